Background: an optimization exercise with open tools, aiming at small area. Do not read the settings as production practice.
At most, simulation tests tie the RTL to the original design; equivalence was not proved.
Order is by start time. A run may have started before the one above it ended, and the first run may already hold edits.
Some runs may be left out. An edit can pass the tests and still lose a function that they never use.
Function not checked in runs 3 to 5 and 29: the RTL went through the layout flow alone.

### run.sh
#!/bin/bash
# synth_recipe.tcl (not shown) runs the flow's synth.tcl, then flattens the netlist and writes it again
# the make line also repeats each setting of config.mk as NAME=value (left out here)
make -C /OpenROAD-flow-scripts/flow DESIGN_CONFIG=/design/flow/config.mk WORK_HOME=/design/flow/orfs CLKGATE_MAP_FILE= SYNTH_SCRIPT=/design/flow/synth_recipe.tcl finish
### config.mk
export PLATFORM = sky130hd
export DESIGN_NAME = Sine_wave
export DESIGN_NICKNAME = Sine_wave
export VERILOG_FILES = /design/flow/design.v
export SDC_FILE = /design/flow/constraint.sdc
export NUM_CORES = 4
export LEC_CHECK = 0
export CAP_MARGIN = 20
export CORE_MARGIN = 2
export CORE_UTILIZATION = 40
export SLEW_MARGIN = 20
### constraint.sdc
create_clock -name core_clock -period 5.0 [get_ports {clk}]
set_input_delay 1.0000 -clock core_clock [delete_from_list [all_inputs] [get_ports {clk}]]
set_output_delay 1.0000 -clock core_clock [all_outputs]
set_load 0.01 [all_outputs]
### design.v
`timescale 1ns / 1ps
module rotator
    #( 
    parameter DATA_WIDTH    = 12,
    parameter ANGLE_WIDTH   = 16,
    parameter ROTATOR_NUMBER = 1
    )(  
    input                                   clk,
    input                                   rst,
    input  wire signed [DATA_WIDTH:0]       x_i,
    input  wire signed [DATA_WIDTH:0]       y_i,
    input  wire signed [ANGLE_WIDTH:0]      z_i,
    input              [1:0]                quarter_in,
    input  wire        [ANGLE_WIDTH:0]      atan,
    output reg signed  [DATA_WIDTH:0]       x_o,
    output reg signed  [DATA_WIDTH:0]       y_o,
    output reg signed  [ANGLE_WIDTH:0]      z_o,
    output reg         [1:0]                quarter_out
);
wire signed [DATA_WIDTH:0] shifted_x;
wire signed [DATA_WIDTH:0] shifted_y;
assign shifted_x = x_i >>> ROTATOR_NUMBER;
assign shifted_y = y_i >>> ROTATOR_NUMBER;
always@(posedge clk)begin
    if (rst) begin
        x_o <= 0;
        y_o <= 0;
        z_o <= 0;
        quarter_out <=0;
    end else begin
        quarter_out <= quarter_in;
        if (z_i > 0) begin
            x_o <= x_i - shifted_y;
            y_o <= y_i + shifted_x;
            z_o <= z_i - atan;
        end else begin
            x_o <= x_i + shifted_y;
            y_o <= y_i - shifted_x;
            z_o <= z_i + atan;
        end
    end
end
endmodule
`timescale 1ns / 1ps
module cordic#(
    parameter DATA_WIDTH    = 12,
    parameter ANGLE_WIDTH   = 16
    )(
    input                           clk,
    input                           rst,
    input  signed [DATA_WIDTH:0]    x_i,
    input         [1:0]             quarter_in,
    input         [ANGLE_WIDTH-1:0]   theta_i,  
    output signed [DATA_WIDTH:0]    x_o,
    output signed [DATA_WIDTH:0]    y_o,
    output        [1:0]             quarter_out
    );
parameter ROTATORS_COUNT = 16;
genvar i;
wire signed   [DATA_WIDTH:0]  x_wire     [ROTATORS_COUNT:0]; 
wire signed   [DATA_WIDTH:0]  y_wire     [ROTATORS_COUNT:0]; 
wire signed   [ANGLE_WIDTH:0] z_wire     [ROTATORS_COUNT:0]; 
wire          [1:0]           quarter    [ROTATORS_COUNT:0]; 
assign x_wire[0][DATA_WIDTH:0] = x_i[DATA_WIDTH:0];
assign y_wire[0][DATA_WIDTH:0] = 0;
assign z_wire[0][ANGLE_WIDTH:0] = theta_i[ANGLE_WIDTH-1:0];
assign quarter[0][1:0] = quarter_in[1:0];
assign x_o[DATA_WIDTH:0] = x_wire[ROTATORS_COUNT][DATA_WIDTH:0];
assign y_o[DATA_WIDTH:0] = y_wire[ROTATORS_COUNT][DATA_WIDTH:0];
assign quarter_out[1:0] = quarter[ROTATORS_COUNT][1:0];
generate
    for(i=0; i < ROTATORS_COUNT; i = i + 1) begin
        rotator
        #( 
        .DATA_WIDTH    (DATA_WIDTH),
        .ANGLE_WIDTH   (ANGLE_WIDTH),
        .ROTATOR_NUMBER(i)
        ) rotator (  
        .clk        ( clk ),
        .rst        ( rst ),
        .x_i        ( x_wire[i][DATA_WIDTH:0]   ),
        .y_i        ( y_wire[i][DATA_WIDTH:0]   ),
        .z_i        ( z_wire[i][ANGLE_WIDTH:0]  ),
        .quarter_in (quarter[i]                 ),
        .atan       ( tanangle(i)               ),
        .x_o        ( x_wire[i+1][DATA_WIDTH:0] ),
        .y_o        ( y_wire[i+1][DATA_WIDTH:0] ),
        .z_o        ( z_wire[i+1][ANGLE_WIDTH:0]),
        .quarter_out( quarter[i+1]              )
        );
    end
endgenerate
function [ANGLE_WIDTH:0] tanangle;
    input [3:0] i;
begin
    case (i)
    4'b0000: tanangle = 25723;  
    4'b0001: tanangle = 15204;  
    4'b0010: tanangle = 8028;  
    4'b0011: tanangle = 4076;  
    4'b0100: tanangle = 2045;  
    4'b0101: tanangle = 1022;  
    4'b0110: tanangle = 511;  
    4'b0111: tanangle = 256;  
    4'b1000: tanangle = 128;  
    4'b1001: tanangle = 65;  
    4'b1010: tanangle = 32;  
    4'b1011: tanangle = 16;  
    4'b1100: tanangle = 8;  
    4'b1101: tanangle = 4;  
    4'b1110: tanangle = 2;  
    4'b1111: tanangle = 1;  
    endcase
    end
endfunction
endmodule
`timescale 1ns / 1ps
module Sine_wave
    #(
        parameter DATA_WIDTH    = 12,
        parameter ANGLE_WIDTH   = 16
    )(
    input                       clk,
    input                       reset,
    input                       ce,
    input  [DATA_WIDTH:0]       ampl,  
    input  [ANGLE_WIDTH-1:0]    step,  
    output [DATA_WIDTH:0]    sin_wave,
    output [DATA_WIDTH:0]    cos_wave   
);
localparam  MID_LVL = 2 << (DATA_WIDTH-1);
localparam angle_90 = 51315; 
wire signed [DATA_WIDTH:0] Xo_cordic, Yo_cordic;
reg [ANGLE_WIDTH-1:0] angle ;
wire [1:0] quarter;
localparam QUARTER_1 = 0;
localparam QUARTER_2 = 1;
localparam QUARTER_3 = 2;
localparam QUARTER_4 = 3;
reg [2:0] state;
cordic # (
    .DATA_WIDTH    (DATA_WIDTH),
    .ANGLE_WIDTH   (ANGLE_WIDTH)
    ) cordic ( 
    .clk        ( clk), 
    .rst        ( reset      ),
    .x_i        ( ampl       ), 
    .quarter_in ( state      ),
    .theta_i    ( angle      ),
    .x_o        ( Xo_cordic  ), 
    .y_o        ( Yo_cordic  ),
    .quarter_out( quarter    )
);
assign sin_wave = (quarter == QUARTER_1) | (quarter == QUARTER_2) ? MID_LVL + Yo_cordic : MID_LVL -Yo_cordic;
assign cos_wave = (quarter == QUARTER_1) | (quarter == QUARTER_4) ? MID_LVL + Xo_cordic : MID_LVL -Xo_cordic;
always@(posedge clk)begin
    if (!ce) begin
    end else if (reset) begin
        state <= QUARTER_1;
        angle <= 0;
    end else begin
        case (state)
            QUARTER_1: begin
                if (angle < angle_90 - step)
                    angle <= angle + step;
                else begin
                    state <= QUARTER_2;
                end
            end
            QUARTER_2: begin
                if (angle > step)
                    angle <= angle - step;
                else begin
                    state <= QUARTER_3;
                end
            end
            QUARTER_3: begin
                if (angle < angle_90 - step)
                    angle <= angle + step;
                else begin
                    state <= QUARTER_4;
                end
            end
            QUARTER_4: begin
                if (angle > step)
                    angle <= angle - step;
                else begin
                    state <= QUARTER_1;
                end
            end
        endcase
    end
end
endmodule
==> results of run 1 <==
## state kept, by name, summed over array words and instances, names as in the netlist
| signal | count |
|---|---|
| angle | 16 |
| cordic.genblk1.rotator.quarter_out | 32 |
| cordic.genblk1.rotator.x_o | 208 |
| cordic.genblk1.rotator.y_o | 207 |
| cordic.genblk1.rotator.z_o | 255 |
| state | 2 |
## Yosys cell counts, types with 83 or more instances
library cell,number
a211oi_1,84
a21o_1,189
a21oi_1,373
clkbuf_1,111
dfxtp_1,702
ha_1,635
inv_1,264
nand2_1,252
nand3_1,92
nor2_1,845
nor2b_1,221
nor3_1,149
nor4_1,85
o21ai_0,252
o21bai_1,83
xnor2_1,379
xor2_1,203
## worst paths after layout
path	start	end	slack, ns	cells after the start
min	cordic.genblk1[7].rotator.quarter_out[1]$_SDFF_PP0_	cordic.genblk1[8].rotator.quarter_out[1]$_SDFF_PP0_	0.42	1
max reg2reg	cordic.genblk1[0].rotator.z_o[9]$_SDFF_PP0_	cordic.genblk1[1].rotator.x_o[12]$_SDFF_PP0_	0.78	13
max	cordic.genblk1[0].rotator.z_o[9]$_SDFF_PP0_	cordic.genblk1[1].rotator.x_o[12]$_SDFF_PP0_	0.78	13
min reg2reg	cordic.genblk1[7].rotator.quarter_out[1]$_SDFF_PP0_	cordic.genblk1[8].rotator.quarter_out[1]$_SDFF_PP0_	0.42	1
## layout make-up
type / instances / area [um^2]
diodes: 1 / 2.502
repair buffers: 88 / 883.3
well taps: 1625 / 2033
fillers: 12016 / 67430
multi-input cells: 4618 / 32790
clock inverters: 31 / 415.4
inverters: 269 / 1022
flip-flops and latches: 720 / 14590
clock buffers: 114 / 2386
## worst reg2reg max path, cell delays in order (launching register included)
cell and delay [ns]:
dfxtp_1 0.32, or4_1 0.54, o41a_1 0.76, inv_2 0.48, a21oi_1 0.10, xor2_1 0.16, ha_1 0.25, a21o_1 0.20
a21o_1 0.17, a2111oi_0 0.56, a21boi_0 0.25, a221oi_1 0.08, xnor2_1 0.18, nor2_1 0.05
## through the flow
stage / util, % / hold slack, ns / cells
floorplan: - / 0.4138 / 5742
global placement: 42.22 / 0.4196 / 7320
detailed placement: 42.22 / 0.4228 / 7320
CTS: 44.52 / 0.4201 / 7465
global route: 44.52 / 0.4456 / 7465
finish: 44.53 / 0.4178 / 7466
## per-layer routing
layer	track usage [%]	wire length, um	up-vias
met5	0	0	-
met4	4.468	2560	0
met3	2.186	3430	169
met2	28.54	48960	542
met1	22.59	52470	17909
li1	-	-	20454
## kinds of logic (layout without fill, tap and decap cells)
logic type	count (synthesis)	in the layout	share of synthesized area (%)
AOI/OAI and AO/OA	1365	1365	18.20
xor gates and xnor gates	586	586	10.59
adders and majority gates	681	681	18.13
buffers and inverters	404	502	3.170
DFF	720	720	29.84
muxes	48	48	1.110
other	0	1	0
and+or+nand+nor	1938	1938	18.96
==> flow_metrics.tcl, run 1 <==
set metrics [dict create \
    status "finished clean" \
    vias 39074 \
    yosys-top-cells-area "dfxtp_1, ha_1, xnor2_1, nor2_1, a21oi_1" \
    grt_pass1_vias 37658 \
    drt-initial-drc-count 2206 \
    rows 128 \
    pre_cts_ws_ns 0.5307 \
    setup_viol 0 \
    overflow 0 \
    critPathLaunchType "register" \
    ys.flop_type "dfxtp_1" \
    chipWidth_um 353.7 \
    cts_buffers 83 \
    drv_slew 0 \
    port_buffers 57 \
    yosysSeqAreaShare_pct 29.84 \
    area_delta_synth_final_pct 10.66 \
    nNetsFinal 6493 \
    crit_slowest_cell "o41a_1" \
    ctsHoldBuffers 0 \
    place_hpwl_mm 83.40 \
    path_class "register to register" \
    clock_latency_ns 0.68 \
    grt_first_pass_wirelength_mm 181.9 \
    worstPathCellList "or4_1 > o41a_1 > inv_2 > a21oi_1 > xor2_1 > ha_1 > a21o_1 > a21o_1 > a2111oi_0 > a21boi_0 > a221oi_1 > xnor2_1 > nor2_1" \
    io_pins 58 \
    clk_pin_slew_worst_paths_ns 0.06 \
    yosysTopAreaCell "dfxtp_1" \
    crit_family "compound AO/OA/AOI/OAI gates" \
    grt_util_all_layers_pct 16.89 \
    fmax_ghz 0.2370 \
    drive_gt1_share_pct 4.349 \
    hold_path.class "register to register" \
    gp_congestion 0.8719 \
    grt_max_degree 162 \
    finalHoldViolations 0 \
    fin_skew_ns 0.04802 \
    crit_top_cell "a21o_1" \
    critical_path.max_fanout 23 \
    slew_headroom_pct 34.27 \
    tns_ns 0 \
    firstDrtPassIters 7 \
    h-tree-depth 3 \
    drv_cap 0 \
    die_y_um 353.7 \
    cts_tree "done" \
    dieArea_um2 125100 \
    rsz0062_at_grt "false" \
    final_cell_mix "nor2_1, dfxtp_1, ha_1" \
    placed_cell_area_um2 51320 \
    core_um2 121600 \
    critPathBufInv 1 \
    clock-sinks 720 \
    synth_edf_count 18 \
    yosys_register_bits 720 \
    worst-slew-pin-transition_ns 0.9849 \
    postLayoutCellArea_um2 54120 \
    ys_types 87 \
    ctsRootBufferMaster "clkbuf_16" \
    worst_ep_required_time_ns 5.53 \
    cts_buffer_depth 3 \
    cts_resized 0 \
    cp.arrival_ns 4.75 \
    synth_top_area_share_pct 28.73 \
    end_kind "register" \
    period_needed_ns 4.219 \
    start_util_pct 40.24 \
    drc 0 \
    final.setup.worst_slack_ns 0.7809 \
    finalCritPeriodShare_pct 84.38 \
    slowest_delay_ns 0.76 \
    cts_setup_buffers 0 \
    layout_commonest_cell "nor2_1" \
    drt-total-wl_mm 107.4 \
    antenna_found_initial 0 \
    syn_inst 5742 \
    vias_per_cell 5.234 \
    synth_area_um2 48910 \
    ys_async_sr_fraction_pct 0 \
    avgSynthCellArea_um2 8.518 \
    wl_per_cell_um 14.39 \
    antenna_left 0 \
    yosys_warnings 19 \
]
Power of run 1 is not shown: the default activity estimate is doubtful for this run.
==> run 2: changes to the inputs <==
==> design.v (replaced) <==
module rotator_rca #(parameter W = 13) (
    input  [W-1:0] a,
    input  [W-1:0] b,
    input          ci,
    output [W-1:0] s
);
wire [W:0] c;
assign c[0] = ci;
genvar i;
generate
    for (i = 0; i < W; i = i + 1) begin : bit_
        assign s[i]   = a[i] ^ b[i] ^ c[i];
        assign c[i+1] = (a[i] & b[i]) | (c[i] & (a[i] ^ b[i]));
    end
endgenerate
endmodule
module rotator_incdec #(parameter W = 13) (
    input  [W-1:0] a,
    input          inc,
    input          dec,
    output [W-1:0] s
);
wire [W:0] pi, pd;
assign pi[0] = inc;
assign pd[0] = dec;
genvar i;
generate
    for (i = 0; i < W; i = i + 1) begin : bit_
        assign s[i]    = a[i] ^ (pi[i] | pd[i]);
        assign pi[i+1] = pi[i] & a[i];
        assign pd[i+1] = pd[i] & ~a[i];
    end
endgenerate
endmodule
module rotator #(parameter SH = 1) (
    input  [12:0] x_i,
    input  [12:0] y_i,
    input         d,
    output [12:0] x_o,
    output [12:0] y_o
);
wire [12:0] sx = {{SH{x_i[12]}}, x_i[12:SH]};
wire [12:0] sy = {{SH{y_i[12]}}, y_i[12:SH]};
rotator_rca #(13) ax (.a(x_i), .b(sy ^ {13{d}}),  .ci(d),  .s(x_o));
rotator_rca #(13) ay (.a(y_i), .b(sx ^ {13{~d}}), .ci(~d), .s(y_o));
endmodule
module rotator_tail (
    input  [12:0] x_i,
    input  [12:0] y_i,
    input         d,
    output [12:0] x_o,
    output [12:0] y_o
);
rotator_incdec #(13) ax (.a(x_i), .inc(y_i[12] & d),  .dec(y_i[12] & ~d), .s(x_o));
rotator_incdec #(13) ay (.a(y_i), .inc(x_i[12] & ~d), .dec(x_i[12] & d),  .s(y_o));
endmodule
module cordic (
    input         clk,
    input         rst,
    input  [12:0] x_i,
    input  [1:0]  quarter_in,
    input  [15:0] theta_i,
    output [12:0] sin_o,
    output [12:0] cos_o
);
reg  [12:0] a1;
reg         n1;
reg  [15:0] z1;
reg  [1:0]  q1;
reg         f1;
wire        big = theta_i > 16'd57121;
wire [15:0] ang = big ? 16'd57121 : theta_i;
wire [15:0] z1_sub;
rotator_rca #(16) az0 (.a(ang), .b(16'd39812), .ci(1'b0), .s(z1_sub));  
wire        nz = |theta_i;
always @(posedge clk) begin
    a1 <= x_i;
    n1 <= nz;
    z1 <= nz ? z1_sub : 16'd25722;
    q1 <= quarter_in;
    f1 <= rst;
end
wire [12:0] neg_a;
rotator_rca #(13) aneg (.a(~a1), .b(13'd0), .ci(1'b1), .s(neg_a));
wire [12:0] y1 = n1 ? a1 : neg_a;
wire        d1 = ~z1[15];
wire [12:0] x2_n, y2_n;
rotator #(1) r1 (.x_i(a1), .y_i(y1), .d(d1), .x_o(x2_n), .y_o(y2_n));
wire [14:0] z2_n;
rotator_rca #(15) az1 (.a(z1[14:0]), .b(d1 ? -15'sd15204 : 15'sd15204), .ci(1'b0), .s(z2_n));
reg [12:0] x2, y2;
reg [14:0] z2;
reg [1:0]  q2;
reg        f2;
always @(posedge clk) begin
    x2 <= x2_n; y2 <= y2_n; z2 <= z2_n; q2 <= q1; f2 <= rst | f1;
end
wire        d2 = ~z2[14];
wire [12:0] x3_n, y3_n;
rotator #(2) r2 (.x_i(x2), .y_i(y2), .d(d2), .x_o(x3_n), .y_o(y3_n));
wire [13:0] z3_n;
rotator_rca #(14) az2 (.a(z2[13:0]), .b(d2 ? -14'sd8028 : 14'sd8028), .ci(1'b0), .s(z3_n));
reg [12:0] x3, y3;
reg [13:0] z3;
reg [1:0]  q3;
reg        f3;
always @(posedge clk) begin
    x3 <= x3_n; y3 <= y3_n; z3 <= z3_n; q3 <= q2; f3 <= rst | f2;
end
wire        d3 = ~z3[13];
wire [12:0] x4_n, y4_n;
rotator #(3) r3 (.x_i(x3), .y_i(y3), .d(d3), .x_o(x4_n), .y_o(y4_n));
wire [12:0] z4_n;
rotator_rca #(13) az3 (.a(z3[12:0]), .b(d3 ? -13'sd4076 : 13'sd4076), .ci(1'b0), .s(z4_n));
reg [12:0] x4, y4;
reg [12:0] z4;
reg [1:0]  q4;
reg        f4;
always @(posedge clk) begin
    x4 <= x4_n; y4 <= y4_n; z4 <= z4_n; q4 <= q3; f4 <= rst | f3;
end
wire        d4 = ~z4[12];
wire [12:0] x5_n, y5_n;
rotator #(4) r4 (.x_i(x4), .y_i(y4), .d(d4), .x_o(x5_n), .y_o(y5_n));
wire [11:0] z5_n;
rotator_rca #(12) az4 (.a(z4[11:0]), .b(d4 ? -12'sd2045 : 12'sd2045), .ci(1'b0), .s(z5_n));
reg [12:0] x5, y5;
reg [11:0] z5;
reg [1:0]  q5;
reg        f5;
always @(posedge clk) begin
    x5 <= x5_n; y5 <= y5_n; z5 <= z5_n; q5 <= q4; f5 <= rst | f4;
end
wire        d5 = ~z5[11];
wire [12:0] x6_n, y6_n;
rotator #(5) r5 (.x_i(x5), .y_i(y5), .d(d5), .x_o(x6_n), .y_o(y6_n));
wire [10:0] z6_n;
rotator_rca #(11) az5 (.a(z5[10:0]), .b(d5 ? -11'sd1022 : 11'sd1022), .ci(1'b0), .s(z6_n));
reg [12:0] x6, y6;
reg [10:0] z6;
reg [1:0]  q6;
reg        f6;
always @(posedge clk) begin
    x6 <= x6_n; y6 <= y6_n; z6 <= z6_n; q6 <= q5; f6 <= rst | f5;
end
wire        d6 = ~z6[10];
wire [12:0] x7_n, y7_n;
rotator #(6) r6 (.x_i(x6), .y_i(y6), .d(d6), .x_o(x7_n), .y_o(y7_n));
wire [9:0] z7_n;
rotator_rca #(10) az6 (.a(z6[9:0]), .b(d6 ? -10'sd511 : 10'sd511), .ci(1'b0), .s(z7_n));
reg [12:0] x7, y7;
reg [9:0]  z7;
reg [1:0]  q7;
reg        f7;
always @(posedge clk) begin
    x7 <= x7_n; y7 <= y7_n; z7 <= z7_n; q7 <= q6; f7 <= rst | f6;
end
wire        d7 = ~z7[9];
wire [12:0] x8_n, y8_n;
rotator #(7) r7 (.x_i(x7), .y_i(y7), .d(d7), .x_o(x8_n), .y_o(y8_n));
reg [12:0] x8, y8;
reg [8:0]  z8;
reg [1:0]  q8;
reg        f8;
always @(posedge clk) begin
    x8 <= x8_n; y8 <= y8_n; z8 <= {~z7[8], z7[7:0]}; q8 <= q7; f8 <= rst | f7;
end
wire        d8 = ~z8[8];
wire [12:0] x9_n, y9_n;
rotator #(8) r8 (.x_i(x8), .y_i(y8), .d(d8), .x_o(x9_n), .y_o(y9_n));
reg [12:0] x9, y9;
reg [7:0]  z9;
reg [1:0]  q9;
reg        f9;
always @(posedge clk) begin
    x9 <= x9_n; y9 <= y9_n; z9 <= {~z8[7], z8[6:0]}; q9 <= q8; f9 <= rst | f8;
end
wire        d9 = ~z9[7];
wire [12:0] x10_n, y10_n;
rotator #(9) r9 (.x_i(x9), .y_i(y9), .d(d9), .x_o(x10_n), .y_o(y10_n));
wire [6:0]  u9 = {~z9[6], z9[5:0]};
wire [6:0]  v9;
rotator_incdec #(7) az9 (.a(u9), .inc(~d9 & (u9 != 7'h3f)), .dec(d9 & (u9 != 7'h40)), .s(v9));
reg [12:0] x10, y10;
reg [5:0]  dd10;      
reg [1:0]  q10;
reg        f10;
always @(posedge clk) begin
    x10 <= x10_n; y10 <= y10_n; dd10 <= {~v9[6], v9[5:1]}; q10 <= q9; f10 <= rst | f9;
end
wire [12:0] x11_n, y11_n;
rotator #(10) r10 (.x_i(x10), .y_i(y10), .d(dd10[5]), .x_o(x11_n), .y_o(y11_n));
reg [12:0] x11, y11;
reg [4:0]  dd11;
reg [1:0]  q11;
reg        f11;
always @(posedge clk) begin
    x11 <= x11_n; y11 <= y11_n; dd11 <= dd10[4:0]; q11 <= q10; f11 <= rst | f10;
end
wire [12:0] x12_n, y12_n;
rotator #(11) r11 (.x_i(x11), .y_i(y11), .d(dd11[4]), .x_o(x12_n), .y_o(y12_n));
reg [12:0] x12, y12;
reg [3:0]  dd12;
reg [1:0]  q12;
reg        f12;
always @(posedge clk) begin
    x12 <= x12_n; y12 <= y12_n; dd12 <= dd11[3:0]; q12 <= q11; f12 <= rst | f11;
end
wire [12:0] x13_n, y13_n;
rotator_tail r12 (.x_i(x12), .y_i(y12), .d(dd12[3]), .x_o(x13_n), .y_o(y13_n));
reg [12:0] x13, y13;
reg [2:0]  dd13;
reg [1:0]  q13;
reg        f13;
always @(posedge clk) begin
    x13 <= x13_n; y13 <= y13_n; dd13 <= dd12[2:0]; q13 <= q12; f13 <= rst | f12;
end
wire [12:0] x14_n, y14_n;
rotator_tail r13 (.x_i(x13), .y_i(y13), .d(dd13[2]), .x_o(x14_n), .y_o(y14_n));
reg [12:0] x14, y14;
reg [1:0]  dd14;
reg [1:0]  q14;
reg        f14;
always @(posedge clk) begin
    x14 <= x14_n; y14 <= y14_n; dd14 <= dd13[1:0]; q14 <= q13; f14 <= rst | f13;
end
wire [12:0] x15_n, y15_n;
rotator_tail r14 (.x_i(x14), .y_i(y14), .d(dd14[1]), .x_o(x15_n), .y_o(y15_n));
reg [12:0] x15, y15;
reg        dd15;
reg [1:0]  q15;
reg        f15;
always @(posedge clk) begin
    x15 <= x15_n; y15 <= y15_n; dd15 <= dd14[0]; q15 <= q14; f15 <= rst | f14;
end
wire [12:0] x16, y16;
rotator_tail r15 (.x_i(x15), .y_i(y15), .d(dd15), .x_o(x16), .y_o(y16));
wire        ns = q15[1];             
wire        nc = q15[1] ^ q15[0];    
wire [12:0] s_n, c_n;
rotator_rca #(13) as (.a(y16 ^ {13{ns}}), .b(13'd0), .ci(ns), .s(s_n));
rotator_rca #(13) ac (.a(x16 ^ {13{nc}}), .b(13'd0), .ci(nc), .s(c_n));
wire        clr = rst | f15;
reg [12:0] sin_r, cos_r;
always @(posedge clk) begin
    sin_r <= clr ? 13'h1000 : {~s_n[12], s_n[11:0]};
    cos_r <= clr ? 13'h1000 : {~c_n[12], c_n[11:0]};
end
assign sin_o = sin_r;
assign cos_o = cos_r;
endmodule
module Sine_wave
    #(
        parameter DATA_WIDTH    = 12,
        parameter ANGLE_WIDTH   = 16
    )(
    input                       clk,
    input                       reset,
    input                       ce,
    input  [DATA_WIDTH:0]       ampl,
    input  [ANGLE_WIDTH-1:0]    step,
    output [DATA_WIDTH:0]    sin_wave,
    output [DATA_WIDTH:0]    cos_wave
);
reg [15:0] angle;
reg [1:0]  state;
wire        up = ~state[0];
wire [16:0] sum;
rotator_rca #(17) aseq (.a({1'b0, angle}), .b({~up, up ? step : ~step}), .ci(~up), .s(sum));
wire        up_ok = (step > 16'd51315) | (sum < 17'd51315);
wire        dn_ok = ~sum[16] & (|sum[15:0]);
wire        ok = up ? up_ok : dn_ok;
always @(posedge clk) begin
    if (ce) begin
        if (reset) begin
            state <= 2'd0;
            angle <= 16'd0;
        end else if (ok) begin
            angle <= sum[15:0];
        end else begin
            state <= state + 2'd1;
        end
    end
end
cordic cordic (
    .clk        (clk),
    .rst        (reset),
    .x_i        (ampl),
    .quarter_in (state),
    .theta_i    (angle),
    .sin_o      (sin_wave),
    .cos_o      (cos_wave)
);
endmodule
==> run 2 against run 1 <==
The layout now fails its checks (setup timing). Global-route usage decreased by 4.5 points. Clock-buffer cell count decreased by 27. Critical path type unchanged. Clock skew shrank 0.026 ns. Non-clock buffer count increased by 54. Sequential cell count is 124 lower. Highest routed layer unchanged. Hold slack worse by 0.11 ns. Routed wire length is 62% lower.
==> flow_metrics.tcl, run 2 <==
set metrics [dict create \
    status "failed layout checks" \
    violations "setup timing" \
    yosys-top-cells-area "dfxtp_1, fa_1, inv_1, xnor2_1, xor2_1" \
    ctsRootBufferMaster "clkbuf_16" \
    critPathLaunchType "register" \
    chipWidth_um 264.4 \
    utilization_pct 47.84 \
    start_util_pct 40.40 \
    vias_per_cell 4.250 \
    fin_skew_ns 0.02187 \
    largestRegisters "angle (16), cordic.z1 (16), cordic.z2 (15)" \
    clk_pin_slew_worst_paths_ns 0.06 \
    rows 95 \
    clock_latency_ns 0.62 \
    yosys_warnings 2 \
    cts_buffer_depth 3 \
    yosys_register_bits 596 \
    overflow 0 \
    setup_viol 26 \
    antenna_left 0 \
    hold_path.class "register to register" \
    period_needed_ns 7.046 \
    end_kind "register" \
    place_hpwl_mm 31.60 \
    syn_inst 2358 \
    io_pins 58 \
    vias 14596 \
    yosysSeqAreaShare_pct 44.64 \
    drt-total-wl_mm 40.44 \
    fmax_ghz 0.1419 \
    worst_ep_required_time_ns 5.36 \
    slew_headroom_pct 34.53 \
    grt_max_degree 25 \
    final_cell_mix "dfxtp_1, inv_1, fa_2" \
    ys.flop_type "dfxtp_1" \
    cts_buffers 59 \
    rsz0062_at_grt "true" \
    final.setup.worst_slack_ns -2.046 \
    avgSynthCellArea_um2 11.51 \
    die_y_um 264.4 \
    finalCritPeriodShare_pct 140.9 \
    grt_pass1_vias 16225 \
    synth_top_area_share_pct 42.65 \
    synthTopCellsByCount "dfxtp_1, inv_1, fa_1" \
    dieArea_um2 69930 \
    wl_per_cell_um 11.78 \
    grt_first_pass_wirelength_mm 72.42 \
    drive_gt1_share_pct 20.85 \
    grt_util_all_layers_pct 12.34 \
    yosysTopAreaCell "dfxtp_1" \
    clock-sinks 596 \
    cts_tree "done" \
    worst-slew-pin-transition_ns 0.9750 \
    tns_ns -39.89 \
    cp.arrival_ns 7.40 \
    synth_area_um2 27130 \
    path_class "register to register" \
    antennaDiodeCount 0 \
    synth_edf_count 18 \
    whs_ns 0.3072 \
    drc 0 \
    nNetsFinal 2902 \
    layout_commonest_cell "dfxtp_1" \
    gp_congestion 0.8304 \
    synth.most_common_cell "dfxtp_1" \
    firstDrtPassIters 5 \
    core_um2 67160 \
    antenna_found_initial 0 \
    drv_cap 0 \
    port_buffers 57 \
    ys_async_sr_fraction_pct 0 \
    finalHoldViolations 0 \
    h-tree-depth 2 \
    drv_slew 0 \
    ys_types 70 \
    critical_path.max_fanout 8 \
    area_delta_synth_final_pct 18.43 \
    drt-initial-drc-count 491 \
    ctsHoldBuffers 0 \
]
==> run 2: changes by cell type after synthesis, moves of 188 or more <==
cell,change
nor2b_1,-212
inv_1,+274
nor2_1,-780
ha_1,-588
fa_1,+267
nand2_1,-189
o21ai_0,-231
a21oi_1,-355
a21o_1,-188
==> run 2: final timing paths <==
path                          startpoint                 endpoint  slack, ns  depth (start not counted)
hold / removal      cordic.z8[0]$_DFF_P_     cordic.z9[0]$_DFF_P_       0.31                          0
hold reg to reg     cordic.z8[0]$_DFF_P_     cordic.z9[0]$_DFF_P_       0.31                          0
setup / recovery  state[0]$_SDFFCE_PP0P_  angle[11]$_SDFFCE_PP0P_      -2.05                         25
setup reg to reg  state[0]$_SDFFCE_PP0P_  angle[11]$_SDFFCE_PP0P_      -2.05                         25
==> run 2: metrics by stage <==
step	instance area (um^2)	setup slack [ns]	std cells
finish	32130	-2.046	3434
global route	32130	-2.253	3434
CTS	31930	-2.063	3424
detailed placement	29800	-3.058	3311
global placement	29800	-2.947	3311
floorplan	27980	-2.251	2358
==> run 2: worst max-delay path, cell delays in order, from the launching register on <==
cell	delay, ns
edfxtp_1	0.51
xnor2_4	0.18
fa_2	0.36
fa_2	0.34
inv_2	0.06
fa_2	0.18
fa_2	0.19
inv_2	0.04
fa_2	0.33
fa_2	0.35
fa_2	0.34
fa_2	0.34
fa_2	0.35
fa_2	0.35
fa_2	0.35
fa_2	0.35
fa_2	0.35
inv_2	0.07
fa_2	0.18
inv_2	0.04
fa_1	0.46
inv_1	0.07
a31oi_1	0.08
a41o_1	0.23
or4_4	0.49
and3_4	0.22
==> run 2: logic make-up after synthesis <==
logic type               count (synthesis)  share of synthesized area, %
AND/OR/NAND/NOR                        325                         6.696
XOR/XNOR                               360                         11.62
adder cells (fa/ha/maj)                360                         25.26
flip-flops                             596                         44.64
multiplexers                            39                         1.490
buffers and inverters                  591                         8.287
AO/OA/AOI/OAI                           87                         2.002
==> run 2: layout make-up <==
class                           count  area [um^2]
Fill cell                        5954        35030
Tap cell                          873         1092
Clock buffer                       87         1753
Clock inverter                     25        275.3
Multi-Input combinational cell   1172        13590
Inverter                          539         2036
Timing Repair Buffer              142         1222
Sequential cell                   596        12160
==> run 2: what timing repair did <==
item,CTS,global route
endpoints found under the setup margin,48,55
pin swaps,14,50
gates cloned,1,0
gates resized for setup,50,43
setup buffers,0,10
==> run 2: per-layer routing <==
metal	vias to the layer above	wire length [um]	track usage [%]
li1	7288	-	-
met1	7088	16450	14.19
met2	153	21730	23.06
met3	67	1308	2.062
met4	0	963	4.208
met5	-	0	0
Power of run 2 is not shown: default switching activity piles up to over one toggle a cycle in this logic, so the estimate is an artifact.
==> run 3: changes to the inputs <==
--- a/design.v
+++ b/design.v
@@ -9,8 +9,8 @@
 genvar i;
 generate
     for (i = 0; i < W; i = i + 1) begin : bit_
-        assign s[i]   = a[i] ^ b[i] ^ c[i];
-        assign c[i+1] = (a[i] & b[i]) | (c[i] & (a[i] ^ b[i]));
+        assign s[i]   = ~(~a[i] ^ b[i] ^ c[i]);
+        assign c[i+1] = ~((~a[i] & ~b[i]) | (~c[i] & (~a[i] | ~b[i])));
     end
 endgenerate
 endmodule
@@ -64,7 +64,7 @@
     output [12:0] cos_o
 );
 reg  [12:0] a1;
-reg         n1;
+reg         n1;       
 reg  [15:0] z1;
 reg  [1:0]  q1;
 reg         f1;
@@ -75,17 +75,17 @@
 wire        nz = |theta_i;
 always @(posedge clk) begin
     a1 <= x_i;
-    n1 <= nz;
+    n1 <= nz | (x_i == 13'h1000);    
     z1 <= nz ? z1_sub : 16'd25722;
     q1 <= quarter_in;
     f1 <= rst;
 end
-wire [12:0] neg_a;
-rotator_rca #(13) aneg (.a(~a1), .b(13'd0), .ci(1'b1), .s(neg_a));
-wire [12:0] y1 = n1 ? a1 : neg_a;
 wire        d1 = ~z1[15];
+wire [12:0] sa = {a1[12], a1[12:1]};
+wire        mx = n1 & d1;
 wire [12:0] x2_n, y2_n;
-rotator #(1) r1 (.x_i(a1), .y_i(y1), .d(d1), .x_o(x2_n), .y_o(y2_n));
+rotator_rca #(13) ax1 (.a(a1), .b(sa ^ {13{mx}}), .ci(mx | (~n1 & a1[0])), .s(x2_n));
+rotator_rca #(13) ay1 (.a(a1 ^ {13{~n1}}), .b(sa ^ {13{~d1}}), .ci(~d1 | ~n1), .s(y2_n));
 wire [14:0] z2_n;
 rotator_rca #(15) az1 (.a(z1[14:0]), .b(d1 ? -15'sd15204 : 15'sd15204), .ci(1'b0), .s(z2_n));
 reg [12:0] x2, y2;
@@ -264,19 +264,18 @@
 );
 reg [15:0] angle;
 reg [1:0]  state;
-wire        up = ~state[0];
-wire [16:0] sum;
-rotator_rca #(17) aseq (.a({1'b0, angle}), .b({~up, up ? step : ~step}), .ci(~up), .s(sum));
-wire        up_ok = (step > 16'd51315) | (sum < 17'd51315);
-wire        dn_ok = ~sum[16] & (|sum[15:0]);
-wire        ok = up ? up_ok : dn_ok;
+wire        up    = ~state[0];    
+wire [15:0] nxt   = up ? angle + step : angle - step;
+wire        up_ok = (step > 16'd51315) | (({1'b0, angle} + {1'b0, step}) < 17'd51315);
+wire        dn_ok = angle > step;
+wire        ok    = up ? up_ok : dn_ok;
 always @(posedge clk) begin
     if (ce) begin
         if (reset) begin
             state <= 2'd0;
             angle <= 16'd0;
         end else if (ok) begin
-            angle <= sum[15:0];
+            angle <= nxt;
         end else begin
             state <= state + 2'd1;
         end
==> run 3 against run 2 <==
The layout still fails its checks (setup timing). Via count shrank 1.5%. Maximum frequency grew 36%. Sequential cell count is the same. Global-route usage grew 0.92 points. Synthesized area shrank 2.3%. Core utilization shrank 0.078 points. Design area shrank 2.3%. First-iteration DRC count shrank 7.1%. Register-to-register slack gained 1.9 ns. Critical path type unchanged.
==> flow_metrics.tcl, run 3 <==
set metrics [dict create \
    slowest_delay_ns 0.40 \
    die_y_um 261.5 \
    clock-sinks 596 \
    worstPathCellList "nand2b_4 > fa_2 > fa_2 > fa_2 > fa_2 > fa_2 > fa_2 > fa_2 > fa_2 > fa_2 > fa_2 > fa_2 > fa_2 > xor2_1 > xnor2_1" \
    slew_headroom_pct 28.05 \
    startpoint "cordic.z1[15]$_SDFF_PN0_" \
    cts_tree "done" \
    avgSynthCellArea_um2 12.53 \
    ys.flop_type "dfxtp_1" \
    tns_ns -0.3693 \
    vias_per_cell 4.530 \
    start_util_pct 40.33 \
    place_hpwl_mm 33.99 \
    grt_util_all_layers_pct 13.26 \
    chipWidth_um 261.5 \
    yosysSeqAreaShare_pct 45.68 \
    violations "setup timing" \
    synthTopCellsByCount "dfxtp_1, fa_1, xnor2_1" \
    endpoint "cordic.y2[12]$_DFF_P_" \
    ctsHoldBuffers 0 \
    setup_viol 3 \
    area_delta_synth_final_pct 18.45 \
    fmax_ghz 0.1937 \
    h-tree-depth 3 \
    gp_congestion 0.8384 \
    yosys_register_bits 596 \
    yosys-top-cells-area "dfxtp_1, fa_1, xnor2_1, xor2_1, ha_1" \
    final_cell_mix "dfxtp_1, xnor2_1, fa_2" \
    hold_path.class "register to register" \
    port_buffers 57 \
    rows 94 \
    r2r_end "cordic.y2[12]$_DFF_P_" \
    antennaDiodeCount 0 \
    rr_worst_depth 15 \
    reg2reg_from "cordic.z1[15]$_SDFF_PN0_" \
    io_pins 58 \
    yosysTopAreaCell "dfxtp_1" \
    clk_pin_slew_worst_paths_ns 0.06 \
    synth_edf_count 18 \
    critical_path.max_fanout 5 \
    clock_latency_ns 0.59 \
    grt_pass1_vias 15334 \
    worst-slew-pin-transition_ns 1.076 \
    grt_max_degree 27 \
    finalHoldViolations 0 \
    crit_slowest_cell "fa_2" \
    cts_buffers 66 \
    end_kind "register" \
    firstDrtPassIters 4 \
    yosys_warnings 2 \
    drc 0 \
    ys_types 65 \
    crit_top_cell "fa_2" \
    final.setup.worst_slack_ns -0.1618 \
    drt-total-wl_mm 43.87 \
    grt_first_pass_wirelength_mm 73.15 \
    ys_async_sr_fraction_pct 0 \
    period_needed_ns 5.162 \
    vias 14375 \
    drv_cap 0 \
    cts_buffer_depth 3 \
    ctsRootBufferMaster "clkbuf_16" \
    syn_inst 2116 \
    wl_per_cell_um 13.83 \
    dieArea_um2 68360 \
    antenna_found_initial 0 \
    worst_ep_required_time_ns 5.48 \
    core_um2 65750 \
    finalCritPeriodShare_pct 103.2 \
    synth_area_um2 26510 \
    overflow 0 \
    layout_commonest_cell "dfxtp_1" \
    drv_slew 0 \
    largestRegisters "angle (16), cordic.z1 (16), cordic.z2 (15)" \
    nNetsFinal 2656 \
    fin_skew_ns 0.02139 \
    drt-initial-drc-count 456 \
    rsz0062_at_grt "true" \
    cp.arrival_ns 5.64 \
    synth.most_common_cell "dfxtp_1" \
    synth_top_area_share_pct 43.64 \
    reg2reg_slack_ns -0.16 \
    status "failed layout checks" \
    drive_gt1_share_pct 19.88 \
    antenna_left 0 \
    path_class "register to register" \
    critPathLaunchType "register" \
]
run 3: worst min-delay path by stage:
stage | start | end | slack [ns] | cells after the start
2_1_floorplan | cordic.dd10[4]$_DFF_P_ | cordic.dd11[4]$_DFF_P_ | 0.31 | 0
3_3_place_gp | cordic.z8[6]$_DFF_P_ | cordic.z9[6]$_DFF_P_ | 0.31 | 0
3_5_place_dp | cordic.z3[0]$_DFF_P_ | cordic.z4[0]$_DFF_P_ | 0.31 | 0
4_1_cts | cordic.q7[0]$_DFF_P_ | cordic.q8[0]$_DFF_P_ | 0.32 | 0
5_1_grt | cordic.q7[0]$_DFF_P_ | cordic.q8[0]$_DFF_P_ | 0.32 | 0
6_report | cordic.q9[1]$_DFF_P_ | cordic.q10[1]$_DFF_P_ | 0.31 | 0
run 3: cell families (layout without fill, tap and decap cells):
kind of cell / count (synthesis) / count (layout) / share of synthesized area [%]
multiplexers: 22 / 22 / 0.8730
adder cells (fa/ha/maj): 368 / 368 / 25.92
flip-flops: 596 / 596 / 45.68
AND/OR/NAND/NOR: 380 / 380 / 7.924
AO/OA/AOI/OAI: 170 / 170 / 4.082
XOR/XNOR: 384 / 384 / 12.69
buffers and inverters: 196 / 389 / 2.836
run 3: per-layer routing:
layer / vias up / share of wire [%] / global-route usage, % / routed length [um]
met3: 88 / 3.3 / 3.000 / 1457
met2: 172 / 53 / 24.02 / 23090
met1: 7017 / 41 / 15.24 / 18120
met5: - / 0 / 0 / 0
li1: 7098 / - / - / -
met4: 0 / 2.8 / 4.877 / 1210
run 3: per-stage QoR:
stage | utilization, % | worst slack [ns] | hold slack (ns) | cell area [um^2] | cells
after global placement | 43.91 | -0.1513 | 0.3096 | 28870 | 3041
after floorplan | - | -0.4676 | 0.3089 | 27140 | 2116
after CTS | 47.44 | -0.1691 | 0.3174 | 31190 | 3163
after global routing | 47.77 | -0.2724 | 0.3216 | 31400 | 3173
final | 47.77 | -0.1618 | 0.3101 | 31400 | 3173
after detailed placement | 43.91 | -0.1971 | 0.3121 | 28870 | 3041
run 3: cell type report:
cell class,instances,area (um^2)
inverter,125,474.2
multi-input combinational,1324,14230
tap,864,1081
fill,5827,34340
timing repair buffer,143,1229
sequential,596,12160
clock buffer,97,1949
clock inverter,24,272.8
run 3: what timing repair did:
action	CTS	global route
setup buffers	2	10
setup endpoints to repair	26	34
endpoints found under the hold margin	0	0
pin swaps	7	9
resized for setup	39	53
run 3: critical path, delay by kind of cell, from the launching register on:
kind | cells | cell delay, ns
xor+xnor | 2 | 0.29
fa+ha+maj | 12 | 4.25
flops | 1 | 0.36
simple gates | 1 | 0.17
Power of run 3 is not shown: the default activity estimate is doubtful for this run.
==> run 4: changes to the inputs <==
--- a/config.mk
+++ b/config.mk
@@ -7,5 +7,7 @@
 export LEC_CHECK = 0
 export CAP_MARGIN = 20
 export CORE_MARGIN = 2
-export CORE_UTILIZATION = 40
+export CORE_UTILIZATION = 60
+export CTS_BUF_LIST = sky130_fd_sc_hd__clkbuf_4
+export CTS_CLUSTER_SIZE = 30
 export SLEW_MARGIN = 20
==> run 4 against run 3 <==
Critical endpoint unchanged. Synthesized area unchanged. The layout still fails its checks (setup timing). Design area fell by 1.8%. Hold slack lost 0.0088 ns. Routed wire length increased by 4.4%. Highest routed layer unchanged. Global-route usage rose by 7.9 points. Critical path type unchanged. Core utilization grew 22 points.
==> flow_metrics.tcl, run 4 <==
set metrics [dict create \
    status "failed layout checks" \
    violations "setup timing" \
    cts_tree "done" \
    synth_top_family_by_area "adder cells" \
    gp_congestion 0.8600 \
    yosysSeqAreaShare_pct 45.68 \
    critPathLaunchType "register" \
    yosysTopAreaCell "dfxtp_1" \
    chipWidth_um 214.2 \
    wl_per_cell_um 15.07 \
    yosys_warnings 2 \
    synth_fa_ha_area_share_pct 25.92 \
    path_class "register to register" \
    synth.most_common_cell "dfxtp_1" \
    slew_headroom_pct 28.34 \
    antenna_found_initial 2 \
    h-tree-depth 4 \
    final_cell_mix "dfxtp_1, xnor2_1, clkbuf_4" \
    grt_first_pass_wirelength_mm 76.67 \
    antenna_left 0 \
    whs_ns 0.3013 \
    vias 14929 \
    reg2reg_slack_ns -0.15 \
    grt_pass1_vias 16190 \
    ys.flop_type "dfxtp_1" \
    rr_worst_depth 15 \
    synthXorXnorAreaFrac_pct 12.69 \
    clk_pin_slew_worst_paths_ns 0.06 \
    cts_buffers 152 \
    yosys-top-cells-area "dfxtp_1, fa_1, xnor2_1, xor2_1, ha_1" \
    rsz0062_at_grt "true" \
    period_needed_ns 5.154 \
    end_kind "register" \
    dieArea_um2 45890 \
    ys_types 65 \
    layout_commonest_cell "dfxtp_1" \
    port_buffers 57 \
    worst-slew-pin-transition_ns 1.067 \
    synth_top_area_share_pct 43.64 \
    cts_buffer_depth 3 \
    grt_max_degree 29 \
    avgSynthCellArea_um2 12.53 \
    cp.arrival_ns 5.96 \
    critPathBufInv 0 \
    synth_area_um2 26510 \
    fmax_ghz 0.1940 \
    r2r_end "cordic.y2[12]$_DFF_P_" \
    finalCritPeriodShare_pct 103.1 \
    syn_inst 2116 \
    drc 0 \
    nNetsFinal 2731 \
    firstDrtPassIters 4 \
    synthTopCellsByCount "dfxtp_1, fa_1, xnor2_1" \
    slowest_delay_ns 0.39 \
    synth-compound-area-share_pct 4.082 \
    start_util_pct 60.35 \
    vias_per_cell 4.916 \
    setup_viol 4 \
    drt-total-wl_mm 45.78 \
    fillers 3268 \
    grt_util_all_layers_pct 21.18 \
    reg2reg_from "cordic.z1[15]$_SDFF_PN0_" \
    hold_path_depth 0 \
    fin_skew_ns 0.06758 \
    drt-initial-drc-count 554 \
    largestRegisters "angle (16), cordic.z1 (16), cordic.z2 (15)" \
    crit_top_cell "fa_2" \
    overflow 0 \
    drv_cap 0 \
    drive_gt1_share_pct 24.25 \
    clock-sinks 596 \
    ys_async_sr_fraction_pct 0 \
    rows 77 \
    drv_slew 0 \
    die_y_um 214.2 \
    ctsHoldBuffers 0 \
    worst_ep_required_time_ns 5.80 \
    critical_path.max_fanout 4 \
    crit_family "adder cells" \
    crit_slowest_cell "fa_2" \
    ctsRootBufferMaster "clkbuf_4" \
    multi_input_area_um2 14270 \
    worstPathCellList "xor2_2 > fa_2 > fa_2 > fa_2 > fa_2 > fa_2 > fa_2 > fa_2 > fa_2 > fa_2 > fa_2 > fa_2 > fa_2 > xor2_1 > xnor2_1" \
    final.setup.worst_slack_ns -0.1538 \
    yosys_register_bits 596 \
    finalHoldViolations 0 \
    core_um2 43930 \
    hold_path.class "register to register" \
    place_hpwl_mm 35.17 \
    synthMuxAreaShare_pct 0.8731 \
    io_pins 58 \
    area_delta_synth_final_pct 16.34 \
    yosys.area_share.simple_pct 7.924 \
    min_from "cordic.dd10[4]$_DFF_P_" \
    register_area_um2 12170 \
    hold_path_end "cordic.dd11[4]$_DFF_P_" \
    clock_latency_ns 0.96 \
    synth_edf_count 18 \
]
## run 4: per-stage QoR
stage	setup WS [ns]	util [%]	area (um^2)	std cells	TNS, ns
finish	-0.1538	70.21	30850	3037	-0.3701
global route	-0.2562	70.21	30850	3037	-1.056
CTS	-0.1417	69.74	30640	3027	-0.3551
detailed placement	-0.2763	64.80	28470	2759	-2.473
global placement	-0.2390	64.80	28470	2759	-1.223
floorplan	-0.4676	-	27140	2116	-1.790
## run 4: layer usage
layer / up-vias / part of all wire, % / track usage [%]
met1: 7200 / 41 / 24.47
met5: - / 0 / 0
met4: 0 / 2.9 / 10.69
met2: 253 / 51 / 36.56
met3: 106 / 4.6 / 5.518
li1: 7370 / - / -
## run 4: timing repair
| action | in CTS | in global routing |
|---|---|---|
| endpoints found under the setup margin | 28 | 34 |
| gates resized for setup | 41 | 64 |
| pin swaps | 3 | 9 |
| buffers inserted | 4 | 6 |
## run 4: how the worst max path moves through the flow
stage	startpoint	end	slack [ns]	depth (start not counted)
final	cordic.z1[15]$_SDFF_PN0_	cordic.y2[12]$_DFF_P_	-0.15	15
after global routing	cordic.z1[15]$_SDFF_PN0_	cordic.y2[12]$_DFF_P_	-0.26	15
after CTS	cordic.z1[15]$_SDFF_PN0_	cordic.y2[12]$_DFF_P_	-0.14	15
after detailed placement	cordic.n1$_DFF_P_	cordic.y2[12]$_DFF_P_	-0.28	15
after global placement	cordic.n1$_DFF_P_	cordic.y2[12]$_DFF_P_	-0.24	15
after floorplan	cordic.z1[15]$_SDFF_PN0_	cordic.y2[12]$_DFF_P_	-0.47	18
## run 4: logic make-up (layout without fill, tap and decap cells)
family                     count (synthesis)  after routing
DFF                                      596            596
xor gates and xnor gates                 384            384
and+or+nand+nor                          380            380
adders and majority gates                368            368
buffers and inverters                    196            521
AOI/OAI and AO/OA                        170            170
muxes                                     22             22
other                                      0              4
## run 4: layout make-up
| cell class | count | share of cell area [%] |
|---|---|---|
| Antenna cell | 4 | 0.03245 |
| Clock buffer | 216 | 5.257 |
| Timing Repair Buffer | 132 | 3.736 |
| Sequential cell | 596 | 39.44 |
| Clock inverter | 48 | 1.347 |
| Tap cell | 592 | 2.401 |
| Inverter | 125 | 1.537 |
| Multi-Input combinational cell | 1324 | 46.25 |
Power of run 4 is not shown: default switching activity piles up to over one toggle a cycle in this logic, so the estimate is an artifact.
==> run 5: changes to the inputs <==
--- a/design.v
+++ b/design.v
@@ -84,8 +84,8 @@
 wire [12:0] sa = {a1[12], a1[12:1]};
 wire        mx = n1 & d1;
 wire [12:0] x2_n, y2_n;
-rotator_rca #(13) ax1 (.a(a1), .b(sa ^ {13{mx}}), .ci(mx | (~n1 & a1[0])), .s(x2_n));
-rotator_rca #(13) ay1 (.a(a1 ^ {13{~n1}}), .b(sa ^ {13{~d1}}), .ci(~d1 | ~n1), .s(y2_n));
+assign x2_n = a1 + (sa ^ {13{mx}}) + {12'd0, mx | (~n1 & a1[0])};
+assign y2_n = (a1 ^ {13{~n1}}) + (sa ^ {13{~d1}}) + {12'd0, ~d1 | ~n1};
 wire [14:0] z2_n;
 rotator_rca #(15) az1 (.a(z1[14:0]), .b(d1 ? -15'sd15204 : 15'sd15204), .ci(1'b0), .s(z2_n));
 reg [12:0] x2, y2;
--- a/config.mk
+++ b/config.mk
@@ -8,6 +8,4 @@
 export CAP_MARGIN = 20
 export CORE_MARGIN = 2
 export CORE_UTILIZATION = 60
-export CTS_BUF_LIST = sky130_fd_sc_hd__clkbuf_4
-export CTS_CLUSTER_SIZE = 30
 export SLEW_MARGIN = 20
==> run 5 against run 4 <==
Now clean on timing, DRC and antenna. Hold slack improved by 0.0089 ns. Global-route usage increased by 1.0 points. Setup slack improved by 0.26 ns. Design area increased by 0.80%. First-iteration DRC count increased by 5.1%.
==> flow_metrics.tcl, run 5 <==
set metrics [dict create \
    status "finished clean" \
    antenna_found_initial 0 \
    antenna_left 0 \
    nNetsFinal 2740 \
    ys.flop_type "dfxtp_1" \
    core_um2 44220 \
    multi_input_area_um2 14550 \
    start_util_pct 60.87 \
    register_area_um2 12170 \
    yosys_warnings 2 \
    grt_pass1_vias 16765 \
    synth_top_area_share_pct 42.99 \
    yosysSeqAreaShare_pct 44.99 \
    syn_inst 2221 \
    cts_buffer_depth 3 \
    crit_top_cell "fa_2" \
    worst_ep_required_time_ns 5.46 \
    synth.most_common_cell "dfxtp_1" \
    period_needed_ns 4.897 \
    cts_buffers 59 \
    largestRegisters "angle (16), cordic.z1 (16), cordic.z2 (15)" \
    critPathBufInv 0 \
    worst-slew-pin-transition_ns 1.067 \
    synth_area_um2 26920 \
    cts_tree "done" \
    drc 0 \
    slowest_delay_ns 0.41 \
    yosysTopAreaCell "dfxtp_1" \
    critical_path.max_fanout 4 \
    critPathLaunchType "register" \
    avgSynthCellArea_um2 12.12 \
    yosys_register_bits 596 \
    firstDrtPassIters 5 \
    synth_edf_count 18 \
    whs_ns 0.3102 \
    h-tree-depth 2 \
    ys_async_sr_fraction_pct 0 \
    drt-total-wl_mm 48.67 \
    ys_types 68 \
    fin_skew_ns 0.01997 \
    drive_gt1_share_pct 17.55 \
    die_y_um 215.8 \
    worstPathCellList "o21ai_0 > fa_1 > fa_2 > fa_2 > fa_2 > fa_2 > fa_2 > fa_2 > fa_2 > fa_2 > fa_1 > fa_2 > xor2_2" \
    vias 15197 \
    io_pins 58 \
    rsz0062_at_grt "false" \
    hold_path.class "register to register" \
    finalCritPeriodShare_pct 97.93 \
    overflow 0 \
    drv_slew 0 \
    vias_per_cell 5.101 \
    clock_latency_ns 0.61 \
    drt-initial-drc-count 582 \
    clk_pin_slew_worst_paths_ns 0.07 \
    fmax_ghz 0.2042 \
    slew_headroom_pct 28.61 \
    path_class "register to register" \
    place_hpwl_mm 37.30 \
    chipWidth_um 215.8 \
    antennaDiodeCount 0 \
    grt_max_degree 28 \
    grt_util_all_layers_pct 22.19 \
    port_buffers 57 \
    layout_commonest_cell "dfxtp_1" \
    synthTopCellsByCount "dfxtp_1, fa_1, xnor2_1" \
    ctsHoldBuffers 0 \
    end_kind "register" \
    dieArea_um2 46570 \
    crit_slowest_cell "dfxtp_1" \
    rows 77 \
    yosys-top-cells-area "dfxtp_1, fa_1, xnor2_1, xor2_1, ha_1" \
    fillers 3173 \
    cp.arrival_ns 5.36 \
    grt_first_pass_wirelength_mm 82.42 \
    clock-sinks 596 \
    setup_viol 0 \
    finalHoldViolations 0 \
    wl_per_cell_um 16.34 \
    ctsRootBufferMaster "clkbuf_16" \
    drv_cap 0 \
    area_delta_synth_final_pct 15.51 \
    crit_family "adder cells" \
    gp_congestion 0.8701 \
    final_cell_mix "dfxtp_1, xnor2_1, fa_2" \
]
-- run 5: cell types whose count changed in the layout (fill, tap and decap cells not counted), sizes merged, moves of 15 or more --
cell	delta
nor2b	+15
fa	-20
ha	+22
inv	+18
a21oi	+20
nor2	+27
clkinv	-19
clkbuf	-137
-- run 5: through the flow --
step / worst slack [ns] / area (um^2) / utilization [%] / setup TNS (ns) / std cells
after floorplan: -0.1007 / 27430 / - / -0.2443 / 2221
after global placement: -0.03465 / 28770 / 65.06 / -0.07424 / 2867
after detailed placement: -0.1922 / 28770 / 65.06 / -1.206 / 2867
after CTS: 0.00003819 / 30910 / 69.90 / 0 / 2979
after global routing: 0.002228 / 31090 / 70.31 / 0 / 2979
final: 0.1033 / 31090 / 70.31 / 0 / 2979
-- run 5: cell families (layout without fill, tap and decap cells) --
group                      Yosys count  after routing  share of synthesized area, %
AOI/OAI and AO/OA                  204            204                         4.792
adders and majority gates          370            370                         25.06
xor gates and xnor gates           395            395                         12.85
and+or+nand+nor                    423            423                         8.353
DFF                                596            596                         44.99
buffers and inverters              208            374                         2.966
muxes                               25             25                        0.9807
-- run 5: worst reg2reg max path: stages (launching register included) --
cell and delay (ns):
dfxtp_1 0.41, o21ai_0 0.14, fa_1 0.41, fa_2 0.37, fa_2 0.36, fa_2 0.35
fa_2 0.37, fa_2 0.35, fa_2 0.34, fa_2 0.35, fa_2 0.34, fa_1 0.39
fa_2 0.37, xor2_2 0.20
-- run 5: layer usage --
| layer | vias to the layer above | GRT usage, % | share of wire, % |
|---|---|---|---|
| li1 | 7421 | - | - |
| met1 | 7504 | 25.72 | 40 |
| met2 | 185 | 42.58 | 55 |
| met3 | 87 | 2.833 | 2.7 |
| met4 | 0 | 6.391 | 2.3 |
| met5 | - | 0 | 0 |
-- run 5: final timing paths --
path | startpoint | endpoint | slack [ns] | cells past startpoint
worst max register to register | cordic.y4[4]$_DFF_P_ | cordic.x5[12]$_DFF_P_ | 0.10 | 13
worst min register to register | cordic.z8[2]$_DFF_P_ | cordic.z9[2]$_DFF_P_ | 0.31 | 0
worst max-delay path | cordic.y4[4]$_DFF_P_ | cordic.x5[12]$_DFF_P_ | 0.10 | 13
worst min-delay path | cordic.z8[2]$_DFF_P_ | cordic.z9[2]$_DFF_P_ | 0.31 | 0
-- run 5: timing repair --
action                                  CTS  global route
resized for setup                        38            70
endpoints found under the hold margin     0             0
endpoints found under the setup margin   23            31
pin swaps                                 5            10
buffers inserted                          2             0
cloned                                    0             0
-- run 5: area by class of cell --
class	instances	share of cell area (%)
multi-input combinational	1417	46.78
sequential	596	39.14
clock buffer	79	5.312
timing repair buffer	125	3.529
tap	592	2.382
inverter	139	1.678
clock inverter	31	1.183
Power of run 5 is left out for the same reason.
==> run 6: changes to the inputs <==
--- a/design.v
+++ b/design.v
@@ -47,12 +47,40 @@
 module rotator_tail (
     input  [12:0] x_i,
     input  [12:0] y_i,
-    input         d,
-    output [12:0] x_o,
-    output [12:0] y_o
+    input  [3:0]  d,       
+    input         nc,
+    input         ns,
+    output [3:0]  kc,
+    output [3:0]  ks
 );
-rotator_incdec #(13) ax (.a(x_i), .inc(y_i[12] & d),  .dec(y_i[12] & ~d), .s(x_o));
-rotator_incdec #(13) ay (.a(y_i), .inc(x_i[12] & ~d), .dec(x_i[12] & d),  .s(y_o));
+wire xa1 = &x_i[11:2], xa0 = ~|x_i[11:2];
+wire ya1 = &y_i[11:2], ya0 = ~|y_i[11:2];
+function sgn;
+    input       s, a1, a0;
+    input [1:0] lo;
+    input [3:0] e;
+    reg   [3:0] t;
+begin
+    t   = {2'b00, lo} + e;
+    sgn = s ^ (~t[3] & t[2] & a1) ^ (t[3] & a0);
+end
+endfunction
+wire [3:0] ex1 = y_i[12] ? (d[3] ? 4'd1 : 4'hf) : 4'd0;
+wire [3:0] ey1 = x_i[12] ? (d[3] ? 4'hf : 4'd1) : 4'd0;
+wire sx1 = sgn(x_i[12], xa1, xa0, x_i[1:0], ex1);
+wire sy1 = sgn(y_i[12], ya1, ya0, y_i[1:0], ey1);
+wire [3:0] ex2 = ex1 + (sy1 ? (d[2] ? 4'd1 : 4'hf) : 4'd0);
+wire [3:0] ey2 = ey1 + (sx1 ? (d[2] ? 4'hf : 4'd1) : 4'd0);
+wire sx2 = sgn(x_i[12], xa1, xa0, x_i[1:0], ex2);
+wire sy2 = sgn(y_i[12], ya1, ya0, y_i[1:0], ey2);
+wire [3:0] ex3 = ex2 + (sy2 ? (d[1] ? 4'd1 : 4'hf) : 4'd0);
+wire [3:0] ey3 = ey2 + (sx2 ? (d[1] ? 4'hf : 4'd1) : 4'd0);
+wire sx3 = sgn(x_i[12], xa1, xa0, x_i[1:0], ex3);
+wire sy3 = sgn(y_i[12], ya1, ya0, y_i[1:0], ey3);
+wire [3:0] ex4 = ex3 + (sy3 ? (d[0] ? 4'd1 : 4'hf) : 4'd0);
+wire [3:0] ey4 = ey3 + (sx3 ? (d[0] ? 4'hf : 4'd1) : 4'd0);
+assign kc = nc ? 4'd1 - ex4 : ex4;
+assign ks = ns ? 4'd1 - ey4 : ey4;
 endmodule
 module cordic (
     input         clk,
@@ -206,45 +234,37 @@
 always @(posedge clk) begin
     x12 <= x12_n; y12 <= y12_n; dd12 <= dd11[3:0]; q12 <= q11; f12 <= rst | f11;
 end
-wire [12:0] x13_n, y13_n;
-rotator_tail r12 (.x_i(x12), .y_i(y12), .d(dd12[3]), .x_o(x13_n), .y_o(y13_n));
-reg [12:0] x13, y13;
-reg [2:0]  dd13;
-reg [1:0]  q13;
+wire        ns = q12[1];             
+wire        nc = q12[1] ^ q12[0];    
+wire [3:0]  kc_n, ks_n;
+rotator_tail tail (
+    .x_i(x12), .y_i(y12), .d(dd12), .nc(nc), .ns(ns), .kc(kc_n), .ks(ks_n)
+);
+reg [12:0] xs13, ys13;
+reg [3:0]  kc13, ks13;
 reg        f13;
 always @(posedge clk) begin
-    x13 <= x13_n; y13 <= y13_n; dd13 <= dd12[2:0]; q13 <= q12; f13 <= rst | f12;
+    xs13 <= x12 ^ {13{nc}}; ys13 <= y12 ^ {13{ns}};
+    kc13 <= kc_n; ks13 <= ks_n; f13 <= rst | f12;
 end
-wire [12:0] x14_n, y14_n;
-rotator_tail r13 (.x_i(x13), .y_i(y13), .d(dd13[2]), .x_o(x14_n), .y_o(y14_n));
-reg [12:0] x14, y14;
-reg [1:0]  dd14;
-reg [1:0]  q14;
+wire [12:0] c_n, s_n;
+rotator_rca #(13) ac (.a(xs13), .b({{9{kc13[3]}}, kc13}), .ci(1'b0), .s(c_n));
+rotator_rca #(13) as (.a(ys13), .b({{9{ks13[3]}}, ks13}), .ci(1'b0), .s(s_n));
+reg [12:0] cos14, sin14;
 reg        f14;
 always @(posedge clk) begin
-    x14 <= x14_n; y14 <= y14_n; dd14 <= dd13[1:0]; q14 <= q13; f14 <= rst | f13;
+    cos14 <= {~c_n[12], c_n[11:0]}; sin14 <= {~s_n[12], s_n[11:0]}; f14 <= rst | f13;
 end
-wire [12:0] x15_n, y15_n;
-rotator_tail r14 (.x_i(x14), .y_i(y14), .d(dd14[1]), .x_o(x15_n), .y_o(y15_n));
-reg [12:0] x15, y15;
-reg        dd15;
-reg [1:0]  q15;
+reg [12:0] cos15, sin15;
 reg        f15;
 always @(posedge clk) begin
-    x15 <= x15_n; y15 <= y15_n; dd15 <= dd14[0]; q15 <= q14; f15 <= rst | f14;
+    cos15 <= cos14; sin15 <= sin14; f15 <= rst | f14;
 end
-wire [12:0] x16, y16;
-rotator_tail r15 (.x_i(x15), .y_i(y15), .d(dd15), .x_o(x16), .y_o(y16));
-wire        ns = q15[1];             
-wire        nc = q15[1] ^ q15[0];    
-wire [12:0] s_n, c_n;
-rotator_rca #(13) as (.a(y16 ^ {13{ns}}), .b(13'd0), .ci(ns), .s(s_n));
-rotator_rca #(13) ac (.a(x16 ^ {13{nc}}), .b(13'd0), .ci(nc), .s(c_n));
 wire        clr = rst | f15;
 reg [12:0] sin_r, cos_r;
 always @(posedge clk) begin
-    sin_r <= clr ? 13'h1000 : {~s_n[12], s_n[11:0]};
-    cos_r <= clr ? 13'h1000 : {~c_n[12], c_n[11:0]};
+    sin_r <= clr ? 13'h1000 : sin15;
+    cos_r <= clr ? 13'h1000 : cos15;
 end
 assign sin_o = sin_r;
 assign cos_o = cos_r;
==> run 6 against run 5 <==
Cell count down 5.9%. Register-to-register slack lost 1.8 ns. Maximum frequency fell by 27%. Largest cell class unchanged. Critical path type unchanged. Hold slack improved by 0.0025 ns. Highest routed layer unchanged. The layout now fails its checks (setup timing). Non-clock buffer count up 127.
==> flow_metrics.tcl, run 6 <==
set metrics [dict create \
    multi_input_area_um2 14130 \
    vias 14063 \
    yosys-top-cells-area "dfxtp_1, fa_1, xnor2_1, xor2_1, ha_1" \
    status "failed layout checks" \
    grt_util_all_layers_pct 21.25 \
    cts_buffers 57 \
    worst-slew-pin-transition_ns 1.097 \
    dieArea_um2 44510 \
    period_needed_ns 6.686 \
    slowest_delay_ns 0.37 \
    drive_gt1_share_pct 27.57 \
    utilization_pct 74.50 \
    path_class "register to register" \
    start_util_pct 61.00 \
    setup_viol 8 \
    finalHoldViolations 0 \
    area_delta_synth_final_pct 22.13 \
    rows 75 \
    final_cell_mix "dfxtp_1, fa_2, buf_4" \
    h-tree-depth 2 \
    placedCellCount 2677 \
    antennaDiodeCount 0 \
    fin_skew_ns 0.01543 \
    ys.flop_type "dfxtp_1" \
    drt-total-wl_mm 44.83 \
    largestRegisters "angle (16), cordic.z1 (16), cordic.z2 (15)" \
    clock-sinks 592 \
    ctsRootBufferMaster "clkbuf_16" \
    grt_pass1_vias 15432 \
    drv_slew 0 \
    register_area_um2 12090 \
    tns_ns -9.062 \
    synth_edf_count 18 \
    overflow 0 \
    yosysSeqAreaShare_pct 46.81 \
    critical_path.max_fanout 3 \
    core_um2 42130 \
    cts_tree "done" \
    antenna_left 0 \
    gp_congestion 0.8566 \
    fillers 2763 \
    critPathLaunchType "register" \
    die_y_um 211.0 \
    avgSynthCellArea_um2 13.09 \
    final.setup.worst_slack_ns -1.686 \
    fmax_ghz 0.1496 \
    wl_per_cell_um 16.00 \
    synth_area_um2 25700 \
    rsz0062_at_grt "true" \
    layout_commonest_cell "dfxtp_1" \
    firstDrtPassIters 4 \
    slew_headroom_pct 26.89 \
    drv_cap 0 \
    drc 0 \
    chipWidth_um 211.0 \
    hold_path.class "register to register" \
    yosys_register_bits 592 \
    antenna_found_initial 0 \
    cts_buffer_depth 3 \
    synth.most_common_cell "dfxtp_1" \
    worst_ep_required_time_ns 5.49 \
    synth_top_area_share_pct 44.71 \
    syn_inst 1963 \
    end_kind "register" \
    ys_async_sr_fraction_pct 0 \
    port_buffers 57 \
    clock_latency_ns 0.60 \
    clk_pin_slew_worst_paths_ns 0.06 \
    ys_types 68 \
    violations "setup timing" \
    cp.arrival_ns 7.18 \
    vias_per_cell 5.019 \
    grt_first_pass_wirelength_mm 75.05 \
    place_hpwl_mm 33.17 \
    finalCritPeriodShare_pct 133.7 \
    yosysTopAreaCell "dfxtp_1" \
    grt_max_degree 37 \
    nNetsFinal 2642 \
    instances_no_fill 2802 \
    crit_top_cell "ha_4" \
    io_pins 58 \
    yosys_warnings 3 \
    synthTopCellsByCount "dfxtp_1, fa_1, xnor2_1" \
    crit_slowest_cell "or3_4" \
    drt-initial-drc-count 473 \
]
run 6: cell count changes after synthesis, moves of 9 or more:
cell	delta
a31oi_1	-9
nor2_1	-31
fa_1	+22
o21bai_1	+13
nor2b_1	-16
and3_1	-10
inv_1	-36
nand2_1	-27
o21ai_0	-20
xor2_1	-19
xnor2_1	-65
nand3_1	-11
nor3_1	-16
run 6: routing by layer:
layer	GRT usage [%]	part of all wire, %
met2	39.84	54
met1	25.14	40
met3	3.479	3.3
met4	5.852	2.4
met5	0	0
run 6: cell families (layout without fill, tap and decap cells):
logic type | after synthesis | count (layout) | share of synthesized area [%]
flops | 592 | 592 | 46.81
buf+inv | 159 | 459 | 2.327
fa+ha+maj | 393 | 393 | 28.01
mux | 27 | 27 | 1.222
simple gates | 298 | 298 | 6.314
compound gates | 181 | 181 | 4.571
xor+xnor | 313 | 313 | 10.75
run 6: critical path: cells and delay by family (launching register included):
kind,cells,cell delay [ns]
buffers and inverters,1,0.04
xor gates and xnor gates,9,1.70
DFF,1,0.36
and+or+nand+nor,9,1.49
AOI/OAI and AO/OA,2,0.40
muxes,4,1.27
adders and majority gates,6,1.27
run 6: through the flow:
step | hold WS, ns | worst slack, ns | area, um^2
2_1_floorplan | 0.3089 | -1.681 | 26330
3_3_place_gp | 0.3108 | -1.669 | 28540
3_5_place_dp | 0.3121 | -1.975 | 28540
4_1_cts | 0.3212 | -1.862 | 30960
5_1_grt | 0.3264 | -1.990 | 31390
6_report | 0.3127 | -1.686 | 31390
run 6: repair_timing:
| action | 4_1_cts | 5_1_grt |
|---|---|---|
| resized for setup | 95 | 94 |
| setup endpoints to repair | 35 | 58 |
| pin swaps | 30 | 47 |
| hold buffers | 0 | 0 |
| buffers inserted | 12 | 8 |
run 6: final cells by class:
| class | count | share of cell area (%) |
|---|---|---|
| clock buffer | 78 | 5.281 |
| clock inverter | 27 | 1.148 |
| inverter | 102 | 1.228 |
| multi-input combinational | 1212 | 45.00 |
| sequential | 592 | 38.52 |
| tap | 539 | 2.148 |
| timing repair buffer | 252 | 6.672 |
run 6: worst paths after layout:
kind,slack (ns),depth (start not counted),start,end
hold reg to reg,0.31,0,cordic.q11[0]$_DFF_P_,cordic.q12[0]$_DFF_P_
setup / recovery,-1.69,31,cordic.dd12[3]$_DFF_P_,cordic.kc13[3]$_DFF_P_
setup reg to reg,-1.69,31,cordic.dd12[3]$_DFF_P_,cordic.kc13[3]$_DFF_P_
hold / removal,0.31,0,cordic.q11[0]$_DFF_P_,cordic.q12[0]$_DFF_P_
Power of run 6 is left out for the same reason.
==> run 7: changes to the inputs <==
--- a/config.mk
+++ b/config.mk
@@ -7,5 +7,8 @@
 export LEC_CHECK = 0
 export CAP_MARGIN = 20
 export CORE_MARGIN = 2
-export CORE_UTILIZATION = 60
+export CORE_UTILIZATION = 65
+export CTS_BUF_LIST = sky130_fd_sc_hd__clkbuf_8
+export CTS_CLUSTER_DIAMETER = 50
+export CTS_CLUSTER_SIZE = 20
 export SLEW_MARGIN = 20
==> run 7 against run 6 <==
The layout still fails its checks (setup timing). Sequential cell count stayed put. Maximum frequency is 0.58% higher. First-iteration DRC count is 13% lower. Synthesized cell count stayed put. Clock-buffer cell count is 30 lower. Critical path depth is 1 higher. Register-to-register slack better by 0.04 ns. Die area is 7.5% lower. Core utilization is 4.2 points higher. Synthesized area stayed put. Critical endpoint unchanged.
==> flow_metrics.tcl, run 7 <==
set metrics [dict create \
    status "failed layout checks" \
    violations "setup timing" \
    ys_types 68 \
    cts_buffer_depth 3 \
    drv_slew 0 \
    highest_layer "met4" \
    grt_first_pass_wirelength_mm 71.53 \
    rsz0062_at_grt "true" \
    cts_buffers 46 \
    area_delta_synth_final_pct 18.90 \
    rows 72 \
    antennaDiodeCount 0 \
    avgSynthCellArea_um2 13.09 \
    drt-initial-drc-count 413 \
    largestRegisters "angle (16), cordic.z1 (16), cordic.z2 (15)" \
    vias 13925 \
    crit_top_cell "ha_4" \
    critical_path.max_fanout 3 \
    ys.flop_type "dfxtp_1" \
    fillers 2312 \
    yosys_register_bits 592 \
    critPathLaunchType "register" \
    synthMuxAreaShare_pct 1.222 \
    cts_tree "done" \
    placed_cell_area_um2 28540 \
    synth.most_common_cell "dfxtp_1" \
    slowest_delay_ns 0.39 \
    synthXorXnorAreaFrac_pct 10.75 \
    core_um2 38830 \
    ctsRootBufferMaster "clkbuf_8" \
    worst-slew-pin-transition_ns 0.9791 \
    final_cell_mix "dfxtp_1, fa_2, buf_4" \
    drc 0 \
    hold_path.class "register to register" \
    io_pins 58 \
    multi_input_area_um2 14260 \
    synthTopCellsByCount "dfxtp_1, fa_1, xnor2_1" \
    synth_top_family_by_area "adder cells" \
    layout_commonest_cell "dfxtp_1" \
    die_y_um 202.9 \
    firstDrtPassIters 4 \
    grt_max_degree 37 \
    h-tree-depth 2 \
    chipWidth_um 202.9 \
    drt-total-wl_mm 43.19 \
    antenna_found_initial 1 \
    ys_async_sr_fraction_pct 0 \
    gp_congestion 0.8606 \
    end_kind "register" \
    yosys_warnings 3 \
    vias_per_cell 5.031 \
    worst_ep_required_time_ns 5.58 \
    wl_met2_mm 22.79 \
    ctsHoldBuffers 0 \
    start_util_pct 66.20 \
    grt_pass1_vias 15089 \
    yosys-top-cells-area "dfxtp_1, fa_1, xnor2_1, xor2_1, ha_1" \
    period_needed_ns 6.648 \
    nNetsFinal 2639 \
    yosysTopAreaCell "dfxtp_1" \
    final.setup.worst_slack_ns -1.648 \
    postLayoutCellArea_um2 30560 \
    drive_gt1_share_pct 27.73 \
    synth_fa_ha_area_share_pct 28.01 \
    synth-compound-area-share_pct 4.571 \
    drt-met1-wl_mm 18.20 \
    port_buffers 57 \
    place_hpwl_mm 33.09 \
    dieArea_um2 41150 \
    path_class "register to register" \
    cp.arrival_ns 7.22 \
    grt_util_all_layers_pct 21.78 \
    clk_pin_slew_worst_paths_ns 0.11 \
    yosys.area_share.simple_pct 6.314 \
    synth_area_um2 25700 \
    fin_skew_ns 0.02117 \
    register_area_um2 12100 \
    wl_per_cell_um 15.60 \
    finalCritPeriodShare_pct 133.0 \
    synth_top_area_share_pct 44.71 \
    synth_edf_count 18 \
    fmax_ghz 0.1504 \
    overflow 0 \
    syn_inst 1963 \
    drv_cap 0 \
    finalHoldViolations 0 \
    clock_latency_ns 0.65 \
    yosysSeqAreaShare_pct 46.81 \
    antenna_left 0 \
    crit_slowest_cell "dfxtp_4" \
    slew_headroom_pct 34.64 \
    clock-sinks 592 \
    setup_viol 8 \
    dr_wl_met3_mm 1.060 \
]
## run 7: cell type report
class                           count  share of cell area, %
Timing Repair Buffer              260                  7.124
Multi-Input combinational cell   1212                  46.67
Sequential cell                   592                  39.60
Clock inverter                     36                  1.048
Clock buffer                       48                  2.162
Inverter                          102                  1.269
Tap cell                          518                  2.121
## run 7: kinds of logic (layout without fill, tap and decap cells)
| logic type | after synthesis | count (layout) |
|---|---|---|
| AND/OR/NAND/NOR | 298 | 298 |
| multiplexers | 27 | 27 |
| flip-flops | 592 | 592 |
| buffers and inverters | 159 | 446 |
| adder cells (fa/ha/maj) | 393 | 393 |
| AO/OA/AOI/OAI | 181 | 181 |
| XOR/XNOR | 313 | 313 |
## run 7: routing by layer
metal,track usage [%],up-vias
met1,26.74,6873
met5,0,-
li1,-,6833
met2,39.71,138
met3,3.242,81
met4,6.752,0
## run 7: final timing paths
path	startpoint	to	slack, ns	depth (start not counted)
max	cordic.dd12[3]$_DFF_P_	cordic.kc13[3]$_DFF_P_	-1.65	32
min	cordic.sin14[8]$_DFF_P_	cordic.sin15[8]$_DFF_P_	0.33	0
max reg2reg	cordic.dd12[3]$_DFF_P_	cordic.kc13[3]$_DFF_P_	-1.65	32
min reg2reg	cordic.sin14[8]$_DFF_P_	cordic.sin15[8]$_DFF_P_	0.33	0
## run 7: stage by stage
stage / setup TNS, ns / util, % / hold slack (ns) / worst slack, ns / instances
CTS: -10.41 / 76.76 / 0.3310 / -1.941 / 2749
global placement: -16.95 / 73.51 / 0.3095 / -1.678 / 2658
floorplan: -8.688 / - / 0.3089 / -1.681 / 1963
detailed placement: -21.11 / 73.51 / 0.3121 / -2.077 / 2658
finish: -8.911 / 78.71 / 0.3289 / -1.648 / 2768
global route: -10.77 / 78.71 / 0.3270 / -1.876 / 2768
## run 7: worst max-delay path: cells and delay by family (launching register included)
kind | cells | cell delay, ns
buf+inv | 2 | 0.23
fa+ha+maj | 7 | 1.34
compound gates | 2 | 0.37
xor+xnor | 9 | 1.71
flops | 1 | 0.39
simple gates | 9 | 1.50
mux | 3 | 1.02
## run 7: timing repair
action,in CTS,in global routing
endpoints found under the setup margin,33,38
gates resized for setup,73,139
setup buffers,7,19
pin swaps,21,59
Power of run 7 is left out for the same reason.
==> run 8: changes to the inputs <==
--- a/design.v
+++ b/design.v
@@ -50,37 +50,39 @@
     input  [3:0]  d,       
     input         nc,
     input         ns,
-    output [3:0]  kc,
-    output [3:0]  ks
+    output [4:0]  kc,
+    output [4:0]  ks
 );
 wire xa1 = &x_i[11:2], xa0 = ~|x_i[11:2];
 wire ya1 = &y_i[11:2], ya0 = ~|y_i[11:2];
 function sgn;
     input       s, a1, a0;
-    input [1:0] lo;
-    input [3:0] e;
-    reg   [3:0] t;
+    input [3:0] w;
 begin
-    t   = {2'b00, lo} + e;
-    sgn = s ^ (~t[3] & t[2] & a1) ^ (t[3] & a0);
+    sgn = s ^ (~w[3] & w[2] & a1) ^ (w[3] & a0);
 end
 endfunction
-wire [3:0] ex1 = y_i[12] ? (d[3] ? 4'd1 : 4'hf) : 4'd0;
-wire [3:0] ey1 = x_i[12] ? (d[3] ? 4'hf : 4'd1) : 4'd0;
-wire sx1 = sgn(x_i[12], xa1, xa0, x_i[1:0], ex1);
-wire sy1 = sgn(y_i[12], ya1, ya0, y_i[1:0], ey1);
-wire [3:0] ex2 = ex1 + (sy1 ? (d[2] ? 4'd1 : 4'hf) : 4'd0);
-wire [3:0] ey2 = ey1 + (sx1 ? (d[2] ? 4'hf : 4'd1) : 4'd0);
-wire sx2 = sgn(x_i[12], xa1, xa0, x_i[1:0], ex2);
-wire sy2 = sgn(y_i[12], ya1, ya0, y_i[1:0], ey2);
-wire [3:0] ex3 = ex2 + (sy2 ? (d[1] ? 4'd1 : 4'hf) : 4'd0);
-wire [3:0] ey3 = ey2 + (sx2 ? (d[1] ? 4'hf : 4'd1) : 4'd0);
-wire sx3 = sgn(x_i[12], xa1, xa0, x_i[1:0], ex3);
-wire sy3 = sgn(y_i[12], ya1, ya0, y_i[1:0], ey3);
-wire [3:0] ex4 = ex3 + (sy3 ? (d[0] ? 4'd1 : 4'hf) : 4'd0);
-wire [3:0] ey4 = ey3 + (sx3 ? (d[0] ? 4'hf : 4'd1) : 4'd0);
-assign kc = nc ? 4'd1 - ex4 : ex4;
-assign ks = ns ? 4'd1 - ey4 : ey4;
+function [3:0] step;
+    input [3:0] w;
+    input       s, up;
+begin
+    step = s ? (up ? w + 4'd1 : w - 4'd1) : w;
+end
+endfunction
+wire [3:0] wx0 = {2'b00, x_i[1:0]}, wy0 = {2'b00, y_i[1:0]};
+wire [3:0] wx1 = step(wx0, y_i[12],  d[3]);
+wire [3:0] wy1 = step(wy0, x_i[12], ~d[3]);
+wire sx1 = sgn(x_i[12], xa1, xa0, wx1), sy1 = sgn(y_i[12], ya1, ya0, wy1);
+wire [3:0] wx2 = step(wx1, sy1,  d[2]);
+wire [3:0] wy2 = step(wy1, sx1, ~d[2]);
+wire sx2 = sgn(x_i[12], xa1, xa0, wx2), sy2 = sgn(y_i[12], ya1, ya0, wy2);
+wire [3:0] wx3 = step(wx2, sy2,  d[1]);
+wire [3:0] wy3 = step(wy2, sx2, ~d[1]);
+wire sx3 = sgn(x_i[12], xa1, xa0, wx3), sy3 = sgn(y_i[12], ya1, ya0, wy3);
+wire [3:0] wx4 = step(wx3, sy3,  d[0]);
+wire [3:0] wy4 = step(wy3, sx3, ~d[0]);
+assign kc = nc ? 5'd4 - {wx4[3], wx4} : {wx4[3], wx4};
+assign ks = ns ? 5'd4 - {wy4[3], wy4} : {wy4[3], wy4};
 endmodule
 module cordic (
     input         clk,
@@ -91,29 +93,42 @@
     output [12:0] sin_o,
     output [12:0] cos_o
 );
-reg  [12:0] a1;
-reg         n1;       
-reg  [15:0] z1;
-reg  [1:0]  q1;
-reg         f1;
 wire        big = theta_i > 16'd57121;
 wire [15:0] ang = big ? 16'd57121 : theta_i;
 wire [15:0] z1_sub;
 rotator_rca #(16) az0 (.a(ang), .b(16'd39812), .ci(1'b0), .s(z1_sub));  
-wire        nz = |theta_i;
+wire        nz  = |theta_i;
+wire        n1v = nz | (x_i == 13'h1000);
+wire        d1v = ~nz | (theta_i >= 16'd25724);    
+wire [12:0] sa0 = {x_i[12], x_i[12:1]};
+wire        mx0 = n1v & d1v;
+wire [3:0]  x2lo_n = {1'b0, x_i[2:0]} + {1'b0, sa0[2:0] ^ {3{mx0}}}
+                     + {3'd0, mx0 | (~n1v & x_i[0])};
+wire [3:0]  y2lo_n = {1'b0, x_i[2:0] ^ {3{~n1v}}} + {1'b0, sa0[2:0] ^ {3{~d1v}}}
+                     + {3'd0, ~d1v | ~n1v};
+reg  [9:0]  ah1;      
+reg  [3:0]  x2lo1, y2lo1;    
+reg         n1;
+reg  [15:0] z1;
+reg  [1:0]  q1;
+reg         f1;
 always @(posedge clk) begin
-    a1 <= x_i;
-    n1 <= nz | (x_i == 13'h1000);    
-    z1 <= nz ? z1_sub : 16'd25722;
-    q1 <= quarter_in;
-    f1 <= rst;
+    ah1   <= x_i[12:3];
+    x2lo1 <= x2lo_n;
+    y2lo1 <= y2lo_n;
+    n1    <= n1v;
+    z1    <= nz ? z1_sub : 16'd25722;
+    q1    <= quarter_in;
+    f1    <= rst;
 end
 wire        d1 = ~z1[15];
-wire [12:0] sa = {a1[12], a1[12:1]};
+wire [9:0]  sah = {ah1[9], ah1[9:1]};    
 wire        mx = n1 & d1;
 wire [12:0] x2_n, y2_n;
-assign x2_n = a1 + (sa ^ {13{mx}}) + {12'd0, mx | (~n1 & a1[0])};
-assign y2_n = (a1 ^ {13{~n1}}) + (sa ^ {13{~d1}}) + {12'd0, ~d1 | ~n1};
+assign x2_n[2:0] = x2lo1[2:0];
+assign y2_n[2:0] = y2lo1[2:0];
+rotator_rca #(10) ax1 (.a(ah1), .b(sah ^ {10{mx}}), .ci(x2lo1[3]), .s(x2_n[12:3]));
+rotator_rca #(10) ay1 (.a(ah1 ^ {10{~n1}}), .b(sah ^ {10{~d1}}), .ci(y2lo1[3]), .s(y2_n[12:3]));
 wire [14:0] z2_n;
 rotator_rca #(15) az1 (.a(z1[14:0]), .b(d1 ? -15'sd15204 : 15'sd15204), .ci(1'b0), .s(z2_n));
 reg [12:0] x2, y2;
@@ -236,20 +251,22 @@
 end
 wire        ns = q12[1];             
 wire        nc = q12[1] ^ q12[0];    
-wire [3:0]  kc_n, ks_n;
+wire [4:0]  kc_n, ks_n;
 rotator_tail tail (
     .x_i(x12), .y_i(y12), .d(dd12), .nc(nc), .ns(ns), .kc(kc_n), .ks(ks_n)
 );
 reg [12:0] xs13, ys13;
-reg [3:0]  kc13, ks13;
+reg [4:0]  kc13, ks13;
 reg        f13;
 always @(posedge clk) begin
-    xs13 <= x12 ^ {13{nc}}; ys13 <= y12 ^ {13{ns}};
+    xs13 <= {x12[12:2] ^ {11{nc}}, 2'b00}; ys13 <= {y12[12:2] ^ {11{ns}}, 2'b00};
     kc13 <= kc_n; ks13 <= ks_n; f13 <= rst | f12;
 end
 wire [12:0] c_n, s_n;
-rotator_rca #(13) ac (.a(xs13), .b({{9{kc13[3]}}, kc13}), .ci(1'b0), .s(c_n));
-rotator_rca #(13) as (.a(ys13), .b({{9{ks13[3]}}, ks13}), .ci(1'b0), .s(s_n));
+assign c_n[1:0] = kc13[1:0];
+assign s_n[1:0] = ks13[1:0];
+rotator_rca #(11) ac (.a(xs13[12:2]), .b({{8{kc13[4]}}, kc13[4:2]}), .ci(1'b0), .s(c_n[12:2]));
+rotator_rca #(11) as (.a(ys13[12:2]), .b({{8{ks13[4]}}, ks13[4:2]}), .ci(1'b0), .s(s_n[12:2]));
 reg [12:0] cos14, sin14;
 reg        f14;
 always @(posedge clk) begin
@@ -284,10 +301,10 @@
 );
 reg [15:0] angle;
 reg [1:0]  state;
-wire        up    = ~state[0];    
-wire [15:0] nxt   = up ? angle + step : angle - step;
-wire        up_ok = (step > 16'd51315) | (({1'b0, angle} + {1'b0, step}) < 17'd51315);
-wire        dn_ok = angle > step;
+wire        up  = ~state[0];    
+wire [16:0] sum = {1'b0, angle} + {~up, step ^ {16{~up}}} + {16'd0, ~up};
+wire        up_ok = (step > 16'd51315) | (sum < 17'd51315);
+wire        dn_ok = ~sum[16] & (|sum[15:0]);
 wire        ok    = up ? up_ok : dn_ok;
 always @(posedge clk) begin
     if (ce) begin
@@ -295,7 +312,7 @@
             state <= 2'd0;
             angle <= 16'd0;
         end else if (ok) begin
-            angle <= nxt;
+            angle <= sum[15:0];
         end else begin
             state <= state + 2'd1;
         end
==> run 8 against run 7 <==
Now clean on timing, DRC and antenna. Register-to-register slack better by 1.8 ns. Synthesized cell count is 5.8% lower. Via count is 8.9% lower. Global-route usage is 1.4 points lower. Clock-buffer cell count is 1 lower. Maximum frequency is 36% higher. Synthesized area is 2.6% lower. Sequential share of layout area is 2.8 points higher. Die area is 2.6% lower. Sequential cell count is 3 higher. Non-clock buffer count is 107 lower.
==> flow_metrics.tcl, run 8 <==
set metrics [dict create \
    antenna_left 0 \
    io_pins 58 \
    placed_cell_area_um2 27160 \
    fillers 2396 \
    place_hpwl_mm 30.23 \
    clock-sinks 595 \
    drv_cap 0 \
    synthTopCellsByCount "dfxtp_1, fa_1, xor2_1" \
    reg2reg_slack_ns 0.11 \
    grt_util_all_layers_pct 20.42 \
    core_um2 37760 \
    finalCritPeriodShare_pct 97.71 \
    crit_slowest_cell "fa_1" \
    ctsRootBufferMaster "clkbuf_8" \
    rows 71 \
    instances_no_fill 2554 \
    wl_per_cell_um 15.11 \
    setup_viol 0 \
    gp_congestion 0.8330 \
    synth_top_area_share_pct 46.14 \
    status "finished clean" \
    largestRegisters "angle (16), cordic.z1 (16), cordic.z2 (15)" \
    yosys_register_bits 595 \
    avgSynthCellArea_um2 13.53 \
    yosys_warnings 3 \
    ys_types 68 \
    layout_commonest_cell "dfxtp_1" \
    worstPathCellList "mux2_2 > fa_2 > fa_2 > fa_2 > fa_2 > fa_2 > fa_2 > fa_2 > fa_1 > fa_2 > fa_2 > fa_2 > xnor2_2" \
    antenna_found_initial 0 \
    fmax_ghz 0.2047 \
    clk_pin_slew_worst_paths_ns 0.11 \
    r2r_end "cordic.y7[12]$_DFF_P_" \
    yosys-top-cells-area "dfxtp_1, fa_1, xor2_1, xnor2_1, ha_1" \
    hold_path.class "register to register" \
    hold_path_depth 0 \
    crit_top_cell "fa_2" \
    synth_area_um2 25030 \
    end_kind "register" \
    finalHoldViolations 0 \
    antennaDiodeCount 0 \
    crit_family "adder cells" \
    critical_path.max_fanout 2 \
    yosysTopAreaCell "dfxtp_1" \
    die_y_um 200.3 \
    vias_per_cell 4.965 \
    rsz0062_at_grt "true" \
    drc 0 \
    slowest_delay_ns 0.39 \
    path_class "register to register" \
    grt_pass1_vias 13777 \
    start_util_pct 66.31 \
    postLayoutCellArea_um2 28650 \
    grt_first_pass_wirelength_mm 66.47 \
    synth_edf_count 18 \
    path_depth 13 \
    fin_skew_ns 0.02759 \
    nNetsFinal 2415 \
    synth.most_common_cell "dfxtp_1" \
    critPathBufInv 0 \
    yosysSeqAreaShare_pct 48.30 \
    dieArea_um2 40100 \
    syn_inst 1850 \
    worst-slew-pin-transition_ns 0.8842 \
    critPathLaunchType "register" \
    drt-initial-drc-count 396 \
    drv_slew 0 \
    ys.flop_type "dfxtp_1" \
    clock_latency_ns 0.64 \
    tns_ns 0 \
    cp.arrival_ns 5.41 \
    h-tree-depth 2 \
    slew_headroom_pct 40.63 \
    cts_tree "done" \
    final_cell_mix "dfxtp_1, fa_2, fa_1" \
    period_needed_ns 4.886 \
    port_buffers 57 \
    ys_async_sr_fraction_pct 0 \
    rr_worst_depth 13 \
    firstDrtPassIters 4 \
    overflow 0 \
    placedCellCount 2469 \
    cts_buffers 45 \
    chipWidth_um 200.3 \
    vias 12681 \
    whs_ns 0.3260 \
    area_delta_synth_final_pct 14.43 \
    endpoint "cordic.y7[12]$_DFF_P_" \
    worst_ep_required_time_ns 5.53 \
    reg2reg_from "cordic.x6[6]$_DFF_P_" \
    drive_gt1_share_pct 22.86 \
    cts_buffer_depth 3 \
    drt-total-wl_mm 38.59 \
    grt_max_degree 25 \
    startpoint "cordic.x6[6]$_DFF_P_" \
]
==> run 8: cell types whose count changed after synthesis, moves of 8 or more <==
cell / before / now
ha_1: 89 / 50
inv_1: 102 / 128
xnor2_1: 174 / 151
a21oi_1: 53 / 33
fa_1: 304 / 323
nand2b_1: 26 / 7
xor2_1: 137 / 154
clkbuf_1: 48 / 32
nor2_1: 68 / 52
or2_2: 16 / 27
o21bai_1: 14 / 4
nor3_1: 20 / 12
==> run 8: how the worst min path moves through the flow <==
stage / slack [ns] / end / startpoint
after floorplan: 0.31 / cordic.dd11[4]$_DFF_P_ / cordic.dd10[4]$_DFF_P_
after global placement: 0.31 / cordic.cos15[1]$_DFF_P_ / cordic.cos14[1]$_DFF_P_
after detailed placement: 0.31 / cordic.dd12[2]$_DFF_P_ / cordic.dd11[2]$_DFF_P_
after CTS: 0.33 / cordic.z9[2]$_DFF_P_ / cordic.z8[2]$_DFF_P_
after global routing: 0.33 / cordic.y2[1]$_DFF_P_ / cordic.y2lo1[1]$_DFF_P_
final: 0.33 / cordic.dd12[2]$_DFF_P_ / cordic.dd11[2]$_DFF_P_
==> run 8: metrics by stage <==
step,utilization [%],setup WS (ns)
CTS,74.81,0.006587
detailed placement,71.95,-0.2016
global route,75.88,-0.05449
floorplan,-,-0.09136
finish,75.88,0.1143
global placement,71.95,-0.09423
==> run 8: layout make-up <==
class	instances	area, um^2	share of cell area, %
clock buffers	47	646.9	2.258
clock inverters	33	335.3	1.171
inverters	129	486.7	1.699
multi-input cells	1086	13050	45.56
flip-flops and latches	595	12160	42.44
well taps	511	639.4	2.232
repair buffers	153	1329	4.638
==> run 8: cells by family after synthesis <==
family | after synthesis | share of synthesized area [%]
flip-flops | 595 | 48.30
adder cells (fa/ha/maj) | 373 | 28.33
XOR/XNOR | 307 | 10.85
AND/OR/NAND/NOR | 255 | 5.468
buffers and inverters | 169 | 2.539
AO/OA/AOI/OAI | 123 | 3.309
multiplexers | 28 | 1.210
==> run 8: routing by layer <==
metal | global-route usage (%) | wire, um
met2 | 36.27 | 20060
met3 | 2.750 | 1088
met1 | 26.21 | 16520
met5 | 0 | 0
met4 | 6.270 | 918
==> run 8: what timing repair did <==
action                     CTS  global route
resized for setup           33            98
pin swaps                    3            20
setup endpoints to repair   20            35
hold buffers                 0             0
setup buffers                1             4
Power of run 8 is left out for the same reason.
==> run 9: changes to the inputs <==
--- a/config.mk
+++ b/config.mk
@@ -8,7 +8,4 @@
 export CAP_MARGIN = 20
 export CORE_MARGIN = 2
 export CORE_UTILIZATION = 65
-export CTS_BUF_LIST = sky130_fd_sc_hd__clkbuf_8
-export CTS_CLUSTER_DIAMETER = 50
-export CTS_CLUSTER_SIZE = 20
 export SLEW_MARGIN = 20
==> run 9 against run 8 <==
Clock-buffer cell count increased by 40. First-iteration DRC count increased by 13%. Critical path type unchanged. Register-to-register slack got worse by 0.05 ns. Core utilization increased by 2.3 points. Non-clock buffer count decreased by 5. Die area unchanged. Synthesized cell count unchanged. Hold slack got worse by 0.0079 ns. Maximum frequency decreased by 0.99%.
==> flow_metrics.tcl, run 9 <==
set metrics [dict create \
    io_pins 58 \
    ys_types 68 \
    synthMuxAreaShare_pct 1.210 \
    yosysSeqAreaShare_pct 48.30 \
    hold_path.class "register to register" \
    synth_top_family_by_area "adder cells" \
    ys.flop_type "dfxtp_1" \
    period_needed_ns 4.935 \
    synth_edf_count 18 \
    ys_async_sr_fraction_pct 0 \
    setup_viol 0 \
    ctsRootBufferMaster "clkbuf_16" \
    avgSynthCellArea_um2 13.53 \
    multi_input_area_um2 13030 \
    place_hpwl_mm 30.23 \
    firstDrtPassIters 4 \
    finalHoldViolations 0 \
    yosys_warnings 3 \
    drt-initial-drc-count 446 \
    rows 71 \
    min_from "cordic.dd11[2]$_DFF_P_" \
    finalCritPeriodShare_pct 98.69 \
    synthTopCellsByCount "dfxtp_1, fa_1, xor2_1" \
    h-tree-depth 2 \
    drv_cap 0 \
    drive_gt1_share_pct 23.00 \
    grt_max_degree 25 \
    grt_util_all_layers_pct 21.09 \
    syn_inst 1850 \
    vias 12773 \
    cts_buffers 56 \
    dieArea_um2 40100 \
    largestRegisters "angle (16), cordic.z1 (16), cordic.z2 (15)" \
    chipWidth_um 200.3 \
    clock-sinks 595 \
    fmax_ghz 0.2027 \
    r2r_end "cordic.x8[12]$_DFF_P_" \
    synth.most_common_cell "dfxtp_1" \
    nNetsFinal 2421 \
    drt-total-wl_mm 40.13 \
    critical_path.max_fanout 5 \
    port_buffers 57 \
    reg2reg_from "cordic.z7[9]$_DFF_P_" \
    final.setup.worst_slack_ns 0.06547 \
    utilization_pct 78.20 \
    register_area_um2 12150 \
    cts_setup_buffers 0 \
    die_y_um 200.3 \
    worst_ep_required_time_ns 5.46 \
    hold_path_depth 0 \
    yosys-top-cells-area "dfxtp_1, fa_1, xor2_1, xnor2_1, ha_1" \
    slew_headroom_pct 40.56 \
    antennaDiodeCount 0 \
    rr_worst_depth 13 \
    fillers 2273 \
    core_um2 37760 \
    worst-slew-pin-transition_ns 0.8852 \
    critPathLaunchType "register" \
    end_kind "register" \
    status "finished clean" \
    fin_skew_ns 0.01059 \
    grt_first_pass_wirelength_mm 68.01 \
    gp_congestion 0.8330 \
    final_cell_mix "dfxtp_1, fa_2, fa_1" \
    layout_commonest_cell "dfxtp_1" \
    wl_per_cell_um 15.60 \
    path_class "register to register" \
    clk_pin_slew_worst_paths_ns 0.06 \
    cp.arrival_ns 5.40 \
    area_delta_synth_final_pct 17.94 \
    yosys_register_bits 595 \
    start_util_pct 66.31 \
    drv_slew 0 \
    yosys.area_share.simple_pct 5.468 \
    cts_buffer_depth 3 \
    hold_path_end "cordic.dd12[2]$_DFF_P_" \
    synth_top_area_share_pct 46.14 \
    yosysTopAreaCell "dfxtp_1" \
    synth-compound-area-share_pct 3.309 \
    vias_per_cell 4.966 \
    grt_pass1_vias 14130 \
    synthXorXnorAreaFrac_pct 10.85 \
    pre_cts_ws_ns -0.2016 \
    rsz0062_at_grt "true" \
    reg2reg_slack_ns 0.07 \
    overflow 0 \
    antenna_left 0 \
    antenna_found_initial 0 \
    synth_fa_ha_area_share_pct 28.33 \
    clock_latency_ns 0.60 \
    drc 0 \
    cts_tree "done" \
    synth_area_um2 25030 \
]
-- run 9: cell counts after synthesis --
No cell type changed its count.
-- run 9: cell families after synthesis --
family / Yosys count
AO/OA/AOI/OAI: 123
XOR/XNOR: 307
adder cells (fa/ha/maj): 373
buffers and inverters: 169
flip-flops: 595
multiplexers: 28
AND/OR/NAND/NOR: 255
-- run 9: worst max-delay path, cell delays in order (launching register included) --
cell and delay (ns):
dfxtp_4 0.37, xnor2_1 0.16, fa_2 0.38, fa_2 0.35, fa_2 0.35, fa_2 0.39, fa_2 0.35, fa_2 0.34
fa_1 0.41, fa_1 0.42, fa_1 0.40, fa_2 0.35, fa_1 0.38, xor2_1 0.16
-- run 9: metal layers --
layer  global-route usage [%]  up-vias  wire (um)
met5                        0        -          0
met2                    37.83      154      21150
li1                         -     6198          -
met4                    6.190        0        970
met1                    26.25     6346      16780
met3                    3.726       75       1235
-- run 9: worst max path at each step --
stage                     cells after the start                endpoint  slack (ns)                   start
final                                        13   cordic.x8[12]$_DFF_P_        0.07    cordic.z7[9]$_DFF_P_
after global routing                         22  cordic.kc13[4]$_DFF_P_       -0.04   cordic.x12[1]$_DFF_P_
after CTS                                    14  cordic.y12[12]$_DFF_P_      0.0003  cordic.dd11[4]$_DFF_P_
after detailed placement                     13   cordic.x9[12]$_DFF_P_       -0.20    cordic.z8[8]$_DFF_P_
after global placement                       18  angle[3]$_SDFFCE_PP0P_       -0.09                 step[0]
after floorplan                              15   cordic.x5[12]$_DFF_P_       -0.09   cordic.z4[12]$_DFF_P_
-- run 9: through the flow --
step	std cells	TNS (ns)	hold slack, ns	area [um^2]
2_1_floorplan	1850	-0.09136	0.3089	25590
3_3_place_gp	2469	-1.635	0.3105	27160
3_5_place_dp	2469	-4.432	0.3121	27160
4_1_cts	2572	0	0.3185	29160
5_1_grt	2572	-0.1043	0.3277	29520
6_report	2572	0	0.3181	29520
-- run 9: final cells by class --
cell class                      count  area share [%]
Clock inverter                     16          0.5975
Sequential cell                   595           41.16
Inverter                          129           1.640
Tap cell                          511           2.166
Multi-Input combinational cell   1086           44.14
Timing Repair Buffer              148           4.331
Clock buffer                       87           5.963
-- run 9: repair_timing --
item | in CTS | in global routing
setup endpoints to repair | 21 | 35
gates resized for setup | 25 | 100
pin swaps | 3 | 18
hold buffers | 0 | 0
endpoints found under the hold margin | 0 | 0
Power of run 9 is left out for the same reason.
==> run 10: changes to the inputs <==
--- a/design.v
+++ b/design.v
@@ -111,7 +111,6 @@
 reg         n1;
 reg  [15:0] z1;
 reg  [1:0]  q1;
-reg         f1;
 always @(posedge clk) begin
     ah1   <= x_i[12:3];
     x2lo1 <= x2lo_n;
@@ -119,7 +118,6 @@
     n1    <= n1v;
     z1    <= nz ? z1_sub : 16'd25722;
     q1    <= quarter_in;
-    f1    <= rst;
 end
 wire        d1 = ~z1[15];
 wire [9:0]  sah = {ah1[9], ah1[9:1]};    
@@ -134,9 +132,8 @@
 reg [12:0] x2, y2;
 reg [14:0] z2;
 reg [1:0]  q2;
-reg        f2;
 always @(posedge clk) begin
-    x2 <= x2_n; y2 <= y2_n; z2 <= z2_n; q2 <= q1; f2 <= rst | f1;
+    x2 <= x2_n; y2 <= y2_n; z2 <= z2_n; q2 <= q1;
 end
 wire        d2 = ~z2[14];
 wire [12:0] x3_n, y3_n;
@@ -146,9 +143,8 @@
 reg [12:0] x3, y3;
 reg [13:0] z3;
 reg [1:0]  q3;
-reg        f3;
 always @(posedge clk) begin
-    x3 <= x3_n; y3 <= y3_n; z3 <= z3_n; q3 <= q2; f3 <= rst | f2;
+    x3 <= x3_n; y3 <= y3_n; z3 <= z3_n; q3 <= q2;
 end
 wire        d3 = ~z3[13];
 wire [12:0] x4_n, y4_n;
@@ -158,9 +154,8 @@
 reg [12:0] x4, y4;
 reg [12:0] z4;
 reg [1:0]  q4;
-reg        f4;
 always @(posedge clk) begin
-    x4 <= x4_n; y4 <= y4_n; z4 <= z4_n; q4 <= q3; f4 <= rst | f3;
+    x4 <= x4_n; y4 <= y4_n; z4 <= z4_n; q4 <= q3;
 end
 wire        d4 = ~z4[12];
 wire [12:0] x5_n, y5_n;
@@ -170,9 +165,8 @@
 reg [12:0] x5, y5;
 reg [11:0] z5;
 reg [1:0]  q5;
-reg        f5;
 always @(posedge clk) begin
-    x5 <= x5_n; y5 <= y5_n; z5 <= z5_n; q5 <= q4; f5 <= rst | f4;
+    x5 <= x5_n; y5 <= y5_n; z5 <= z5_n; q5 <= q4;
 end
 wire        d5 = ~z5[11];
 wire [12:0] x6_n, y6_n;
@@ -182,9 +176,8 @@
 reg [12:0] x6, y6;
 reg [10:0] z6;
 reg [1:0]  q6;
-reg        f6;
 always @(posedge clk) begin
-    x6 <= x6_n; y6 <= y6_n; z6 <= z6_n; q6 <= q5; f6 <= rst | f5;
+    x6 <= x6_n; y6 <= y6_n; z6 <= z6_n; q6 <= q5;
 end
 wire        d6 = ~z6[10];
 wire [12:0] x7_n, y7_n;
@@ -194,9 +187,8 @@
 reg [12:0] x7, y7;
 reg [9:0]  z7;
 reg [1:0]  q7;
-reg        f7;
 always @(posedge clk) begin
-    x7 <= x7_n; y7 <= y7_n; z7 <= z7_n; q7 <= q6; f7 <= rst | f6;
+    x7 <= x7_n; y7 <= y7_n; z7 <= z7_n; q7 <= q6;
 end
 wire        d7 = ~z7[9];
 wire [12:0] x8_n, y8_n;
@@ -204,9 +196,8 @@
 reg [12:0] x8, y8;
 reg [8:0]  z8;
 reg [1:0]  q8;
-reg        f8;
 always @(posedge clk) begin
-    x8 <= x8_n; y8 <= y8_n; z8 <= {~z7[8], z7[7:0]}; q8 <= q7; f8 <= rst | f7;
+    x8 <= x8_n; y8 <= y8_n; z8 <= {~z7[8], z7[7:0]}; q8 <= q7;
 end
 wire        d8 = ~z8[8];
 wire [12:0] x9_n, y9_n;
@@ -214,9 +205,8 @@
 reg [12:0] x9, y9;
 reg [7:0]  z9;
 reg [1:0]  q9;
-reg        f9;
 always @(posedge clk) begin
-    x9 <= x9_n; y9 <= y9_n; z9 <= {~z8[7], z8[6:0]}; q9 <= q8; f9 <= rst | f8;
+    x9 <= x9_n; y9 <= y9_n; z9 <= {~z8[7], z8[6:0]}; q9 <= q8;
 end
 wire        d9 = ~z9[7];
 wire [12:0] x10_n, y10_n;
@@ -227,27 +217,24 @@
 reg [12:0] x10, y10;
 reg [5:0]  dd10;      
 reg [1:0]  q10;
-reg        f10;
 always @(posedge clk) begin
-    x10 <= x10_n; y10 <= y10_n; dd10 <= {~v9[6], v9[5:1]}; q10 <= q9; f10 <= rst | f9;
+    x10 <= x10_n; y10 <= y10_n; dd10 <= {~v9[6], v9[5:1]}; q10 <= q9;
 end
 wire [12:0] x11_n, y11_n;
 rotator #(10) r10 (.x_i(x10), .y_i(y10), .d(dd10[5]), .x_o(x11_n), .y_o(y11_n));
 reg [12:0] x11, y11;
 reg [4:0]  dd11;
 reg [1:0]  q11;
-reg        f11;
 always @(posedge clk) begin
-    x11 <= x11_n; y11 <= y11_n; dd11 <= dd10[4:0]; q11 <= q10; f11 <= rst | f10;
+    x11 <= x11_n; y11 <= y11_n; dd11 <= dd10[4:0]; q11 <= q10;
 end
 wire [12:0] x12_n, y12_n;
 rotator #(11) r11 (.x_i(x11), .y_i(y11), .d(dd11[4]), .x_o(x12_n), .y_o(y12_n));
 reg [12:0] x12, y12;
 reg [3:0]  dd12;
 reg [1:0]  q12;
-reg        f12;
 always @(posedge clk) begin
-    x12 <= x12_n; y12 <= y12_n; dd12 <= dd11[3:0]; q12 <= q11; f12 <= rst | f11;
+    x12 <= x12_n; y12 <= y12_n; dd12 <= dd11[3:0]; q12 <= q11;
 end
 wire        ns = q12[1];             
 wire        nc = q12[1] ^ q12[0];    
@@ -257,10 +244,9 @@
 );
 reg [12:0] xs13, ys13;
 reg [4:0]  kc13, ks13;
-reg        f13;
 always @(posedge clk) begin
     xs13 <= {x12[12:2] ^ {11{nc}}, 2'b00}; ys13 <= {y12[12:2] ^ {11{ns}}, 2'b00};
-    kc13 <= kc_n; ks13 <= ks_n; f13 <= rst | f12;
+    kc13 <= kc_n; ks13 <= ks_n;
 end
 wire [12:0] c_n, s_n;
 assign c_n[1:0] = kc13[1:0];
@@ -268,16 +254,21 @@
 rotator_rca #(11) ac (.a(xs13[12:2]), .b({{8{kc13[4]}}, kc13[4:2]}), .ci(1'b0), .s(c_n[12:2]));
 rotator_rca #(11) as (.a(ys13[12:2]), .b({{8{ks13[4]}}, ks13[4:2]}), .ci(1'b0), .s(s_n[12:2]));
 reg [12:0] cos14, sin14;
-reg        f14;
 always @(posedge clk) begin
-    cos14 <= {~c_n[12], c_n[11:0]}; sin14 <= {~s_n[12], s_n[11:0]}; f14 <= rst | f13;
+    cos14 <= {~c_n[12], c_n[11:0]}; sin14 <= {~s_n[12], s_n[11:0]};
 end
 reg [12:0] cos15, sin15;
-reg        f15;
 always @(posedge clk) begin
-    cos15 <= cos14; sin15 <= sin14; f15 <= rst | f14;
+    cos15 <= cos14; sin15 <= sin14;
 end
-wire        clr = rst | f15;
+reg  [3:0]  since_rst;
+always @(posedge clk) begin
+    if (rst)
+        since_rst <= 4'd0;
+    else if (since_rst != 4'd15)
+        since_rst <= since_rst + 4'd1;
+end
+wire        clr = rst | (since_rst != 4'd15);
 reg [12:0] sin_r, cos_r;
 always @(posedge clk) begin
     sin_r <= clr ? 13'h1000 : sin15;
--- a/config.mk
+++ b/config.mk
@@ -8,4 +8,7 @@
 export CAP_MARGIN = 20
 export CORE_MARGIN = 2
 export CORE_UTILIZATION = 65
+export CTS_BUF_LIST = sky130_fd_sc_hd__clkbuf_8
+export CTS_CLUSTER_DIAMETER = 50
+export CTS_CLUSTER_SIZE = 20
 export SLEW_MARGIN = 20
==> run 10 against run 9 <==
Clock-buffer cell count decreased by 38. Setup slack improved by 0.044 ns. Critical path depth unchanged. Global-route usage increased by 0.092 points. Synthesized area increased by 0.15%. Sequential share of layout area increased by 0.53 points. Largest cell class unchanged. Critical endpoint is now cordic.y10[12]$_DFF_P_.
==> flow_metrics.tcl, run 10 <==
set metrics [dict create \
    chipWidth_um 200.4 \
    dieArea_um2 40160 \
    path_depth 13 \
    drt-total-wl_mm 40.23 \
    layout_commonest_cell "dfxtp_1" \
    rsz0062_at_grt "true" \
    critical_path.max_fanout 2 \
    pre_cts_ws_ns -0.1290 \
    vias 13107 \
    grt_util_all_layers_pct 21.19 \
    end_kind "register" \
    hold_path_depth 0 \
    placed_cell_area_um2 27130 \
    die_y_um 200.4 \
    status "finished clean" \
    yosysSeqAreaShare_pct 47.35 \
    clk_pin_slew_worst_paths_ns 0.11 \
    hold_path.class "register to register" \
    grt_max_degree 28 \
    finalHoldViolations 0 \
    drc 0 \
    worstPathCellList "mux2_2 > fa_1 > fa_2 > fa_2 > fa_1 > fa_2 > fa_2 > fa_2 > fa_2 > fa_2 > fa_1 > fa_2 > xnor2_1" \
    grt_first_pass_wirelength_mm 68.72 \
    antennaDiodeCount 0 \
    ys_types 76 \
    io_pins 58 \
    firstDrtPassIters 4 \
    yosys-top-cells-area "dfxtp_1, fa_1, xnor2_1, xor2_1, ha_1" \
    fin_skew_ns 0.03486 \
    synth.most_common_cell "dfxtp_1" \
    avgSynthCellArea_um2 13.35 \
    grt_pass1_vias 14236 \
    postLayoutCellArea_um2 28640 \
    fmax_ghz 0.2045 \
    gp_congestion 0.8830 \
    clock_latency_ns 0.64 \
    rows 71 \
    drt-initial-drc-count 484 \
    synth_edf_count 18 \
    crit_family "adder cells" \
    worst-slew-pin-transition_ns 0.8553 \
    critPathBufInv 0 \
    start_util_pct 66.25 \
    setup_viol 0 \
    crit_top_cell "fa_2" \
    utilization_pct 75.67 \
    slew_headroom_pct 42.57 \
    ctsRootBufferMaster "clkbuf_8" \
    finalCritPeriodShare_pct 97.81 \
    yosys_register_bits 584 \
    vias_per_cell 5.074 \
    cts_tree "done" \
    h-tree-depth 2 \
    path_class "register to register" \
    crit_slowest_cell "fa_1" \
    wl_per_cell_um 15.57 \
    antenna_found_initial 0 \
    final.setup.worst_slack_ns 0.1097 \
    overflow 0 \
    synth_top_area_share_pct 45.19 \
    cp.arrival_ns 5.40 \
    yosysTopAreaCell "dfxtp_1" \
    syn_inst 1878 \
    final_cell_mix "dfxtp_1, fa_2, fa_1" \
    synthTopCellsByCount "dfxtp_1, fa_1, xnor2_1" \
    drv_cap 0 \
    core_um2 37840 \
    fillers 2482 \
    yosys_warnings 3 \
    cts_buffer_depth 3 \
    antenna_left 0 \
    clock-sinks 584 \
    drv_slew 0 \
    synth_area_um2 25070 \
    rr_worst_depth 13 \
    ctsHoldBuffers 0 \
    slowest_delay_ns 0.39 \
    area_delta_synth_final_pct 14.21 \
    drive_gt1_share_pct 21.81 \
    ys.flop_type "dfxtp_1" \
    critPathLaunchType "register" \
    ys_async_sr_fraction_pct 0 \
    port_buffers 57 \
    period_needed_ns 4.890 \
    largestRegisters "angle (16), cordic.z1 (16), cordic.z2 (15)" \
    place_hpwl_mm 31.40 \
    cts_buffers 44 \
    nNetsFinal 2448 \
    worst_ep_required_time_ns 5.51 \
]
-- run 10: area by class of cell --
class	instances	area (um^2)	share of cell area [%]
Clock buffer	49	674.4	2.355
Sequential cell	584	11940	41.69
Tap cell	511	639.4	2.233
Inverter	128	483.0	1.687
Timing Repair Buffer	157	1345	4.697
Multi-Input combinational cell	1126	13260	46.31
Clock inverter	28	292.8	1.022
-- run 10: worst paths after layout --
path	from	endpoint	slack, ns
max	cordic.x9[9]$_DFF_P_	cordic.y10[12]$_DFF_P_	0.11
min	cordic.z8[4]$_DFF_P_	cordic.z9[4]$_DFF_P_	0.30
max reg2reg	cordic.x9[9]$_DFF_P_	cordic.y10[12]$_DFF_P_	0.11
min reg2reg	cordic.z8[4]$_DFF_P_	cordic.z9[4]$_DFF_P_	0.30
-- run 10: layer usage --
| metal | vias to the layer above | wire [um] | global-route usage [%] |
|---|---|---|---|
| li1 | 6317 | - | - |
| met5 | - | 0 | 0 |
| met2 | 167 | 21200 | 37.93 |
| met4 | 0 | 803 | 5.185 |
| met3 | 64 | 1332 | 3.645 |
| met1 | 6559 | 16890 | 26.91 |
-- run 10: kinds of logic (layout without fill, tap and decap cells) --
family	Yosys count	after routing	share of synthesized area [%]
AOI/OAI and AO/OA	146	146	3.982
DFF	584	584	47.35
buffers and inverters	168	362	2.535
adders and majority gates	375	375	28.36
and+or+nand+nor	268	268	5.704
xor gates and xnor gates	310	310	10.92
muxes	27	27	1.153
-- run 10: metrics by stage --
| step | cells | TNS, ns | hold slack (ns) |
|---|---|---|---|
| CTS | 2573 | 0 | 0.3121 |
| global route | 2583 | -0.2113 | 0.3180 |
| finish | 2583 | 0 | 0.2999 |
| detailed placement | 2491 | -0.7532 | 0.3121 |
| global placement | 2491 | -0.01180 | 0.3097 |
| floorplan | 1878 | -0.07735 | 0.3089 |
-- run 10: timing repair --
action | CTS | global route
pin swaps | 4 | 26
resized for setup | 31 | 100
setup endpoints to repair | 21 | 38
setup buffers | 5 | 10
Power of run 10 is left out for the same reason.
==> run 11: changes to the inputs <==
==> flow/run.sh (new file) <==
#!/bin/bash
set -euo pipefail
{
  echo 'export CTS_ARGS = -sink_clustering_enable -repair_clock_nets -dont_use_dummy_load -buf_list sky130_fd_sc_hd__clkbuf_8 -sink_clustering_size 20 -sink_clustering_max_diameter 50'
  echo 'export BUFFER_PORTS_ARGS = -buffer_cell sky130_fd_sc_hd__buf_2'
} >> config.mk
bash standard.sh > standard_flow.log 2>&1
==> standard.sh (new file) <==
#!/bin/bash
# synth_recipe.tcl (not shown) runs the flow's synth.tcl, then flattens the netlist and writes it again
# the make line also repeats each setting of config.mk as NAME=value (left out here)
make -C /OpenROAD-flow-scripts/flow DESIGN_CONFIG=/design/flow/config.mk WORK_HOME=/design/flow/orfs CLKGATE_MAP_FILE= SYNTH_SCRIPT=/design/flow/synth_recipe.tcl "${@:-finish}"
--- a/config.mk
+++ b/config.mk
@@ -12,3 +12,5 @@
 export CTS_CLUSTER_DIAMETER = 50
 export CTS_CLUSTER_SIZE = 20
 export SLEW_MARGIN = 20
+export CTS_ARGS = -sink_clustering_enable -repair_clock_nets -dont_use_dummy_load -buf_list sky130_fd_sc_hd__clkbuf_8 -sink_clustering_size 20 -sink_clustering_max_diameter 50
+export BUFFER_PORTS_ARGS = -buffer_cell sky130_fd_sc_hd__buf_2
removed: run.sh
==> run 11 against run 10 <==
Synthesized area did not move. Sequential share of layout area increased by 0.92 points. Cell count is 1.4% lower. Critical path depth unchanged. Critical path type unchanged.
==> flow_metrics.tcl, run 11 <==
set metrics [dict create \
    start_util_pct 66.25 \
    vias_per_cell 5.038 \
    grt_max_degree 28 \
    ys_async_sr_fraction_pct 0 \
    gp_congestion 0.8900 \
    wl_met2_mm 21.06 \
    ctsRootBufferMaster "clkbuf_8" \
    yosysSeqAreaShare_pct 47.35 \
    critPathLaunchType "register" \
    cp.arrival_ns 5.41 \
    drive_gt1_share_pct 23.61 \
    core_um2 37840 \
    synthTopCellsByCount "dfxtp_1, fa_1, xnor2_1" \
    fin_skew_ns 0.05981 \
    worst-slew-pin-transition_ns 0.9758 \
    fmax_ghz 0.2041 \
    syn_inst 1878 \
    yosys_register_bits 584 \
    clk_pin_slew_worst_paths_ns 0.10 \
    wl_per_cell_um 15.74 \
    yosys-top-cells-area "dfxtp_1, fa_1, xnor2_1, xor2_1, ha_1" \
    grt_first_pass_wirelength_mm 67.68 \
    vias 12837 \
    path_class "register to register" \
    area_delta_synth_final_pct 11.75 \
    synth_top_area_share_pct 45.19 \
    die_y_um 200.4 \
    drv_cap 0 \
    antenna_found_initial 0 \
    critical_path.max_fanout 2 \
    place_hpwl_mm 31.43 \
    h-tree-depth 2 \
    final_cell_mix "dfxtp_1, fa_1, fa_2" \
    clock-sinks 584 \
    ctsHoldBuffers 0 \
    synth.most_common_cell "dfxtp_1" \
    yosysTopAreaCell "dfxtp_1" \
    io_pins 58 \
    drt-met1-wl_mm 16.91 \
    finalCritPeriodShare_pct 98.00 \
    period_needed_ns 4.900 \
    ys_types 76 \
    largestRegisters "angle (16), cordic.z1 (16), cordic.z2 (15)" \
    clock_latency_ns 0.63 \
    port_buffers 57 \
    yosys_warnings 3 \
    placed_cell_area_um2 26790 \
    dieArea_um2 40160 \
    chipWidth_um 200.4 \
    ys.flop_type "dfxtp_1" \
    end_kind "register" \
    drc 0 \
    highest_layer "met4" \
    drv_slew 0 \
    rows 71 \
    placedCellCount 2486 \
    worst_ep_required_time_ns 5.51 \
    status "finished clean" \
    synth_area_um2 25070 \
    drt-total-wl_mm 40.11 \
    hold_path.class "register to register" \
    cts_buffers 46 \
    setup_viol 0 \
    antennaDiodeCount 0 \
    firstDrtPassIters 4 \
    slew_headroom_pct 34.73 \
    cts_tree "done" \
    synth_edf_count 18 \
    postLayoutCellArea_um2 28020 \
    layout_commonest_cell "dfxtp_1" \
    grt_util_all_layers_pct 20.95 \
    grt_pass1_vias 14166 \
    avgSynthCellArea_um2 13.35 \
    antenna_left 0 \
    nNetsFinal 2446 \
    overflow 0 \
    finalHoldViolations 0 \
    cts_buffer_depth 3 \
    drt-initial-drc-count 468 \
    instances_no_fill 2548 \
    dr_wl_met3_mm 1.175 \
]
[run 11: cell counts after synthesis]
Identical to the previous run, type by type.
[run 11: timing repair]
action	4_1_cts	5_1_grt
setup buffers	3	13
gates resized for setup	28	106
endpoints found under the setup margin	18	37
pin swaps	3	24
[run 11: final cells by class]
| class | instances | area (um^2) |
|---|---|---|
| multi-input cells | 1126 | 13300 |
| flip-flops and latches | 584 | 11940 |
| fillers | 2602 | 9826 |
| repair buffers | 153 | 1017 |
| well taps | 511 | 639.4 |
| clock buffers | 46 | 633.1 |
| inverters | 128 | 485.5 |
[run 11: worst max-delay path: stages (launching register included)]
cell and delay (ns):
dfxtp_2 0.34, mux2_2 0.34, fa_1 0.38, fa_2 0.35, fa_2 0.35, fa_2 0.35, fa_1 0.39, fa_2 0.35
fa_2 0.35, fa_2 0.35, fa_1 0.39, fa_2 0.35, fa_1 0.38, xnor2_1 0.13
[run 11: logic make-up after synthesis]
group | after synthesis | synth area share (%)
AOI/OAI and AO/OA | 146 | 3.982
muxes | 27 | 1.153
and+or+nand+nor | 268 | 5.704
buffers and inverters | 168 | 2.535
xor gates and xnor gates | 310 | 10.92
DFF | 584 | 47.35
adders and majority gates | 375 | 28.36
[run 11: path summary, 6_finish.rpt]
path	from	end	slack [ns]	cells past startpoint
min	cordic.q1[0]$_DFF_P_	cordic.q2[0]$_DFF_P_	0.26	0
min reg2reg	cordic.q1[0]$_DFF_P_	cordic.q2[0]$_DFF_P_	0.26	0
max	cordic.x7[7]$_DFF_P_	cordic.y8[12]$_DFF_P_	0.10	13
max reg2reg	cordic.x7[7]$_DFF_P_	cordic.y8[12]$_DFF_P_	0.10	13
[run 11: layer usage]
metal	global-route usage (%)	up-vias
li1	-	6260
met1	26.42	6363
met2	37.43	147
met3	3.124	67
met4	6.534	0
met5	0	-
[run 11: metrics by stage]
stage                     hold WS, ns  setup TNS [ns]  setup WS (ns)  util (%)
after floorplan                0.3089        -0.07735       -0.07735         -
after global placement         0.3097        -0.01320       -0.01320     70.80
after detailed placement       0.3121         -0.8171        -0.1088     70.80
after CTS                      0.2579               0       0.004449     72.74
after global routing           0.2503         -0.3927        -0.1122     74.04
final                          0.2610               0         0.1002     74.04
Power of run 11 is left out for the same reason.
==> run 12: changes to the inputs <==
--- a/config.mk
+++ b/config.mk
@@ -7,10 +7,8 @@
 export LEC_CHECK = 0
 export CAP_MARGIN = 20
 export CORE_MARGIN = 2
-export CORE_UTILIZATION = 65
-export CTS_BUF_LIST = sky130_fd_sc_hd__clkbuf_8
-export CTS_CLUSTER_DIAMETER = 50
-export CTS_CLUSTER_SIZE = 20
+export CORE_UTILIZATION = 80
+export PLACE_DENSITY = 0.8
 export SLEW_MARGIN = 20
 export CTS_ARGS = -sink_clustering_enable -repair_clock_nets -dont_use_dummy_load -buf_list sky130_fd_sc_hd__clkbuf_8 -sink_clustering_size 20 -sink_clustering_max_diameter 50
 export BUFFER_PORTS_ARGS = -buffer_cell sky130_fd_sc_hd__buf_2
==> run 12 against run 11 <==
Now fails the layout checks on setup timing. Die area fell by 18%. Routed wire length rose by 48%. Critical endpoint is now cordic.ks13[3]$_DFF_P_. Synthesized area did not move. Sequential cell count did not move. Register-to-register slack got worse by 0.22 ns. Sequential share of layout area fell by 0.052 points. Clock skew rose by 0.0074 ns.
==> flow_metrics.tcl, run 12 <==
set metrics [dict create \
    critical_path.max_fanout 3 \
    r2r_end "cordic.ks13[3]$_DFF_P_" \
    fmax_ghz 0.1952 \
    drv_cap 0 \
    yosys-top-cells-area "dfxtp_1, fa_1, xnor2_1, xor2_1, ha_1" \
    register_area_um2 11940 \
    synth.most_common_cell "dfxtp_1" \
    rows 64 \
    end_kind "register" \
    clock_latency_ns 0.62 \
    h-tree-depth 2 \
    yosys_register_bits 584 \
    grt_util_all_layers_pct 33.19 \
    largestRegisters "angle (16), cordic.z1 (16), cordic.z2 (15)" \
    startpoint "cordic.x12[0]$_DFF_P_" \
    vias 14575 \
    cts_buffers 44 \
    cts_buffer_depth 3 \
    finalCritPeriodShare_pct 102.5 \
    synth_edf_count 18 \
    clock-sinks 584 \
    endpoint "cordic.ks13[3]$_DFF_P_" \
    drt-initial-drc-count 1301 \
    reg2reg_slack_ns -0.12 \
    synth_area_um2 25070 \
    ys.flop_type "dfxtp_1" \
    overflow 0 \
    wl_per_cell_um 24.55 \
    drv_slew 0 \
    hold_path.class "register to register" \
    synthTopCellsByCount "dfxtp_1, fa_1, xnor2_1" \
    gp_congestion 0.8535 \
    cp.arrival_ns 5.57 \
    layout_commonest_cell "dfxtp_1" \
    finalHoldViolations 0 \
    ys_types 76 \
    status "failed layout checks" \
    yosysSeqAreaShare_pct 47.35 \
    syn_inst 1878 \
    violations "setup timing" \
    reg2reg_from "cordic.x12[0]$_DFF_P_" \
    area_delta_synth_final_pct 11.90 \
    ctsRootBufferMaster "clkbuf_8" \
    antenna_left 0 \
    core_um2 30750 \
    path_class "register to register" \
    dieArea_um2 32770 \
    chipWidth_um 181.0 \
    drc 0 \
    rsz0062_at_grt "true" \
    final_cell_mix "dfxtp_1, fa_2, xnor2_1" \
    avgSynthCellArea_um2 13.35 \
    cts_tree "done" \
    slew_headroom_pct 32.67 \
    multi_input_area_um2 13510 \
    utilization_pct 91.24 \
    rr_worst_depth 22 \
    antennaDiodeCount 0 \
    clk_pin_slew_worst_paths_ns 0.11 \
    grt_pass1_vias 15939 \
    setup_viol 5 \
    nNetsFinal 2439 \
    fin_skew_ns 0.06725 \
    yosys_warnings 3 \
    drt-total-wl_mm 59.56 \
    placed_cell_area_um2 26610 \
    firstDrtPassIters 5 \
    drive_gt1_share_pct 26.06 \
    antenna_found_initial 1 \
    die_y_um 181.0 \
    grt_max_degree 28 \
    period_needed_ns 5.123 \
    vias_per_cell 6.008 \
    postLayoutCellArea_um2 28060 \
    place_hpwl_mm 35.36 \
    ys_async_sr_fraction_pct 0 \
    worst_ep_required_time_ns 5.44 \
    start_util_pct 81.53 \
    worst-slew-pin-transition_ns 1.003 \
    synth_top_area_share_pct 45.19 \
    fillers 1041 \
    io_pins 58 \
    critPathLaunchType "register" \
    port_buffers 57 \
    final.setup.worst_slack_ns -0.1233 \
    grt_first_pass_wirelength_mm 83.76 \
    yosysTopAreaCell "dfxtp_1" \
    tns_ns -0.3111 \
]
## run 12: how the worst min path moves through the flow
stage	startpoint	end	slack, ns	depth (start not counted)
finish	cordic.dd10[2]$_DFF_P_	cordic.dd11[2]$_DFF_P_	0.28	0
global route	cordic.dd10[2]$_DFF_P_	cordic.dd11[2]$_DFF_P_	0.27	0
CTS	cordic.dd10[2]$_DFF_P_	cordic.dd11[2]$_DFF_P_	0.25	0
detailed placement	cordic.cos14[3]$_DFF_P_	cordic.cos15[3]$_DFF_P_	0.31	0
global placement	cordic.z8[4]$_DFF_P_	cordic.z9[4]$_DFF_P_	0.31	0
floorplan	cordic.dd10[4]$_DFF_P_	cordic.dd11[4]$_DFF_P_	0.31	0
## run 12: repair_timing
action                                  in CTS  in global routing
buffers inserted                             5                 12
hold buffers                                 0                  0
hold endpoints to repair                     0                  0
endpoints found under the setup margin      30                 41
pin swaps                                    8                 39
gates resized for setup                     78                122
## run 12: worst max-delay path: stages, from the launching register on
cell and delay (ns):
dfxtp_1 0.36, inv_1 0.09, ha_1 0.33, xnor2_1 0.16, mux2i_2 0.26, inv_1 0.12, ha_4 0.29, buf_4 0.10
inv_1 0.04, o21ai_2 0.15, o2bb2ai_2 0.08, a211o_1 0.35, nor4_4 0.32, nor3_2 0.09, buf_4 0.17, nor2_1 0.24
nor2_1 0.12, a21oi_2 0.21, buf_4 0.18, fa_1 0.48, o311ai_0 0.51, a21boi_1 0.16, xor2_1 0.18
## run 12: kinds of logic after synthesis
| logic type | share of synthesized area (%) |
|---|---|
| multiplexers | 1.153 |
| adder cells (fa/ha/maj) | 28.36 |
| buffers and inverters | 2.535 |
| flip-flops | 47.35 |
| XOR/XNOR | 10.92 |
| AO/OA/AOI/OAI | 3.982 |
| AND/OR/NAND/NOR | 5.704 |
## run 12: per-stage QoR
step                hold WS [ns]  std cells  setup slack (ns)
finish                    0.2796       2426           -0.1233
global route              0.2738       2426           -0.2645
CTS                       0.2503       2414          0.001797
detailed placement        0.3121       2365           -0.2698
global placement          0.3101       2365          -0.06193
floorplan                 0.3089       1878          -0.07735
## run 12: metal layers
metal / wire length (um) / GRT usage [%] / up-vias
met3: 3383 / 4.777 / 285
met1: 20120 / 37.35 / 7314
met2: 32340 / 63.14 / 716
met4: 3694 / 13.63 / 2
li1: - / - / 6258
met5: 12 / 0 / -
## run 12: cell type report
cell class                 instances  share of cell area (%)
multi-input combinational       1126                   48.16
inverter                         128                   1.713
timing repair buffer             148                   3.639
tap                              396                   1.766
sequential                       584                   42.56
clock buffer                      44                   2.158
Power of run 12 is left out for the same reason.
==> run 13: changes to the inputs <==
--- a/design.v
+++ b/design.v
@@ -293,7 +293,13 @@
 reg [15:0] angle;
 reg [1:0]  state;
 wire        up  = ~state[0];    
-wire [16:0] sum = {1'b0, angle} + {~up, step ^ {16{~up}}} + {16'd0, ~up};
+wire [15:0] op  = step ^ {16{~up}};
+wire [8:0]  lo, hi0, hi1;
+rotator_rca #(9) alo (.a({1'b0, angle[7:0]}),  .b({1'b0, op[7:0]}),  .ci(~up),  .s(lo));
+rotator_rca #(9) ah0 (.a({1'b0, angle[15:8]}), .b({1'b0, op[15:8]}), .ci(1'b0), .s(hi0));
+rotator_rca #(9) ah1 (.a({1'b0, angle[15:8]}), .b({1'b0, op[15:8]}), .ci(1'b1), .s(hi1));
+wire [8:0]  hi  = lo[8] ? hi1 : hi0;
+wire [16:0] sum = {hi[8] ^ ~up, hi[7:0], lo[7:0]};
 wire        up_ok = (step > 16'd51315) | (sum < 17'd51315);
 wire        dn_ok = ~sum[16] & (|sum[15:0]);
 wire        ok    = up ? up_ok : dn_ok;
--- a/config.mk
+++ b/config.mk
@@ -7,8 +7,10 @@
 export LEC_CHECK = 0
 export CAP_MARGIN = 20
 export CORE_MARGIN = 2
-export CORE_UTILIZATION = 80
-export PLACE_DENSITY = 0.8
+export CORE_UTILIZATION = 65
+export CTS_BUF_LIST = sky130_fd_sc_hd__clkbuf_8
+export CTS_CLUSTER_DIAMETER = 50
+export CTS_CLUSTER_SIZE = 20
 export SLEW_MARGIN = 20
 export CTS_ARGS = -sink_clustering_enable -repair_clock_nets -dont_use_dummy_load -buf_list sky130_fd_sc_hd__clkbuf_8 -sink_clustering_size 20 -sink_clustering_max_diameter 50
 export BUFFER_PORTS_ARGS = -buffer_cell sky130_fd_sc_hd__buf_2
==> run 13 against run 12 <==
Now clean on timing, DRC and antenna. Global-route usage fell by 13 points. Hold slack got worse by 0.011 ns. Cell count is 2.6% higher. Clock skew down 0.0024 ns. Register-to-register slack better by 0.22 ns. Synthesized area decreased by 0.48%. Sequential share of layout area grew 0.33 points. Sequential cell count unchanged. Clock-buffer cell count rose by 2. Non-clock buffer count is 2 higher. Die area grew 22%. Design area decreased by 0.88%.
==> flow_metrics.tcl, run 13 <==
set metrics [dict create \
    synth_edf_count 18 \
    ys_types 79 \
    ys.flop_type "dfxtp_1" \
    pre_cts_ws_ns -0.4031 \
    clock-sinks 584 \
    avgSynthCellArea_um2 13.67 \
    core_um2 37760 \
    rr_worst_depth 13 \
    drv_cap 0 \
    critical_path.max_fanout 2 \
    hold_path_depth 0 \
    r2r_end "cordic.x11[12]$_DFF_P_" \
    firstDrtPassIters 5 \
    yosys-top-cells-area "dfxtp_1, fa_1, xnor2_1, xor2_1, edfxtp_1" \
    synthTopCellsByCount "dfxtp_1, fa_1, xnor2_1" \
    cts_buffer_depth 3 \
    die_y_um 199.9 \
    cp.arrival_ns 5.36 \
    cts_buffers 46 \
    cts_tree "done" \
    rows 71 \
    h-tree-depth 2 \
    end_kind "register" \
    tns_ns 0 \
    drt-total-wl_mm 38.05 \
    drt-initial-drc-count 401 \
    clock_latency_ns 0.63 \
    final.setup.worst_slack_ns 0.09682 \
    gp_congestion 0.8920 \
    setup_viol 0 \
    drv_slew 0 \
    yosysTopAreaCell "dfxtp_1" \
    dieArea_um2 39970 \
    vias_per_cell 4.971 \
    reg2reg_slack_ns 0.1 \
    finalCritPeriodShare_pct 98.06 \
    wl_per_cell_um 15.28 \
    yosys_register_bits 584 \
    slew_headroom_pct 30.19 \
    final_cell_mix "dfxtp_1, fa_2, fa_1" \
    drc 0 \
    io_pins 58 \
    multi_input_area_um2 13110 \
    synth.most_common_cell "dfxtp_1" \
    reg2reg_from "cordic.y10[10]$_DFF_P_" \
    critPathLaunchType "register" \
    largestRegisters "angle (16), cordic.z1 (16), cordic.z2 (15)" \
    worst_ep_required_time_ns 5.45 \
    antenna_found_initial 0 \
    fillers 2584 \
    fmax_ghz 0.2039 \
    finalHoldViolations 0 \
    worst-slew-pin-transition_ns 1.040 \
    ys_async_sr_fraction_pct 0 \
    path_class "register to register" \
    layout_commonest_cell "dfxtp_1" \
    place_hpwl_mm 30.01 \
    antenna_left 0 \
    whs_ns 0.2687 \
    hold_path_end "cordic.cos14[1]$_DFF_P_" \
    nNetsFinal 2396 \
    clk_pin_slew_worst_paths_ns 0.10 \
    drive_gt1_share_pct 24.25 \
    grt_max_degree 28 \
    yosysSeqAreaShare_pct 47.58 \
    status "finished clean" \
    area_delta_synth_final_pct 11.45 \
    hold_path.class "register to register" \
    ctsRootBufferMaster "clkbuf_8" \
    chipWidth_um 199.9 \
    syn_inst 1825 \
    fin_skew_ns 0.06490 \
    start_util_pct 66.09 \
    grt_first_pass_wirelength_mm 63.98 \
    register_area_um2 11930 \
    antennaDiodeCount 0 \
    overflow 0 \
    grt_util_all_layers_pct 20.36 \
    vias 12377 \
    period_needed_ns 4.903 \
    port_buffers 57 \
    yosys_warnings 3 \
    synth_top_area_share_pct 45.41 \
    min_from "cordic.kc13[1]$_DFF_P_" \
    grt_pass1_vias 13346 \
    synth_area_um2 24950 \
]
run 13: cell count changes in the layout (fill, tap and decap cells not counted), sizes merged, moves of 5 or more:
cell    change
a21oi       -7
inv         +7
fa         +20
ha         -12
nand4       -6
xor2       -16
nor3        -5
a211o       -5
a211oi      -7
nor2b       -7
nand2      -10
a21o        -6
run 13: worst max-delay path: stages (launching register included):
cell     delay [ns]
dfxtp_2        0.34
mux2_2         0.35
fa_2           0.35
fa_2           0.35
fa_2           0.35
fa_2           0.34
fa_1           0.39
fa_2           0.35
fa_1           0.39
fa_2           0.35
fa_2           0.34
fa_2           0.34
fa_1           0.38
xnor2_1        0.13
run 13: repair_timing:
action	4_1_cts	5_1_grt
pin swaps	3	13
buffers inserted	0	8
cloned	0	0
hold buffers	0	0
endpoints found under the setup margin	26	54
endpoints found under the hold margin	0	0
resized for setup	45	75
run 13: cell families (layout without fill, tap and decap cells):
| logic type | after synthesis | after routing | synth area share, % |
|---|---|---|---|
| DFF | 584 | 584 | 47.58 |
| adders and majority gates | 383 | 383 | 29.50 |
| xor gates and xnor gates | 295 | 295 | 10.39 |
| and+or+nand+nor | 257 | 257 | 5.732 |
| buffers and inverters | 177 | 331 | 2.818 |
| AOI/OAI and AO/OA | 98 | 98 | 2.648 |
| muxes | 31 | 31 | 1.344 |
run 13: worst max-delay path by stage:
| stage | start | endpoint | slack, ns | cells after the start |
|---|---|---|---|---|
| after floorplan | cordic.z4[12]$_DFF_P_ | cordic.x5[12]$_DFF_P_ | -0.04 | 15 |
| after global placement | step[8] | angle[1]$_SDFFCE_PP0P_ | -0.26 | 21 |
| after detailed placement | step[8] | angle[4]$_SDFFCE_PP0P_ | -0.40 | 21 |
| after CTS | cordic.x5[5]$_DFF_P_ | cordic.y6[12]$_DFF_P_ | 0.005 | 13 |
| after global routing | cordic.x12[12]$_DFF_P_ | cordic.kc13[4]$_DFF_P_ | -0.02 | 18 |
| final | cordic.y10[10]$_DFF_P_ | cordic.x11[12]$_DFF_P_ | 0.1 | 13 |
run 13: routing by layer:
metal  GRT usage (%)  wire (um)
met3           3.696       1477
met2           35.31      19440
met4           4.691        679
met5               0          0
met1           26.90      16460
run 13: per-stage QoR:
stage / utilization, % / cells / instance area [um^2]
after CTS: 72.66 / 2482 / 27430
after global routing: 73.66 / 2490 / 27810
after global placement: 70.67 / 2436 / 26680
after detailed placement: 70.67 / 2436 / 26680
final: 73.66 / 2490 / 27810
after floorplan: - / 1825 / 25490
run 13: area by class of cell:
type / instances / area share (%)
Multi-Input combinational cell: 1064 / 47.13
Clock buffer: 46 / 2.277
Inverter: 135 / 1.840
Sequential cell: 584 / 42.90
Tap cell: 511 / 2.299
Timing Repair Buffer: 150 / 3.563
Power of run 13 is left out for the same reason.
==> run 14: changes to the inputs <==
--- a/design.v
+++ b/design.v
@@ -293,13 +293,7 @@
 reg [15:0] angle;
 reg [1:0]  state;
 wire        up  = ~state[0];    
-wire [15:0] op  = step ^ {16{~up}};
-wire [8:0]  lo, hi0, hi1;
-rotator_rca #(9) alo (.a({1'b0, angle[7:0]}),  .b({1'b0, op[7:0]}),  .ci(~up),  .s(lo));
-rotator_rca #(9) ah0 (.a({1'b0, angle[15:8]}), .b({1'b0, op[15:8]}), .ci(1'b0), .s(hi0));
-rotator_rca #(9) ah1 (.a({1'b0, angle[15:8]}), .b({1'b0, op[15:8]}), .ci(1'b1), .s(hi1));
-wire [8:0]  hi  = lo[8] ? hi1 : hi0;
-wire [16:0] sum = {hi[8] ^ ~up, hi[7:0], lo[7:0]};
+wire [16:0] sum = {1'b0, angle} + {~up, step ^ {16{~up}}} + {16'd0, ~up};
 wire        up_ok = (step > 16'd51315) | (sum < 17'd51315);
 wire        dn_ok = ~sum[16] & (|sum[15:0]);
 wire        ok    = up ? up_ok : dn_ok;
==> flow/run.sh (replaced) <==
#!/bin/bash
set -euo pipefail
{
  echo 'export CTS_ARGS = -sink_clustering_enable -repair_clock_nets -dont_use_dummy_load -buf_list sky130_fd_sc_hd__clkbuf_8 -sink_clustering_size 20 -sink_clustering_max_diameter 50'
  echo 'export BUFFER_PORTS_ARGS = -buffer_cell sky130_fd_sc_hd__buf_2'
  echo 'export RECOVER_POWER = 100'
} >> config.mk
bash standard.sh > standard_flow.log 2>&1
--- a/config.mk
+++ b/config.mk
@@ -14,3 +14,4 @@
 export SLEW_MARGIN = 20
 export CTS_ARGS = -sink_clustering_enable -repair_clock_nets -dont_use_dummy_load -buf_list sky130_fd_sc_hd__clkbuf_8 -sink_clustering_size 20 -sink_clustering_max_diameter 50
 export BUFFER_PORTS_ARGS = -buffer_cell sky130_fd_sc_hd__buf_2
+export RECOVER_POWER = 100
==> run 14 against run 13 <==
Still clean on timing, DRC and antenna. Sequential share of layout area down 0.20 points. Setup slack better by 0.0045 ns. Hold slack worse by 0.0072 ns. Global-route usage up 0.59 points. Critical path depth unchanged. Sequential cell count unchanged. Cell count up 2.3%. Die area up 0.47%. Critical endpoint is now cordic.y8[12]$_DFF_P_.
==> flow_metrics.tcl, run 14 <==
set metrics [dict create \
    avgSynthCellArea_um2 13.35 \
    cp.arrival_ns 5.41 \
    yosys-top-cells-area "dfxtp_1, fa_1, xnor2_1, xor2_1, ha_1" \
    grt_max_degree 28 \
    clk_pin_slew_worst_paths_ns 0.10 \
    nNetsFinal 2446 \
    ctsRootBufferMaster "clkbuf_8" \
    synth_edf_count 18 \
    drive_gt1_share_pct 22.29 \
    grt_util_all_layers_pct 20.95 \
    yosysTopAreaCell "dfxtp_1" \
    cts_tree "done" \
    setup_viol 0 \
    critPathBufInv 0 \
    rows 71 \
    start_util_pct 66.25 \
    antenna_found_initial 0 \
    grt_pass1_vias 14166 \
    grt_first_pass_wirelength_mm 67.68 \
    ys_types 76 \
    yosys_register_bits 584 \
    drc 0 \
    worst_ep_required_time_ns 5.51 \
    core_um2 37840 \
    end_kind "register" \
    vias_per_cell 5.055 \
    overflow 0 \
    die_y_um 200.4 \
    place_hpwl_mm 31.43 \
    crit_family "adder cells" \
    synth_top_area_share_pct 45.19 \
    final_cell_mix "dfxtp_1, fa_1, fa_2" \
    clock_latency_ns 0.63 \
    postLayoutCellArea_um2 27950 \
    synthTopCellsByCount "dfxtp_1, fa_1, xnor2_1" \
    gp_congestion 0.8900 \
    cts_buffer_depth 3 \
    syn_inst 1878 \
    pre_cts_ws_ns -0.1088 \
    antennaDiodeCount 0 \
    yosysSeqAreaShare_pct 47.35 \
    clock-sinks 584 \
    cts_buffers 46 \
    finalHoldViolations 0 \
    synth.most_common_cell "dfxtp_1" \
    slowest_delay_ns 0.39 \
    register_area_um2 11940 \
    crit_top_cell "fa_2" \
    wl_per_cell_um 15.76 \
    worst-slew-pin-transition_ns 0.9758 \
    drt-total-wl_mm 40.15 \
    final.setup.worst_slack_ns 0.1014 \
    utilization_pct 73.86 \
    fmax_ghz 0.2041 \
    worstPathCellList "mux2_2 > fa_1 > fa_2 > fa_2 > fa_2 > fa_1 > fa_2 > fa_2 > fa_2 > fa_1 > fa_2 > fa_1 > xnor2_1" \
    firstDrtPassIters 5 \
    critical_path.max_fanout 2 \
    finalCritPeriodShare_pct 97.97 \
    fin_skew_ns 0.05958 \
    hold_path.class "register to register" \
    io_pins 58 \
    ctsHoldBuffers 0 \
    period_needed_ns 4.899 \
    port_buffers 57 \
    status "finished clean" \
    multi_input_area_um2 13300 \
    drv_slew 0 \
    drt-initial-drc-count 462 \
    antenna_left 0 \
    ys.flop_type "dfxtp_1" \
    fillers 2622 \
    yosys_warnings 3 \
    crit_slowest_cell "fa_1" \
    largestRegisters "angle (16), cordic.z1 (16), cordic.z2 (15)" \
    reg2reg_slack_ns 0.10 \
    layout_commonest_cell "dfxtp_1" \
    critPathLaunchType "register" \
    drv_cap 0 \
    ys_async_sr_fraction_pct 0 \
    placed_cell_area_um2 26790 \
    synth_area_um2 25070 \
    chipWidth_um 200.4 \
    dieArea_um2 40160 \
    h-tree-depth 2 \
    path_class "register to register" \
    vias 12879 \
    slew_headroom_pct 34.73 \
    area_delta_synth_final_pct 11.49 \
]
run 14: layout make-up:
type,instances,area share (%)
flip-flops and latches,584,42.70
inverters,128,1.737
multi-input cells,1126,47.57
well taps,511,2.287
repair buffers,153,3.447
clock buffers,46,2.265
run 14: kinds of logic (layout without fill, tap and decap cells):
logic type / after synthesis / count (layout) / synth area share, %
compound gates: 146 / 146 / 3.982
xor+xnor: 310 / 310 / 10.92
simple gates: 268 / 268 / 5.704
fa+ha+maj: 375 / 375 / 28.36
mux: 27 / 27 / 1.153
flops: 584 / 584 / 47.35
buf+inv: 168 / 327 / 2.535
run 14: path summary, 6_finish.rpt:
kind | startpoint | end | cells after the start
max | cordic.x7[7]$_DFF_P_ | cordic.y8[12]$_DFF_P_ | 13
min reg2reg | cordic.q1[0]$_DFF_P_ | cordic.q2[0]$_DFF_P_ | 0
max reg2reg | cordic.x7[7]$_DFF_P_ | cordic.y8[12]$_DFF_P_ | 13
min | cordic.q1[0]$_DFF_P_ | cordic.q2[0]$_DFF_P_ | 0
run 14: metrics by stage:
stage | hold WS (ns) | setup TNS (ns) | instances
after CTS | 0.2579 | 0 | 2535
after global placement | 0.3097 | -0.01320 | 2486
final | 0.2615 | 0 | 2548
after detailed placement | 0.3121 | -0.8171 | 2486
after global routing | 0.2503 | -0.4053 | 2548
after floorplan | 0.3089 | -0.07735 | 1878
run 14: layer usage:
layer	part of all wire, %	global-route usage [%]
met1	42	26.42
met4	2.5	6.534
met2	52	37.43
met5	0	0
met3	2.7	3.124
run 14: repair_timing:
item	CTS	global route
pin swaps	3	24
resized for setup	28	106
endpoints found under the setup margin	18	37
buffers inserted	3	13
Power of run 14 is left out for the same reason.
==> run 15: changes to the inputs <==
--- a/design.v
+++ b/design.v
@@ -293,7 +293,13 @@
 reg [15:0] angle;
 reg [1:0]  state;
 wire        up  = ~state[0];    
-wire [16:0] sum = {1'b0, angle} + {~up, step ^ {16{~up}}} + {16'd0, ~up};
+wire [15:0] op  = step ^ {16{~up}};
+wire [8:0]  lo, hi0, hi1;
+rotator_rca #(9) alo (.a({1'b0, angle[7:0]}),  .b({1'b0, op[7:0]}),  .ci(~up),  .s(lo));
+rotator_rca #(9) ah0 (.a({1'b0, angle[15:8]}), .b({1'b0, op[15:8]}), .ci(1'b0), .s(hi0));
+rotator_rca #(9) ah1 (.a({1'b0, angle[15:8]}), .b({1'b0, op[15:8]}), .ci(1'b1), .s(hi1));
+wire [8:0]  hi  = lo[8] ? hi1 : hi0;
+wire [16:0] sum = {hi[8] ^ ~up, hi[7:0], lo[7:0]};
 wire        up_ok = (step > 16'd51315) | (sum < 17'd51315);
 wire        dn_ok = ~sum[16] & (|sum[15:0]);
 wire        ok    = up ? up_ok : dn_ok;
==> flow/run.sh (replaced) <==
#!/bin/bash
set -euo pipefail
{
  echo 'export CTS_ARGS = -sink_clustering_enable -repair_clock_nets -dont_use_dummy_load -buf_list sky130_fd_sc_hd__clkbuf_16 -sink_clustering_size 30 -sink_clustering_max_diameter 60'
  echo 'export BUFFER_PORTS_ARGS = -buffer_cell sky130_fd_sc_hd__buf_2'
  echo 'export RECOVER_POWER = 100'
} >> config.mk
bash standard.sh > standard_flow.log 2>&1
--- a/config.mk
+++ b/config.mk
@@ -12,6 +12,6 @@
 export CTS_CLUSTER_DIAMETER = 50
 export CTS_CLUSTER_SIZE = 20
 export SLEW_MARGIN = 20
-export CTS_ARGS = -sink_clustering_enable -repair_clock_nets -dont_use_dummy_load -buf_list sky130_fd_sc_hd__clkbuf_8 -sink_clustering_size 20 -sink_clustering_max_diameter 50
+export CTS_ARGS = -sink_clustering_enable -repair_clock_nets -dont_use_dummy_load -buf_list sky130_fd_sc_hd__clkbuf_16 -sink_clustering_size 30 -sink_clustering_max_diameter 60
 export BUFFER_PORTS_ARGS = -buffer_cell sky130_fd_sc_hd__buf_2
 export RECOVER_POWER = 100
==> run 15 against run 14 <==
Still clean. Routed wire length down 3.9%. Synthesized area down 0.48%. First-iteration DRC count down 1.9%. Clock skew up 0.0069 ns. Synthesized cell count down 2.8%. Cell count down 2.6%.
==> flow_metrics.tcl, run 15 <==
set metrics [dict create \
    wl_per_cell_um 15.56 \
    drv_slew 0 \
    slew_headroom_pct 15.99 \
    grt_util_all_layers_pct 20.54 \
    tns_ns 0 \
    clock-sinks 584 \
    overflow 0 \
    min_from "cordic.dd10[2]$_DFF_P_" \
    avgSynthCellArea_um2 13.67 \
    ys_types 79 \
    synth.most_common_cell "dfxtp_1" \
    antenna_left 0 \
    yosysSeqAreaShare_pct 47.58 \
    multi_input_area_um2 13090 \
    nNetsFinal 2387 \
    synthTopCellsByCount "dfxtp_1, fa_1, xnor2_1" \
    die_y_um 199.9 \
    synth_top_area_share_pct 45.41 \
    worst-slew-pin-transition_ns 1.255 \
    rsz0062_at_grt "true" \
    drc 0 \
    placedCellCount 2436 \
    hold_path.class "register to register" \
    area_delta_synth_final_pct 12.13 \
    syn_inst 1825 \
    core_um2 37760 \
    final_cell_mix "dfxtp_1, fa_1, fa_2" \
    cts_buffer_depth 3 \
    ys_async_sr_fraction_pct 0 \
    instances_no_fill 2481 \
    drt-total-wl_mm 38.60 \
    finalHoldViolations 0 \
    firstDrtPassIters 5 \
    finalCritPeriodShare_pct 98.78 \
    ys.flop_type "dfxtp_1" \
    drt-initial-drc-count 453 \
    fillers 2576 \
    antennaDiodeCount 0 \
    vias_per_cell 4.979 \
    vias 12353 \
    layout_commonest_cell "dfxtp_1" \
    synth_edf_count 18 \
    chipWidth_um 199.9 \
    cts_buffers 36 \
    h-tree-depth 2 \
    period_needed_ns 4.939 \
    cts_tree "done" \
    status "finished clean" \
    antenna_found_initial 0 \
    yosys_register_bits 584 \
    fmax_ghz 0.2025 \
    dieArea_um2 39970 \
    fin_skew_ns 0.06652 \
    critical_path.max_fanout 2 \
    clk_pin_slew_worst_paths_ns 0.10 \
    ctsRootBufferMaster "clkbuf_16" \
    startpoint "cordic.y10[10]$_DFF_P_" \
    critPathLaunchType "register" \
    yosys_warnings 3 \
    place_hpwl_mm 30.01 \
    path_class "register to register" \
    cp.arrival_ns 5.33 \
    whs_ns 0.2742 \
    yosys-top-cells-area "dfxtp_1, fa_1, xnor2_1, xor2_1, edfxtp_1" \
    rows 71 \
    reg2reg_slack_ns 0.06 \
    yosysTopAreaCell "dfxtp_1" \
    grt_first_pass_wirelength_mm 64.37 \
    reg2reg_from "cordic.y10[10]$_DFF_P_" \
    gp_congestion 0.8920 \
    io_pins 58 \
    end_kind "register" \
    largestRegisters "angle (16), cordic.z1 (16), cordic.z2 (15)" \
    drive_gt1_share_pct 20.76 \
    clock_latency_ns 0.58 \
    worst_ep_required_time_ns 5.39 \
    grt_pass1_vias 13380 \
    grt_max_degree 31 \
    drv_cap 0 \
    start_util_pct 66.09 \
    synth_area_um2 24950 \
    port_buffers 57 \
    setup_viol 0 \
    register_area_um2 11920 \
]
==> run 15: cell count changes in the layout (fill, tap and decap cells not counted), sizes merged, moves of 10 or more <==
cell	change
buf	-31
clkbuf	+18
fa	+20
ha	-12
nand2	-10
xor2	-16
==> run 15: path summary, 6_finish.rpt <==
kind	endpoint	cells after the start
setup reg to reg	cordic.x11[12]$_DFF_P_	13
hold reg to reg	cordic.dd11[2]$_DFF_P_	0
hold / removal	cordic.dd11[2]$_DFF_P_	0
setup / recovery	cordic.x11[12]$_DFF_P_	13
==> run 15: area by class of cell <==
type / count / area share, %
clock buffer: 36 / 3.220
inverter: 135 / 1.829
multi-input combinational: 1065 / 46.77
sequential: 584 / 42.61
tap: 511 / 2.285
timing repair buffer: 150 / 3.282
==> run 15: through the flow <==
stage | utilization [%] | setup slack (ns) | area (um^2)
floorplan | - | -0.03705 | 25490
global placement | 70.67 | -0.2558 | 26680
detailed placement | 70.67 | -0.4031 | 26680
CTS | 73.30 | -0.02328 | 27680
global route | 74.10 | -0.05609 | 27980
finish | 74.10 | 0.06121 | 27980
==> run 15: what timing repair did <==
action                                  in CTS  in global routing
gates resized for setup                     36                 88
hold endpoints to repair                     0                  0
hold buffers                                 0                  0
cloned                                       0                  1
setup buffers                                0                  8
endpoints found under the setup margin      27                 57
pin swaps                                    1                 14
==> run 15: critical path, cell delays in order (launching register included) <==
cell,delay (ns)
dfxtp_1,0.35
mux2_2,0.36
fa_2,0.35
fa_2,0.35
fa_2,0.35
fa_2,0.34
fa_1,0.39
fa_2,0.35
fa_1,0.39
fa_2,0.35
fa_2,0.34
fa_2,0.34
fa_1,0.38
xnor2_1,0.13
==> run 15: kinds of logic after synthesis <==
| family | Yosys count | synth area share [%] |
|---|---|---|
| flip-flops | 584 | 47.58 |
| XOR/XNOR | 295 | 10.39 |
| buffers and inverters | 177 | 2.818 |
| AO/OA/AOI/OAI | 98 | 2.648 |
| adder cells (fa/ha/maj) | 383 | 29.50 |
| AND/OR/NAND/NOR | 257 | 5.732 |
| multiplexers | 31 | 1.344 |
==> run 15: routing by layer <==
layer,vias to the layer above,wire (um),global-route usage (%),share of wire (%)
met2,140,19910,35.91,52
li1,6005,-,-,-
met5,-,0,0,0
met1,6163,16750,26.98,43
met4,0,710,6.063,1.8
met3,45,1229,2.789,3.2
Power of run 15 is left out for the same reason.
==> run 16: changes to the inputs <==
==> flow/run.sh (replaced) <==
#!/bin/bash
set -euo pipefail
{
  echo 'export CTS_ARGS = -sink_clustering_enable -repair_clock_nets -dont_use_dummy_load -buf_list sky130_fd_sc_hd__clkbuf_8 -sink_clustering_size 20 -sink_clustering_max_diameter 50'
  echo 'export BUFFER_PORTS_ARGS = -buffer_cell sky130_fd_sc_hd__buf_2'
  echo 'export RECOVER_POWER = 100'
} >> config.mk
bash standard.sh > standard_flow.log 2>&1
==> config.mk (replaced) <==
export PLATFORM = sky130hd
export DESIGN_NAME = Sine_wave
export DESIGN_NICKNAME = Sine_wave
export VERILOG_FILES = /design/flow/design.v
export SDC_FILE = /design/flow/constraint.sdc
export NUM_CORES = 4
export LEC_CHECK = 0
export CAP_MARGIN = 20
export CORE_MARGIN = 2
export CORE_UTILIZATION = 65
export GPL_TIMING_DRIVEN = 0
export SLEW_MARGIN = 20
export CTS_ARGS = -sink_clustering_enable -repair_clock_nets -dont_use_dummy_load -buf_list sky130_fd_sc_hd__clkbuf_8 -sink_clustering_size 20 -sink_clustering_max_diameter 50
export BUFFER_PORTS_ARGS = -buffer_cell sky130_fd_sc_hd__buf_2
export RECOVER_POWER = 100
==> run 16 against run 15 <==
Now fails the layout checks on setup timing. Synthesized cell count unchanged. Clock skew increased by 0.0058 ns. Sequential share of layout area decreased by 0.27 points. Clock-buffer cell count increased by 9. Cell count increased by 0.44%. Hold slack got worse by 0.00097 ns. Die area unchanged. Routed wire length increased by 2.0%. Register-to-register slack got worse by 0.11 ns. Via count increased by 2.4%. Non-clock buffer count increased by 2. First-iteration DRC count increased by 9.9%. Critical path type unchanged.
==> flow_metrics.tcl, run 16 <==
set metrics [dict create \
    status "failed layout checks" \
    violations "setup timing" \
    dieArea_um2 39970 \
    worst-slew-pin-transition_ns 1.003 \
    core_um2 37760 \
    drv_slew 0 \
    firstDrtPassIters 5 \
    setup_viol 9 \
    hold_path.class "register to register" \
    antenna_found_initial 0 \
    layout_commonest_cell "dfxtp_1" \
    cts_buffers 45 \
    drc 0 \
    vias 12644 \
    pre_cts_ws_ns -0.5711 \
    clock-sinks 584 \
    final_cell_mix "dfxtp_1, fa_2, fa_1" \
    yosys_warnings 3 \
    yosysSeqAreaShare_pct 47.58 \
    drt-initial-drc-count 498 \
    drv_cap 0 \
    syn_inst 1825 \
    gp_congestion 0.8713 \
    antennaDiodeCount 0 \
    synth.most_common_cell "dfxtp_1" \
    drive_gt1_share_pct 23.32 \
    antenna_left 0 \
    ys_async_sr_fraction_pct 0 \
    chipWidth_um 199.9 \
    vias_per_cell 5.074 \
    cts_buffer_depth 3 \
    reg2reg_slack_ns -0.05 \
    period_needed_ns 5.054 \
    crit_slowest_cell "o41a_4" \
    grt_pass1_vias 13676 \
    yosys-top-cells-area "dfxtp_1, fa_1, xnor2_1, xor2_1, edfxtp_1" \
    finalHoldViolations 0 \
    avgSynthCellArea_um2 13.67 \
    wl_per_cell_um 15.80 \
    die_y_um 199.9 \
    area_delta_synth_final_pct 12.75 \
    path_class "register to register" \
    ctsHoldBuffers 0 \
    synthTopCellsByCount "dfxtp_1, fa_1, xnor2_1" \
    rsz0062_at_grt "true" \
    yosys_register_bits 584 \
    io_pins 58 \
    yosysTopAreaCell "dfxtp_1" \
    worst_ep_required_time_ns 5.34 \
    grt_max_degree 21 \
    cp.arrival_ns 5.39 \
    nNetsFinal 2398 \
    grt_util_all_layers_pct 20.88 \
    final.setup.worst_slack_ns -0.05351 \
    overflow 0 \
    ctsRootBufferMaster "clkbuf_8" \
    crit_top_cell "fa_1" \
    h-tree-depth 2 \
    fin_skew_ns 0.07236 \
    finalCritPeriodShare_pct 101.1 \
    fmax_ghz 0.1979 \
    grt_first_pass_wirelength_mm 65.32 \
    slowest_delay_ns 0.55 \
    slew_headroom_pct 32.83 \
    ys.flop_type "dfxtp_1" \
    cts_tree "done" \
    rows 71 \
    start_util_pct 66.09 \
    critPathLaunchType "register" \
    synth_edf_count 18 \
    clk_pin_slew_worst_paths_ns 0.10 \
    ys_types 79 \
    synth_area_um2 24950 \
    clock_latency_ns 0.64 \
    synth_top_area_share_pct 45.41 \
    end_kind "register" \
    drt-total-wl_mm 39.37 \
    worstPathCellList "buf_6 > buf_8 > xnor2_4 > fa_1 > fa_1 > fa_2 > fa_1 > inv_1 > fa_1 > fa_1 > fa_1 > buf_4 > mux2_1 > nand2_1 > nor4_1 > a31oi_4 > o41a_4" \
    place_hpwl_mm 30.15 \
    largestRegisters "angle (16), cordic.z1 (16), cordic.z2 (15)" \
    port_buffers 56 \
    critical_path.max_fanout 10 \
]
[run 16: path summary, 6_finish.rpt]
kind / end / from / cells past startpoint
max: angle[10]$_SDFFCE_PP0P_ / state[0]$_SDFFCE_PP0P_ / 17
min: cordic.cos14[0]$_DFF_P_ / cordic.kc13[0]$_DFF_P_ / 0
max reg2reg: angle[10]$_SDFFCE_PP0P_ / state[0]$_SDFFCE_PP0P_ / 17
min reg2reg: cordic.cos14[0]$_DFF_P_ / cordic.kc13[0]$_DFF_P_ / 0
[run 16: final cells by class]
cell class / count / area [um^2]
plain buffers: 37 / 395.4
fillers: 2498 / 9622
repair buffers: 115 / 683.2
well taps: 511 / 639.4
multi-input cells: 1065 / 13370
flip-flops and latches: 584 / 11910
inverters: 135 / 514.2
clock buffers: 45 / 619.3
[run 16: through the flow]
stage / utilization (%) / TNS, ns / cell area (um^2) / hold slack, ns / instances
floorplan: - / -0.03705 / 25490 / 0.3089 / 1825
global placement: 69.95 / -13.43 / 26410 / 0.3097 / 2392
detailed placement: 70.12 / -17.94 / 26480 / 0.3121 / 2394
CTS: 73.23 / -0.1094 / 27650 / 0.2710 / 2456
global route: 74.52 / -4.548 / 28130 / 0.2682 / 2492
finish: 74.52 / -0.4243 / 28130 / 0.2732 / 2492
[run 16: critical path: cells and delay by family, from the launching register on]
kind	cells	cell delay [ns]
buffers and inverters	4	0.56
AND/OR/NAND/NOR	2	0.59
AO/OA/AOI/OAI	2	0.76
adder cells (fa/ha/maj)	7	2.08
flip-flops	1	0.42
XOR/XNOR	1	0.13
multiplexers	1	0.24
[run 16: what timing repair did]
item                       CTS  global route
pin swaps                   11            41
setup buffers               20            36
setup endpoints to repair   68            61
gates resized for setup    121           104
cloned                       1             0
[run 16: layer usage]
layer	track usage (%)	wire, um	vias up	part of all wire, %
met5	0	0	-	0
met3	3.814	1344	87	3.4
met4	5.816	981	0	2.5
li1	-	-	6024	-
met2	37.82	20770	177	53
met1	25.71	16280	6356	41
[run 16: cell families (layout without fill, tap and decap cells)]
| group | count (synthesis) | in the layout | share of synthesized area (%) |
|---|---|---|---|
| XOR/XNOR | 295 | 295 | 10.39 |
| adder cells (fa/ha/maj) | 383 | 383 | 29.50 |
| AO/OA/AOI/OAI | 98 | 99 | 2.648 |
| multiplexers | 31 | 31 | 1.344 |
| AND/OR/NAND/NOR | 257 | 257 | 5.732 |
| flip-flops | 584 | 584 | 47.58 |
| buffers and inverters | 177 | 332 | 2.818 |
Power of run 16 is left out for the same reason.
==> run 17: changes to the inputs <==
--- a/config.mk
+++ b/config.mk
@@ -8,7 +8,9 @@
 export CAP_MARGIN = 20
 export CORE_MARGIN = 2
 export CORE_UTILIZATION = 65
-export GPL_TIMING_DRIVEN = 0
+export CTS_BUF_LIST = sky130_fd_sc_hd__clkbuf_8
+export CTS_CLUSTER_DIAMETER = 50
+export CTS_CLUSTER_SIZE = 20
 export SLEW_MARGIN = 20
 export CTS_ARGS = -sink_clustering_enable -repair_clock_nets -dont_use_dummy_load -buf_list sky130_fd_sc_hd__clkbuf_8 -sink_clustering_size 20 -sink_clustering_max_diameter 50
 export BUFFER_PORTS_ARGS = -buffer_cell sky130_fd_sc_hd__buf_2
==> run 17 against run 16 <==
The run now finishes clean. Cell count about the same. Synthesized cell count unchanged. Critical endpoint is now cordic.x11[12]$_DFF_P_. Non-clock buffer count decreased by 2. Setup slack improved by 0.14 ns. First-iteration DRC count decreased by 13%. Clock-buffer cell count increased by 1. Routed wire length decreased by 3.3%. Global-route usage decreased by 0.52 points. Design area decreased by 1.5%. Sequential share of layout area increased by 0.70 points.
==> flow_metrics.tcl, run 17 <==
set metrics [dict create \
    status "finished clean" \
    place_hpwl_mm 30.01 \
    io_pins 58 \
    cp.arrival_ns 5.36 \
    die_y_um 199.9 \
    synth_area_um2 24950 \
    port_buffers 57 \
    drt-total-wl_mm 38.09 \
    grt_pass1_vias 13346 \
    ys_async_sr_fraction_pct 0 \
    drc 0 \
    wl_per_cell_um 15.29 \
    yosys-top-cells-area "dfxtp_1, fa_1, xnor2_1, xor2_1, edfxtp_1" \
    pre_cts_ws_ns -0.4031 \
    end_kind "register" \
    period_needed_ns 4.910 \
    fillers 2610 \
    drv_cap 0 \
    core_um2 37760 \
    finalCritPeriodShare_pct 98.19 \
    ctsHoldBuffers 0 \
    layout_commonest_cell "dfxtp_1" \
    cts_buffers 46 \
    avgSynthCellArea_um2 13.67 \
    firstDrtPassIters 5 \
    area_delta_synth_final_pct 11.04 \
    clock_latency_ns 0.63 \
    fmax_ghz 0.2037 \
    ys.flop_type "dfxtp_1" \
    yosys_register_bits 584 \
    worst_ep_required_time_ns 5.45 \
    ys_types 79 \
    cts_tree "done" \
    finalHoldViolations 0 \
    start_util_pct 66.09 \
    fin_skew_ns 0.06478 \
    drive_gt1_share_pct 21.42 \
    gp_congestion 0.8920 \
    rows 71 \
    largestRegisters "angle (16), cordic.z1 (16), cordic.z2 (15)" \
    final.setup.worst_slack_ns 0.09030 \
    synth_edf_count 18 \
    antenna_left 0 \
    synth.most_common_cell "dfxtp_1" \
    nNetsFinal 2396 \
    yosysSeqAreaShare_pct 47.58 \
    cts_buffer_depth 3 \
    path_class "register to register" \
    syn_inst 1825 \
    setup_viol 0 \
    clock-sinks 584 \
    hold_path.class "register to register" \
    grt_util_all_layers_pct 20.36 \
    grt_first_pass_wirelength_mm 63.98 \
    clk_pin_slew_worst_paths_ns 0.10 \
    yosysTopAreaCell "dfxtp_1" \
    overflow 0 \
    grt_max_degree 28 \
    final_cell_mix "dfxtp_1, fa_1, fa_2" \
    slew_headroom_pct 14.86 \
    critPathLaunchType "register" \
    dieArea_um2 39970 \
    ctsRootBufferMaster "clkbuf_8" \
    drv_slew 0 \
    h-tree-depth 2 \
    synth_top_area_share_pct 45.41 \
    worst-slew-pin-transition_ns 1.272 \
    vias 12362 \
    antenna_found_initial 0 \
    vias_per_cell 4.963 \
    yosys_warnings 3 \
    chipWidth_um 199.9 \
    synthTopCellsByCount "dfxtp_1, fa_1, xnor2_1" \
    critical_path.max_fanout 2 \
    drt-initial-drc-count 433 \
]
## run 17: cell types whose count changed in the layout (fill, tap and decap cells not counted), sizes merged
cell and change:
clkbuf -9, o41a -1, buf +8, diode +1
## run 17: through the flow
step           utilization [%]  instances  instance area (um^2)  setup TNS [ns]  hold WS [ns]
2_1_floorplan                -       1825                 25490        -0.03705        0.3089
3_3_place_gp             70.67       2436                 26680          -4.970        0.3099
3_5_place_dp             70.67       2436                 26680          -8.939        0.3121
4_1_cts                  72.66       2482                 27430               0        0.2693
5_1_grt                  73.38       2490                 27700        -0.01973        0.2613
6_report                 73.39       2491                 27710               0        0.2697
## run 17: kinds of logic (layout without fill, tap and decap cells)
logic type | after synthesis | count (layout) | share of synthesized area [%]
flip-flops | 584 | 584 | 47.58
adder cells (fa/ha/maj) | 383 | 383 | 29.50
XOR/XNOR | 295 | 295 | 10.39
AND/OR/NAND/NOR | 257 | 257 | 5.732
buffers and inverters | 177 | 331 | 2.818
AO/OA/AOI/OAI | 98 | 98 | 2.648
multiplexers | 31 | 31 | 1.344
other | 0 | 1 | 0
## run 17: metal layers
layer	wire, um	vias up	track usage, %
met5	0	-	0
met4	648	0	4.691
met3	1343	51	3.696
met2	19480	149	35.31
met1	16610	6157	26.90
li1	-	6005	-
## run 17: cell type report
class	count	area (um^2)	share of cell area [%]
antenna	1	2.502	0.009032
clock buffer	46	633.1	2.285
inverter	135	511.7	1.847
multi-input combinational	1064	13090	47.25
sequential	584	11930	43.05
tap	511	639.4	2.308
timing repair buffer	150	903.4	3.260
## run 17: worst max-delay path, stage by stage (launching register included)
cell and delay [ns]:
dfxtp_2 0.34, mux2_2 0.35, fa_2 0.35, fa_2 0.35, fa_2 0.35, fa_2 0.34
fa_1 0.39, fa_2 0.35, fa_1 0.39, fa_2 0.35, fa_2 0.34, fa_2 0.34
fa_1 0.38, xnor2_1 0.13
## run 17: worst paths after layout
check,startpoint,to,slack (ns),cells after the start
worst min register to register,cordic.kc13[1]$_DFF_P_,cordic.cos14[1]$_DFF_P_,0.27,0
worst max-delay path,cordic.y10[10]$_DFF_P_,cordic.x11[12]$_DFF_P_,0.09,13
worst min-delay path,cordic.kc13[1]$_DFF_P_,cordic.cos14[1]$_DFF_P_,0.27,0
worst max register to register,cordic.y10[10]$_DFF_P_,cordic.x11[12]$_DFF_P_,0.09,13
## run 17: what timing repair did
| action | in CTS | in global routing |
|---|---|---|
| setup endpoints to repair | 26 | 54 |
| setup buffers | 0 | 8 |
| resized for setup | 45 | 75 |
| endpoints found under the hold margin | 0 | 0 |
| pin swaps | 3 | 13 |
Power of run 17 is left out for the same reason.
==> run 18: changes to the inputs <==
==> flow/run.sh (replaced) <==
#!/bin/bash
set -euo pipefail
{
  echo 'export CTS_ARGS = -sink_clustering_enable -repair_clock_nets -dont_use_dummy_load -buf_list {sky130_fd_sc_hd__clkbuf_4 sky130_fd_sc_hd__clkbuf_8} -sink_clustering_size 20 -sink_clustering_max_diameter 50'
  echo 'export BUFFER_PORTS_ARGS = -buffer_cell sky130_fd_sc_hd__buf_2'
  echo 'export RECOVER_POWER = 100'
} >> config.mk
bash standard.sh > standard_flow.log 2>&1
--- a/config.mk
+++ b/config.mk
@@ -12,6 +12,6 @@
 export CTS_CLUSTER_DIAMETER = 50
 export CTS_CLUSTER_SIZE = 20
 export SLEW_MARGIN = 20
-export CTS_ARGS = -sink_clustering_enable -repair_clock_nets -dont_use_dummy_load -buf_list sky130_fd_sc_hd__clkbuf_8 -sink_clustering_size 20 -sink_clustering_max_diameter 50
+export CTS_ARGS = -sink_clustering_enable -repair_clock_nets -dont_use_dummy_load -buf_list {sky130_fd_sc_hd__clkbuf_4 sky130_fd_sc_hd__clkbuf_8} -sink_clustering_size 20 -sink_clustering_max_diameter 50
 export BUFFER_PORTS_ARGS = -buffer_cell sky130_fd_sc_hd__buf_2
 export RECOVER_POWER = 100
==> run 18 against run 17 <==
Non-clock buffer count unchanged. Clock-buffer cell count is the same. Sequential share of layout area did not move. Clock skew stayed put. Critical endpoint unchanged.
==> flow_metrics.tcl, run 18 <==
set metrics [dict create \
    status "finished clean" \
    worst-slew-pin-transition_ns 1.272 \
    syn_inst 1825 \
    die_y_um 199.9 \
    end_kind "register" \
    avgSynthCellArea_um2 13.67 \
    grt_busiest_layer "met2" \
    pre_cts_ws_ns -0.4031 \
    h-tree-depth 2 \
    synthTopCellsByCount "dfxtp_1, fa_1, xnor2_1" \
    synth_edf_count 18 \
    yosysTopAreaCell "dfxtp_1" \
    start_util_pct 66.09 \
    cts_buffer_depth 3 \
    placed_cell_area_um2 26680 \
    clock-sinks 584 \
    rows 71 \
    io_pins 58 \
    use_met2_pct 35.31 \
    grt_max_degree 28 \
    nNetsFinal 2396 \
    drc 0 \
    finalCritPeriodShare_pct 98.19 \
    vias 12362 \
    register_area_um2 11930 \
    yosys-top-cells-area "dfxtp_1, fa_1, xnor2_1, xor2_1, edfxtp_1" \
    critical_path.max_fanout 2 \
    overflow 0 \
    setup_viol 0 \
    ctsRootBufferMaster "clkbuf_8" \
    yosys_warnings 3 \
    port_buffers 57 \
    vias_per_cell 4.963 \
    final.setup.worst_slack_ns 0.09030 \
    fillers 2610 \
    finalHoldViolations 0 \
    final_cell_mix "dfxtp_1, fa_1, fa_2" \
    place_hpwl_mm 30.01 \
    area_delta_synth_final_pct 11.04 \
    chipWidth_um 199.9 \
    fin_skew_ns 0.06478 \
    path_class "register to register" \
    cp.arrival_ns 5.36 \
    antenna_found_initial 0 \
    layout_commonest_cell "dfxtp_1" \
    ys_async_sr_fraction_pct 0 \
    synth_top_area_share_pct 45.41 \
    drv_cap 0 \
    utilization_pct 73.39 \
    drive_gt1_share_pct 21.42 \
    grtUsageMet1_pct 26.90 \
    cts_tree "done" \
    worst_ep_required_time_ns 5.45 \
    ys_types 79 \
    postLayoutCellArea_um2 27710 \
    core_um2 37760 \
    multi_input_area_um2 13090 \
    tns_ns 0 \
    drv_slew 0 \
    period_needed_ns 4.910 \
    cts_buffers 46 \
    clk_pin_slew_worst_paths_ns 0.10 \
    dieArea_um2 39970 \
    ys.flop_type "dfxtp_1" \
    fmax_ghz 0.2037 \
    grt_pass1_vias 13346 \
    reg2reg_slack_ns 0.09 \
    yosys_register_bits 584 \
    gp_congestion 0.8920 \
    synth_area_um2 24950 \
    largestRegisters "angle (16), cordic.z1 (16), cordic.z2 (15)" \
    drt-total-wl_mm 38.09 \
    drt-initial-drc-count 433 \
    yosysSeqAreaShare_pct 47.58 \
    slew_headroom_pct 14.86 \
    hold_path.class "register to register" \
    grt_util_all_layers_pct 20.36 \
    clock_latency_ns 0.63 \
    synth.most_common_cell "dfxtp_1" \
    wl_per_cell_um 15.29 \
    firstDrtPassIters 5 \
    grt_first_pass_wirelength_mm 63.98 \
    antenna_left 0 \
    critPathLaunchType "register" \
    grt.met3_usage_pct 3.696 \
]
==> run 18: cell counts in the layout (fill, tap and decap cells not counted) <==
No cell type changed its count.
==> run 18: metal layers <==
| layer | share of wire, % | up-vias |
|---|---|---|
| met5 | 0 | - |
| li1 | - | 6005 |
| met2 | 51 | 149 |
| met1 | 44 | 6157 |
| met3 | 3.5 | 51 |
| met4 | 1.7 | 0 |
==> run 18: kinds of logic (layout without fill, tap and decap cells) <==
kind of cell    Yosys count  in the layout  synth area share (%)
compound gates           98             98                 2.648
xor+xnor                295            295                 10.39
buf+inv                 177            331                 2.818
mux                      31             31                 1.344
flops                   584            584                 47.58
other cells               0              1                     0
fa+ha+maj               383            383                 29.50
simple gates            257            257                 5.732
==> run 18: repair_timing <==
item / CTS / global route
hold buffers: 0 / 0
pin swaps: 3 / 13
setup endpoints to repair: 26 / 54
setup buffers: 0 / 8
gates resized for setup: 45 / 75
==> run 18: per-stage QoR <==
step / hold WS, ns / instances
floorplan: 0.3089 / 1825
global placement: 0.3099 / 2436
global route: 0.2613 / 2490
CTS: 0.2693 / 2482
detailed placement: 0.3121 / 2436
finish: 0.2697 / 2491
==> run 18: critical path: stages (launching register included) <==
cell and delay (ns):
dfxtp_2 0.34, mux2_2 0.35, fa_2 0.35, fa_2 0.35, fa_2 0.35, fa_2 0.34
fa_1 0.39, fa_2 0.35, fa_1 0.39, fa_2 0.35, fa_2 0.34, fa_2 0.34
fa_1 0.38, xnor2_1 0.13
==> run 18: final timing paths <==
| path | startpoint | to | cells past startpoint |
|---|---|---|---|
| setup / recovery | cordic.y10[10]$_DFF_P_ | cordic.x11[12]$_DFF_P_ | 13 |
| setup reg to reg | cordic.y10[10]$_DFF_P_ | cordic.x11[12]$_DFF_P_ | 13 |
| hold reg to reg | cordic.kc13[1]$_DFF_P_ | cordic.cos14[1]$_DFF_P_ | 0 |
| hold / removal | cordic.kc13[1]$_DFF_P_ | cordic.cos14[1]$_DFF_P_ | 0 |
==> run 18: layout make-up <==
class                           instances  share of cell area, %
Clock buffer                           46                  2.285
Sequential cell                       584                  43.05
Tap cell                              511                  2.308
Timing Repair Buffer                  150                  3.260
Multi-Input combinational cell       1064                  47.25
Antenna cell                            1               0.009032
Inverter                              135                  1.847
Power of run 18 is left out for the same reason.
==> run 19: changes to the inputs <==
==> flow/run.sh (replaced) <==
#!/bin/bash
set -euo pipefail
{
  echo 'export CTS_ARGS = -sink_clustering_enable -repair_clock_nets -dont_use_dummy_load -buf_list sky130_fd_sc_hd__clkbuf_8 -sink_clustering_size 20 -sink_clustering_max_diameter 50'
  echo 'export BUFFER_PORTS_ARGS = -buffer_cell sky130_fd_sc_hd__buf_2'
  echo 'export RECOVER_POWER = 100'
} >> config.mk
bash standard.sh > standard_flow.log 2>&1
==> config.mk (replaced) <==
export PLATFORM = sky130hd
export DESIGN_NAME = Sine_wave
export DESIGN_NICKNAME = Sine_wave
export VERILOG_FILES = /design/flow/design.v
export SDC_FILE = /design/flow/constraint.sdc
export NUM_CORES = 4
export LEC_CHECK = 0
export CAP_MARGIN = 20
export CORE_MARGIN = 2
export CORE_UTILIZATION = 55
export SLEW_MARGIN = 20
export CTS_ARGS = -sink_clustering_enable -repair_clock_nets -dont_use_dummy_load -buf_list sky130_fd_sc_hd__clkbuf_8 -sink_clustering_size 20 -sink_clustering_max_diameter 50
export BUFFER_PORTS_ARGS = -buffer_cell sky130_fd_sc_hd__buf_2
export RECOVER_POWER = 100
==> run 19 against run 18 <==
Still clean. Design area up 0.60%. Critical path depth stayed put. Global-route usage shrank 3.0 points. Setup slack got worse by 0.041 ns. Die area grew 18%. Clock-buffer cell count is 4 higher. Via count grew 0.55%. Cell count rose by 3.8%. Critical endpoint is now cordic.x8[12]$_DFF_P_. Highest routed layer unchanged.
==> flow_metrics.tcl, run 19 <==
set metrics [dict create \
    yosys_register_bits 584 \
    syn_inst 1825 \
    grt_util_all_layers_pct 17.34 \
    largestRegisters "angle (16), cordic.z1 (16), cordic.z2 (15)" \
    die_y_um 217.0 \
    dieArea_um2 47090 \
    synthXorXnorAreaFrac_pct 10.39 \
    utilization_pct 61.82 \
    placed_cell_area_um2 26840 \
    status "finished clean" \
    fin_skew_ns 0.08155 \
    io_pins 58 \
    clk_pin_slew_worst_paths_ns 0.11 \
    period_needed_ns 4.951 \
    final_cell_mix "dfxtp_1, fa_1, fa_2" \
    crit_slowest_cell "fa_1" \
    multi_input_area_um2 13080 \
    drive_gt1_share_pct 21.05 \
    critPathBufInv 0 \
    vias_per_cell 4.807 \
    synth_top_area_share_pct 45.41 \
    synth_area_um2 24950 \
    drv_slew 0 \
    vias 12430 \
    hold_path.class "register to register" \
    antenna_left 0 \
    yosys.area_share.simple_pct 5.732 \
    synth.most_common_cell "dfxtp_1" \
    worst-slew-pin-transition_ns 1.230 \
    place_hpwl_mm 30.65 \
    worstPathCellList "xnor2_1 > fa_1 > fa_2 > fa_2 > fa_2 > fa_2 > fa_2 > fa_1 > fa_1 > fa_1 > fa_2 > fa_1 > xor2_1" \
    yosys_warnings 3 \
    rsz0062_at_grt "true" \
    register_area_um2 11920 \
    fillers 3618 \
    cts_buffers 50 \
    postLayoutCellArea_um2 27870 \
    antennaDiodeCount 0 \
    cp.arrival_ns 5.46 \
    yosys-top-cells-area "dfxtp_1, fa_1, xnor2_1, xor2_1, edfxtp_1" \
    overflow 0 \
    gp_congestion 0.8627 \
    drt-initial-drc-count 385 \
    critPathLaunchType "register" \
    setup_viol 0 \
    port_buffers 57 \
    critical_path.max_fanout 6 \
    area_delta_synth_final_pct 11.71 \
    tns_ns 0 \
    ys_async_sr_fraction_pct 0 \
    yosysSeqAreaShare_pct 47.58 \
    drc 0 \
    ys.flop_type "dfxtp_1" \
    fmax_ghz 0.2020 \
    grt_pass1_vias 13459 \
    cts_tree "done" \
    avgSynthCellArea_um2 13.67 \
    firstDrtPassIters 5 \
    synth_top_family_by_area "adder cells" \
    synthTopCellsByCount "dfxtp_1, fa_1, xnor2_1" \
    crit_top_cell "fa_2" \
    end_kind "register" \
    nNetsFinal 2403 \
    drv_cap 0 \
    worst_ep_required_time_ns 5.51 \
    synth_fa_ha_area_share_pct 29.50 \
    yosysTopAreaCell "dfxtp_1" \
    path_class "register to register" \
    layout_commonest_cell "dfxtp_1" \
    grt_first_pass_wirelength_mm 65.41 \
    core_um2 45090 \
    chipWidth_um 217.0 \
    crit_family "adder cells" \
    clock_latency_ns 0.65 \
    synth_edf_count 18 \
    start_util_pct 55.34 \
    finalHoldViolations 0 \
    grt_max_degree 28 \
    clock-sinks 584 \
    finalCritPeriodShare_pct 99.01 \
    synthMuxAreaShare_pct 1.344 \
    cts_buffer_depth 3 \
    ctsRootBufferMaster "clkbuf_8" \
    synth-compound-area-share_pct 2.648 \
    rows 78 \
    h-tree-depth 2 \
    slowest_delay_ns 0.43 \
    antenna_found_initial 0 \
    drt-total-wl_mm 38.58 \
    slew_headroom_pct 17.70 \
    ys_types 79 \
    wl_per_cell_um 14.92 \
]
-- run 19: cell counts after synthesis --
Identical to the previous run, type by type.
-- run 19: final timing paths --
check | endpoint | from | cells past startpoint | slack (ns)
setup / recovery | cordic.x8[12]$_DFF_P_ | cordic.z7[9]$_DFF_P_ | 13 | 0.05
hold / removal | cordic.sin15[9]$_DFF_P_ | cordic.sin14[9]$_DFF_P_ | 0 | 0.30
setup reg to reg | cordic.x8[12]$_DFF_P_ | cordic.z7[9]$_DFF_P_ | 13 | 0.05
hold reg to reg | cordic.sin15[9]$_DFF_P_ | cordic.sin14[9]$_DFF_P_ | 0 | 0.30
-- run 19: layout make-up --
type,instances,area share [%]
sequential,584,42.76
tap,600,2.693
clock buffer,50,2.469
timing repair buffer,153,3.326
inverter,135,1.836
multi-input combinational,1064,46.92
-- run 19: cell families after synthesis --
kind of cell | count (synthesis)
compound gates | 98
xor+xnor | 295
fa+ha+maj | 383
buf+inv | 177
flops | 584
mux | 31
simple gates | 257
-- run 19: per-stage QoR --
step | setup slack (ns) | hold slack (ns) | std cells
2_1_floorplan | -0.03705 | 0.3089 | 1825
3_3_place_gp | -0.2919 | 0.3099 | 2529
3_5_place_dp | -0.3657 | 0.3121 | 2529
4_1_cts | 0.004757 | 0.2903 | 2580
5_1_grt | -0.08096 | 0.2873 | 2586
6_report | 0.04926 | 0.2959 | 2586
-- run 19: layer usage --
layer  part of all wire (%)  track usage [%]  wire length [um]  up-vias
li1                       -                -                 -     6024
met2                     52            30.66             19910      160
met4                    2.4            5.205               938        0
met3                    3.4            2.586              1315       65
met1                     43            22.10             16410     6181
met5                      0                0                 0        -
-- run 19: timing repair --
| item | 4_1_cts | 5_1_grt |
|---|---|---|
| setup endpoints to repair | 24 | 51 |
| pin swaps | 4 | 18 |
| hold buffers | 0 | 0 |
| setup buffers | 1 | 6 |
| resized for setup | 43 | 79 |
-- run 19: worst register-to-register path: stages, from the launching register on --
cell     delay [ns]
dfxtp_4        0.38
xnor2_1        0.15
fa_1           0.43
fa_2           0.36
fa_2           0.35
fa_2           0.38
fa_2           0.36
fa_2           0.35
fa_1           0.40
fa_1           0.39
fa_1           0.39
fa_2           0.35
fa_1           0.38
xor2_1         0.16
Power of run 19 is left out for the same reason.
==> run 20: changes to the inputs <==
==> config.mk (replaced) <==
export PLATFORM = sky130hd
export DESIGN_NAME = Sine_wave
export DESIGN_NICKNAME = Sine_wave
export VERILOG_FILES = /design/flow/design.v
export SDC_FILE = /design/flow/constraint.sdc
export NUM_CORES = 4
export LEC_CHECK = 0
export CAP_MARGIN = 5
export CORE_MARGIN = 2
export CORE_UTILIZATION = 65
export SLEW_MARGIN = 5
export CTS_ARGS = -sink_clustering_enable -repair_clock_nets -dont_use_dummy_load -buf_list sky130_fd_sc_hd__clkbuf_8 -sink_clustering_size 20 -sink_clustering_max_diameter 50
export BUFFER_PORTS_ARGS = -buffer_cell sky130_fd_sc_hd__buf_2
export RECOVER_POWER = 100
==> run 20 against run 19 <==
Maximum frequency is 0.84% higher. Design area is 0.60% lower. Cell count is 3.7% lower. Core utilization up 12 points. Setup slack better by 0.041 ns. Via count decreased by 0.55%. Critical path type unchanged.
==> flow_metrics.tcl, run 20 <==
set metrics [dict create \
    status "finished clean" \
    placed_cell_area_um2 26680 \
    placedCellCount 2436 \
    nNetsFinal 2396 \
    drc 0 \
    slew_headroom_pct 14.86 \
    synth_area_um2 24950 \
    instances_no_fill 2491 \
    clk_pin_slew_worst_paths_ns 0.10 \
    ctsRootBufferMaster "clkbuf_8" \
    yosys-top-cells-area "dfxtp_1, fa_1, xnor2_1, xor2_1, edfxtp_1" \
    yosys_warnings 3 \
    grt_pass1_vias 13346 \
    overflow 0 \
    h-tree-depth 2 \
    worst-slew-pin-transition_ns 1.272 \
    hold_path.class "register to register" \
    finalHoldViolations 0 \
    path_class "register to register" \
    yosysSeqAreaShare_pct 47.58 \
    area_delta_synth_final_pct 11.04 \
    drt-initial-drc-count 433 \
    antenna_left 0 \
    syn_inst 1825 \
    firstDrtPassIters 5 \
    yosysTopAreaCell "dfxtp_1" \
    cts_buffer_depth 3 \
    drt-total-wl_mm 38.09 \
    wl_per_cell_um 15.29 \
    place_hpwl_mm 30.01 \
    ys.flop_type "dfxtp_1" \
    die_y_um 199.9 \
    utilization_pct 73.39 \
    ys_types 79 \
    fin_skew_ns 0.06478 \
    cp.arrival_ns 5.36 \
    dieArea_um2 39970 \
    port_buffers 57 \
    io_pins 58 \
    synth.most_common_cell "dfxtp_1" \
    start_util_pct 66.09 \
    yosys_register_bits 584 \
    fillers 2610 \
    grt_first_pass_wirelength_mm 63.98 \
    cts_tree "done" \
    setup_viol 0 \
    postLayoutCellArea_um2 27710 \
    end_kind "register" \
    critical_path.max_fanout 2 \
    whs_ns 0.2697 \
    synth_edf_count 18 \
    ys_async_sr_fraction_pct 0 \
    antenna_found_initial 0 \
    grt_max_degree 28 \
    critPathLaunchType "register" \
    drv_slew 0 \
    core_um2 37760 \
    chipWidth_um 199.9 \
    drive_gt1_share_pct 21.42 \
    fmax_ghz 0.2037 \
    clock_latency_ns 0.63 \
    synthTopCellsByCount "dfxtp_1, fa_1, xnor2_1" \
    drv_cap 0 \
    cts_buffers 46 \
    synth_top_area_share_pct 45.41 \
    clock-sinks 584 \
    avgSynthCellArea_um2 13.67 \
    layout_commonest_cell "dfxtp_1" \
    period_needed_ns 4.910 \
    finalCritPeriodShare_pct 98.19 \
    vias 12362 \
    gp_congestion 0.8920 \
    rows 71 \
    vias_per_cell 4.963 \
    largestRegisters "angle (16), cordic.z1 (16), cordic.z2 (15)" \
    final_cell_mix "dfxtp_1, fa_1, fa_2" \
    grt_util_all_layers_pct 20.36 \
    worst_ep_required_time_ns 5.45 \
]
-- run 20: cell counts after synthesis --
Identical to the previous run, type by type.
-- run 20: layout make-up --
| cell class | instances | area (um^2) | share of cell area [%] |
|---|---|---|---|
| Antenna cell | 1 | 2.502 | 0.009032 |
| Clock buffer | 46 | 633.1 | 2.285 |
| Inverter | 135 | 511.7 | 1.847 |
| Multi-Input combinational cell | 1064 | 13090 | 47.25 |
| Sequential cell | 584 | 11930 | 43.05 |
| Tap cell | 511 | 639.4 | 2.308 |
| Timing Repair Buffer | 150 | 903.4 | 3.260 |
-- run 20: metrics by stage --
stage           TNS, ns  setup WS [ns]
4_1_cts               0       0.004541
3_3_place_gp     -4.970        -0.2558
5_1_grt        -0.01973       -0.01524
2_1_floorplan  -0.03705       -0.03705
3_5_place_dp     -8.939        -0.4031
6_report              0        0.09030
-- run 20: worst paths after layout --
| kind | to | slack [ns] | startpoint | cells past startpoint |
|---|---|---|---|---|
| max reg2reg | cordic.x11[12]$_DFF_P_ | 0.09 | cordic.y10[10]$_DFF_P_ | 13 |
| max | cordic.x11[12]$_DFF_P_ | 0.09 | cordic.y10[10]$_DFF_P_ | 13 |
| min reg2reg | cordic.cos14[1]$_DFF_P_ | 0.27 | cordic.kc13[1]$_DFF_P_ | 0 |
| min | cordic.cos14[1]$_DFF_P_ | 0.27 | cordic.kc13[1]$_DFF_P_ | 0 |
-- run 20: what timing repair did --
action / 4_1_cts / 5_1_grt
pin swaps: 3 / 13
setup buffers: 0 / 8
hold buffers: 0 / 0
setup endpoints to repair: 26 / 54
resized for setup: 45 / 75
-- run 20: cell families after synthesis --
group,Yosys count,share of synthesized area (%)
buffers and inverters,177,2.818
flip-flops,584,47.58
adder cells (fa/ha/maj),383,29.50
AO/OA/AOI/OAI,98,2.648
multiplexers,31,1.344
AND/OR/NAND/NOR,257,5.732
XOR/XNOR,295,10.39
-- run 20: layer usage --
layer | track usage, % | vias to the layer above | wire [um]
li1 | - | 6005 | -
met1 | 26.90 | 6157 | 16610
met2 | 35.31 | 149 | 19480
met3 | 3.696 | 51 | 1343
met4 | 4.691 | 0 | 648
met5 | 0 | - | 0
-- run 20: worst max-delay path, stage by stage, from the launching register on --
cell and delay, ns:
dfxtp_2 0.34, mux2_2 0.35, fa_2 0.35, fa_2 0.35, fa_2 0.35, fa_2 0.34
fa_1 0.39, fa_2 0.35, fa_1 0.39, fa_2 0.35, fa_2 0.34, fa_2 0.34
fa_1 0.38, xnor2_1 0.13
Power of run 20 is left out for the same reason.
==> run 21: changes to the inputs <==
==> flow/run.sh (replaced) <==
#!/bin/bash
set -euo pipefail
{
  echo 'export CTS_ARGS = -sink_clustering_enable -repair_clock_nets -dont_use_dummy_load -buf_list sky130_fd_sc_hd__clkbuf_8 -sink_clustering_size 20 -sink_clustering_max_diameter 50'
  echo 'export BUFFER_PORTS_ARGS = -buffer_cell sky130_fd_sc_hd__buf_2'
  echo 'export RECOVER_POWER = 100'
  echo 'export REMOVE_ABC_BUFFERS = 1'
} >> config.mk
bash standard.sh > standard_flow.log 2>&1
--- a/config.mk
+++ b/config.mk
@@ -5,10 +5,14 @@
 export SDC_FILE = /design/flow/constraint.sdc
 export NUM_CORES = 4
 export LEC_CHECK = 0
-export CAP_MARGIN = 5
+export CAP_MARGIN = 20
 export CORE_MARGIN = 2
 export CORE_UTILIZATION = 65
-export SLEW_MARGIN = 5
+export CTS_BUF_LIST = sky130_fd_sc_hd__clkbuf_8
+export CTS_CLUSTER_DIAMETER = 50
+export CTS_CLUSTER_SIZE = 20
+export SLEW_MARGIN = 20
 export CTS_ARGS = -sink_clustering_enable -repair_clock_nets -dont_use_dummy_load -buf_list sky130_fd_sc_hd__clkbuf_8 -sink_clustering_size 20 -sink_clustering_max_diameter 50
 export BUFFER_PORTS_ARGS = -buffer_cell sky130_fd_sc_hd__buf_2
 export RECOVER_POWER = 100
+export REMOVE_ABC_BUFFERS = 1
==> run 21 against run 20 <==
Register-to-register slack barely moved. Synthesized area unchanged. Critical path type unchanged. Sequential cell count is the same. Synthesized cell count is the same. Design area is 1.1% higher. Routed wire length is 0.99% higher. Non-clock buffer count grew 45.
==> flow_metrics.tcl, run 21 <==
set metrics [dict create \
    path_depth 13 \
    firstDrtPassIters 5 \
    vias 12655 \
    r2r_end "cordic.y5[12]$_DFF_P_" \
    yosysSeqAreaShare_pct 47.58 \
    startpoint "cordic.z4[12]$_DFF_P_" \
    fin_skew_ns 0.05961 \
    cts_buffer_depth 3 \
    ys_async_sr_fraction_pct 0 \
    gp_congestion 0.8591 \
    finalCritPeriodShare_pct 98.10 \
    slowest_delay_ns 0.39 \
    slew_headroom_pct 32.22 \
    worst_ep_required_time_ns 5.47 \
    nNetsFinal 2439 \
    hold_path.class "register to register" \
    grt_max_degree 28 \
    grt_first_pass_wirelength_mm 65.63 \
    postLayoutCellArea_um2 28010 \
    synth_area_um2 24950 \
    crit_slowest_cell "fa_1" \
    port_buffers 57 \
    antenna_left 0 \
    finalHoldViolations 0 \
    chipWidth_um 199.9 \
    clock-sinks 584 \
    core_um2 37760 \
    critPathBufInv 0 \
    end_kind "register" \
    critPathLaunchType "register" \
    crit_family "adder cells" \
    yosys_register_bits 584 \
    yosys-top-cells-area "dfxtp_1, fa_1, xnor2_1, xor2_1, edfxtp_1" \
    rows 71 \
    layout_commonest_cell "dfxtp_1" \
    worst-slew-pin-transition_ns 1.009 \
    drt-initial-drc-count 426 \
    largestRegisters "angle (16), cordic.z1 (16), cordic.z2 (15)" \
    ctsRootBufferMaster "clkbuf_8" \
    reg2reg_slack_ns 0.1 \
    fmax_ghz 0.2039 \
    clock_latency_ns 0.62 \
    antennaDiodeCount 0 \
    overflow 0 \
    worstPathCellList "mux2_2 > fa_2 > fa_2 > fa_2 > fa_2 > fa_1 > fa_2 > fa_2 > fa_2 > fa_2 > fa_2 > fa_2 > xnor2_2" \
    synth_top_area_share_pct 45.41 \
    yosysTopAreaCell "dfxtp_1" \
    period_needed_ns 4.905 \
    ys_types 79 \
    synth.most_common_cell "dfxtp_1" \
    cp.arrival_ns 5.37 \
    path_class "register to register" \
    grt_pass1_vias 13883 \
    avgSynthCellArea_um2 13.67 \
    syn_inst 1825 \
    drc 0 \
    clk_pin_slew_worst_paths_ns 0.10 \
    ys.flop_type "dfxtp_1" \
    area_delta_synth_final_pct 12.27 \
    yosys_warnings 3 \
    die_y_um 199.9 \
    placed_cell_area_um2 26680 \
    status "finished clean" \
    final_cell_mix "dfxtp_1, fa_1, fa_2" \
    drt-total-wl_mm 38.46 \
    cts_buffers 44 \
    antenna_found_initial 0 \
    vias_per_cell 4.996 \
    drv_slew 0 \
    wl_per_cell_um 15.18 \
    start_util_pct 66.09 \
    drive_gt1_share_pct 24.33 \
    critical_path.max_fanout 6 \
    synthTopCellsByCount "dfxtp_1, fa_1, xnor2_1" \
    endpoint "cordic.y5[12]$_DFF_P_" \
    fillers 2467 \
    grt_util_all_layers_pct 20.94 \
    setup_viol 0 \
    synth_edf_count 18 \
    tns_ns 0 \
    cts_tree "done" \
    ctsHoldBuffers 0 \
    crit_top_cell "fa_2" \
    reg2reg_from "cordic.z4[12]$_DFF_P_" \
    place_hpwl_mm 30.51 \
    dieArea_um2 39970 \
    h-tree-depth 2 \
    whs_ns 0.2929 \
    rr_worst_depth 13 \
    io_pins 58 \
    drv_cap 0 \
]
==> run 21: through the flow <==
| stage | instances | utilization, % | setup slack, ns |
|---|---|---|---|
| after floorplan | 1783 | - | -1.119 |
| after global placement | 2480 | 70.66 | -0.2943 |
| after detailed placement | 2480 | 70.66 | -0.4164 |
| after CTS | 2525 | 73.16 | -0.04113 |
| after global routing | 2533 | 74.20 | -0.02037 |
| final | 2533 | 74.20 | 0.09521 |
==> run 21: layer usage <==
metal	up-vias	share of wire, %	track usage (%)
met4	0	2.4	6.310
met3	64	3.1	3.024
met5	-	0	0
li1	6090	-	-
met1	6340	43	26.51
met2	161	52	37.53
==> run 21: area by class of cell <==
cell class                 instances  area, um^2  area share, %
timing repair buffer             195        1294          4.618
sequential                       584       11920          42.55
inverter                         135       506.7          1.809
clock buffer                      44       605.6          2.162
multi-input combinational       1064       13050          46.58
tap                              511       639.4          2.282
==> run 21: logic make-up (layout without fill, tap and decap cells) <==
kind of cell,after synthesis,count (layout),synth area share [%]
adders and majority gates,383,383,29.50
muxes,31,31,1.344
AOI/OAI and AO/OA,98,98,2.648
and+or+nand+nor,257,257,5.732
DFF,584,584,47.58
xor gates and xnor gates,295,295,10.39
buffers and inverters,177,374,2.818
==> run 21: how the worst min path moves through the flow <==
stage | slack [ns] | cells past startpoint | to | startpoint
3_3_place_gp | 0.31 | 0 | cordic.q2[0]$_DFF_P_ | cordic.q1[0]$_DFF_P_
2_1_floorplan | 0.31 | 0 | cordic.cos14[0]$_DFF_P_ | cordic.kc13[0]$_DFF_P_
4_1_cts | 0.30 | 0 | cordic.cos14[0]$_DFF_P_ | cordic.kc13[0]$_DFF_P_
3_5_place_dp | 0.31 | 0 | cordic.q10[1]$_DFF_P_ | cordic.q9[1]$_DFF_P_
6_report | 0.29 | 0 | cordic.cos14[0]$_DFF_P_ | cordic.kc13[0]$_DFF_P_
5_1_grt | 0.31 | 0 | cordic.cos15[1]$_DFF_P_ | cordic.cos14[1]$_DFF_P_
==> run 21: timing repair <==
action                     CTS  global route
setup endpoints to repair   43            59
pin swaps                    5            17
buffers inserted             1             8
resized for setup          134           108
Power of run 21 is left out for the same reason.
==> run 22: changes to the inputs <==
==> flow/run.sh (replaced) <==
#!/bin/bash
set -euo pipefail
{
  echo 'export CTS_ARGS = -sink_clustering_enable -repair_clock_nets -dont_use_dummy_load -buf_list sky130_fd_sc_hd__clkbuf_8 -sink_clustering_size 20 -sink_clustering_max_diameter 50'
  echo 'export BUFFER_PORTS_ARGS = -buffer_cell sky130_fd_sc_hd__buf_1'
  echo 'export RECOVER_POWER = 100'
} >> config.mk
bash standard.sh > standard_flow.log 2>&1
--- a/config.mk
+++ b/config.mk
@@ -13,6 +13,5 @@
 export CTS_CLUSTER_SIZE = 20
 export SLEW_MARGIN = 20
 export CTS_ARGS = -sink_clustering_enable -repair_clock_nets -dont_use_dummy_load -buf_list sky130_fd_sc_hd__clkbuf_8 -sink_clustering_size 20 -sink_clustering_max_diameter 50
-export BUFFER_PORTS_ARGS = -buffer_cell sky130_fd_sc_hd__buf_2
+export BUFFER_PORTS_ARGS = -buffer_cell sky130_fd_sc_hd__buf_1
 export RECOVER_POWER = 100
-export REMOVE_ABC_BUFFERS = 1
==> run 22 against run 21 <==
First-iteration DRC count fell by 3.3%. Critical path depth unchanged. Synthesized cell count is the same. Clock-buffer cell count is 1 higher. Largest cell class unchanged.
==> flow_metrics.tcl, run 22 <==
set metrics [dict create \
    status "finished clean" \
    vias 12558 \
    ctsRootBufferMaster "clkbuf_8" \
    path_class "register to register" \
    endpoint "cordic.y5[12]$_DFF_P_" \
    drt-initial-drc-count 412 \
    antenna_found_initial 1 \
    crit_top_cell "fa_2" \
    hold_path.class "register to register" \
    dr_wl_met3_mm 1.461 \
    yosysTopAreaCell "dfxtp_1" \
    reg2reg_from "cordic.x4[4]$_DFF_P_" \
    reg2reg_slack_ns 0.06 \
    ys_async_sr_fraction_pct 0 \
    period_needed_ns 4.939 \
    yosys_register_bits 584 \
    fmax_ghz 0.2025 \
    cts_buffers 45 \
    grt_util_all_layers_pct 20.57 \
    rows 71 \
    overflow 0 \
    final_cell_mix "dfxtp_1, fa_2, fa_1" \
    syn_inst 1825 \
    vias_per_cell 5.039 \
    avgSynthCellArea_um2 13.67 \
    drc 0 \
    wl_per_cell_um 15.36 \
    cts_buffer_depth 3 \
    drv_slew 0 \
    die_y_um 199.9 \
    drt-met1-wl_mm 16.45 \
    whs_ns 0.2767 \
    dieArea_um2 39970 \
    slowest_delay_ns 0.39 \
    ctsHoldBuffers 0 \
    antenna_left 0 \
    worstPathCellList "mux2_2 > fa_2 > fa_2 > fa_2 > fa_2 > fa_2 > fa_1 > fa_2 > fa_2 > fa_2 > fa_2 > fa_1 > xnor2_1" \
    port_buffers 57 \
    finalCritPeriodShare_pct 98.78 \
    rsz0062_at_grt "true" \
    area_delta_synth_final_pct 10.98 \
    worst-slew-pin-transition_ns 1.213 \
    drv_cap 0 \
    core_um2 37760 \
    startpoint "cordic.x4[4]$_DFF_P_" \
    crit_slowest_cell "fa_1" \
    io_pins 58 \
    tns_ns 0 \
    cts_tree "done" \
    nNetsFinal 2397 \
    critPathBufInv 0 \
    layout_commonest_cell "dfxtp_1" \
    grt_max_degree 28 \
    path_depth 13 \
    place_hpwl_mm 30.10 \
    cp.arrival_ns 5.47 \
    critical_path.max_fanout 2 \
    crit_family "adder cells" \
    rr_worst_depth 13 \
    r2r_end "cordic.y5[12]$_DFF_P_" \
    clk_pin_slew_worst_paths_ns 0.10 \
    wl_met2_mm 19.55 \
    yosys_warnings 3 \
    synth_top_area_share_pct 45.41 \
    yosysSeqAreaShare_pct 47.58 \
    h-tree-depth 2 \
    critPathLaunchType "register" \
    worst_ep_required_time_ns 5.53 \
    min_from "cordic.kc13[1]$_DFF_P_" \
    gp_congestion 0.9129 \
    firstDrtPassIters 5 \
    synth.most_common_cell "dfxtp_1" \
    clock-sinks 584 \
    fillers 2585 \
    clock_latency_ns 0.63 \
    fin_skew_ns 0.04654 \
    yosys-top-cells-area "dfxtp_1, fa_1, xnor2_1, xor2_1, edfxtp_1" \
    ys.flop_type "dfxtp_1" \
    ys_types 79 \
    grt_first_pass_wirelength_mm 64.63 \
    synth_area_um2 24950 \
    drt-total-wl_mm 38.29 \
    end_kind "register" \
    slew_headroom_pct 18.83 \
    synthTopCellsByCount "dfxtp_1, fa_1, xnor2_1" \
    synth_edf_count 18 \
    setup_viol 0 \
    chipWidth_um 199.9 \
    highest_layer "met4" \
    utilization_pct 73.35 \
    finalHoldViolations 0 \
    drive_gt1_share_pct 20.30 \
    largestRegisters "angle (16), cordic.z1 (16), cordic.z2 (15)" \
    start_util_pct 66.09 \
    grt_pass1_vias 13421 \
]
[run 22: cell types whose count changed in the layout (fill, tap and decap cells not counted), moves of 3 or more]
| cell | change |
|---|---|
| buf_2 | -49 |
| mux2_1 | +3 |
| and2_0 | +18 |
| and2_1 | -18 |
| clkbuf_1 | -3 |
| fa_1 | -12 |
| buf_1 | +57 |
| dfxtp_2 | -3 |
| fa_2 | +12 |
| buf_4 | -46 |
[run 22: logic make-up after synthesis]
family | count (synthesis) | synth area share [%]
XOR/XNOR | 295 | 10.39
AO/OA/AOI/OAI | 98 | 2.648
adder cells (fa/ha/maj) | 383 | 29.50
multiplexers | 31 | 1.344
buffers and inverters | 177 | 2.818
AND/OR/NAND/NOR | 257 | 5.732
flip-flops | 584 | 47.58
[run 22: timing repair]
item	in CTS	in global routing
resized for setup	36	93
setup endpoints to repair	23	53
setup buffers	1	7
cloned	0	1
pin swaps	1	17
[run 22: metrics by stage]
step | setup WS [ns] | instance area [um^2] | cells
6_report | 0.06115 | 27690 | 2492
5_1_grt | -0.04828 | 27690 | 2492
4_1_cts | 0.00006217 | 27340 | 2483
3_5_place_dp | -0.3825 | 26620 | 2437
3_3_place_gp | -0.2468 | 26620 | 2437
2_1_floorplan | -0.03705 | 25490 | 1825
[run 22: metal layers]
layer | up-vias | GRT usage (%)
met4 | 0 | 5.597
met2 | 189 | 35.17
li1 | 6019 | -
met5 | - | 0
met3 | 68 | 3.730
met1 | 6282 | 27.29
[run 22: worst min-delay path by stage]
| stage | cells after the start | endpoint | slack [ns] |
|---|---|---|---|
| detailed placement | 0 | cordic.cos15[5]$_DFF_P_ | 0.31 |
| global placement | 0 | cordic.q6[0]$_DFF_P_ | 0.31 |
| global route | 0 | cordic.cos14[1]$_DFF_P_ | 0.27 |
| finish | 0 | cordic.cos14[1]$_DFF_P_ | 0.28 |
| CTS | 0 | cordic.cos14[1]$_DFF_P_ | 0.28 |
| floorplan | 0 | cordic.dd11[4]$_DFF_P_ | 0.31 |
[run 22: layout make-up]
cell class	count	area [um^2]	share of cell area [%]
Timing Repair Buffer	151	874.6	3.158
Clock buffer	45	619.3	2.237
Antenna cell	1	2.502	0.009037
Inverter	135	511.7	1.848
Tap cell	511	639.4	2.309
Sequential cell	584	11920	43.06
Multi-Input combinational cell	1065	13120	47.38
[run 22: worst reg2reg max path, cell delays in order (launching register included)]
cell and delay [ns]:
dfxtp_1 0.34, mux2_2 0.35, fa_2 0.36, fa_2 0.35
fa_2 0.36, fa_2 0.35, fa_2 0.36, fa_1 0.39
fa_2 0.36, fa_2 0.34, fa_2 0.36, fa_2 0.37
fa_1 0.38, xnor2_1 0.19
Power of run 22 is left out for the same reason.
==> run 23: changes to the inputs <==
--- a/design.v
+++ b/design.v
@@ -65,8 +65,13 @@
 function [3:0] step;
     input [3:0] w;
     input       s, up;
+    reg   [3:0] p;
 begin
-    step = s ? (up ? w + 4'd1 : w - 4'd1) : w;
+    p[0] = s;
+    p[1] = p[0] & ~(w[0] ^ up);
+    p[2] = p[1] & ~(w[1] ^ up);
+    p[3] = p[2] & ~(w[2] ^ up);
+    step = w ^ p;
 end
 endfunction
 wire [3:0] wx0 = {2'b00, x_i[1:0]}, wy0 = {2'b00, y_i[1:0]};
==> flow/run.sh (replaced) <==
#!/bin/bash
set -euo pipefail
{
  echo 'export CTS_ARGS = -sink_clustering_enable -repair_clock_nets -dont_use_dummy_load -buf_list sky130_fd_sc_hd__clkbuf_8 -sink_clustering_size 20 -sink_clustering_max_diameter 50'
  echo 'export BUFFER_PORTS_ARGS = -buffer_cell sky130_fd_sc_hd__buf_2'
  echo 'export RECOVER_POWER = 100'
} >> config.mk
bash standard.sh > standard_flow.log 2>&1
--- a/config.mk
+++ b/config.mk
@@ -13,5 +13,5 @@
 export CTS_CLUSTER_SIZE = 20
 export SLEW_MARGIN = 20
 export CTS_ARGS = -sink_clustering_enable -repair_clock_nets -dont_use_dummy_load -buf_list sky130_fd_sc_hd__clkbuf_8 -sink_clustering_size 20 -sink_clustering_max_diameter 50
-export BUFFER_PORTS_ARGS = -buffer_cell sky130_fd_sc_hd__buf_1
+export BUFFER_PORTS_ARGS = -buffer_cell sky130_fd_sc_hd__buf_2
 export RECOVER_POWER = 100
==> run 23 against run 22 <==
Still clean. Clock skew rose by 0.021 ns. Synthesized area increased by 0.23%. Synthesized cell count shrank 0.66%. First-iteration DRC count rose by 29%. Via count increased by 0.56%. Routed wire length is 1.6% higher. Register-to-register slack improved by 0.03 ns. Non-clock buffer count shrank 12. Critical endpoint is now cordic.x11[11]$_DFF_P_.
==> flow_metrics.tcl, run 23 <==
set metrics [dict create \
    port_buffers 57 \
    ys.flop_type "dfxtp_1" \
    grt_pass1_vias 13829 \
    pre_cts_ws_ns -0.3875 \
    yosysSeqAreaShare_pct 47.47 \
    wl_per_cell_um 15.85 \
    clock_latency_ns 0.62 \
    gp_congestion 0.8490 \
    worst_ep_required_time_ns 5.56 \
    cp.arrival_ns 5.46 \
    slowest_delay_ns 0.52 \
    hold_path_depth 0 \
    layout_commonest_cell "dfxtp_1" \
    area_delta_synth_final_pct 10.09 \
    final.setup.worst_slack_ns 0.09591 \
    postLayoutCellArea_um2 27530 \
    critPathLaunchType "register" \
    critical_path.max_fanout 2 \
    place_hpwl_mm 30.36 \
    io_pins 58 \
    setup_viol 0 \
    dieArea_um2 40060 \
    synth_edf_count 18 \
    nNetsFinal 2340 \
    die_y_um 200.2 \
    fmax_ghz 0.2039 \
    firstDrtPassIters 7 \
    rr_worst_depth 12 \
    drt-total-wl_mm 38.92 \
    ys_types 94 \
    antennaDiodeCount 0 \
    period_needed_ns 4.904 \
    largestRegisters "angle (16), cordic.z1 (16), cordic.z2 (15)" \
    ctsRootBufferMaster "clkbuf_8" \
    cts_buffer_depth 3 \
    crit_top_cell "fa_2" \
    multi_input_area_um2 13140 \
    antenna_left 0 \
    grt_first_pass_wirelength_mm 66.25 \
    drc 0 \
    antenna_found_initial 1 \
    finalCritPeriodShare_pct 98.08 \
    final_cell_mix "dfxtp_1, fa_2, fa_1" \
    yosys-top-cells-area "dfxtp_1, fa_1, xnor2_1, xor2_1, edfxtp_1" \
    utilization_pct 72.92 \
    status "finished clean" \
    yosys_register_bits 584 \
    fillers 2556 \
    vias 12628 \
    hold_path.class "register to register" \
    path_depth 12 \
    worstPathCellList "mux2_2 > fa_2 > fa_2 > fa_2 > fa_1 > fa_1 > fa_1 > fa_1 > fa_2 > fa_2 > fa_2 > fa_2" \
    slew_headroom_pct 26.05 \
    critPathBufInv 0 \
    synth_area_um2 25010 \
    overflow 0 \
    cts_buffers 46 \
    crit_family "adder cells" \
    drt-initial-drc-count 531 \
    cts_tree "done" \
    syn_inst 1813 \
    worst-slew-pin-transition_ns 1.108 \
    rows 71 \
    drv_slew 0 \
    avgSynthCellArea_um2 13.79 \
    synth_top_area_share_pct 45.31 \
    drv_cap 0 \
    core_um2 37760 \
    vias_per_cell 5.142 \
    grt_max_degree 26 \
    ys_async_sr_fraction_pct 0 \
    placed_cell_area_um2 26610 \
    yosys_warnings 3 \
    clk_pin_slew_worst_paths_ns 0.10 \
    synth.most_common_cell "dfxtp_1" \
    end_kind "register" \
    chipWidth_um 200.2 \
    start_util_pct 66.24 \
    finalHoldViolations 0 \
    clock-sinks 584 \
    register_area_um2 11930 \
    yosysTopAreaCell "dfxtp_1" \
    synthTopCellsByCount "dfxtp_1, fa_1, xnor2_1" \
    fin_skew_ns 0.06792 \
    path_class "register to register" \
    crit_slowest_cell "fa_2" \
    drive_gt1_share_pct 22.52 \
    tns_ns 0 \
    grt_util_all_layers_pct 20.48 \
    h-tree-depth 2 \
]
## run 23: cell count changes after synthesis, sizes merged, moves of 5 or more
cell | previous run | this run
inv | 135 | 73
ha | 41 | 25
and2 | 27 | 39
nand2b | 6 | 17
or2 | 16 | 5
buf | 14 | 24
nand3 | 13 | 23
fa | 342 | 336
mux2i | 14 | 20
nor3 | 14 | 20
or4 | 7 | 1
a31oi | 5 | 10
and4 | 1 | 6
nand4 | 8 | 13
## run 23: cells by family after synthesis
kind of cell | Yosys count | synth area share (%)
AO/OA/AOI/OAI | 125 | 3.757
multiplexers | 34 | 1.476
adder cells (fa/ha/maj) | 361 | 28.15
XOR/XNOR | 299 | 10.77
AND/OR/NAND/NOR | 281 | 6.264
flip-flops | 584 | 47.47
buffers and inverters | 129 | 2.121
## run 23: metal layers
layer,part of all wire (%),vias up,global-route usage (%)
li1,-,6047,-
met1,43,6330,26.41
met2,51,190,36.02
met3,3.1,61,2.766
met4,2.4,0,6.690
met5,0,-,0
## run 23: cell type report
class / instances / area share [%]
Inverter: 75 / 1.022
Timing Repair Buffer: 139 / 3.290
Multi-Input combinational cell: 1101 / 47.72
Clock buffer: 46 / 2.299
Tap cell: 511 / 2.322
Sequential cell: 584 / 43.34
## run 23: final timing paths
path                                               from                 endpoint  slack, ns
worst max-delay path             cordic.y10[10]$_DFF_P_   cordic.x11[11]$_DFF_P_        0.1
worst min-delay path            cordic.cos14[4]$_DFF_P_  cordic.cos15[4]$_DFF_P_       0.29
worst max register to register   cordic.y10[10]$_DFF_P_   cordic.x11[11]$_DFF_P_        0.1
worst min register to register  cordic.cos14[4]$_DFF_P_  cordic.cos15[4]$_DFF_P_       0.29
## run 23: timing repair
action | CTS | global route
setup buffers | 0 | 9
gates cloned | 0 | 1
resized for setup | 32 | 54
pin swaps | 0 | 5
hold buffers | 0 | 0
setup endpoints to repair | 20 | 52
## run 23: through the flow
step                hold slack (ns)  instances
detailed placement           0.3121       2400
global route                 0.2971       2456
floorplan                    0.3089       1813
CTS                          0.2952       2446
finish                       0.2901       2456
global placement             0.3099       2400
## run 23: worst register-to-register path, delay by kind of cell (launching register included)
family	cells	cell delay (ns)
adders and majority gates	11	4.17
DFF	1	0.33
muxes	1	0.34
Power of run 23 is left out for the same reason.
==> run 24: changes to the inputs <==
==> config.mk (replaced) <==
export PLATFORM = sky130hd
export DESIGN_NAME = Sine_wave
export DESIGN_NICKNAME = Sine_wave
export VERILOG_FILES = /design/flow/design.v
export SDC_FILE = /design/flow/constraint.sdc
export NUM_CORES = 4
export LEC_CHECK = 0
export ABC_AREA = 1
export CAP_MARGIN = 20
export CORE_MARGIN = 2
export CORE_UTILIZATION = 65
export SLEW_MARGIN = 20
export CTS_ARGS = -sink_clustering_enable -repair_clock_nets -dont_use_dummy_load -buf_list sky130_fd_sc_hd__clkbuf_8 -sink_clustering_size 20 -sink_clustering_max_diameter 50
export BUFFER_PORTS_ARGS = -buffer_cell sky130_fd_sc_hd__buf_2
export RECOVER_POWER = 100
==> run 24 against run 23 <==
The layout now fails its checks (capacitance limit, slew limit). Highest routed layer unchanged. Synthesized cell count grew 11%. First-iteration DRC count decreased by 13%. Critical path type unchanged. Sequential share of layout area shrank 0.094 points. Setup slack better by 0.0045 ns. Largest cell class unchanged.
==> flow_metrics.tcl, run 24 <==
set metrics [dict create \
    synthTopCellsByCount "dfxtp_1, fa_1, nand2_1" \
    gp_congestion 0.8521 \
    synth_top_area_share_pct 45.29 \
    ys.flop_type "dfxtp_1" \
    instances_no_fill 2667 \
    end_kind "register" \
    cts_buffer_depth 3 \
    multi_input_area_um2 12790 \
    firstDrtPassIters 5 \
    ctsRootBufferMaster "clkbuf_8" \
    antenna_left 0 \
    fillers 2627 \
    yosys_warnings 3 \
    worst_ep_required_time_ns 5.53 \
    vias_per_cell 4.842 \
    grt_util_all_layers_pct 20.33 \
    wl_per_cell_um 14.23 \
    drt-total-wl_mm 37.94 \
    yosys_register_bits 584 \
    layout_commonest_cell "dfxtp_1" \
    worst-slew-pin-transition_ns 1.787 \
    final_cell_mix "dfxtp_1, nand2_1, fa_2" \
    yosys-top-cells-area "dfxtp_1, fa_1, xor2_1, xnor2_1, nand2_1" \
    critPathLaunchType "register" \
    path_class "register to register" \
    place_hpwl_mm 30.26 \
    reg2reg_slack_ns 0.10 \
    largestRegisters "angle (16), cordic.z1 (16), cordic.z2 (15)" \
    syn_inst 2009 \
    clock_latency_ns 0.64 \
    clock-sinks 584 \
    rows 71 \
    antennaDiodeCount 0 \
    grt_max_degree 27 \
    antenna_found_initial 0 \
    avgSynthCellArea_um2 12.45 \
    drv_cap 1 \
    finalCritPeriodShare_pct 97.99 \
    start_util_pct 66.26 \
    h-tree-depth 2 \
    ctsHoldBuffers 0 \
    port_buffers 57 \
    synth.most_common_cell "dfxtp_1" \
    pre_cts_ws_ns -0.4003 \
    utilization_pct 72.94 \
    die_y_um 200.2 \
    slew_headroom_pct -20.00 \
    hold_path.class "register to register" \
    drt-initial-drc-count 460 \
    violations "capacitance limit, slew limit" \
    period_needed_ns 4.900 \
    vias 12914 \
    ys_async_sr_fraction_pct 0 \
    ys_types 51 \
    area_delta_synth_final_pct 10.08 \
    drc 0 \
    chipWidth_um 200.2 \
    cts_buffers 45 \
    setup_viol 0 \
    placedCellCount 2613 \
    finalHoldViolations 0 \
    status "failed layout checks" \
    yosysSeqAreaShare_pct 47.45 \
    cp.arrival_ns 5.43 \
    rr_worst_depth 14 \
    final.setup.worst_slack_ns 0.1004 \
    nNetsFinal 2551 \
    overflow 0 \
    grt_first_pass_wirelength_mm 65.90 \
    synth_edf_count 18 \
    dieArea_um2 40070 \
    fmax_ghz 0.2041 \
    grt_pass1_vias 14103 \
    drv_slew 17 \
    synth_area_um2 25020 \
    drive_gt1_share_pct 19.67 \
    placed_cell_area_um2 26810 \
    register_area_um2 11910 \
    io_pins 58 \
    postLayoutCellArea_um2 27540 \
    fin_skew_ns 0.04747 \
    hold_path_depth 0 \
    critical_path.max_fanout 8 \
    core_um2 37760 \
    cts_tree "done" \
    yosysTopAreaCell "dfxtp_1" \
    clk_pin_slew_worst_paths_ns 0.11 \
]
[run 24: layer usage]
layer  wire length [um]  share of wire (%)  GRT usage [%]
met1              15870                 42          24.89
met4               1154                3.0          6.423
met5                  0                  0              0
met2              19580                 52          36.56
met3               1343                3.5          3.726
[run 24: logic make-up (layout without fill, tap and decap cells)]
family / Yosys count / after routing / share of synthesized area, %
AO/OA/AOI/OAI: 54 / 54 / 1.295
XOR/XNOR: 299 / 299 / 10.68
adder cells (fa/ha/maj): 361 / 361 / 28.14
buffers and inverters: 228 / 375 / 3.466
flip-flops: 584 / 584 / 47.45
multiplexers: 4 / 4 / 0.1700
AND/OR/NAND/NOR: 479 / 479 / 8.798
[run 24: critical path, cell delays in order, from the launching register on]
cell,delay (ns)
dfxtp_4,0.42
or2_2,0.13
nand2_1,0.06
fa_2,0.34
fa_2,0.35
fa_2,0.36
fa_1,0.39
fa_1,0.40
fa_1,0.39
fa_1,0.40
fa_2,0.36
fa_2,0.35
fa_2,0.35
fa_1,0.39
xnor2_1,0.13
[run 24: what timing repair did]
action / 4_1_cts / 5_1_grt
resized for setup: 29 / 39
buffers inserted: 2 / 7
pin swaps: 0 / 5
endpoints found under the setup margin: 18 / 39
[run 24: final timing paths]
| path | startpoint | end |
|---|---|---|
| max | cordic.z8[8]$_DFF_P_ | cordic.x9[12]$_DFF_P_ |
| min | cordic.cos14[11]$_DFF_P_ | cordic.cos15[11]$_DFF_P_ |
| max reg2reg | cordic.z8[8]$_DFF_P_ | cordic.x9[12]$_DFF_P_ |
| min reg2reg | cordic.cos14[11]$_DFF_P_ | cordic.cos15[11]$_DFF_P_ |
[run 24: final cells by class]
| cell class | count | area share (%) |
|---|---|---|
| clock buffers | 45 | 2.249 |
| multi-input cells | 1197 | 46.44 |
| well taps | 511 | 2.322 |
| flip-flops and latches | 584 | 43.25 |
| inverters | 191 | 2.613 |
| repair buffers | 139 | 3.131 |
[run 24: through the flow]
stage	hold WS [ns]	setup TNS [ns]
2_1_floorplan	0.3096	-1.431
5_1_grt	0.2826	-0.7607
3_5_place_dp	0.3121	-9.162
6_report	0.2822	0
4_1_cts	0.2822	0
3_3_place_gp	0.3097	-5.094
Power of run 24 is left out for the same reason.
==> run 25: changes to the inputs <==
--- a/design.v
+++ b/design.v
@@ -86,8 +86,8 @@
 wire sx3 = sgn(x_i[12], xa1, xa0, wx3), sy3 = sgn(y_i[12], ya1, ya0, wy3);
 wire [3:0] wx4 = step(wx3, sy3,  d[0]);
 wire [3:0] wy4 = step(wy3, sx3, ~d[0]);
-assign kc = nc ? 5'd4 - {wx4[3], wx4} : {wx4[3], wx4};
-assign ks = ns ? 5'd4 - {wy4[3], wy4} : {wy4[3], wy4};
+rotator_rca #(5) akc (.a({wx4[3], wx4} ^ {5{nc}}), .b({2'b00, nc, 1'b0, nc}), .ci(1'b0), .s(kc));
+rotator_rca #(5) aks (.a({wy4[3], wy4} ^ {5{ns}}), .b({2'b00, ns, 1'b0, ns}), .ci(1'b0), .s(ks));
 endmodule
 module cordic (
     input         clk,
@@ -98,19 +98,32 @@
     output [12:0] sin_o,
     output [12:0] cos_o
 );
-wire        big = theta_i > 16'd57121;
+function lt16;
+    input [15:0] v;
+    input [15:0] k;
+    integer j;
+    reg r;
+begin
+    r = 1'b0;
+    for (j = 0; j < 16; j = j + 1)
+        r = k[j] ? (~v[j] | r) : (~v[j] & r);
+    lt16 = r;
+end
+endfunction
+wire        big = lt16(16'd57121, theta_i);
 wire [15:0] ang = big ? 16'd57121 : theta_i;
 wire [15:0] z1_sub;
 rotator_rca #(16) az0 (.a(ang), .b(16'd39812), .ci(1'b0), .s(z1_sub));  
 wire        nz  = |theta_i;
 wire        n1v = nz | (x_i == 13'h1000);
-wire        d1v = ~nz | (theta_i >= 16'd25724);    
+wire        d1v = ~nz | ~lt16(theta_i, 16'd25724);    
 wire [12:0] sa0 = {x_i[12], x_i[12:1]};
 wire        mx0 = n1v & d1v;
-wire [3:0]  x2lo_n = {1'b0, x_i[2:0]} + {1'b0, sa0[2:0] ^ {3{mx0}}}
-                     + {3'd0, mx0 | (~n1v & x_i[0])};
-wire [3:0]  y2lo_n = {1'b0, x_i[2:0] ^ {3{~n1v}}} + {1'b0, sa0[2:0] ^ {3{~d1v}}}
-                     + {3'd0, ~d1v | ~n1v};
+wire [3:0]  x2lo_n, y2lo_n;
+rotator_rca #(4) ax0 (.a({1'b0, x_i[2:0]}), .b({1'b0, sa0[2:0] ^ {3{mx0}}}),
+                      .ci(mx0 | (~n1v & x_i[0])), .s(x2lo_n));
+rotator_rca #(4) ay0 (.a({1'b0, x_i[2:0] ^ {3{~n1v}}}), .b({1'b0, sa0[2:0] ^ {3{~d1v}}}),
+                      .ci(~d1v | ~n1v), .s(y2lo_n));
 reg  [9:0]  ah1;      
 reg  [3:0]  x2lo1, y2lo1;    
 reg         n1;
@@ -305,7 +318,19 @@
 rotator_rca #(9) ah1 (.a({1'b0, angle[15:8]}), .b({1'b0, op[15:8]}), .ci(1'b1), .s(hi1));
 wire [8:0]  hi  = lo[8] ? hi1 : hi0;
 wire [16:0] sum = {hi[8] ^ ~up, hi[7:0], lo[7:0]};
-wire        up_ok = (step > 16'd51315) | (sum < 17'd51315);
+function lt16;
+    input [15:0] v;
+    input [15:0] k;
+    integer j;
+    reg r;
+begin
+    r = 1'b0;
+    for (j = 0; j < 16; j = j + 1)
+        r = k[j] ? (~v[j] | r) : (~v[j] & r);
+    lt16 = r;
+end
+endfunction
+wire        up_ok = lt16(16'd51315, step) | (sum < 17'd51315);
 wire        dn_ok = ~sum[16] & (|sum[15:0]);
 wire        ok    = up ? up_ok : dn_ok;
 always @(posedge clk) begin
--- a/config.mk
+++ b/config.mk
@@ -5,10 +5,12 @@
 export SDC_FILE = /design/flow/constraint.sdc
 export NUM_CORES = 4
 export LEC_CHECK = 0
-export ABC_AREA = 1
 export CAP_MARGIN = 20
 export CORE_MARGIN = 2
 export CORE_UTILIZATION = 65
+export CTS_BUF_LIST = sky130_fd_sc_hd__clkbuf_8
+export CTS_CLUSTER_DIAMETER = 50
+export CTS_CLUSTER_SIZE = 20
 export SLEW_MARGIN = 20
 export CTS_ARGS = -sink_clustering_enable -repair_clock_nets -dont_use_dummy_load -buf_list sky130_fd_sc_hd__clkbuf_8 -sink_clustering_size 20 -sink_clustering_max_diameter 50
 export BUFFER_PORTS_ARGS = -buffer_cell sky130_fd_sc_hd__buf_2
==> run 25 against run 24 <==
Now clean on timing, DRC and antenna. Cell count down 8.9%. Sequential share of layout area up 0.44 points. Non-clock buffer count grew 9. Routed wire length is 0.82% higher. Synthesized cell count decreased by 11%. Synthesized area decreased by 0.96%. Register-to-register slack barely moved. Critical path type unchanged. Largest cell class unchanged. Highest routed layer unchanged.
==> flow_metrics.tcl, run 25 <==
set metrics [dict create \
    status "finished clean" \
    grt_util_all_layers_pct 21.00 \
    antenna_left 0 \
    largestRegisters "angle (16), cordic.z1 (16), cordic.z2 (15)" \
    clk_pin_slew_worst_paths_ns 0.10 \
    drv_slew 0 \
    ys_async_sr_fraction_pct 0 \
    clock_latency_ns 0.63 \
    antenna_found_initial 1 \
    fin_skew_ns 0.05481 \
    hold_path.class "register to register" \
    core_um2 37580 \
    placed_cell_area_um2 26520 \
    grt_max_degree 28 \
    h-tree-depth 2 \
    synthTopCellsByCount "dfxtp_1, fa_1, xnor2_1" \
    firstDrtPassIters 5 \
    setup_viol 0 \
    worst_ep_required_time_ns 5.50 \
    drv_cap 0 \
    synth_area_um2 24780 \
    drive_gt1_share_pct 22.73 \
    overflow 0 \
    cts_buffers 42 \
    rr_worst_depth 13 \
    path_class "register to register" \
    yosysSeqAreaShare_pct 47.91 \
    vias_per_cell 5.100 \
    port_buffers 57 \
    critical_path.max_fanout 5 \
    antennaDiodeCount 0 \
    area_delta_synth_final_pct 10.19 \
    drc 0 \
    grt_pass1_vias 13441 \
    place_hpwl_mm 30.02 \
    yosys_register_bits 584 \
    drt-total-wl_mm 38.25 \
    layout_commonest_cell "dfxtp_1" \
    cts_tree "done" \
    vias 12389 \
    finalHoldViolations 0 \
    yosys_warnings 3 \
    cp.arrival_ns 5.41 \
    period_needed_ns 4.907 \
    avgSynthCellArea_um2 13.91 \
    yosysTopAreaCell "dfxtp_1" \
    rows 71 \
    ys_types 83 \
    synth.most_common_cell "dfxtp_1" \
    cts_buffer_depth 3 \
    critPathLaunchType "register" \
    gp_congestion 0.9074 \
    whs_ns 0.3118 \
    die_y_um 199.2 \
    final_cell_mix "dfxtp_1, fa_2, xnor2_1" \
    chipWidth_um 199.2 \
    slew_headroom_pct 15.21 \
    ctsRootBufferMaster "clkbuf_8" \
    clock-sinks 584 \
    nNetsFinal 2314 \
    synth_edf_count 18 \
    utilization_pct 72.65 \
    dieArea_um2 39690 \
    syn_inst 1781 \
    postLayoutCellArea_um2 27300 \
    start_util_pct 65.93 \
    finalCritPeriodShare_pct 98.14 \
    io_pins 58 \
    wl_per_cell_um 15.75 \
    hold_path_depth 0 \
    worst-slew-pin-transition_ns 1.272 \
    synth_top_area_share_pct 45.73 \
    grt_first_pass_wirelength_mm 65.09 \
    drt-initial-drc-count 561 \
    fmax_ghz 0.2038 \
    end_kind "register" \
    ys.flop_type "dfxtp_1" \
    yosys-top-cells-area "dfxtp_1, fa_1, xnor2_1, xor2_1, edfxtp_1" \
]
==> run 25: cell types whose count changed after synthesis, moves of 15 or more <==
cell | previous run | this run
nand3_1 | 45 | 18
mux2i_1 | 2 | 18
xnor2_1 | 135 | 167
nor3_1 | 8 | 23
nor2_1 | 110 | 46
nand2_2 | 18 | 0
and2_1 | 2 | 31
or2_2 | 26 | 11
xor2_1 | 160 | 135
nand2_1 | 214 | 43
inv_1 | 180 | 73
==> run 25: final timing paths <==
path,from,to,slack [ns]
min,cordic.cos14[9]$_DFF_P_,cordic.cos15[9]$_DFF_P_,0.31
max,cordic.z7[9]$_DFF_P_,cordic.x8[12]$_DFF_P_,0.09
max reg2reg,cordic.z7[9]$_DFF_P_,cordic.x8[12]$_DFF_P_,0.09
min reg2reg,cordic.cos14[9]$_DFF_P_,cordic.cos15[9]$_DFF_P_,0.31
==> run 25: logic make-up (layout without fill, tap and decap cells) <==
logic type               after synthesis  after routing  share of synthesized area [%]
adder cells (fa/ha/maj)              362            362                          28.52
XOR/XNOR                             307            307                          11.07
flip-flops                           584            584                          47.91
buffers and inverters                129            265                          2.192
multiplexers                          32             32                          1.363
AND/OR/NAND/NOR                      271            271                          6.121
AO/OA/AOI/OAI                         96             97                          2.813
==> run 25: final cells by class <==
cell class,count,area (um^2)
clock buffers,42,578.1
fillers,2620,10280
inverters,75,281.5
multi-input cells,1069,12920
flip-flops and latches,584,11930
well taps,511,639.4
repair buffers,148,957.2
==> run 25: per-stage QoR <==
step | instances | setup WS [ns] | setup TNS [ns]
5_1_grt | 2429 | -0.008736 | -0.03263
3_3_place_gp | 2386 | -0.3287 | -6.550
6_report | 2429 | 0.09288 | 0
3_5_place_dp | 2386 | -0.4197 | -9.425
2_1_floorplan | 1781 | -0.005013 | -0.009011
4_1_cts | 2428 | 0.001148 | 0
==> run 25: critical path, stage by stage, from the launching register on <==
cell and delay (ns):
dfxtp_4 0.38, xnor2_1 0.15, fa_2 0.37, fa_2 0.35, fa_2 0.36, fa_2 0.37, fa_2 0.36, fa_2 0.35
fa_1 0.39, fa_1 0.39, fa_1 0.39, fa_1 0.39, fa_1 0.38, xor2_1 0.16
==> run 25: repair_timing <==
item,CTS,global route
buffers inserted,0,0
pin swaps,1,4
endpoints found under the setup margin,23,48
gates resized for setup,43,52
hold buffers,0,0
gates cloned,0,1
==> run 25: per-layer routing <==
metal / GRT usage [%] / share of wire (%)
met1: 26.92 / 42
met2: 36.56 / 51
met3: 3.696 / 3.8
met4: 6.495 / 2.9
met5: 0 / 0
Power of run 25 is left out for the same reason.
==> run 26: changes to the inputs <==
--- a/config.mk
+++ b/config.mk
@@ -8,9 +8,7 @@
 export CAP_MARGIN = 20
 export CORE_MARGIN = 2
 export CORE_UTILIZATION = 65
-export CTS_BUF_LIST = sky130_fd_sc_hd__clkbuf_8
-export CTS_CLUSTER_DIAMETER = 50
-export CTS_CLUSTER_SIZE = 20
+export PLACE_DENSITY = 0.75
 export SLEW_MARGIN = 20
 export CTS_ARGS = -sink_clustering_enable -repair_clock_nets -dont_use_dummy_load -buf_list sky130_fd_sc_hd__clkbuf_8 -sink_clustering_size 20 -sink_clustering_max_diameter 50
 export BUFFER_PORTS_ARGS = -buffer_cell sky130_fd_sc_hd__buf_2
==> run 26 against run 25 <==
Still clean on timing, DRC and antenna. Design area about the same. Clock skew increased by 0.0086 ns. Synthesized cell count unchanged. Clock-buffer cell count up 2. Critical endpoint is now cordic.x9[12]$_DFF_P_. Highest routed layer unchanged.
==> flow_metrics.tcl, run 26 <==
set metrics [dict create \
    status "finished clean" \
    h-tree-depth 2 \
    start_util_pct 65.93 \
    fillers 2566 \
    finalHoldViolations 0 \
    clk_pin_slew_worst_paths_ns 0.10 \
    vias 12393 \
    path_class "register to register" \
    worst_ep_required_time_ns 5.50 \
    end_kind "register" \
    clock-sinks 584 \
    drt-total-wl_mm 38.09 \
    final_cell_mix "dfxtp_1, fa_2, xnor2_1" \
    drc 0 \
    multi_input_area_um2 12920 \
    yosysTopAreaCell "dfxtp_1" \
    worst-slew-pin-transition_ns 0.9653 \
    vias_per_cell 5.098 \
    register_area_um2 11920 \
    avgSynthCellArea_um2 13.91 \
    area_delta_synth_final_pct 10.29 \
    largestRegisters "angle (16), cordic.z1 (16), cordic.z2 (15)" \
    die_y_um 199.2 \
    dieArea_um2 39690 \
    gp_congestion 0.8960 \
    rr_worst_depth 13 \
    synth.most_common_cell "dfxtp_1" \
    yosys_warnings 3 \
    grt_first_pass_wirelength_mm 64.94 \
    antenna_left 0 \
    grt_util_all_layers_pct 20.92 \
    wl_per_cell_um 15.67 \
    yosysSeqAreaShare_pct 47.91 \
    grt_max_degree 28 \
    drt-initial-drc-count 617 \
    critical_path.max_fanout 5 \
    ys_types 83 \
    synthTopCellsByCount "dfxtp_1, fa_1, xnor2_1" \
    drv_slew 0 \
    hold_path.class "register to register" \
    path_depth 13 \
    antenna_found_initial 0 \
    critPathBufInv 0 \
    ctsHoldBuffers 0 \
    ys.flop_type "dfxtp_1" \
    grt_pass1_vias 13537 \
    crit_top_cell "fa_2" \
    cp.arrival_ns 5.41 \
    drv_cap 0 \
    syn_inst 1781 \
    place_hpwl_mm 29.74 \
    utilization_pct 72.72 \
    overflow 0 \
    ys_async_sr_fraction_pct 0 \
    slowest_delay_ns 0.40 \
    hold_path_depth 0 \
    crit_slowest_cell "fa_1" \
    synth_top_area_share_pct 45.73 \
    cts_tree "done" \
    fmax_ghz 0.2036 \
    cts_buffers 44 \
    whs_ns 0.2824 \
    finalCritPeriodShare_pct 98.23 \
    yosys-top-cells-area "dfxtp_1, fa_1, xnor2_1, xor2_1, edfxtp_1" \
    fin_skew_ns 0.06337 \
    worstPathCellList "xnor2_1 > fa_2 > fa_2 > fa_2 > fa_1 > fa_1 > fa_1 > fa_1 > fa_2 > fa_2 > fa_2 > fa_1 > xor2_1" \
    setup_viol 0 \
    synth_edf_count 18 \
    port_buffers 57 \
    layout_commonest_cell "dfxtp_1" \
    chipWidth_um 199.2 \
    rows 71 \
    firstDrtPassIters 5 \
    critPathLaunchType "register" \
    slew_headroom_pct 35.56 \
    yosys_register_bits 584 \
    nNetsFinal 2315 \
    synth_area_um2 24780 \
    core_um2 37580 \
    clock_latency_ns 0.63 \
    io_pins 58 \
    cts_buffer_depth 3 \
    ctsRootBufferMaster "clkbuf_8" \
    crit_family "adder cells" \
    period_needed_ns 4.911 \
    drive_gt1_share_pct 22.98 \
]
[run 26: path summary, 6_finish.rpt]
path                          start                endpoint  slack (ns)
min reg2reg  cordic.dd10[2]$_DFF_P_  cordic.dd11[2]$_DFF_P_        0.28
min          cordic.dd10[2]$_DFF_P_  cordic.dd11[2]$_DFF_P_        0.28
max            cordic.z8[8]$_DFF_P_   cordic.x9[12]$_DFF_P_        0.09
max reg2reg    cordic.z8[8]$_DFF_P_   cordic.x9[12]$_DFF_P_        0.09
[run 26: what timing repair did]
item	in CTS	in global routing
setup buffers	0	4
endpoints found under the setup margin	38	46
pin swaps	0	5
gates resized for setup	39	52
hold endpoints to repair	0	0
gates cloned	0	1
[run 26: cell type report]
class | count | share of cell area, %
antenna | 1 | 0.009158
sequential | 584 | 43.62
tap | 511 | 2.340
clock buffer | 44 | 2.216
timing repair buffer | 147 | 3.498
inverter | 75 | 1.030
multi-input combinational | 1069 | 47.29
[run 26: through the flow]
stage / setup WS [ns] / cells / setup TNS (ns) / instance area, um^2
floorplan: -0.005013 / 1781 / -0.009011 / 25330
finish: 0.08863 / 2431 / 0 / 27330
global placement: -0.3341 / 2381 / -6.448 / 26470
CTS: 0.01641 / 2425 / 0 / 27170
global route: -0.02991 / 2430 / -0.3584 / 27320
detailed placement: -0.4492 / 2381 / -9.642 / 26470
[run 26: routing by layer]
metal  up-vias  GRT usage, %  wire [um]  share of wire, %
li1       5926             -          -                 -
met1      6183         26.14      15690                41
met2       199         36.91      19820                52
met3        85         3.797       1458               3.8
met4         0         6.910       1120               2.9
met5         -             0          0                 0
[run 26: cell families (layout without fill, tap and decap cells)]
kind of cell               after synthesis  in the layout  synth area share [%]
AOI/OAI and AO/OA                       96             97                 2.813
muxes                                   32             32                 1.363
xor gates and xnor gates               307            307                 11.07
other                                    0              1                     0
and+or+nand+nor                        271            271                 6.121
adders and majority gates              362            362                 28.52
DFF                                    584            584                 47.91
buffers and inverters                  129            266                 2.192
Power of run 26 is left out for the same reason.
==> run 27: changes to the inputs <==
--- a/design.v
+++ b/design.v
@@ -93,7 +93,8 @@
     input         clk,
     input         rst,
     input  [12:0] x_i,
-    input  [1:0]  quarter_in,
+    input         quarter_inc,    
+    input         quarter_clr,    
     input  [15:0] theta_i,
     output [12:0] sin_o,
     output [12:0] cos_o
@@ -111,9 +112,8 @@
 end
 endfunction
 wire        big = lt16(16'd57121, theta_i);
-wire [15:0] ang = big ? 16'd57121 : theta_i;
 wire [15:0] z1_sub;
-rotator_rca #(16) az0 (.a(ang), .b(16'd39812), .ci(1'b0), .s(z1_sub));  
+rotator_rca #(16) az0 (.a(theta_i), .b(16'd39812), .ci(1'b0), .s(z1_sub));  
 wire        nz  = |theta_i;
 wire        n1v = nz | (x_i == 13'h1000);
 wire        d1v = ~nz | ~lt16(theta_i, 16'd25724);    
@@ -128,14 +128,12 @@
 reg  [3:0]  x2lo1, y2lo1;    
 reg         n1;
 reg  [15:0] z1;
-reg  [1:0]  q1;
 always @(posedge clk) begin
     ah1   <= x_i[12:3];
     x2lo1 <= x2lo_n;
     y2lo1 <= y2lo_n;
     n1    <= n1v;
-    z1    <= nz ? z1_sub : 16'd25722;
-    q1    <= quarter_in;
+    z1    <= ~nz ? 16'd25722 : big ? 16'd31397 : z1_sub;    
 end
 wire        d1 = ~z1[15];
 wire [9:0]  sah = {ah1[9], ah1[9:1]};    
@@ -149,9 +147,8 @@
 rotator_rca #(15) az1 (.a(z1[14:0]), .b(d1 ? -15'sd15204 : 15'sd15204), .ci(1'b0), .s(z2_n));
 reg [12:0] x2, y2;
 reg [14:0] z2;
-reg [1:0]  q2;
 always @(posedge clk) begin
-    x2 <= x2_n; y2 <= y2_n; z2 <= z2_n; q2 <= q1;
+    x2 <= x2_n; y2 <= y2_n; z2 <= z2_n;
 end
 wire        d2 = ~z2[14];
 wire [12:0] x3_n, y3_n;
@@ -160,9 +157,8 @@
 rotator_rca #(14) az2 (.a(z2[13:0]), .b(d2 ? -14'sd8028 : 14'sd8028), .ci(1'b0), .s(z3_n));
 reg [12:0] x3, y3;
 reg [13:0] z3;
-reg [1:0]  q3;
 always @(posedge clk) begin
-    x3 <= x3_n; y3 <= y3_n; z3 <= z3_n; q3 <= q2;
+    x3 <= x3_n; y3 <= y3_n; z3 <= z3_n;
 end
 wire        d3 = ~z3[13];
 wire [12:0] x4_n, y4_n;
@@ -171,9 +167,8 @@
 rotator_rca #(13) az3 (.a(z3[12:0]), .b(d3 ? -13'sd4076 : 13'sd4076), .ci(1'b0), .s(z4_n));
 reg [12:0] x4, y4;
 reg [12:0] z4;
-reg [1:0]  q4;
 always @(posedge clk) begin
-    x4 <= x4_n; y4 <= y4_n; z4 <= z4_n; q4 <= q3;
+    x4 <= x4_n; y4 <= y4_n; z4 <= z4_n;
 end
 wire        d4 = ~z4[12];
 wire [12:0] x5_n, y5_n;
@@ -182,9 +177,8 @@
 rotator_rca #(12) az4 (.a(z4[11:0]), .b(d4 ? -12'sd2045 : 12'sd2045), .ci(1'b0), .s(z5_n));
 reg [12:0] x5, y5;
 reg [11:0] z5;
-reg [1:0]  q5;
 always @(posedge clk) begin
-    x5 <= x5_n; y5 <= y5_n; z5 <= z5_n; q5 <= q4;
+    x5 <= x5_n; y5 <= y5_n; z5 <= z5_n;
 end
 wire        d5 = ~z5[11];
 wire [12:0] x6_n, y6_n;
@@ -193,9 +187,8 @@
 rotator_rca #(11) az5 (.a(z5[10:0]), .b(d5 ? -11'sd1022 : 11'sd1022), .ci(1'b0), .s(z6_n));
 reg [12:0] x6, y6;
 reg [10:0] z6;
-reg [1:0]  q6;
 always @(posedge clk) begin
-    x6 <= x6_n; y6 <= y6_n; z6 <= z6_n; q6 <= q5;
+    x6 <= x6_n; y6 <= y6_n; z6 <= z6_n;
 end
 wire        d6 = ~z6[10];
 wire [12:0] x7_n, y7_n;
@@ -204,27 +197,24 @@
 rotator_rca #(10) az6 (.a(z6[9:0]), .b(d6 ? -10'sd511 : 10'sd511), .ci(1'b0), .s(z7_n));
 reg [12:0] x7, y7;
 reg [9:0]  z7;
-reg [1:0]  q7;
 always @(posedge clk) begin
-    x7 <= x7_n; y7 <= y7_n; z7 <= z7_n; q7 <= q6;
+    x7 <= x7_n; y7 <= y7_n; z7 <= z7_n;
 end
 wire        d7 = ~z7[9];
 wire [12:0] x8_n, y8_n;
 rotator #(7) r7 (.x_i(x7), .y_i(y7), .d(d7), .x_o(x8_n), .y_o(y8_n));
 reg [12:0] x8, y8;
 reg [8:0]  z8;
-reg [1:0]  q8;
 always @(posedge clk) begin
-    x8 <= x8_n; y8 <= y8_n; z8 <= {~z7[8], z7[7:0]}; q8 <= q7;
+    x8 <= x8_n; y8 <= y8_n; z8 <= {~z7[8], z7[7:0]};
 end
 wire        d8 = ~z8[8];
 wire [12:0] x9_n, y9_n;
 rotator #(8) r8 (.x_i(x8), .y_i(y8), .d(d8), .x_o(x9_n), .y_o(y9_n));
 reg [12:0] x9, y9;
 reg [7:0]  z9;
-reg [1:0]  q9;
 always @(posedge clk) begin
-    x9 <= x9_n; y9 <= y9_n; z9 <= {~z8[7], z8[6:0]}; q9 <= q8;
+    x9 <= x9_n; y9 <= y9_n; z9 <= {~z8[7], z8[6:0]};
 end
 wire        d9 = ~z9[7];
 wire [12:0] x10_n, y10_n;
@@ -234,25 +224,33 @@
 rotator_incdec #(7) az9 (.a(u9), .inc(~d9 & (u9 != 7'h3f)), .dec(d9 & (u9 != 7'h40)), .s(v9));
 reg [12:0] x10, y10;
 reg [5:0]  dd10;      
-reg [1:0]  q10;
 always @(posedge clk) begin
-    x10 <= x10_n; y10 <= y10_n; dd10 <= {~v9[6], v9[5:1]}; q10 <= q9;
+    x10 <= x10_n; y10 <= y10_n; dd10 <= {~v9[6], v9[5:1]};
 end
 wire [12:0] x11_n, y11_n;
 rotator #(10) r10 (.x_i(x10), .y_i(y10), .d(dd10[5]), .x_o(x11_n), .y_o(y11_n));
 reg [12:0] x11, y11;
 reg [4:0]  dd11;
-reg [1:0]  q11;
 always @(posedge clk) begin
-    x11 <= x11_n; y11 <= y11_n; dd11 <= dd10[4:0]; q11 <= q10;
+    x11 <= x11_n; y11 <= y11_n; dd11 <= dd10[4:0];
 end
 wire [12:0] x12_n, y12_n;
 rotator #(11) r11 (.x_i(x11), .y_i(y11), .d(dd11[4]), .x_o(x12_n), .y_o(y12_n));
 reg [12:0] x12, y12;
 reg [3:0]  dd12;
-reg [1:0]  q12;
 always @(posedge clk) begin
-    x12 <= x12_n; y12 <= y12_n; dd12 <= dd11[3:0]; q12 <= q11;
+    x12 <= x12_n; y12 <= y12_n; dd12 <= dd11[3:0];
+end
+reg  [11:0] qsteps;
+reg  [1:0]  q12;
+always @(posedge clk) begin
+    if (quarter_clr) begin
+        qsteps <= 12'd0;
+        q12    <= 2'd0;
+    end else begin
+        qsteps <= {qsteps[10:0], quarter_inc};
+        q12    <= q12 + {1'b0, qsteps[11]};
+    end
 end
 wire        ns = q12[1];             
 wire        nc = q12[1] ^ q12[0];    
@@ -349,7 +347,8 @@
     .clk        (clk),
     .rst        (reset),
     .x_i        (ampl),
-    .quarter_in (state),
+    .quarter_inc(ce & ~reset & ~ok),
+    .quarter_clr(ce & reset),
     .theta_i    (angle),
     .sin_o      (sin_wave),
     .cos_o      (cos_wave)
--- a/config.mk
+++ b/config.mk
@@ -8,7 +8,10 @@
 export CAP_MARGIN = 20
 export CORE_MARGIN = 2
 export CORE_UTILIZATION = 65
-export PLACE_DENSITY = 0.75
+export CTS_BUF_LIST = sky130_fd_sc_hd__clkbuf_8
+export CTS_CLUSTER_DIAMETER = 50
+export CTS_CLUSTER_SIZE = 20
+export SETUP_SLACK_MARGIN = 0.05
 export SLEW_MARGIN = 20
 export CTS_ARGS = -sink_clustering_enable -repair_clock_nets -dont_use_dummy_load -buf_list sky130_fd_sc_hd__clkbuf_8 -sink_clustering_size 20 -sink_clustering_max_diameter 50
 export BUFFER_PORTS_ARGS = -buffer_cell sky130_fd_sc_hd__buf_2
==> run 27 against run 26 <==
Via count decreased by 4.8%. Clock skew down 0.00071 ns. Register-to-register slack got worse by 0.06 ns. Highest routed layer unchanged.
==> flow_metrics.tcl, run 27 <==
set metrics [dict create \
    port_buffers 57 \
    reg2reg_slack_ns 0.03 \
    die_y_um 196.7 \
    dieArea_um2 38700 \
    synth_edf_count 17 \
    drv_slew 0 \
    end_kind "register" \
    grt_first_pass_wirelength_mm 61.24 \
    final_cell_mix "dfxtp_1, fa_2, xnor2_1" \
    cp.arrival_ns 5.44 \
    drt-total-wl_mm 35.96 \
    ys_async_sr_fraction_pct 0 \
    antennaDiodeCount 0 \
    cts_buffers 44 \
    finalHoldViolations 0 \
    ctsHoldBuffers 0 \
    overflow 0 \
    clock-sinks 573 \
    area_delta_synth_final_pct 11.09 \
    nNetsFinal 2260 \
    antenna_found_initial 1 \
    yosysTopAreaCell "dfxtp_1" \
    firstDrtPassIters 5 \
    r2r_end "cordic.y11[12]$_DFF_P_" \
    rr_worst_depth 13 \
    period_needed_ns 4.973 \
    fillers 2440 \
    clk_pin_slew_worst_paths_ns 0.11 \
    endpoint "cordic.y11[12]$_DFF_P_" \
    yosys_register_bits 573 \
    core_um2 36610 \
    critPathLaunchType "register" \
    synth.most_common_cell "dfxtp_1" \
    ctsRootBufferMaster "clkbuf_8" \
    synth_area_um2 24140 \
    cts_buffer_depth 3 \
    critical_path.max_fanout 4 \
    yosys-top-cells-area "dfxtp_1, fa_1, xnor2_1, xor2_1, edfxtp_1" \
    syn_inst 1724 \
    whs_ns 0.3101 \
    drc 0 \
    multi_input_area_um2 12730 \
    synth_top_area_share_pct 46.11 \
    fin_skew_ns 0.06267 \
    layout_commonest_cell "dfxtp_1" \
    place_hpwl_mm 28.17 \
    ys_types 67 \
    yosys_warnings 3 \
    drt-initial-drc-count 441 \
    io_pins 58 \
    start_util_pct 65.94 \
    clock_latency_ns 0.63 \
    status "finished clean" \
    chipWidth_um 196.7 \
    grt_max_degree 28 \
    finalCritPeriodShare_pct 99.46 \
    rows 70 \
    reg2reg_from "cordic.dd10[5]$_DFF_P_" \
    cts_tree "done" \
    vias_per_cell 5.067 \
    startpoint "cordic.dd10[5]$_DFF_P_" \
    yosysSeqAreaShare_pct 48.22 \
    hold_path.class "register to register" \
    register_area_um2 11680 \
    vias 11802 \
    grt_pass1_vias 12888 \
    avgSynthCellArea_um2 14.00 \
    slew_headroom_pct 24.72 \
    rsz0062_at_grt "true" \
    grt_util_all_layers_pct 19.98 \
    path_class "register to register" \
    gp_congestion 0.8859 \
    largestRegisters "angle (16), cordic.z1 (16), cordic.z2 (15)" \
    setup_viol 0 \
    synthTopCellsByCount "dfxtp_1, fa_1, xnor2_1" \
    drv_cap 0 \
    h-tree-depth 2 \
    worst_ep_required_time_ns 5.46 \
    wl_per_cell_um 15.44 \
    worst-slew-pin-transition_ns 1.129 \
    antenna_left 0 \
    drive_gt1_share_pct 24.61 \
    ys.flop_type "dfxtp_1" \
    fmax_ghz 0.2011 \
]
-- run 27: cell types whose count changed in the layout (fill, tap and decap cells not counted), sizes merged, moves of 8 or more --
cell	change
and2	+8
buf	-13
dfxtp	-10
inv	+8
nand2	+8
nor2b	-9
xnor2	-9
-- run 27: worst min-delay path by stage --
stage,cells after the start,end,from
2_1_floorplan,0,cordic.dd11[4]$_DFF_P_,cordic.dd10[4]$_DFF_P_
6_report,0,cordic.cos15[6]$_DFF_P_,cordic.cos14[6]$_DFF_P_
3_3_place_gp,0,cordic.z9[5]$_DFF_P_,cordic.z8[5]$_DFF_P_
4_1_cts,0,cordic.sin15[2]$_DFF_P_,cordic.sin14[2]$_DFF_P_
3_5_place_dp,0,cordic.cos15[4]$_DFF_P_,cordic.cos14[4]$_DFF_P_
5_1_grt,0,cordic.cos15[6]$_DFF_P_,cordic.cos14[6]$_DFF_P_
-- run 27: logic make-up (layout without fill, tap and decap cells) --
logic type | Yosys count | after routing | share of synthesized area, %
multiplexers | 32 | 32 | 1.524
XOR/XNOR | 302 | 302 | 11.14
AO/OA/AOI/OAI | 84 | 84 | 2.327
adder cells (fa/ha/maj) | 365 | 365 | 29.43
buffers and inverters | 127 | 264 | 2.089
AND/OR/NAND/NOR | 241 | 241 | 5.266
flip-flops | 573 | 573 | 48.22
-- run 27: worst max-delay path, cell delays in order, from the launching register on --
cell and delay (ns):
dfxtp_4 0.38, xnor2_2 0.14, fa_2 0.37, fa_2 0.37, fa_2 0.37, fa_2 0.37
fa_2 0.37, fa_2 0.38, fa_2 0.41, fa_2 0.37, fa_2 0.37, fa_2 0.38
fa_2 0.36, xor2_1 0.17
-- run 27: per-layer routing --
metal  routed length (um)  vias to the layer above  GRT usage [%]
li1                     -                     5666              -
met1                14900                     5891          25.08
met2                18770                      172          35.74
met3                 1329                       73          3.131
met4                  963                        0          6.433
met5                    0                        -              0
-- run 27: layout make-up --
class,instances,share of cell area [%]
clock buffer,44,2.258
inverter,81,1.134
sequential,573,43.54
tap,468,2.184
timing repair buffer,139,3.401
multi-input combinational,1024,47.48
-- run 27: timing repair --
action                                  in CTS  in global routing
endpoints found under the hold margin        0                  0
buffers inserted                             2                  6
resized for setup                           45                 70
cloned                                       0                  1
endpoints found under the setup margin      22                 46
pin swaps                                    1                 20
-- run 27: metrics by stage --
step / worst slack (ns) / cells / util, % / cell area, um^2 / setup TNS [ns]
floorplan: -0.05445 / 1724 / - / 24790 / -0.8750
global placement: -0.2053 / 2276 / 70.61 / 25850 / -3.820
detailed placement: -0.2833 / 2276 / 70.61 / 25850 / -5.743
CTS: -0.02164 / 2322 / 72.60 / 26580 / -0.02164
global route: -0.1185 / 2329 / 73.25 / 26820 / -0.8741
finish: 0.02682 / 2329 / 73.25 / 26820 / 0
Power of run 27 is left out for the same reason.
==> run 28: changes to the inputs <==
==> flow/run.sh (replaced) <==
#!/bin/bash
set -euo pipefail
{
  echo 'export CTS_ARGS = -sink_clustering_enable -repair_clock_nets -dont_use_dummy_load -buf_list sky130_fd_sc_hd__clkbuf_8 -sink_clustering_size 20 -sink_clustering_max_diameter 50'
  echo 'export BUFFER_PORTS_ARGS = -buffer_cell sky130_fd_sc_hd__buf_2'
} >> config.mk
bash standard.sh > standard_flow.log 2>&1
--- a/config.mk
+++ b/config.mk
@@ -15,4 +15,3 @@
 export SLEW_MARGIN = 20
 export CTS_ARGS = -sink_clustering_enable -repair_clock_nets -dont_use_dummy_load -buf_list sky130_fd_sc_hd__clkbuf_8 -sink_clustering_size 20 -sink_clustering_max_diameter 50
 export BUFFER_PORTS_ARGS = -buffer_cell sky130_fd_sc_hd__buf_2
-export RECOVER_POWER = 100
==> run 28 against run 27 <==
Design area up 0.22%. Critical path depth unchanged. Sequential share of layout area about the same. Core utilization up 0.16 points. Register-to-register slack about the same. First-iteration DRC count down 5.9%. Maximum frequency about the same.
==> flow_metrics.tcl, run 28 <==
set metrics [dict create \
    vias_per_cell 5.073 \
    core_um2 36610 \
    start_util_pct 65.94 \
    pre_cts_ws_ns -0.2833 \
    synth.most_common_cell "dfxtp_1" \
    antennaDiodeCount 0 \
    cts_buffer_depth 3 \
    hold_path_end "cordic.cos15[6]$_DFF_P_" \
    yosysSeqAreaShare_pct 48.22 \
    crit_slowest_cell "fa_2" \
    synth_top_area_share_pct 46.11 \
    wl_per_cell_um 15.44 \
    avgSynthCellArea_um2 14.00 \
    ctsRootBufferMaster "clkbuf_8" \
    setup_viol 0 \
    grt_util_all_layers_pct 19.98 \
    final.setup.worst_slack_ns 0.02959 \
    ys_async_sr_fraction_pct 0 \
    critical_path.max_fanout 4 \
    drv_cap 0 \
    final_cell_mix "dfxtp_1, fa_2, xnor2_1" \
    place_hpwl_mm 28.17 \
    die_y_um 196.7 \
    drt-initial-drc-count 415 \
    finalCritPeriodShare_pct 99.41 \
    layout_commonest_cell "dfxtp_1" \
    yosys_register_bits 573 \
    yosysTopAreaCell "dfxtp_1" \
    drt-total-wl_mm 35.95 \
    rows 70 \
    drv_slew 0 \
    gp_congestion 0.8859 \
    synth_area_um2 24140 \
    yosys-top-cells-area "dfxtp_1, fa_1, xnor2_1, xor2_1, edfxtp_1" \
    cp.arrival_ns 5.43 \
    reg2reg_slack_ns 0.03 \
    worst_ep_required_time_ns 5.46 \
    firstDrtPassIters 5 \
    slowest_delay_ns 0.41 \
    placed_cell_area_um2 25850 \
    period_needed_ns 4.970 \
    ctsHoldBuffers 0 \
    nNetsFinal 2260 \
    clk_pin_slew_worst_paths_ns 0.11 \
    tns_ns 0 \
    overflow 0 \
    cts_tree "done" \
    grt_pass1_vias 12888 \
    synth_edf_count 17 \
    area_delta_synth_final_pct 11.33 \
    fmax_ghz 0.2012 \
    min_from "cordic.cos14[6]$_DFF_P_" \
    h-tree-depth 2 \
    finalHoldViolations 0 \
    syn_inst 1724 \
    grt_max_degree 28 \
    yosys_warnings 3 \
    postLayoutCellArea_um2 26880 \
    crit_top_cell "fa_2" \
    clock-sinks 573 \
    dieArea_um2 38700 \
    worstPathCellList "xnor2_2 > fa_2 > fa_2 > fa_2 > fa_2 > fa_2 > fa_2 > fa_2 > fa_2 > fa_2 > fa_2 > fa_2 > xor2_1" \
    rr_worst_depth 13 \
    vias 11815 \
    ys_types 67 \
    slew_headroom_pct 27.52 \
    cts_buffers 44 \
    hold_path_depth 0 \
    rsz0062_at_grt "true" \
    drive_gt1_share_pct 26.22 \
    r2r_end "cordic.y11[12]$_DFF_P_" \
    reg2reg_from "cordic.dd10[5]$_DFF_P_" \
    critPathLaunchType "register" \
    hold_path.class "register to register" \
    worst-slew-pin-transition_ns 1.079 \
    grt_first_pass_wirelength_mm 61.24 \
    path_class "register to register" \
    port_buffers 57 \
    fin_skew_ns 0.06260 \
    chipWidth_um 196.7 \
    synthTopCellsByCount "dfxtp_1, fa_1, xnor2_1" \
    antenna_found_initial 1 \
    antenna_left 0 \
    status "finished clean" \
    io_pins 58 \
    largestRegisters "angle (16), cordic.z1 (16), cordic.z2 (15)" \
    ys.flop_type "dfxtp_1" \
    end_kind "register" \
    drc 0 \
    clock_latency_ns 0.63 \
]
==> run 28: cell counts after synthesis <==
No cell type changed its count.
==> run 28: critical path: cells and delay by family (launching register included) <==
kind | cells | cell delay [ns]
fa+ha+maj | 11 | 4.12
flops | 1 | 0.38
xor+xnor | 2 | 0.31
==> run 28: area by class of cell <==
| class | instances | area [um^2] |
|---|---|---|
| Inverter | 81 | 304.0 |
| Multi-Input combinational cell | 1024 | 12730 |
| Sequential cell | 573 | 11700 |
| Tap cell | 468 | 585.6 |
| Timing Repair Buffer | 139 | 945.9 |
| Clock buffer | 44 | 605.6 |
| Fill cell | 2420 | 9734 |
==> run 28: logic make-up (layout without fill, tap and decap cells) <==
group                      after synthesis  in the layout  synth area share (%)
DFF                                    573            573                 48.22
AOI/OAI and AO/OA                       84             84                 2.327
xor gates and xnor gates               302            302                 11.14
and+or+nand+nor                        241            241                 5.266
muxes                                   32             32                 1.524
buffers and inverters                  127            264                 2.089
adders and majority gates              365            365                 29.43
==> run 28: worst max-delay path by stage <==
stage | slack (ns) | start | to | depth (start not counted)
4_1_cts | -0.02 | cordic.dd10[5]$_DFF_P_ | cordic.y11[12]$_DFF_P_ | 13
3_3_place_gp | -0.21 | step[8] | angle[3]$_SDFFCE_PP0P_ | 20
3_5_place_dp | -0.28 | step[8] | state[0]$_SDFFCE_PP0P_ | 18
2_1_floorplan | -0.05 | step[8] | angle[0]$_SDFFCE_PP0P_ | 18
5_1_grt | -0.12 | cordic.dd10[5]$_DFF_P_ | cordic.y11[12]$_DFF_P_ | 13
6_report | 0.03 | cordic.dd10[5]$_DFF_P_ | cordic.y11[12]$_DFF_P_ | 13
==> run 28: metrics by stage <==
| stage | hold WS (ns) | utilization, % | instances |
|---|---|---|---|
| 2_1_floorplan | 0.3089 | - | 1724 |
| 3_3_place_gp | 0.3103 | 70.61 | 2276 |
| 3_5_place_dp | 0.3121 | 70.61 | 2276 |
| 4_1_cts | 0.3127 | 72.60 | 2322 |
| 5_1_grt | 0.3191 | 73.41 | 2329 |
| 6_report | 0.3101 | 73.41 | 2329 |
==> run 28: repair_timing <==
action / in CTS / in global routing
gates cloned: 0 / 1
resized for setup: 45 / 70
endpoints found under the setup margin: 22 / 46
pin swaps: 1 / 20
setup buffers: 2 / 6
==> run 28: layer usage <==
| metal | GRT usage [%] | vias to the layer above | wire [um] |
|---|---|---|---|
| met4 | 6.433 | 0 | 969 |
| li1 | - | 5668 | - |
| met3 | 3.131 | 77 | 1316 |
| met5 | 0 | - | 0 |
| met2 | 35.74 | 172 | 18780 |
| met1 | 25.08 | 5898 | 14880 |
Power of run 28 is left out for the same reason.
==> run 29: changes to the inputs <==
--- a/design.v
+++ b/design.v
@@ -259,16 +259,17 @@
     .x_i(x12), .y_i(y12), .d(dd12), .nc(nc), .ns(ns), .kc(kc_n), .ks(ks_n)
 );
 reg [12:0] xs13, ys13;
-reg [4:0]  kc13, ks13;
+reg [3:0]  kc13, ks13;
 always @(posedge clk) begin
     xs13 <= {x12[12:2] ^ {11{nc}}, 2'b00}; ys13 <= {y12[12:2] ^ {11{ns}}, 2'b00};
-    kc13 <= kc_n; ks13 <= ks_n;
+    kc13 <= kc_n[3:0]; ks13 <= ks_n[3:0];
 end
 wire [12:0] c_n, s_n;
 assign c_n[1:0] = kc13[1:0];
 assign s_n[1:0] = ks13[1:0];
-rotator_rca #(11) ac (.a(xs13[12:2]), .b({{8{kc13[4]}}, kc13[4:2]}), .ci(1'b0), .s(c_n[12:2]));
-rotator_rca #(11) as (.a(ys13[12:2]), .b({{8{ks13[4]}}, ks13[4:2]}), .ci(1'b0), .s(s_n[12:2]));
+wire        kc4 = kc13[3] & kc13[2], ks4 = ks13[3] & ks13[2];
+rotator_rca #(11) ac (.a(xs13[12:2]), .b({{9{kc4}}, kc13[3:2]}), .ci(1'b0), .s(c_n[12:2]));
+rotator_rca #(11) as (.a(ys13[12:2]), .b({{9{ks4}}, ks13[3:2]}), .ci(1'b0), .s(s_n[12:2]));
 reg [12:0] cos14, sin14;
 always @(posedge clk) begin
     cos14 <= {~c_n[12], c_n[11:0]}; sin14 <= {~s_n[12], s_n[11:0]};
==> flow/run.sh (replaced) <==
#!/bin/bash
set -euo pipefail
{
  echo 'export CTS_ARGS = -sink_clustering_enable -repair_clock_nets -dont_use_dummy_load -buf_list sky130_fd_sc_hd__clkbuf_8 -sink_clustering_size 20 -sink_clustering_max_diameter 50'
  echo 'export BUFFER_PORTS_ARGS = -buffer_cell sky130_fd_sc_hd__buf_2'
  echo 'export RECOVER_POWER = 100'
} >> config.mk
bash standard.sh > standard_flow.log 2>&1
--- a/config.mk
+++ b/config.mk
@@ -15,3 +15,4 @@
 export SLEW_MARGIN = 20
 export CTS_ARGS = -sink_clustering_enable -repair_clock_nets -dont_use_dummy_load -buf_list sky130_fd_sc_hd__clkbuf_8 -sink_clustering_size 20 -sink_clustering_max_diameter 50
 export BUFFER_PORTS_ARGS = -buffer_cell sky130_fd_sc_hd__buf_2
+export RECOVER_POWER = 100
==> run 29 against run 28 <==
Clock skew is 0.00070 ns higher. Clock-buffer cell count is 1 higher. Design area rose by 1.7%. First-iteration DRC count increased by 1.2%. Non-clock buffer count increased by 13. Routed wire length rose by 6.2%. Global-route usage is 0.84 points higher. Setup slack improved by 0.049 ns. Cell count up 5.3%. Hold slack improved by 0.0052 ns. Maximum frequency rose by 0.99%. Core utilization shrank 0.30 points.
==> flow_metrics.tcl, run 29 <==
set metrics [dict create \
    status "finished clean" \
    worst-slew-pin-transition_ns 1.206 \
    wl_per_cell_um 15.57 \
    r2r_end "cordic.y11[12]$_DFF_P_" \
    critPathLaunchType "register" \
    grt_max_degree 29 \
    worstPathCellList "xnor2_2 > fa_2 > fa_2 > fa_2 > fa_2 > fa_2 > fa_2 > fa_2 > fa_2 > fa_2 > fa_2 > fa_2 > xor2_1" \
    tns_ns 0 \
    critical_path.max_fanout 5 \
    critPathBufInv 0 \
    h-tree-depth 2 \
    cts_buffer_depth 3 \
    drv_cap 0 \
    hold_path_depth 0 \
    ctsHoldBuffers 0 \
    synth_area_um2 24560 \
    drt-total-wl_mm 38.17 \
    start_util_pct 65.67 \
    final.setup.worst_slack_ns 0.07853 \
    ctsRootBufferMaster "clkbuf_8" \
    yosys-top-cells-area "dfxtp_1, fa_1, xnor2_1, xor2_1, edfxtp_1" \
    finalCritPeriodShare_pct 98.43 \
    chipWidth_um 198.4 \
    place_hpwl_mm 30.14 \
    largestRegisters "angle (16), cordic.z1 (16), cordic.z2 (15)" \
    cp.arrival_ns 5.45 \
    die_y_um 198.4 \
    reg2reg_from "cordic.dd10[5]$_DFF_P_" \
    fmax_ghz 0.2032 \
    hold_path_end "cordic.z8[1]$_DFF_P_" \
    multi_input_area_um2 13100 \
    rows 71 \
    reg2reg_slack_ns 0.08 \
    fillers 2518 \
    layout_commonest_cell "dfxtp_1" \
    synth_top_area_share_pct 45.16 \
    synth.most_common_cell "dfxtp_1" \
    antenna_left 0 \
    instances_no_fill 2452 \
    pre_cts_ws_ns -0.4705 \
    placedCellCount 2396 \
    antenna_found_initial 0 \
    ys.flop_type "dfxtp_1" \
    drv_slew 0 \
    clock-sinks 571 \
    cts_buffers 45 \
    slowest_delay_ns 0.40 \
    grt_first_pass_wirelength_mm 64.12 \
    setup_viol 0 \
    end_kind "register" \
    yosys_warnings 3 \
    vias 12402 \
    clk_pin_slew_worst_paths_ns 0.11 \
    avgSynthCellArea_um2 13.66 \
    core_um2 37400 \
    dieArea_um2 39360 \
    hold_path.class "register to register" \
    yosysSeqAreaShare_pct 47.23 \
    cts_tree "done" \
    rr_worst_depth 13 \
    register_area_um2 11650 \
    overflow 0 \
    drive_gt1_share_pct 23.49 \
    fin_skew_ns 0.06329 \
    gp_congestion 0.8488 \
    ys_types 72 \
    syn_inst 1798 \
    crit_family "adder cells" \
    ys_async_sr_fraction_pct 0 \
    synthTopCellsByCount "dfxtp_1, fa_1, xnor2_1" \
    port_buffers 57 \
    grt_pass1_vias 13263 \
    path_class "register to register" \
    min_from "cordic.z7[1]$_DFF_P_" \
    drc 0 \
    final_cell_mix "dfxtp_1, fa_2, xnor2_1" \
    clock_latency_ns 0.64 \
    crit_slowest_cell "fa_2" \
    area_delta_synth_final_pct 11.33 \
    io_pins 58 \
    yosys_register_bits 571 \
    slew_headroom_pct 19.62 \
    grt_util_all_layers_pct 20.82 \
    yosysTopAreaCell "dfxtp_1" \
    nNetsFinal 2338 \
    vias_per_cell 5.058 \
    finalHoldViolations 0 \
    rsz0062_at_grt "true" \
    antennaDiodeCount 0 \
    worst_ep_required_time_ns 5.53 \
    drt-initial-drc-count 420 \
    firstDrtPassIters 5 \
    synth_edf_count 17 \
    crit_top_cell "fa_2" \
    period_needed_ns 4.921 \
]
[run 29: cell count changes after synthesis, moves of 5 or more]
cell / previous run / this run
and3_1: 1 / 6
xor2_1: 140 / 146
o21ai_0: 24 / 30
a31oi_1: 8 / 3
nor3_1: 17 / 11
o211ai_1: 3 / 9
nand2_1: 51 / 68
nor2b_1: 3 / 9
nand3_1: 12 / 17
mux2i_1: 17 / 25
xnor2_1: 156 / 162
clkbuf_1: 28 / 36
[run 29: layer usage]
metal  share of wire [%]  track usage (%)
met4                 1.8            5.569
met5                   0                0
met3                 4.0            3.628
met1                  42            26.45
met2                  52            36.99
[run 29: metrics by stage]
step | util, % | hold slack (ns) | area, um^2
3_3_place_gp | 70.59 | 0.3101 | 26400
4_1_cts | 72.61 | 0.3188 | 27160
5_1_grt | 73.11 | 0.3227 | 27340
6_report | 73.11 | 0.3154 | 27340
2_1_floorplan | - | 0.3089 | 25230
3_5_place_dp | 70.60 | 0.3121 | 26400
[run 29: repair_timing]
item | CTS | global route
buffers inserted | 1 | 9
gates cloned | 0 | 1
resized for setup | 46 | 53
pin swaps | 9 | 14
endpoints found under the setup margin | 39 | 46
[run 29: worst register-to-register path: stages, from the launching register on]
cell	delay (ns)
dfxtp_4	0.38
xnor2_2	0.14
fa_2	0.38
fa_2	0.40
fa_2	0.35
fa_2	0.37
fa_2	0.38
fa_2	0.37
fa_2	0.37
fa_2	0.37
fa_2	0.39
fa_2	0.38
fa_2	0.37
xor2_1	0.16
[run 29: kinds of logic after synthesis]
group / after synthesis / share of synthesized area [%]
mux: 39 / 1.717
buf+inv: 136 / 2.145
flops: 571 / 47.23
compound gates: 108 / 3.072
simple gates: 271 / 5.848
xor+xnor: 310 / 11.16
fa+ha+maj: 363 / 28.82
[run 29: final cells by class]
class | instances | share of cell area, %
inverter | 82 | 1.126
timing repair buffer | 152 | 3.757
clock buffer | 45 | 2.265
sequential | 571 | 42.60
tap | 511 | 2.338
multi-input combinational | 1091 | 47.91
[run 29: how the worst max path moves through the flow]
stage / startpoint / to / slack, ns / depth (start not counted)
6_report: cordic.dd10[5]$_DFF_P_ / cordic.y11[12]$_DFF_P_ / 0.08 / 13
5_1_grt: cordic.x12[4]$_DFF_P_ / cordic.ks13[3]$_DFF_P_ / -0.10 / 21
4_1_cts: cordic.dd10[5]$_DFF_P_ / cordic.y11[12]$_DFF_P_ / 0.002 / 13
3_5_place_dp: step[1] / angle[3]$_SDFFCE_PP0P_ / -0.47 / 18
3_3_place_gp: step[1] / angle[3]$_SDFFCE_PP0P_ / -0.41 / 18
2_1_floorplan: step[8] / angle[0]$_SDFFCE_PP0P_ / -0.06 / 18
Power of run 29 is left out for the same reason.

-- separate check: timing with driven ports --
The flow's constraints put no driver on any port. The routed layouts listed below were extracted and timed again, unchanged, in two steps. Step 1 (the two cells are an assumption about what drives the block):
set clk [get_ports {clk}]
set_driving_cell -lib_cell sky130_fd_sc_hd__clkbuf_16 $clk
set_driving_cell -lib_cell sky130_fd_sc_hd__buf_2 [delete_from_list [all_inputs] $clk]
Step 2 adds t to the input delays and takes it off the output delays; t is the mean of the earliest and latest rising clock arrival at the registers after step 1. Input paths then give back, and output paths get back, about the clock's delay inside the block. a / b / c = ideal ports / drivers / drivers and shift; a / b = the first two.
run | t, ns | setup WS [ns] | clock arrival spread, ns
run 1 | 0.733 | 0.781 / 0.781 / 0.527 | 0.051 / 0.050
run 2 | 0.665 | -2.046 / -2.046 / -2.659 | 0.024 / 0.024
run 3 | 0.642 | -0.162 / -0.162 / -0.162 | 0.027 / 0.026
run 4 | 0.975 | -0.154 / -0.154 / -0.154 | 0.075 / 0.074
run 5 | 0.657 | 0.103 / 0.103 / 0.103 | 0.022 / 0.021
run 6 | 0.648 | -1.686 / -1.686 / -1.686 | 0.016 / 0.016
run 7 | 0.691 | -1.648 / -1.648 / -1.648 | 0.025 / 0.025
run 8 | 0.678 | 0.114 / 0.114 / -0.188 | 0.034 / 0.034
run 9 | 0.649 | 0.065 / 0.065 / -0.196 | 0.015 / 0.015
run 10 | 0.675 | 0.110 / 0.110 / 0.018 | 0.040 / 0.041
run 11 | 0.661 | 0.100 / 0.100 / 0.100 | 0.081 / 0.081
run 12 | 0.629 | -0.123 / -0.123 / -0.123 | 0.083 / 0.083
run 13 | 0.645 | 0.097 / 0.097 / -0.412 | 0.067 / 0.067
run 14 | 0.659 | 0.101 / 0.101 / 0.098 | 0.080 / 0.080
run 15 | 0.599 | 0.061 / 0.061 / -0.418 | 0.067 / 0.068
run 16 | 0.659 | -0.054 / -0.054 / -0.486 | 0.074 / 0.074
run 17 | 0.645 | 0.090 / 0.090 / -0.403 | 0.066 / 0.066
run 18 | 0.645 | 0.090 / 0.090 / -0.403 | 0.066 / 0.066
run 19 | 0.665 | 0.049 / 0.049 / -0.309 | 0.083 / 0.083
run 20 | 0.645 | 0.090 / 0.090 / -0.403 | 0.066 / 0.066
run 21 | 0.647 | 0.095 / 0.095 / -0.308 | 0.069 / 0.069
run 22 | 0.653 | 0.061 / 0.061 / -0.276 | 0.052 / 0.053
run 23 | 0.656 | 0.096 / 0.096 / -0.349 | 0.099 / 0.100
run 24 | 0.662 | 0.100 / 0.100 / -0.330 | 0.052 / 0.052
run 25 | 0.651 | 0.093 / 0.093 / -0.329 | 0.055 / 0.055
run 26 | 0.652 | 0.089 / 0.089 / -0.350 | 0.081 / 0.081
run 27 | 0.647 | 0.027 / 0.027 / -0.453 | 0.065 / 0.065
run 28 | 0.647 | 0.030 / 0.030 / -0.445 | 0.065 / 0.065
run 29 | 0.657 | 0.079 / 0.079 / -0.358 | 0.068 / 0.068
For run 2, which loses most, drivers alone change the setup slack by 0.000 ns; drivers and shift together by -0.613 ns.
